Background: an optimization exercise with open tools, aiming at small area. Do not read the settings as production practice.
Only simulation tests tie the RTL to the original design; equivalence was not proved.
Order is by start time. A run may have started before the one above it ended, and the first run may already hold edits.
Not every run is shown, and edits may drop behaviour that the tests do not exercise.

==> design.v <==
`timescale 1ns / 1ps
module PosedgeDetector(edgeout, clk, signal, rst);
	input clk;
	input signal;
	input rst;
	output edgeout;
	wire signal;
	wire edgeout;
	reg signal_d;
	always @ (posedge clk) begin
		if (rst)
			signal_d <= 1'b0;
		else
			signal_d <= signal;
	end
	assign edgeout = signal & (~signal_d);
endmodule
`timescale 1ns / 1ps
module ShiftReg(Qout, clk, en, rst);
	input clk;
	input en;
	input rst;
	output [3:0] Qout;
	reg [3:0] Q;
	always @ (posedge clk) begin
		if (rst) begin
			Q <= 4'b0001;
		end else if (en) begin
			Q[3]<=Q[0];
			Q[2]<=Q[3];
			Q[1]<=Q[2];
			Q[0]<=Q[1];
		end
	end
	assign Qout = Q;
endmodule
`timescale 1ns / 1ps
module GameClockDivider(clock_out, tick, clock_in, hz, rst);
	 input [10:0] hz;
    input clock_in;
    input rst;
    output clock_out;
    output tick;
	 reg c_out;
	 reg [28:0] count;
	 wire wrap = (count >= 100000 / hz);
	 always @ (posedge clock_in) begin
		if (rst) begin
			c_out <= 1'b0;
			count <= 29'b0;
		end else begin
			count <= count + 1'b1;
			if (wrap) begin
				c_out <= c_out + 1'b1;
				count <= 29'b0;
			end
		end
	end
	assign clock_out = c_out;
	assign tick = wrap & ~c_out;
endmodule
`timescale 1ns / 1ps
module Clock220(clock_out, tick, clock_in, rst);
    input clock_in;
    input rst;
    output clock_out;
    output tick;
	 reg c_out;
	 reg [25:0] count;
	 wire wrap = (count >= 227);  
	 always @ (posedge clock_in) begin
		if (rst) begin
			c_out <= 1'b0;
			count <= 26'b0;
		end else begin
			count <= count + 1'b1;
			if (wrap) begin
				c_out <= c_out + 1'b1;
				count <= 26'b0;
			end
		end
	end
	assign clock_out = c_out;
	assign tick = wrap & ~c_out;
endmodule
`timescale 1ns / 1ps
module Debouncer250ms(debounced, signal, clk, rst);
	input signal;
	input clk;
	input rst;
	output debounced;
	reg [25:0] delay;
	reg [1:0] state;
	reg debounced;
	always @ (posedge clk) begin
		if (rst) begin
			delay <= 26'b0;
			state <= 2'b00;
			debounced <= 1'b0;
		end else begin
		case (state)
			2'b00: begin
				if (signal) begin
					state <= 2'b01;
				end
				debounced <= 0;
				delay <= 26'b0;
			end
			2'b01: begin
				debounced <= 1;
				state <= 2'b10;
			end
			2'b10: begin
				if (delay >= 25000) begin
					state <= 2'b00;
				end
				else begin
					delay <= delay + 1;
				end
			end
		endcase
		end
	end
endmodule
`timescale 1ns / 1ps
module Debouncer500ms(debounced, signal, clk, rst);
	input signal;
	input clk;
	input rst;
	output debounced;
	reg [25:0] delay;
	reg [1:0] state;
	reg debounced;
	always @ (posedge clk) begin
		if (rst) begin
			delay <= 26'b0;
			state <= 2'b00;
			debounced <= 1'b0;
		end else begin
		case (state)
			2'b00: begin
				if (signal) begin
					state <= 2'b01;
				end
				debounced <= 0;
				delay <= 26'b0;
			end
			2'b01: begin
				debounced <= 1;
				state <= 2'b10;
			end
			2'b10: begin
				debounced <= 0;
				if (delay >= 50000) begin
					state <= 2'b00;
				end
				else begin
					delay <= delay + 1;
				end
			end
		endcase
		end
	end
endmodule
`timescale 1ns / 1ps
module ButtonDebouncer(debounced, signal, clk, rst);
    input signal;
    input clk;
    input rst;
    output debounced;
	reg [25:0] delay;
	reg [1:0] state;
	reg debounced;
	always @ (posedge clk) begin
		if (rst) begin
			delay <= 26'b0;
			state <= 2'b00;
			debounced <= 1'b0;
		end else begin
		case (state)
			2'b00: begin
				if (signal) begin
					state <= 2'b01;
				end
				debounced <= 0;
				delay <= 26'b0;
			end
			2'b01: begin
				debounced <= 1;
				state <= 2'b10;
			end
			2'b10: begin
				debounced <= 0;
				if (delay >= 454) begin
					state <= 2'b00;
				end else begin
					delay <= delay + 1;
				end
			end
		endcase
		end
	end
endmodule
`timescale 1ns / 1ps
module Clock_Counter(count_o, clk, rst);
	input clk;
	input rst;
	output reg count_o;
	reg [13:0] count;
	always @ (posedge clk) begin
		if (rst) begin
			count <= 14'b0;
			count_o <= 1'b0;
		end else begin
			count <= count + 1'b1;
			if (count <= 8192)
				count_o <= 1'b0;
			else
				count_o <= 1'b1;
		end
	end
endmodule
`timescale 1ns / 1ps
module LED_Driver(LED, AN, num_0, num_1, count);
	input count;
	input [3:0] num_0, num_1;
	output reg [6:0] LED;
	output reg [3:0] AN;
	reg [3:0] led_num;
	always @ * begin
		case (count)
			1'b0: begin
				led_num <= num_0;
				AN = 4'b0111;
			end
			1'b1: begin
				led_num <= num_1;
				AN = 4'b1110;
			end
		endcase
	end
	always @ * begin
		case (led_num)
			4'b0000: LED = 7'b0000001;
			4'b0001: LED = 7'b1001111;
			4'b0010: LED = 7'b0010010;
			4'b0011: LED = 7'b0000110;
			4'b0100: LED = 7'b1001100;
			4'b0101: LED = 7'b0100100;
			4'b0110: LED = 7'b0100000;
			4'b0111: LED = 7'b0001111;		
			4'b1000: LED = 7'b0000000;
			4'b1001: LED = 7'b0000100;
			default LED = 7'b0000001;
		endcase
	end
endmodule
`timescale 1ns / 1ps
module ButtonCounter(countout, btn_0, btn_1, reset, clk, num_0, num_1, paddlewidth);
	input btn_0, btn_1, reset, clk;
	input [3:0] num_0, num_1;
	output [8:0] countout;	
	reg [8:0] count;
	wire btn_0_edge, btn_1_edge;
	input [5:0] paddlewidth;
	wire reset_debounced;
	PosedgeDetector p1(btn_0_edge, clk, btn_0, reset);
	PosedgeDetector p2(btn_1_edge, clk, btn_1, reset);
	Debouncer250ms d1(reset_debounced, reset, clk, reset);
	always @ (posedge clk) begin
		if (reset || reset_debounced || num_0 > 8 || num_1 > 8) begin
			count <= 9'b011011100;
		end else if (btn_0_edge && count >= 10 && count <= 470 - paddlewidth) begin
			count <= count + 9'b111111111;
		end else if (btn_1_edge && count <= 470 - paddlewidth && count >= 10) begin
			count <= count + 9'b000000001;
		end else if (count < 10) begin
			count <= 10;
		end else if (count > 470 - paddlewidth) begin
			count <= 470 - paddlewidth;
		end else begin
			count <= count;
		end
	end
	assign countout = count;
endmodule
`timescale 1ns / 1ps
module Collision(coll_L, coll_R, coll_T, coll_B, reset, score, 
						x, y, paddle_0, paddle_1, clk, en, rst, paddlewidth);
	input [9:0] x;
	input [8:0] y;
	input [8:0] paddle_0, paddle_1;
	input clk;
	input en;
	input rst;
	input [5:0] paddlewidth;
	output reg coll_L, coll_R, coll_T, coll_B, reset;
	output reg [1:0] score;
	always @ (posedge clk) begin
		if (rst) begin
			coll_L <= 0;
			coll_R <= 0;
			coll_T <= 0;
			coll_B <= 0;
			reset <= 0;
			score <= 0;
		end
		else if (en) begin
		if (y >= 10 && y <= (480 - 8 - 10) && x >= 40 && x <= (600 - 8)) begin    
			coll_L <= 0;
			coll_R <= 0;
			coll_T <= 0;
			coll_B <= 0;
			reset <= 0;
			score <= 0;
		end
		else begin		 
			if (y <= 10) begin		 
				coll_L <= 0;
				coll_R <= 0;
				coll_T <= 1;
				coll_B <= 0;
				reset <= 0;
				score <= 0;
			end
			else if ( y >= (480 - 8 - 10)) begin	 
				coll_L <= 0;
				coll_R <= 0;
				coll_T <= 0;
				coll_B <= 1;
				reset <= 0;
				score <= 0;
			end
			else if (x <= 40) begin	
				if ((y + 8) >= paddle_0 && (y) <= paddle_0 + paddlewidth) begin	 
					coll_L <= 1;
					coll_R <= 0;
					coll_T <= 0;
					coll_B <= 0;
					reset <= 0;
					score <= 0;
				end
				else begin
					coll_L <= 0;
					coll_R <= 0;
					coll_T <= 0;
					coll_B <= 0;
					reset <= 1;
					score <= 2;		 
				end
			end
			else if (x >= (600 - 8)) begin
				if ((y + 8) >= paddle_1 && (y) <= paddle_1 + paddlewidth) begin
					coll_L <= 0;
					coll_R <= 1;
					coll_T <= 0;
					coll_B <= 0;
					reset <= 0;
					score <= 0;	
				end
				else begin
					coll_L <= 0;
					coll_R <= 0;
					coll_T <= 0;
					coll_B <= 0;
					reset <= 1;
					score <= 1;		 
				end
			end
		end
		end
	end
endmodule
`timescale 1ns / 1ps
module AI(comppos, ball_x, ball_y, clk, rst, paddlewidth, gamestate, enabled, outofbounds);
	input [9:0] ball_x;
	input [8:0] ball_y;
	input clk;
	input rst;
	input [5:0] paddlewidth;
	input [3:0] gamestate;
	input enabled;
	input outofbounds;
	output [8:0] comppos;
	wire gs1_edge;
	wire gs2_edge;
	wire oob_edge;
	wire clock220;
	wire tick220;
	reg [8:0] aipos;
	reg hitreg;
	reg [1:0] noise;
	reg [6:0] count;
	PosedgeDetector p1(gs1_edge, clk, gamestate[0], rst);
	PosedgeDetector p2(gs2_edge, clk, gamestate[3], rst);
	PosedgeDetector p3(oob_edge, clk, outofbounds, rst);
	always @ (posedge clk) begin
		if (rst) begin
			hitreg <= 1'b0;
			noise <= 2'b0;
		end
		else if (gs1_edge || gs2_edge || oob_edge) begin
			if (count >= 100 && ~oob_edge) begin
				hitreg <= 0;  
			end
			else begin
				hitreg <= 1;  
			end
			if (count[0]) begin
				noise <= 0;  
			end
			else begin
				noise <= 1;  
			end
		end
	end
	Clock220 c220(clock220, tick220, clk, rst);
	always @ (posedge clk) begin
		if (rst) begin
			count <= 7'b0;
			aipos <= 9'b011011100;
		end
		else if (tick220) begin
		count <= count + 1;
		if (ball_x < 320 && (gamestate == 1 || gamestate == 8) && enabled && hitreg) begin 
			if (ball_y - paddlewidth/4 * noise  + 6 > aipos && aipos - (paddlewidth/2) <= 470 - paddlewidth) begin
				aipos <= aipos + 1;
			end
			else if (ball_y + paddlewidth/4 * noise - 6 < aipos && aipos - (paddlewidth/2) > 10) begin
				aipos <= aipos - 1;
			end
		end
		else if (ball_x < 320 && (gamestate == 1 || gamestate == 8) && enabled && ~hitreg) begin
			if ((paddlewidth/2 + 10 > ball_y) || (ball_y - paddlewidth/2 - 10 > aipos && aipos - (paddlewidth/2) <= 470 - paddlewidth)) begin
				aipos <= aipos + 1;
			end
			else if (ball_y + paddlewidth/2 + 10 < aipos && aipos - (paddlewidth/2) > 10) begin
				aipos <= aipos - 1;
			end		
		end
		else begin
			if (240 > aipos && aipos - (paddlewidth/2) <= 470 - paddlewidth) begin
				aipos <= aipos + 1;
			end
			else if (240 < aipos && aipos - (paddlewidth/2) > 10) begin
				aipos <= aipos - 1;
			end		
		end
		end
	end
	assign comppos = aipos - (paddlewidth / 2);
endmodule
`timescale 1ns / 1ps
module GameFSM(ballX, ballY, score1, score2, ballclockout, balltickout, winner, paddlewidth, gamestate, 
						clk, button0, button1, button2, button3, outofbounds, whoscored,
							coll_L, coll_T, coll_R, coll_B, reset, varyballspeed);
	input clk;
	input button0;
	input button1;
	input button2;
	input button3;
	input outofbounds;
	input [1:0] whoscored;
	input coll_L;
	input coll_T;
	input coll_R;
	input coll_B;
	input reset;
	input varyballspeed;
	output [9:0] ballX;
	output [8:0] ballY;
	output [3:0] score1;
	output [3:0] score2;
	output ballclockout;
	output balltickout;
	output [1:0] winner;
	output [5:0] paddlewidth;
	output [3:0] gamestate;
	reg [3:0] score1reg;
	reg [3:0] score2reg;
	reg [3:0] state;
	wire ballclock;
	wire balltick;
	reg startgamereg;
	reg [9:0] ballXreg;
	reg [8:0] ballYreg;
	reg stopgame;	
	reg [10:0] hz;
	reg gameover;
	wire startgame;
	wire outofbounds_debounced;
	wire [3:0] Qout;
	reg [1:0] winnereg;
	reg [5:0] paddlewidthreg;
	reg [10:0] hzreg;
	GameClockDivider CD(ballclock, balltick, clk, hzreg, reset);
	Debouncer250ms D(startgame, startgamereg, clk, reset);
	Debouncer500ms OOB(outofbounds_debounced, outofbounds, clk, reset);
	ShiftReg r1 (Qout, clk, balltick, reset);
	always @ * begin
		if (state == 0 && (button0 || button1 || button2 || button3) && gameover == 1'b0) begin  
			startgamereg = 1'b1;
		end 
		else begin
			startgamereg = 1'b0;
		end
	end
	always @ * begin
		if (varyballspeed && hz <= 250) begin
			hzreg = hz;
		end
		else if (varyballspeed) begin
			hzreg = 250;
		end
		else begin
			hzreg =  150;
		end
	end
	always @ (posedge clk) begin
		if (reset) begin
			ballXreg <= 0;
			ballYreg <= 0;
			score1reg <= 0;
			score2reg <= 0;
			gameover <= 1'b0;
			stopgame <= 1'b0;
			hz <=  150;
			state <= 0;
			winnereg <= 2'b00;
			paddlewidthreg <= 40;
		end
		else if (balltick || outofbounds_debounced) begin
		if (gameover == 1'b1) begin
			stopgame <= 1'b1;
			hz <= 150;
			state <= 0;
			ballXreg <= 316;  
			ballYreg <= 236;  
			if (score1reg > 8) begin
				winnereg <= 2'b01;
			end
			else if (score2reg > 8) begin
				winnereg <= 2'b10;
			end
		end
		else if (outofbounds_debounced) begin  
			stopgame <= 1'b1;
			if (score1reg > 8) begin
				winnereg <= 2'b01;
			end
			else if (score2reg > 8) begin
				winnereg <= 2'b10;
			end
		end 
		else begin
			if (score1reg > 8) begin
				winnereg <= 2'b01;
			end
			else if (score2reg > 8) begin
				winnereg <= 2'b10;
			end
			if (stopgame == 1'b1) begin  
				stopgame <= 1'b0;
				if (whoscored[0] == 1'b1 && score1reg < 9 && gameover == 1'b0) begin
					score1reg <= score1reg + 1;
					if (paddlewidthreg >= 18) begin
						paddlewidthreg <= paddlewidthreg - 2;
					end
				end 
				else if (whoscored[1] == 1'b1 && score1reg < 9 && gameover == 1'b0) begin
					score2reg <= score2reg + 1;
					if (paddlewidthreg >= 18) begin
						paddlewidthreg <= paddlewidthreg - 2;
					end
				end
				if (score1reg > 8 || score2reg > 8) begin
					gameover <= 1'b1;
				end
				ballXreg <= 316;  
				ballYreg <= 236;  
				state <= 0;
			end 
			else begin
				case (state)
						0: begin  
							ballXreg <= 316;  
							ballYreg <= 236;  
							if (startgame == 1'b1 && gameover == 1'b0 && score1reg < 9 && score2reg < 9) begin  
								state <= Qout;  
							end 
							else begin
								state <= 0;
							end
						end
						1: begin
							ballXreg <= ballXreg - 2;
							ballYreg <= ballYreg - 1;
							if (coll_T) begin
								state <= 8;
							end 
							else if (coll_L) begin
								state <= 2;
								hz <= hz + 10;
							end 
							else begin
								state <= 1;
							end							
						end
						2: begin
							ballXreg <= ballXreg + 2;
							ballYreg <= ballYreg - 1;
							state <= 2;
							if (coll_T) begin
								state <= 4;
							end 
							else if (coll_R) begin
								state <= 1;
								hz <= hz + 10;
							end 
							else begin
								state <= 2;
							end							
						end
						4: begin
							ballXreg <= ballXreg + 2;
							ballYreg <= ballYreg + 1;
							state <= 4;
							if (coll_B) begin
								state <= 2;
							end 
							else if (coll_R) begin
								state <= 8;
								hz <= hz + 10;
							end 
							else begin
								state <= 4;
							end							
						end				
						8: begin
							ballXreg <= ballXreg - 2;
							ballYreg <= ballYreg + 1;
							state <= 8;
							if (coll_B) begin
								state <= 1;
							end 
							else if (coll_L) begin
								state <= 4;
								hz <= hz + 10;
							end 
							else begin
								state <= 8;
							end							
						end			
				endcase
			end
		end
		end
	end
	assign ballX = ballXreg;
	assign ballY = ballYreg;
	assign score1 = score1reg;
	assign score2 = score2reg;
	assign ballclockout = ballclock;
	assign balltickout = balltick;
	assign winner = winnereg;
	assign paddlewidth = paddlewidthreg;
	assign gamestate = state;
endmodule
`timescale 1ns / 1ps
module vga_controller_640_60 (rst,clk,pixel_en,HS,VS,hcounter,vcounter,blank);
	input rst, clk;	 
	input pixel_en;	 
	output reg HS, VS, blank;	 
	output reg [10:0] hcounter, vcounter;	 
	parameter HMAX = 800; 	 
	parameter VMAX = 525; 	 
	parameter HLINES = 640;	 
	parameter HFP = 648; 	 
	parameter HSP = 744; 	 
	parameter VLINES = 480;	 
	parameter VFP = 482; 	 
	parameter VSP = 484; 	 
	parameter SPP = 0;		 
	wire video_enable;	 
	always@(posedge clk)begin
		if(rst == 1) blank <= 1'b1;
		else if (pixel_en) blank <= ~video_enable; 
	end
	always@(posedge clk)begin
		if(rst == 1) hcounter <= 0;
		else if (!pixel_en) hcounter <= hcounter;
		else if (hcounter == HMAX) hcounter <= 0;
		else hcounter <= hcounter + 1'b1;
	end
	always@(posedge clk)begin
		if(rst == 1) vcounter <=0;
		else if(pixel_en && hcounter == HMAX) begin
			if(vcounter == VMAX) vcounter <= 0;
			else vcounter <= vcounter + 1'b1; 
		end
	end
	always@(posedge clk)begin
		if(rst == 1) HS <= ~SPP;
		else if (!pixel_en) HS <= HS;
		else if(hcounter >= HFP && hcounter < HSP) HS <= SPP;
		else HS <= ~SPP; 
	end
	always@(posedge clk)begin
		if(rst == 1) VS <= ~SPP;
		else if (!pixel_en) VS <= VS;
		else if(vcounter >= VFP && vcounter < VSP) VS <= SPP;
		else VS <= ~SPP; 
	end
	assign video_enable = (hcounter < HLINES && vcounter < VLINES) ? 1'b1 : 1'b0;
endmodule
`timescale 1ns / 1ps
module vga_display(R, G, B, HS, VS, 
							rst, clk, invis_switch, count_0, count_1, 
								ball_x, ball_y, score0, score1, winner, paddlewidth);
	input rst;	 
	input clk;	 
	input [3:0] score0;
	input [3:0] score1;
	input [1:0] winner;
	input [5:0] paddlewidth;
	input invis_switch; 
	input [8:0] count_0, count_1;
	output reg [2:0] R, G;
	output reg [1:0] B;
	output HS;
	output VS;
	input [9:0] ball_x;
	input [8:0] ball_y;
	wire [10:0] hcount, vcount;	 
	wire blank;	 
	wire paddle_0;	 
	wire paddle_1;
	wire ball;
	wire frame_t, frame_b;
	parameter N = 2;	 
	reg clk_25Mhz;
	reg [N-1:0] count;
	always @ (posedge clk) begin
		if (rst) begin
			count <= 0;
			clk_25Mhz <= 1'b0;
		end else begin
			count <= count + 1'b1;
			clk_25Mhz <= count[N-1];
		end
	end
	wire pixel_en = count[N-1] & ~clk_25Mhz;
	vga_controller_640_60 vc(
		.rst(rst), 
		.clk(clk), 
		.pixel_en(pixel_en), 
		.HS(HS), 
		.VS(VS), 
		.hcounter(hcount), 
		.vcounter(vcount), 
		.blank(blank));
	wire [9:0] ssd_0_offset_x = 10;
	wire [9:0] ssd_0_offset_y = 20;
	reg num_0_A;
	reg num_0_B;
	reg num_0_C;
	reg num_0_D;
	reg num_0_E;
	reg num_0_F;
	reg num_0_G;
	reg [6:0] num_0_all;
	reg [9:0] ssd_w_offset_x;
	reg [9:0] ssd_w_offset_y;
	reg [9:0] ssd_i_offset_x;
	reg [9:0] ssd_i_offset_y;
	reg [9:0] ssd_n_offset_x;
	reg [9:0] ssd_n_offset_y;
	wire [9:0] ssd_1_offset_x = 620;
	wire [9:0] ssd_1_offset_y = 20;
	reg num_1_A;
	reg num_1_B;
	reg num_1_C;
	reg num_1_D;
	reg num_1_E;
	reg num_1_F;
	reg num_1_G;
	reg [6:0] num_1_all;
	wire ssd_0_A, ssd_0_B, ssd_0_C, ssd_0_D, ssd_0_E, ssd_0_F, ssd_0_G;
	wire ssd_w_1;
	wire ssd_w_2;
	wire ssd_w_3;
	wire ssd_w_4;
	wire ssd_i_1;
	wire ssd_n_1;
	wire ssd_n_2;
	wire ssd_n_3;	
	wire ssd_1_A, ssd_1_B, ssd_1_C, ssd_1_D, ssd_1_E, ssd_1_F, ssd_1_G;
	assign paddle_0 = ~blank & (hcount >= 30 & hcount <= 40 & vcount >= count_0 & vcount <= count_0 + paddlewidth);
	assign paddle_1 = ~blank & (hcount >= 600 & hcount <= 610 & vcount >= count_1 & vcount <= count_1 + paddlewidth);
	assign ball = ~blank & (hcount >= ball_x & hcount <= ball_x + 8 & vcount >= ball_y & vcount <= ball_y + 8);
	assign frame_t = ~blank & (hcount >= 0 & hcount <= 640 & vcount >= 0 & vcount <= 10);
	assign frame_b = ~blank & (hcount >= 0 & hcount <= 640 & vcount >= 470 & vcount <= 480);
	assign ssd_0_A = ~blank & (hcount >= ssd_0_offset_x & hcount <= ssd_0_offset_x + 12 & vcount >= ssd_0_offset_y & vcount <= ssd_0_offset_y + 3) & ~num_0_A;
	assign ssd_0_B = ~blank & (hcount >= ssd_0_offset_x + 9 & hcount <= ssd_0_offset_x + 12 & vcount >= ssd_0_offset_y & vcount <= ssd_0_offset_y + 10) & ~num_0_B;
	assign ssd_0_C = ~blank & (hcount >= ssd_0_offset_x + 9 & hcount <= ssd_0_offset_x + 12 & vcount >= ssd_0_offset_y + 10 & vcount <= ssd_0_offset_y + 20) & ~num_0_C;
	assign ssd_0_D = ~blank & (hcount >= ssd_0_offset_x & hcount <= ssd_0_offset_x + 12 & vcount >= ssd_0_offset_y + 17 & vcount <= ssd_0_offset_y + 20) & ~num_0_D;
	assign ssd_0_E = ~blank & (hcount >= ssd_0_offset_x & hcount <= ssd_0_offset_x + 3 & vcount >= ssd_0_offset_y + 10 & vcount <= ssd_0_offset_y + 20) & ~num_0_E;
	assign ssd_0_F = ~blank & (hcount >= ssd_0_offset_x & hcount <= ssd_0_offset_x + 3 & vcount >= ssd_0_offset_y & vcount <= ssd_0_offset_y + 10) & ~num_0_F;
	assign ssd_0_G = ~blank & (hcount >= ssd_0_offset_x & hcount <= ssd_0_offset_x + 12 & vcount >= ssd_0_offset_y + 9 & vcount <= ssd_0_offset_y + 12) & ~num_0_G;
	assign ssd_1_A = ~blank & (hcount >= ssd_1_offset_x & hcount <= ssd_1_offset_x + 12 & vcount >= ssd_1_offset_y & vcount <= ssd_1_offset_y + 3) & ~num_1_A;
	assign ssd_1_B = ~blank & (hcount >= ssd_1_offset_x + 9 & hcount <= ssd_1_offset_x + 12 & vcount >= ssd_1_offset_y & vcount <= ssd_1_offset_y + 10) & ~num_1_B;
	assign ssd_1_C = ~blank & (hcount >= ssd_1_offset_x + 9 & hcount <= ssd_1_offset_x + 12 & vcount >= ssd_1_offset_y + 10 & vcount <= ssd_1_offset_y + 20) & ~num_1_C;
	assign ssd_1_D = ~blank & (hcount >= ssd_1_offset_x & hcount <= ssd_1_offset_x + 12 & vcount >= ssd_1_offset_y + 17 & vcount <= ssd_1_offset_y + 20) & ~num_1_D;
	assign ssd_1_E = ~blank & (hcount >= ssd_1_offset_x & hcount <= ssd_1_offset_x + 3 & vcount >= ssd_1_offset_y + 10 & vcount <= ssd_1_offset_y + 20) & ~num_1_E;
	assign ssd_1_F = ~blank & (hcount >= ssd_1_offset_x & hcount <= ssd_1_offset_x + 3 & vcount >= ssd_1_offset_y & vcount <= ssd_1_offset_y + 10) & ~num_1_F;
	assign ssd_1_G = ~blank & (hcount >= ssd_1_offset_x & hcount <= ssd_1_offset_x + 12 & vcount >= ssd_1_offset_y + 9 & vcount <= ssd_1_offset_y + 12) & ~num_1_G;
	assign ssd_w_1 = (winner != 2'b0) & ~blank & (hcount >= ssd_w_offset_x & hcount <= ssd_w_offset_x + 5 & vcount >= ssd_w_offset_y & vcount <= ssd_w_offset_y + 26);
	assign ssd_w_2 = (winner != 2'b0) & ~blank & (hcount >= ssd_w_offset_x + 5 & hcount <= ssd_w_offset_x + 13 & vcount >= (-1 * hcount + ssd_w_offset_y + ssd_w_offset_x + 26) & vcount <= (-1 * hcount + ssd_w_offset_y + ssd_w_offset_x + 26 + 5));
	assign ssd_w_3 = (winner != 2'b0) & ~blank & (hcount >= ssd_w_offset_x + 13 & hcount <= ssd_w_offset_x + 21 & vcount >= (1 * hcount + ssd_w_offset_y - ssd_w_offset_x) & vcount <= (1 * hcount + ssd_w_offset_y - ssd_w_offset_x + 5));
	assign ssd_w_4 = (winner != 2'b0) & ~blank & (hcount >= ssd_w_offset_x + 21 & hcount <= ssd_w_offset_x + 26 & vcount >= ssd_w_offset_y & vcount <= ssd_w_offset_y + 26);
	assign ssd_i_1 = (winner != 2'b0) & ~blank & (hcount >= ssd_i_offset_x & hcount <= ssd_i_offset_x + 5 & vcount >= ssd_i_offset_y & vcount <= ssd_i_offset_y + 26);
	assign ssd_n_1 = (winner != 2'b0) & ~blank & (hcount >= ssd_n_offset_x & hcount <= ssd_n_offset_x + 5 & vcount >= ssd_n_offset_y & vcount <= ssd_n_offset_y + 26);
	assign ssd_n_2 = (winner != 2'b0) & ~blank & (hcount >= ssd_n_offset_x + 5 & hcount <= ssd_n_offset_x + 21 & vcount >= (1 * hcount + ssd_n_offset_y - ssd_n_offset_x - 5) & vcount <= (1 * hcount + ssd_n_offset_y - ssd_n_offset_x + 5));
	assign ssd_n_3 = (winner != 2'b0) & ~blank & (hcount >= ssd_n_offset_x + 21 & hcount <= ssd_n_offset_x + 26 & vcount >= ssd_n_offset_y & vcount <= ssd_n_offset_y + 26);
	always @ (posedge clk) begin
		case (score0)
			4'b0000: num_0_all = 7'b0000001;
			4'b0001: num_0_all = 7'b1001111;
			4'b0010: num_0_all = 7'b0010010;
			4'b0011: num_0_all = 7'b0000110;
			4'b0100: num_0_all = 7'b1001100;
			4'b0101: num_0_all = 7'b0100100;
			4'b0110: num_0_all = 7'b0100000;
			4'b0111: num_0_all = 7'b0001111;		
			4'b1000: num_0_all = 7'b0000000;
			4'b1001: num_0_all = 7'b0000100;
			default num_0_all = 7'b0000001;
		endcase
		case (score1)
			4'b0000: num_1_all = 7'b0000001;
			4'b0001: num_1_all = 7'b1001111;
			4'b0010: num_1_all = 7'b0010010;
			4'b0011: num_1_all = 7'b0000110;
			4'b0100: num_1_all = 7'b1001100;
			4'b0101: num_1_all = 7'b0100100;
			4'b0110: num_1_all = 7'b0100000;
			4'b0111: num_1_all = 7'b0001111;		
			4'b1000: num_1_all = 7'b0000000;
			4'b1001: num_1_all = 7'b0000100;
			default num_1_all = 7'b0000001;
		endcase
		num_0_A <= num_0_all[6];
		num_0_B <= num_0_all[5];
		num_0_C <= num_0_all[4];
		num_0_D <= num_0_all[3];
		num_0_E <= num_0_all[2];
		num_0_F <= num_0_all[1];
		num_0_G <= num_0_all[0];
		num_1_A <= num_1_all[6];
		num_1_B <= num_1_all[5];
		num_1_C <= num_1_all[4];
		num_1_D <= num_1_all[3];
		num_1_E <= num_1_all[2];
		num_1_F <= num_1_all[1];
		num_1_G <= num_1_all[0];
	end
	always @ * begin
		case (winner)
			2'b01: begin
				ssd_w_offset_x = 150;
				ssd_w_offset_y = 230;
				ssd_i_offset_x = 180;
				ssd_i_offset_y = 230;
				ssd_n_offset_x = 190;
				ssd_n_offset_y = 230;			
			end
			2'b10: begin
				ssd_w_offset_x = 424;
				ssd_w_offset_y = 230;
				ssd_i_offset_x = 454;
				ssd_i_offset_y = 230;
				ssd_n_offset_x = 464;
				ssd_n_offset_y = 230;				
			end
			default: begin
				ssd_w_offset_x = 150;
				ssd_w_offset_y = 230;
				ssd_i_offset_x = 180;
				ssd_i_offset_y = 230;
				ssd_n_offset_x = 190;
				ssd_n_offset_y = 230;					
			end
		endcase
	end
	always @ (posedge clk) begin
		if (paddle_0 || paddle_1) begin	 
			R <= {invis_switch, invis_switch, invis_switch};
			G <= {invis_switch, invis_switch, invis_switch};
			B <= {invis_switch, invis_switch};
		end
		else if (ssd_n_1 || ssd_n_2 || ssd_n_3 || ssd_w_1 || ssd_w_2 || ssd_w_3 || ssd_w_4 || ssd_i_1 || ball || frame_t || frame_b || ssd_0_A || ssd_0_B || ssd_0_C || ssd_0_D || ssd_0_E || ssd_0_F || ssd_0_G|| ssd_1_A || ssd_1_B || ssd_1_C || ssd_1_D || ssd_1_E || ssd_1_F || ssd_1_G) begin
			R <= 3'b111;
			G <= 3'b111;
			B <= 2'b11;
		end
		else begin	 
			R <= 0;
			G <= 0;
			B <= 0;
		end
	end
endmodule
`timescale 1ns / 1ps
module Main(LED, AN, R, G, B, HS, VS, 
					reset, clk, i_0, i_1, i_2, i_3, AI_switch, invis_switch, paddlesize_switch, ballspeed_switch);
	input i_0, i_1, i_2, i_3, clk, reset;
	input AI_switch;
	input paddlesize_switch;
	input ballspeed_switch;
	input invis_switch;
	output [2:0] R, G;
	output [1:0] B;
	output HS;
	output VS;
	output [6:0] LED;
	output [3:0] AN;
	wire btn_0, btn_1, btn_2, btn_3;
	wire [8:0] count_1, count_0_player;
	wire [3:0] num_0, num_1;
	wire clk_new;
	wire count_clk;
	wire ball_tick;
	wire [9:0] ball_x;
	wire [8:0] ball_y;
	wire ball_clk;
	wire [1:0] who_scored;
	wire coll_L, coll_R, coll_T, coll_B;
	wire outofbounds;
	wire [8:0] comppos;
	wire [1:0] winner;
	wire [5:0] variablepaddlewidth;
	wire [3:0] gamestate;
	reg [8:0] count_0;
	reg [5:0] paddlewidth;
	vga_display v0 (R, G, B, HS, VS, 
							reset, clk, invis_switch, count_0, count_1, 
								ball_x, ball_y, num_0, num_1, winner, paddlewidth);
	AI complayer(comppos, ball_x, ball_y, clk, reset, paddlewidth, gamestate, AI_switch, outofbounds);
	always @ * begin
		if (AI_switch) begin
			count_0 = comppos;
		end else begin
			count_0 = count_0_player;
		end
		if (paddlesize_switch) begin
			if (variablepaddlewidth >= 16) begin
				paddlewidth = variablepaddlewidth;
			end else begin
				paddlewidth = 16;
			end
		end else begin
			paddlewidth = 40;
		end
	end
	ButtonDebouncer d0 (btn_0, i_0, clk, reset);
	ButtonDebouncer d1 (btn_1, i_1, clk, reset);
	ButtonDebouncer d2 (btn_2, i_2, clk, reset);
	ButtonDebouncer d3 (btn_3, i_3, clk, reset);
	ButtonCounter b0 (count_0_player, btn_0, btn_1, reset, clk, num_0, num_1, paddlewidth);
	ButtonCounter b1 (count_1, btn_2, btn_3, reset, clk, num_0, num_1, paddlewidth);
	Clock_Counter c0 (count_clk, clk, reset);
	LED_Driver l0 (LED, AN, num_0, num_1, count_clk);
	GameFSM g0 (ball_x, ball_y, num_0, num_1, ball_clk, ball_tick, winner, variablepaddlewidth, gamestate, 
					clk, btn_0, btn_1, btn_2, btn_3, outofbounds, who_scored,
						coll_L, coll_T, coll_R, coll_B, reset, ballspeed_switch);
	Collision c1(coll_L, coll_R, coll_T, coll_B, outofbounds, who_scored, 
						ball_x, ball_y, count_0, count_1, clk, ball_tick, reset, paddlewidth);
endmodule
==> run.sh <==
#!/bin/bash
# synth_recipe.tcl (not shown) runs the flow's synth.tcl, then flattens the netlist and writes it again
# the make line also repeats each setting of config.mk as NAME=value (left out here)
make -C /OpenROAD-flow-scripts/flow DESIGN_CONFIG=/design/flow/config.mk WORK_HOME=/design/flow/orfs CLKGATE_MAP_FILE= SYNTH_SCRIPT=/design/flow/synth_recipe.tcl finish
==> config.mk <==
export PLATFORM = sky130hd
export DESIGN_NAME = Main
export DESIGN_NICKNAME = Main
export VERILOG_FILES = /design/flow/design.v
export SDC_FILE = /design/flow/constraint.sdc
export NUM_CORES = 4
export LEC_CHECK = 0
export CAP_MARGIN = 20
export CORE_MARGIN = 2
export CORE_UTILIZATION = 40
export SLEW_MARGIN = 20
==> constraint.sdc <==
create_clock -name core_clock -period 100.0 [get_ports {clk}]
set_input_delay 20.0000 -clock core_clock [delete_from_list [all_inputs] [get_ports {clk}]]
set_output_delay 20.0000 -clock core_clock [all_outputs]
set_load 0.01 [all_outputs]
==> results of run 1 <==
flip-flops by register name (all words and copies together), names as in the netlist, 5 cells and up:
| signal | flops |
|---|---|
| g0.D.delay | 26 |
| g0.ballXreg | 9 |
| complayer.count | 7 |
| complayer.c220.count | 26 |
| d0.delay | 26 |
| d1.delay | 26 |
| b1.count | 9 |
| g0.ballYreg | 9 |
| g0.CD.count | 29 |
| d3.delay | 26 |
| c0.count | 14 |
| g0.paddlewidthreg | 5 |
| b0.count | 9 |
| d2.delay | 26 |
| v0.vc.vcounter | 11 |
| complayer.aipos | 9 |
| v0.vc.hcounter | 11 |
| g0.OOB.delay | 26 |
| g0.hz | 10 |
kinds of logic after synthesis:
group,after synthesis
flops,392
compound gates,2040
simple gates,2798
mux,119
other cells,2
xor+xnor,514
buf+inv,609
fa+ha+maj,828
repair_timing:
action	in CTS	in global routing
setup buffers	1	79
gates resized for setup	11	140
setup endpoints to repair	89	90
hold endpoints to repair	0	0
cloned	2	5
pin swaps	3	66
how the worst max path moves through the flow:
stage	from	slack (ps)	to	cells after the start
global route	ballspeed_switch	-620	g0.hz[10]$_SDFFE_PP0P_	452
global placement	ballspeed_switch	170	g0.state[3]$_SDFFE_PP0P_	437
CTS	ballspeed_switch	60	g0.hz[10]$_SDFFE_PP0P_	445
floorplan	ballspeed_switch	7	g0.hz[10]$_SDFFE_PP0P_	478
detailed placement	ballspeed_switch	-1520	g0.state[3]$_SDFFE_PP0P_	443
finish	ballspeed_switch	5510	g0.hz[10]$_SDFFE_PP0P_	445
final cells by class:
type	count	area, um2
fill	13800	74000
multi-input combinational	6424	45300
sequential	392	7850
timing repair buffer	331	2560
tap	1781	2230
inverter	408	1570
clock buffer	60	1270
clock inverter	21	343
timing repair inverter	1	5.00
antenna	2	5.00
through the flow:
| stage | setup slack, ps | hold WS [ps] | cell area (um2) | std cells |
|---|---|---|---|---|
| final | 5510 | 431 | 61100 | 9420 |
| after global routing | -621 | 448 | 61100 | 9418 |
| after CTS | 64.0 | 444 | 60000 | 9334 |
| after detailed placement | -1520 | 431 | 58300 | 9250 |
| after global placement | 175 | 422 | 58300 | 9250 |
| after floorplan | 6.84 | 387 | 55000 | 7419 |
placed cells by master, fill, tap and decap left out, types with 210 or more instances in the layout:
cell type,count
a21oi_1,540
buf_4,302
dfxtp_1,392
ha_1,767
inv_1,381
nand2_1,487
nand2b_1,210
nand3_1,233
nor2_1,780
o21ai_0,403
xnor2_1,326
metal layers:
layer / share of wire / wire length, um
met5: 0 / 0
met4: 0.024 / 3780
met3: 0.044 / 7040
met2: 0.46 / 72700
met1: 0.47 / 74900
==> flow_metrics.py, run 1 <==
metrics = {
    "clocking": {
        "cts-root-buf": "clkbuf_16",
        "cts.sinks": 392,
        "clkTransAtPathRegs_ps": 70,
        "htreeDepth": 2,
        "tritoncts": "yes",
        "clkLatencyLatePin_ps": 610,
        "hold_buffers": 0,
        "numCtsBuffers": 44,
        "cts_max_path_buffers": 3,
    },
    "die": {
        "coreArea_um2": 135000,
        "dieArea_um2": 139000,
        "start_util": 0.402,
        "die_w_um": 373,
        "ios": 31,
        "die_y_um": 373,
        "rows": 135,
    },
    "synth": {
        "synth_cells": 7302,
        "synth_fa_ha_area_frac": 0.199,
        "muxShareOfSynthArea": 0.0240,
        "syn_area_um2": 54400,
        "ys_seq_area_frac": 0.144,
        "yosysTopAreaCell": "ha_1",
        "synth-seq-cells": 392,
        "synth_xor_area_frac": 0.0828,
        "yosys.area.top_type_share": 0.177,
        "ys_warn_count": 16,
        "synth_simple_gate_area_share": 0.262,
        "async_flop_share": 0,
        "synth_compound_area_frac": 0.244,
        "synth.distinct_cells": 134,
        "synth_most_common_cell": "nor2_1",
        "synth_area_leaders": "ha_1 18%, dfxtp_1 14%, nor2_1 5.4%",
        "synth_edf_count": 0,
        "yosys-top-cells-count": "787 x nor2_1, 769 x ha_1, 581 x a21oi_1, 493 x nand2_1, 430 x o21ai_0",
        "synth_top_family_by_area": "simple AND/OR/NAND/NOR gates",
        "synth_top_flop_cell": "dfxtp_1",
        "syn_avg_cell_area_um2": 7.45,
    },
    "critical_path": {
        "crit_type": "input pin to register",
        "worst_setup_path_start_kind": "input pin",
        "worst-path-max-fanout": 12,
        "reg2reg_setup_slack_ps": 24120,
        "r2r_cells": 443,
        "arrival_ps": 94950,
        "cp_num_buf_inv": 31,
        "crit_required_ps": 100460,
        "cpLargestDelayFamily": "compound AO/OA/AOI/OAI gates",
        "critical_path.most_common_cell": "a21o_1",
        "end_kind": "register",
        "cpMaxStageDelayCell": "or4b_4",
        "reg2reg_from": "g0.hz[1]$_SDFFE_PP1P_",
        "cpPeakStageDelay_ps": 630,
        "timing.rr.end": "g0.hz[10]$_SDFFE_PP0P_",
    },
    "worst_hold_path": {
        "hold_path.class": "register to register",
        "hold_end": "v0.R[1]$_DFF_P_",
        "hold_depth": 1,
        "hold_start": "v0.vc.blank$_SDFFE_PP1P_",
    },
    "sta": {
        "final-setup-viol-count": 0,
        "slew_viol_final": 0,
        "fmax_ghz": 0.0106,
        "min_period_ps": 94490,
        "relSlewSlack": 0.199,
        "finalClockSkew_ps": 40.3,
        "finalSetupTns_ps": 0,
        "worst_pin_slew_ps": 1170,
        "finalHoldViolCount": 0,
        "min_period_over_period": 0.945,
    },
    "routing": {
        "routed_wl_mm": 158,
        "vias_per_cell": 5.71,
        "drtIter0Drc": 3987,
        "firstDrtPassIters": 7,
        "wl_per_cell_um": 16.8,
        "vias": 53800,
        "postRouteAntennaNets": 0,
        "drc": 0,
    },
    "grt": {
        "antenna_found_initial": 1,
        "gr-total-overflow": 0,
        "busiest_layer": "met2",
        "met3_usage": 0.0186,
        "use_met1": 0.294,
        "grt_pass1_wl_mm": 258,
        "grt_pass1_vias": 50600,
        "grt_max_degree": 74,
        "met2_usage": 0.366,
        "grt_util_all_layers": 0.216,
    },
    "cells_and_area": {
        "final_util": 0.452,
        "nets": 8440,
        "areaGrowthSynthToFinish_pct": 12.4,
        "drive_above_1_share": 0.0952,
    },
    "outcome": {
        "status": "no timing/DRC/antenna violations",
    },
    "placed_design": {
        "dp_hpwl_mm": 123,
        "place.gp.congestion": 0.929,
        "io_buffers": 28,
    },
    "flow_run": {
        "maxCapViolCount": 0,
    },
}
Power of run 1 is not shown: the default activity estimate is doubtful for this run.
==> run 2, diff against run 1 <==
==> design.v (replaced) <==
module Deb454(deb, sig, clk, rst);
  input sig, clk, rst;
  output deb;
  reg [8:0] c;
  always @(posedge clk) begin
    if (rst) c <= 9'd0;
    else if (c == 9'd0) c <= {8'd0, sig};
    else if (c == 9'd456) c <= 9'd0;
    else c <= c + 9'd1;
  end
  assign deb = (c == 9'd2);
endmodule
module Main(LED, AN, R, G, B, HS, VS,
            reset, clk, i_0, i_1, i_2, i_3, AI_switch, invis_switch, paddlesize_switch, ballspeed_switch);
  input i_0, i_1, i_2, i_3, clk, reset;
  input AI_switch;
  input paddlesize_switch;
  input ballspeed_switch;
  input invis_switch;
  output [2:0] R, G;
  output [1:0] B;
  output HS;
  output VS;
  output [6:0] LED;
  output [3:0] AN;
  function [6:0] seg;
    input [3:0] n;
    case (n)
      4'd0: seg = 7'b0000001;
      4'd1: seg = 7'b1001111;
      4'd2: seg = 7'b0010010;
      4'd3: seg = 7'b0000110;
      4'd4: seg = 7'b1001100;
      4'd5: seg = 7'b0100100;
      4'd6: seg = 7'b0100000;
      4'd7: seg = 7'b0001111;
      4'd8: seg = 7'b0000000;
      4'd9: seg = 7'b0000100;
      default: seg = 7'b0000001;
    endcase
  endfunction
  reg [13:0] cc;
  reg cc_o;
  always @(posedge clk) begin
    if (reset) begin
      cc <= 14'd0;
      cc_o <= 1'b0;
    end else begin
      cc <= cc + 14'd1;
      cc_o <= (cc > 14'd8192);
    end
  end
  wire pixel_en = (cc[1:0] == 2'd2);
  reg [9:0] hc, vc;
  always @(posedge clk) begin
    if (reset) begin
      hc <= 10'd0;
      vc <= 10'd0;
    end else if (pixel_en) begin
      if (hc == 10'd800) begin
        hc <= 10'd0;
        vc <= (vc == 10'd525) ? 10'd0 : vc + 10'd1;
      end else
        hc <= hc + 10'd1;
    end
  end
  wire vis = (hc != 10'd0) && (hc <= 10'd640) && (vc < 10'd480);
  assign HS = ~((hc >= 10'd649) && (hc <= 10'd744));
  assign VS = ~((hc != 10'd0) ? (vc == 10'd482 || vc == 10'd483) : (vc == 10'd483 || vc == 10'd484));
  wire btn_0, btn_1, btn_2, btn_3;
  Deb454 d0(btn_0, i_0, clk, reset);
  Deb454 d1(btn_1, i_1, clk, reset);
  Deb454 d2(btn_2, i_2, clk, reset);
  Deb454 d3(btn_3, i_3, clk, reset);
  reg [3:0] s1, s2;
  reg gameover, stopgame;
  reg [9:0] hh;            
  reg mv, left, up;        
  reg ql, qu;              
  reg [1:0] winner;
  reg [3:0] pk;            
  reg [8:0] bx;            
  reg [8:0] by;
  reg cL, cR, cT, cB;
  reg [1:0] sc;
  wire outofbounds = sc[0] | sc[1];
  wire [5:0] pwreg = 6'd16 + {1'b0, pk, 1'b0};
  wire [5:0] paddlewidth = paddlesize_switch ? pwreg : 6'd40;
  wire [9:0] ball_x = {bx, 1'b0};
  wire [8:0] ball_y = by;
  wire [9:0] hsel = ballspeed_switch ? ((hh <= 10'd125) ? hh : 10'd125) : 10'd75;
  reg [15:0] tdiv;
  always @* begin
    case (hsel[6:0])
      7'd0: tdiv = 16'd0;
      7'd1: tdiv = 16'd50000;
      7'd2: tdiv = 16'd25000;
      7'd3: tdiv = 16'd16666;
      7'd4: tdiv = 16'd12500;
      7'd5: tdiv = 16'd10000;
      7'd6: tdiv = 16'd8333;
      7'd7: tdiv = 16'd7142;
      7'd8: tdiv = 16'd6250;
      7'd9: tdiv = 16'd5555;
      7'd10: tdiv = 16'd5000;
      7'd11: tdiv = 16'd4545;
      7'd12: tdiv = 16'd4166;
      7'd13: tdiv = 16'd3846;
      7'd14: tdiv = 16'd3571;
      7'd15: tdiv = 16'd3333;
      7'd16: tdiv = 16'd3125;
      7'd17: tdiv = 16'd2941;
      7'd18: tdiv = 16'd2777;
      7'd19: tdiv = 16'd2631;
      7'd20: tdiv = 16'd2500;
      7'd21: tdiv = 16'd2380;
      7'd22: tdiv = 16'd2272;
      7'd23: tdiv = 16'd2173;
      7'd24: tdiv = 16'd2083;
      7'd25: tdiv = 16'd2000;
      7'd26: tdiv = 16'd1923;
      7'd27: tdiv = 16'd1851;
      7'd28: tdiv = 16'd1785;
      7'd29: tdiv = 16'd1724;
      7'd30: tdiv = 16'd1666;
      7'd31: tdiv = 16'd1612;
      7'd32: tdiv = 16'd1562;
      7'd33: tdiv = 16'd1515;
      7'd34: tdiv = 16'd1470;
      7'd35: tdiv = 16'd1428;
      7'd36: tdiv = 16'd1388;
      7'd37: tdiv = 16'd1351;
      7'd38: tdiv = 16'd1315;
      7'd39: tdiv = 16'd1282;
      7'd40: tdiv = 16'd1250;
      7'd41: tdiv = 16'd1219;
      7'd42: tdiv = 16'd1190;
      7'd43: tdiv = 16'd1162;
      7'd44: tdiv = 16'd1136;
      7'd45: tdiv = 16'd1111;
      7'd46: tdiv = 16'd1086;
      7'd47: tdiv = 16'd1063;
      7'd48: tdiv = 16'd1041;
      7'd49: tdiv = 16'd1020;
      7'd50: tdiv = 16'd1000;
      7'd51: tdiv = 16'd980;
      7'd52: tdiv = 16'd961;
      7'd53: tdiv = 16'd943;
      7'd54: tdiv = 16'd925;
      7'd55: tdiv = 16'd909;
      7'd56: tdiv = 16'd892;
      7'd57: tdiv = 16'd877;
      7'd58: tdiv = 16'd862;
      7'd59: tdiv = 16'd847;
      7'd60: tdiv = 16'd833;
      7'd61: tdiv = 16'd819;
      7'd62: tdiv = 16'd806;
      7'd63: tdiv = 16'd793;
      7'd64: tdiv = 16'd781;
      7'd65: tdiv = 16'd769;
      7'd66: tdiv = 16'd757;
      7'd67: tdiv = 16'd746;
      7'd68: tdiv = 16'd735;
      7'd69: tdiv = 16'd724;
      7'd70: tdiv = 16'd714;
      7'd71: tdiv = 16'd704;
      7'd72: tdiv = 16'd694;
      7'd73: tdiv = 16'd684;
      7'd74: tdiv = 16'd675;
      7'd75: tdiv = 16'd666;
      7'd76: tdiv = 16'd657;
      7'd77: tdiv = 16'd649;
      7'd78: tdiv = 16'd641;
      7'd79: tdiv = 16'd632;
      7'd80: tdiv = 16'd625;
      7'd81: tdiv = 16'd617;
      7'd82: tdiv = 16'd609;
      7'd83: tdiv = 16'd602;
      7'd84: tdiv = 16'd595;
      7'd85: tdiv = 16'd588;
      7'd86: tdiv = 16'd581;
      7'd87: tdiv = 16'd574;
      7'd88: tdiv = 16'd568;
      7'd89: tdiv = 16'd561;
      7'd90: tdiv = 16'd555;
      7'd91: tdiv = 16'd549;
      7'd92: tdiv = 16'd543;
      7'd93: tdiv = 16'd537;
      7'd94: tdiv = 16'd531;
      7'd95: tdiv = 16'd526;
      7'd96: tdiv = 16'd520;
      7'd97: tdiv = 16'd515;
      7'd98: tdiv = 16'd510;
      7'd99: tdiv = 16'd505;
      7'd100: tdiv = 16'd500;
      7'd101: tdiv = 16'd495;
      7'd102: tdiv = 16'd490;
      7'd103: tdiv = 16'd485;
      7'd104: tdiv = 16'd480;
      7'd105: tdiv = 16'd476;
      7'd106: tdiv = 16'd471;
      7'd107: tdiv = 16'd467;
      7'd108: tdiv = 16'd462;
      7'd109: tdiv = 16'd458;
      7'd110: tdiv = 16'd454;
      7'd111: tdiv = 16'd450;
      7'd112: tdiv = 16'd446;
      7'd113: tdiv = 16'd442;
      7'd114: tdiv = 16'd438;
      7'd115: tdiv = 16'd434;
      7'd116: tdiv = 16'd431;
      7'd117: tdiv = 16'd427;
      7'd118: tdiv = 16'd423;
      7'd119: tdiv = 16'd420;
      7'd120: tdiv = 16'd416;
      7'd121: tdiv = 16'd413;
      7'd122: tdiv = 16'd409;
      7'd123: tdiv = 16'd406;
      7'd124: tdiv = 16'd403;
      7'd125: tdiv = 16'd400;
      default: tdiv = 16'd0;
    endcase
  end
  reg [15:0] gcnt;
  reg gc_o;
  wire gwrap = (gcnt >= tdiv);
  always @(posedge clk) begin
    if (reset) begin
      gcnt <= 16'd0;
      gc_o <= 1'b0;
    end else if (gwrap) begin
      gcnt <= 16'd0;
      gc_o <= ~gc_o;
    end else
      gcnt <= gcnt + 16'd1;
  end
  wire balltick = gwrap & ~gc_o;
  wire startgamereg = ~mv & (btn_0 | btn_1 | btn_2 | btn_3) & ~gameover;
  reg [14:0] sd;
  always @(posedge clk) begin
    if (reset) sd <= 15'd0;
    else if (sd == 15'd0 || sd == 15'd25003) sd <= {14'd0, startgamereg};
    else if (sd == 15'd25002) sd <= 15'd25003;
    else sd <= sd + 15'd1;
  end
  wire startgame = (sd >= 15'd2);
  reg [15:0] od;
  always @(posedge clk) begin
    if (reset) od <= 16'd0;
    else if (od == 16'd0) od <= {15'd0, outofbounds};
    else if (od == 16'd50002) od <= 16'd0;
    else od <= od + 16'd1;
  end
  wire oobd = (od == 16'd2);
  reg [8:0] aipos;
  wire [8:0] comppos = aipos - (paddlewidth / 2);
  reg [8:0] p0, p1;
  wire [8:0] count_0 = AI_switch ? comppos : p0;
  wire [8:0] count_1 = p1;
  wire prst = reset | (s1 > 4'd8) | (s2 > 4'd8);
  always @(posedge clk) begin
    if (prst) p0 <= 9'd220;
    else if (btn_0 && p0 >= 10 && p0 <= 470 - paddlewidth) p0 <= p0 - 9'd1;
    else if (btn_1 && p0 <= 470 - paddlewidth && p0 >= 10) p0 <= p0 + 9'd1;
    else if (p0 < 10) p0 <= 9'd10;
    else if (p0 > 470 - paddlewidth) p0 <= 470 - paddlewidth;
  end
  always @(posedge clk) begin
    if (prst) p1 <= 9'd220;
    else if (btn_2 && p1 >= 10 && p1 <= 470 - paddlewidth) p1 <= p1 - 9'd1;
    else if (btn_3 && p1 <= 470 - paddlewidth && p1 >= 10) p1 <= p1 + 9'd1;
    else if (p1 < 10) p1 <= 9'd10;
    else if (p1 > 470 - paddlewidth) p1 <= 470 - paddlewidth;
  end
  always @(posedge clk) begin
    if (reset) begin
      cL <= 0; cR <= 0; cT <= 0; cB <= 0; sc <= 2'd0;
    end else if (balltick) begin
      cL <= 0; cR <= 0; cT <= 0; cB <= 0; sc <= 2'd0;
      if (ball_y >= 10 && ball_y <= 462 && ball_x >= 40 && ball_x <= 592) begin
      end else if (ball_y <= 10) cT <= 1;
      else if (ball_y >= 462) cB <= 1;
      else if (ball_x <= 40) begin
        if ((ball_y + 8) >= count_0 && (ball_y) <= count_0 + paddlewidth) cL <= 1;
        else sc <= 2'd2;
      end else if (ball_x >= 592) begin
        if ((ball_y + 8) >= count_1 && (ball_y) <= count_1 + paddlewidth) cR <= 1;
        else sc <= 2'd1;
      end
    end
  end
  wire gev = balltick | oobd;
  wire scoring = gev & ~gameover & ~oobd & stopgame;
  wire inc1 = scoring & sc[0] & (s1 < 4'd9);
  wire inc2 = scoring & ~(sc[0] & (s1 < 4'd9)) & sc[1] & (s1 < 4'd9);
  always @(posedge clk) begin
    if (reset) begin
      bx <= 9'd0; by <= 9'd0; s1 <= 4'd0; s2 <= 4'd0;
      gameover <= 1'b0; stopgame <= 1'b0; hh <= 10'd75;
      mv <= 1'b0; left <= 1'b0; up <= 1'b0; winner <= 2'b00; pk <= 4'd12;
    end else if (gev) begin
      if (s1 > 4'd8) winner <= 2'b01;
      else if (s2 > 4'd8) winner <= 2'b10;
      if (gameover) begin
        stopgame <= 1'b1; hh <= 10'd75; mv <= 1'b0; bx <= 9'd158; by <= 9'd236;
      end else if (oobd) begin
        stopgame <= 1'b1;
      end else if (stopgame) begin
        stopgame <= 1'b0;
        if (inc1) s1 <= s1 + 4'd1;
        if (inc2) s2 <= s2 + 4'd1;
        if ((inc1 | inc2) && pk != 4'd0) pk <= pk - 4'd1;
        if (s1 > 4'd8 || s2 > 4'd8) gameover <= 1'b1;
        bx <= 9'd158; by <= 9'd236; mv <= 1'b0;
      end else if (!mv) begin
        bx <= 9'd158; by <= 9'd236;
        if (startgame && s1 < 4'd9 && s2 < 4'd9) begin
          mv <= 1'b1; left <= ql; up <= qu;
        end
      end else begin
        bx <= left ? bx - 9'd1 : bx + 9'd1;
        by <= up ? by - 9'd1 : by + 9'd1;
        if (up ? cT : cB) up <= ~up;
        else if (left ? cL : cR) begin
          left <= ~left;
          hh <= hh + 10'd5;
        end
      end
    end
  end
  always @(posedge clk) begin
    if (reset) begin
      ql <= 1'b1; qu <= 1'b1;
    end else if (balltick) begin
      ql <= qu; qu <= ~ql;
    end
  end
  wire gs1 = mv & left & up;
  wire gs2 = mv & left & ~up;
  reg gs1_d, gs2_d, oob_d;
  always @(posedge clk) begin
    if (reset) begin
      gs1_d <= 1'b0; gs2_d <= 1'b0; oob_d <= 1'b0;
    end else begin
      gs1_d <= gs1; gs2_d <= gs2; oob_d <= outofbounds;
    end
  end
  wire gs1_edge = gs1 & ~gs1_d;
  wire gs2_edge = gs2 & ~gs2_d;
  wire oob_edge = outofbounds & ~oob_d;
  reg hitreg;
  reg noise;
  reg [6:0] aicnt;
  always @(posedge clk) begin
    if (reset) begin
      hitreg <= 1'b0; noise <= 1'b0;
    end else if (gs1_edge || gs2_edge || oob_edge) begin
      hitreg <= ~(aicnt >= 7'd100 && ~oob_edge);
      noise <= ~aicnt[0];
    end
  end
  reg [8:0] c220;
  always @(posedge clk) begin
    if (reset) c220 <= 9'd0;
    else if (c220 == 9'd455) c220 <= 9'd0;
    else c220 <= c220 + 9'd1;
  end
  wire tick220 = (c220 == 9'd227);
  wire [1:0] noise2 = {1'b0, noise};
  wire aiplay = (ball_x < 320) && mv && left && AI_switch;
  always @(posedge clk) begin
    if (reset) begin
      aicnt <= 7'd0;
      aipos <= 9'd220;
    end else if (tick220) begin
      aicnt <= aicnt + 7'd1;
      if (aiplay && hitreg) begin
        if (ball_y - paddlewidth/4 * noise2 + 6 > aipos && aipos - (paddlewidth/2) <= 470 - paddlewidth)
          aipos <= aipos + 9'd1;
        else if (ball_y + paddlewidth/4 * noise2 - 6 < aipos && aipos - (paddlewidth/2) > 10)
          aipos <= aipos - 9'd1;
      end else if (aiplay && ~hitreg) begin
        if ((paddlewidth/2 + 10 > ball_y) || (ball_y - paddlewidth/2 - 10 > aipos && aipos - (paddlewidth/2) <= 470 - paddlewidth))
          aipos <= aipos + 9'd1;
        else if (ball_y + paddlewidth/2 + 10 < aipos && aipos - (paddlewidth/2) > 10)
          aipos <= aipos - 9'd1;
      end else begin
        if (240 > aipos && aipos - (paddlewidth/2) <= 470 - paddlewidth)
          aipos <= aipos + 9'd1;
        else if (240 < aipos && aipos - (paddlewidth/2) > 10)
          aipos <= aipos - 9'd1;
      end
    end
  end
  wire [3:0] led_num = cc_o ? s2 : s1;
  assign AN = cc_o ? 4'b1110 : 4'b0111;
  assign LED = seg(led_num);
  reg inc1_d, inc2_d;
  always @(posedge clk) begin
    if (reset) begin
      inc1_d <= 1'b0; inc2_d <= 1'b0;
    end else begin
      inc1_d <= inc1; inc2_d <= inc2;
    end
  end
  wire [6:0] n0 = seg(s1 - {3'd0, inc1_d});
  wire [6:0] n1 = seg(s2 - {3'd0, inc2_d});
  wire [10:0] h = {1'b0, hc};
  wire [10:0] v = {1'b0, vc};
  wire pad0 = (h >= 30 && h <= 40 && v >= count_0 && v <= count_0 + paddlewidth);
  wire pad1 = (h >= 600 && h <= 610 && v >= count_1 && v <= count_1 + paddlewidth);
  wire ball = (h >= ball_x && h <= ball_x + 8 && v >= ball_y && v <= ball_y + 8);
  wire frame = (v <= 10) || (v >= 470);
  wire d0A = (h >= 10 && h <= 22 && v >= 20 && v <= 23) & ~n0[6];
  wire d0B = (h >= 19 && h <= 22 && v >= 20 && v <= 30) & ~n0[5];
  wire d0C = (h >= 19 && h <= 22 && v >= 30 && v <= 40) & ~n0[4];
  wire d0D = (h >= 10 && h <= 22 && v >= 37 && v <= 40) & ~n0[3];
  wire d0E = (h >= 10 && h <= 13 && v >= 30 && v <= 40) & ~n0[2];
  wire d0F = (h >= 10 && h <= 13 && v >= 20 && v <= 30) & ~n0[1];
  wire d0G = (h >= 10 && h <= 22 && v >= 29 && v <= 32) & ~n0[0];
  wire d1A = (h >= 620 && h <= 632 && v >= 20 && v <= 23) & ~n1[6];
  wire d1B = (h >= 629 && h <= 632 && v >= 20 && v <= 30) & ~n1[5];
  wire d1C = (h >= 629 && h <= 632 && v >= 30 && v <= 40) & ~n1[4];
  wire d1D = (h >= 620 && h <= 632 && v >= 37 && v <= 40) & ~n1[3];
  wire d1E = (h >= 620 && h <= 623 && v >= 30 && v <= 40) & ~n1[2];
  wire d1F = (h >= 620 && h <= 623 && v >= 20 && v <= 30) & ~n1[1];
  wire d1G = (h >= 620 && h <= 632 && v >= 29 && v <= 32) & ~n1[0];
  wire digits = d0A | d0B | d0C | d0D | d0E | d0F | d0G | d1A | d1B | d1C | d1D | d1E | d1F | d1G;
  wire signed [11:0] dh = {1'b0, h} - ((winner == 2'b10) ? 12'sd424 : 12'sd150);
  wire signed [11:0] dv = {1'b0, v} - 12'sd230;
  wire signed [11:0] sp = dv + dh;
  wire signed [11:0] sm = dv - dh;
  wire bar = (dv >= 0) && (dv <= 26);
  wire w1 = (dh >= 0) && (dh <= 5) && bar;
  wire w2 = (dh >= 5) && (dh <= 13) && (sp >= 26) && (sp <= 31);
  wire w3 = (dh >= 13) && (dh <= 21) && (sm >= 0) && (sm <= 5);
  wire w4 = (dh >= 21) && (dh <= 26) && bar;
  wire i1 = (dh >= 30) && (dh <= 35) && bar;
  wire m1 = (dh >= 40) && (dh <= 45) && bar;
  wire m2 = (dh >= 45) && (dh <= 61) && (sm >= -45) && (sm <= -35);
  wire m3 = (dh >= 61) && (dh <= 66) && bar;
  wire win = (winner != 2'b00) && (w1 | w2 | w3 | w4 | i1 | m1 | m2 | m3);
  wire pad = vis & (pad0 | pad1);
  wire white = vis & (ball | frame | digits | win);
  reg col;
  always @(posedge clk) col <= pad ? invis_switch : white;
  assign R = {3{col}};
  assign G = {3{col}};
  assign B = {2{col}};
endmodule
--- a/config.mk
+++ b/config.mk
@@ -5,7 +5,8 @@
 export SDC_FILE = /design/flow/constraint.sdc
 export NUM_CORES = 4
 export LEC_CHECK = 0
+export ABC_AREA = 1
 export CAP_MARGIN = 20
 export CORE_MARGIN = 2
-export CORE_UTILIZATION = 40
+export CORE_UTILIZATION = 70
 export SLEW_MARGIN = 20
==> run 2 against run 1 <==
Sequential cell count shrank 167. Critical path depth decreased by 415. Synthesized cell count down 50%. Non-clock buffer count decreased by 295. Synthesized area down 55%. Worst setup slack better by 69000 ps. Cell area shrank 58%. Clock skew decreased by 20 ps. Sequential share of layout area grew 4.6 points. Critical endpoint is now col$_DFF_P_. Largest cell class unchanged.
==> flow_metrics.py, run 2 <==
metrics = {
    "routing": {
        "vias": 25800,
        "wl_per_cell_um": 17.4,
        "vias_per_cell": 6.22,
        "routed_wl_mm": 72.2,
        "drtIter0Drc": 2759,
        "postRouteAntennaNets": 0,
        "drc": 0,
        "firstDrtPassIters": 6,
    },
    "critical_path": {
        "crit_type": "input pin to register",
        "worst_setup_path_start_kind": "input pin",
        "cpPeakStageDelay_ps": 520,
        "cpLargestDelayFamily": "compound AO/OA/AOI/OAI gates",
        "cp_num_buf_inv": 8,
        "arrival_ps": 25870,
        "cpMaxStageDelayCell": "clkdlybuf4s50_1",
        "end_kind": "register",
        "worst-path-max-fanout": 10,
        "critical_path.most_common_cell": "inv_1",
        "crit_required_ps": 100450,
        "reg2reg_from": "hh[1]$_SDFFE_PP1P_",
        "reg2reg_setup_slack_ps": 93770,
        "startpoint": "paddlesize_switch",
    },
    "synth": {
        "synth-seq-cells": 225,
        "ys_seq_area_frac": 0.185,
        "yosys-top-cells-count": "679 x nand2_1, 505 x inv_1, 406 x nor2_1, 377 x ha_1, 273 x a21oi_1",
        "synth.distinct_cells": 80,
        "syn_avg_cell_area_um2": 6.65,
        "synth_cells": 3672,
        "async_flop_share": 0,
        "synth_most_common_cell": "nand2_1",
        "yosysTopAreaCell": "ha_1",
        "synth_edf_count": 0,
        "synth_top_flop_cell": "dfxtp_1",
        "ys_warn_count": 2,
        "yosys.area.top_type_share": 0.193,
        "syn_area_um2": 24400,
        "synth_area_leaders": "ha_1 19%, dfxtp_1 18%, nand2_1 10%",
    },
    "grt": {
        "grt_max_degree": 49,
        "gr-total-overflow": 0,
        "antenna_found_initial": 0,
        "grt_pass1_vias": 24500,
        "grt_util_all_layers": 0.389,
        "grt_pass1_wl_mm": 118,
    },
    "sta": {
        "relSlewSlack": 0.363,
        "worst_pin_slew_ps": 955,
        "min_period_over_period": 0.254,
        "final-setup-viol-count": 0,
        "finalHoldViolCount": 0,
        "finalClockSkew_ps": 20.1,
        "whs_ps": 448,
        "min_period_ps": 25430,
        "finalSetupTns_ps": 0,
        "slew_viol_final": 0,
        "fmax_ghz": 0.0393,
        "rsz0062_at_grt": "false",
    },
    "clocking": {
        "cts-root-buf": "clkbuf_16",
        "cts_setup_buffers": 0,
        "hold_buffers": 0,
        "cts_resized": 0,
        "numCtsBuffers": 27,
        "htreeDepth": 1,
        "cts.sinks": 225,
        "clkTransAtPathRegs_ps": 60,
        "tritoncts": "yes",
        "cts_max_path_buffers": 3,
        "clkLatencyLatePin_ps": 590,
    },
    "cells_and_area": {
        "final_util": 0.750,
        "final_common_cell": "nand2_1",
        "nets": 4069,
        "areaGrowthSynthToFinish_pct": 5.88,
        "seq_area_um2": 4500,
        "top_regs": "gcnt x16, od x16, sd x15",
        "multi_input_area_um2": 17500,
        "drive_above_1_share": 0.0396,
        "mostFrequentLayoutCells": "679 x nand2_1, 504 x inv_1, 405 x nor2_1",
        "fillers": 2702,
        "fin_area_um2": 25800,
    },
    "die": {
        "die_w_um": 191,
        "rows": 68,
        "die_y_um": 191,
        "start_util": 0.708,
        "ios": 31,
        "dieArea_um2": 36400,
        "coreArea_um2": 34500,
    },
    "outcome": {
        "status": "no timing/DRC/antenna violations",
    },
    "placed_design": {
        "io_buffers": 28,
        "placed_area_um2": 25000,
        "place.gp.congestion": 1.04,
        "dp_hpwl_mm": 54.4,
    },
    "worst_hold_path": {
        "hold_path.class": "register to register",
        "hold_start": "cc[0]$_SDFF_PP0_",
    },
    "flow_run": {
        "maxCapViolCount": 0,
    },
}
-- run 2: cell types whose count changed after synthesis, moves of 104 or more --
cell	delta
ha_1	-392
nor2b_1	-146
nor2_1	-381
nor3_1	-108
o21a_1	-104
nand2_1	+186
a21oi_1	-308
dfxtp_1	-167
nand2b_1	-210
xnor2_1	-297
inv_1	+119
clkbuf_1	-115
o21ai_0	-228
a21o_1	-165
-- run 2: routing by layer --
metal	GRT usage	wire length (um)
met1	0.499	30000
met2	0.647	32200
met3	0.0615	7030
met4	0.167	3020
met5	0	0
-- run 2: kinds of logic after synthesis --
family                     after synthesis  share of synthesized area
and+or+nand+nor                       1617                      0.294
xor gates and xnor gates               148                     0.0539
buffers and inverters                  603                     0.0972
other                                    1                   0.000154
AOI/OAI and AO/OA                      688                      0.166
muxes                                    1                   0.000410
DFF                                    225                      0.185
adders and majority gates              389                      0.203
-- run 2: final timing paths --
check	endpoint	cells after the start
hold / removal	cc[0]$_SDFF_PP0_	1
setup / recovery	col$_DFF_P_	30
hold reg to reg	cc[0]$_SDFF_PP0_	1
setup reg to reg	bx[6]$_SDFFE_PP0P_	28
-- run 2: final cells by class --
type / count / area share
tap: 455 / 0.0220
clock inverter: 10 / 0.00499
antenna: 2 / 0.000194
timing repair buffer: 36 / 0.0130
multi-input combinational: 2845 / 0.679
clock buffer: 36 / 0.0290
sequential: 225 / 0.174
inverter: 535 / 0.0777
-- run 2: per-stage QoR --
| step | setup slack (ps) | std cells |
|---|---|---|
| 4_1_cts | 74610 | 4142 |
| 3_3_place_gp | 74340 | 4096 |
| 6_report | 74570 | 4144 |
| 2_1_floorplan | 76120 | 3673 |
| 5_1_grt | 74030 | 4142 |
| 3_5_place_dp | 74060 | 4096 |
-- run 2: worst register-to-register path: cells and delay by family, from the launching register on --
kind | cells | cell delay (ps)
flops | 1 | 360
compound gates | 6 | 880
fa+ha+maj | 2 | 470
simple gates | 17 | 3520
buf+inv | 3 | 920
Power of run 2 is not shown: the default activity estimate is doubtful for this run.
==> run 3, diff against run 2 <==
--- a/design.v
+++ b/design.v
@@ -272,21 +272,24 @@
     else if (p1 < 10) p1 <= 9'd10;
     else if (p1 > 470 - paddlewidth) p1 <= 470 - paddlewidth;
   end
+  wire yT = (by <= 10);
+  wire yB = (by >= 462);
+  wire xL = (bx <= 20);
+  wire mid = (by >= 10) && (by <= 462) && (bx >= 20) && (bx <= 296);
+  wire [8:0] cpad = xL ? count_0 : count_1;
+  wire [9:0] fy = {1'b0, by} - {1'b0, cpad};
+  wire [9:0] cw = {1'b0, cpad} + {4'b0, paddlewidth};
+  wire hit = !cw[9] && (fy[9] ? (fy[8:3] == 6'h3f) : (fy[8:0] <= {3'b0, paddlewidth}));
+  wire side = !yT && !yB && !mid;
   always @(posedge clk) begin
     if (reset) begin
       cL <= 0; cR <= 0; cT <= 0; cB <= 0; sc <= 2'd0;
     end else if (balltick) begin
-      cL <= 0; cR <= 0; cT <= 0; cB <= 0; sc <= 2'd0;
-      if (ball_y >= 10 && ball_y <= 462 && ball_x >= 40 && ball_x <= 592) begin
-      end else if (ball_y <= 10) cT <= 1;
-      else if (ball_y >= 462) cB <= 1;
-      else if (ball_x <= 40) begin
-        if ((ball_y + 8) >= count_0 && (ball_y) <= count_0 + paddlewidth) cL <= 1;
-        else sc <= 2'd2;
-      end else if (ball_x >= 592) begin
-        if ((ball_y + 8) >= count_1 && (ball_y) <= count_1 + paddlewidth) cR <= 1;
-        else sc <= 2'd1;
-      end
+      cT <= yT && !mid;
+      cB <= !yT && yB && !mid;
+      cL <= side && xL && hit;
+      cR <= side && !xL && hit;
+      sc <= {side && xL && !hit, side && !xL && !hit};
     end
   end
   wire gev = balltick | oobd;
@@ -366,30 +369,32 @@
     else c220 <= c220 + 9'd1;
   end
   wire tick220 = (c220 == 9'd227);
-  wire [1:0] noise2 = {1'b0, noise};
-  wire aiplay = (ball_x < 320) && mv && left && AI_switch;
+  wire aiplay = (bx < 9'd160) && mv && left && AI_switch;
+  wire [4:0] hp = paddlewidth[5:1];             
+  wire [3:0] qn = noise ? paddlewidth[5:2] : 4'd0;   
+  wire signed [11:0] sby = {3'b0, by};
+  wire signed [11:0] sap = {3'b0, aipos};
+  wire signed [11:0] shp = {7'b0, hp};
+  wire signed [11:0] sqn = {8'b0, qn};
+  wire signed [11:0] dya = sby - sap;
+  wire Bc = (sap >= shp) && (sap + shp <= 12'sd470);
+  wire Dc = (sap < shp) || (sap > shp + 12'sd10);
+  wire cA = (sby + 12'sd6 < sqn) || (dya + 12'sd6 - sqn > 12'sd0);
+  wire cC = (sby + sqn >= 12'sd6) && (dya + sqn - 12'sd6 < 12'sd0);
+  wire cE = (sby < shp + 12'sd10) || ((dya > shp + 12'sd10) && Bc);
+  wire cF = (dya + shp + 12'sd10 < 12'sd0) && Dc;
+  wire cG = (sap < 12'sd240) && Bc;
+  wire cH = (sap > 12'sd240) && Dc;
+  wire ai_inc = aiplay ? (hitreg ? (cA && Bc) : cE) : cG;
+  wire ai_dec = aiplay ? (hitreg ? (cC && Dc) : cF) : cH;
   always @(posedge clk) begin
     if (reset) begin
       aicnt <= 7'd0;
       aipos <= 9'd220;
     end else if (tick220) begin
       aicnt <= aicnt + 7'd1;
-      if (aiplay && hitreg) begin
-        if (ball_y - paddlewidth/4 * noise2 + 6 > aipos && aipos - (paddlewidth/2) <= 470 - paddlewidth)
-          aipos <= aipos + 9'd1;
-        else if (ball_y + paddlewidth/4 * noise2 - 6 < aipos && aipos - (paddlewidth/2) > 10)
-          aipos <= aipos - 9'd1;
-      end else if (aiplay && ~hitreg) begin
-        if ((paddlewidth/2 + 10 > ball_y) || (ball_y - paddlewidth/2 - 10 > aipos && aipos - (paddlewidth/2) <= 470 - paddlewidth))
-          aipos <= aipos + 9'd1;
-        else if (ball_y + paddlewidth/2 + 10 < aipos && aipos - (paddlewidth/2) > 10)
-          aipos <= aipos - 9'd1;
-      end else begin
-        if (240 > aipos && aipos - (paddlewidth/2) <= 470 - paddlewidth)
-          aipos <= aipos + 9'd1;
-        else if (240 < aipos && aipos - (paddlewidth/2) > 10)
-          aipos <= aipos - 9'd1;
-      end
+      if (ai_inc) aipos <= aipos + 9'd1;
+      else if (ai_dec) aipos <= aipos - 9'd1;
     end
   end
   wire [3:0] led_num = cc_o ? s2 : s1;
@@ -405,42 +410,45 @@
   end
   wire [6:0] n0 = seg(s1 - {3'd0, inc1_d});
   wire [6:0] n1 = seg(s2 - {3'd0, inc2_d});
-  wire [10:0] h = {1'b0, hc};
-  wire [10:0] v = {1'b0, vc};
-  wire pad0 = (h >= 30 && h <= 40 && v >= count_0 && v <= count_0 + paddlewidth);
-  wire pad1 = (h >= 600 && h <= 610 && v >= count_1 && v <= count_1 + paddlewidth);
-  wire ball = (h >= ball_x && h <= ball_x + 8 && v >= ball_y && v <= ball_y + 8);
-  wire frame = (v <= 10) || (v >= 470);
-  wire d0A = (h >= 10 && h <= 22 && v >= 20 && v <= 23) & ~n0[6];
-  wire d0B = (h >= 19 && h <= 22 && v >= 20 && v <= 30) & ~n0[5];
-  wire d0C = (h >= 19 && h <= 22 && v >= 30 && v <= 40) & ~n0[4];
-  wire d0D = (h >= 10 && h <= 22 && v >= 37 && v <= 40) & ~n0[3];
-  wire d0E = (h >= 10 && h <= 13 && v >= 30 && v <= 40) & ~n0[2];
-  wire d0F = (h >= 10 && h <= 13 && v >= 20 && v <= 30) & ~n0[1];
-  wire d0G = (h >= 10 && h <= 22 && v >= 29 && v <= 32) & ~n0[0];
-  wire d1A = (h >= 620 && h <= 632 && v >= 20 && v <= 23) & ~n1[6];
-  wire d1B = (h >= 629 && h <= 632 && v >= 20 && v <= 30) & ~n1[5];
-  wire d1C = (h >= 629 && h <= 632 && v >= 30 && v <= 40) & ~n1[4];
-  wire d1D = (h >= 620 && h <= 632 && v >= 37 && v <= 40) & ~n1[3];
-  wire d1E = (h >= 620 && h <= 623 && v >= 30 && v <= 40) & ~n1[2];
-  wire d1F = (h >= 620 && h <= 623 && v >= 20 && v <= 30) & ~n1[1];
-  wire d1G = (h >= 620 && h <= 632 && v >= 29 && v <= 32) & ~n1[0];
-  wire digits = d0A | d0B | d0C | d0D | d0E | d0F | d0G | d1A | d1B | d1C | d1D | d1E | d1F | d1G;
-  wire signed [11:0] dh = {1'b0, h} - ((winner == 2'b10) ? 12'sd424 : 12'sd150);
-  wire signed [11:0] dv = {1'b0, v} - 12'sd230;
-  wire signed [11:0] sp = dv + dh;
-  wire signed [11:0] sm = dv - dh;
-  wire bar = (dv >= 0) && (dv <= 26);
-  wire w1 = (dh >= 0) && (dh <= 5) && bar;
-  wire w2 = (dh >= 5) && (dh <= 13) && (sp >= 26) && (sp <= 31);
-  wire w3 = (dh >= 13) && (dh <= 21) && (sm >= 0) && (sm <= 5);
-  wire w4 = (dh >= 21) && (dh <= 26) && bar;
-  wire i1 = (dh >= 30) && (dh <= 35) && bar;
-  wire m1 = (dh >= 40) && (dh <= 45) && bar;
-  wire m2 = (dh >= 45) && (dh <= 61) && (sm >= -45) && (sm <= -35);
-  wire m3 = (dh >= 61) && (dh <= 66) && bar;
-  wire win = (winner != 2'b00) && (w1 | w2 | w3 | w4 | i1 | m1 | m2 | m3);
-  wire pad = vis & (pad0 | pad1);
+  wire hl = (hc >= 30 && hc <= 40);
+  wire hr = (hc >= 600 && hc <= 610);
+  wire [8:0] cp = hc[9] ? count_1 : count_0;
+  wire [10:0] e0 = {1'b0, vc} - {2'b0, cp};
+  wire padx = (hl | hr) && !e0[10] && e0[9:6] == 4'd0 && e0[5:0] <= paddlewidth;
+  wire [9:0] eh = {1'b0, hc[9:1]} - {1'b0, bx};
+  wire [10:0] ev = {1'b0, vc} - {2'b0, by};
+  wire ball = (eh[9:2] == 8'd0 || eh == 10'd4 && !hc[0]) && !ev[10] && (ev[9:3] == 8'd0 || ev[9:0] == 10'd8);
+  wire frame = (vc <= 10) || (vc >= 470);
+  wire h0 = (hc >= 10 && hc <= 22);
+  wire h0l = (hc >= 10 && hc <= 13);
+  wire h0r = (hc >= 19 && hc <= 22);
+  wire h1 = (hc >= 620 && hc <= 632);
+  wire h1l = (hc >= 620 && hc <= 623);
+  wire h1r = (hc >= 629 && hc <= 632);
+  wire vA = (vc >= 20 && vc <= 23);
+  wire vBF = (vc >= 20 && vc <= 30);
+  wire vCE = (vc >= 30 && vc <= 40);
+  wire vD = (vc >= 37 && vc <= 40);
+  wire vG = (vc >= 29 && vc <= 32);
+  wire digits = (h0 & (vA & ~n0[6] | vD & ~n0[3] | vG & ~n0[0])) | (h0r & (vBF & ~n0[5] | vCE & ~n0[4])) | (h0l & (vCE & ~n0[2] | vBF & ~n0[1]))
+              | (h1 & (vA & ~n1[6] | vD & ~n1[3] | vG & ~n1[0])) | (h1r & (vBF & ~n1[5] | vCE & ~n1[4])) | (h1l & (vCE & ~n1[2] | vBF & ~n1[1]));
+  wire wr = (winner == 2'b10);
+  wire [9:0] dh10 = hc - (wr ? 10'd424 : 10'd150);
+  wire [6:0] dh = dh10[6:0];
+  wire bar = (vc >= 230) && (vc <= 256);
+  wire [4:0] dv = vc[4:0] + 5'd26;
+  wire [5:0] s6 = {2'b0, dh[3:0]} + {1'b0, dv};
+  wire [5:0] d6 = {1'b0, dv} - {1'b0, dh[4:0]};
+  wire w1 = (dh <= 5);
+  wire w2 = (dh >= 5) && (dh <= 13) && (s6 >= 26) && (s6 <= 31);
+  wire w3 = (dh >= 13) && (dh <= 21) && (d6 <= 5);
+  wire w4 = (dh >= 21) && (dh <= 26);
+  wire i1 = (dh >= 30) && (dh <= 35);
+  wire m1 = (dh >= 40) && (dh <= 45);
+  wire m2 = (dh >= 45) && (dh <= 61) && (d6 >= 64-13) && (d6 <= 64-3);
+  wire m3 = (dh >= 61) && (dh <= 66);
+  wire win = (winner != 2'b00) && bar && (dh10[9:7] == 3'd0) && (w1 | w2 | w3 | w4 | i1 | m1 | m2 | m3);
+  wire pad = vis & padx;
   wire white = vis & (ball | frame | digits | win);
   reg col;
   always @(posedge clk) col <= pad ? invis_switch : white;
==> run 3 against run 2 <==
Still clean. Critical path depth is 9 higher. Final cell count is 9.5% lower. Via count is 12% lower. Maximum frequency is 0.28% lower. Non-clock buffer count is 1 lower. Largest cell class unchanged. Highest routed layer unchanged.
==> flow_metrics.py, run 3 <==
metrics = {
    "grt": {
        "grt_util_all_layers": 0.363,
        "gr-total-overflow": 0,
        "grt_max_degree": 60,
        "antenna_found_initial": 0,
        "grt_pass1_vias": 21900,
        "grt_pass1_wl_mm": 101,
    },
    "synth": {
        "yosys.area.top_type_share": 0.207,
        "synth.distinct_cells": 66,
        "ys_warn_count": 2,
        "muxShareOfSynthArea": 0,
        "synth_most_common_cell": "nand2_1",
        "async_flop_share": 0,
        "synth_compound_area_frac": 0.173,
        "synth_simple_gate_area_share": 0.293,
        "syn_area_um2": 21800,
        "yosysTopAreaCell": "dfxtp_1",
        "synth_edf_count": 0,
        "synth-seq-cells": 225,
        "yosys-top-cells-count": "651 x nand2_1, 512 x inv_1, 344 x nor2_1, 279 x ha_1, 252 x a21oi_1",
        "synth_xor_area_frac": 0.0446,
        "synth_fa_ha_area_frac": 0.175,
        "synth_area_leaders": "dfxtp_1 21%, ha_1 16%, nand2_1 11%",
        "synth_cells": 3344,
        "ys_seq_area_frac": 0.207,
        "synth_top_flop_cell": "dfxtp_1",
        "synth_top_family_by_area": "simple AND/OR/NAND/NOR gates",
        "syn_avg_cell_area_um2": 6.51,
    },
    "clocking": {
        "cts_resized": 0,
        "clkLatencyLatePin_ps": 590,
        "numCtsBuffers": 26,
        "cts_max_path_buffers": 3,
        "tritoncts": "yes",
        "cts-root-buf": "clkbuf_16",
        "clkTransAtPathRegs_ps": 60,
        "hold_buffers": 0,
        "htreeDepth": 1,
        "cts.sinks": 225,
        "cts_setup_buffers": 0,
    },
    "die": {
        "die_w_um": 180,
        "rows": 64,
        "die_y_um": 180,
        "coreArea_um2": 30600,
        "ios": 31,
        "dieArea_um2": 32500,
        "start_util": 0.712,
    },
    "routing": {
        "drtIter0Drc": 2617,
        "postRouteAntennaNets": 0,
        "routed_wl_mm": 60.6,
        "wl_per_cell_um": 16.1,
        "firstDrtPassIters": 7,
        "vias": 22700,
        "drc": 0,
        "vias_per_cell": 6.05,
    },
    "sta": {
        "min_period_over_period": 0.255,
        "rsz0062_at_grt": "false",
        "finalSetupTns_ps": 0,
        "worst_slack_ps": 74500,
        "relSlewSlack": 0.245,
        "finalHoldViolCount": 0,
        "final-setup-viol-count": 0,
        "min_period_ps": 25500,
        "finalClockSkew_ps": 48.2,
        "fmax_ghz": 0.0392,
        "slew_viol_final": 0,
        "worst_pin_slew_ps": 1130,
    },
    "cells_and_area": {
        "final_common_cell": "nand2_1",
        "nets": 3641,
        "drive_above_1_share": 0.0361,
        "mostFrequentLayoutCells": "651 x nand2_1, 511 x inv_1, 344 x nor2_1",
        "top_regs": "gcnt x16, od x16, sd x15",
        "fin_cells": 3750,
        "areaGrowthSynthToFinish_pct": 6.42,
        "antenna_cells": 0,
    },
    "outcome": {
        "status": "no timing/DRC/antenna violations",
    },
    "placed_design": {
        "place.gp.congestion": 0.970,
        "dp.cells": 3704,
        "dpl_worst_slack_ps": 74090,
        "dp_hpwl_mm": 45.0,
        "io_buffers": 28,
    },
    "critical_path": {
        "crit_type": "input pin to register",
        "cpPeakStageDelay_ps": 640,
        "worst-path-max-fanout": 11,
        "cpMaxStageDelayCell": "nor2_1",
        "critical_path.most_common_cell": "nand2_1",
        "arrival_ps": 25950,
        "end_kind": "register",
        "worst_setup_path_start_kind": "input pin",
        "crit_required_ps": 100450,
    },
    "flow_run": {
        "maxCapViolCount": 0,
    },
    "worst_hold_path": {
        "hold_path.class": "register to register",
    },
}
[run 3: cell count changes after synthesis, moves of 12 or more]
cell	before	now
ha_1	377	279
a21oi_1	273	252
nand4_1	77	47
a211oi_1	25	13
xor2_1	118	79
a31oi_1	19	32
nor2_1	406	344
nand2_1	679	651
[run 3: final cells by class]
type	instances	area, um2
clock buffer	33	697
timing repair buffer	35	328
clock inverter	13	250
inverter	526	1970
tap	396	495
fill	2359	7410
multi-input combinational	2522	14900
sequential	225	4500
[run 3: kinds of logic (layout without fill, tap and decap cells)]
logic type / Yosys count / after routing
AOI/OAI and AO/OA: 651 / 651
xor gates and xnor gates: 111 / 111
adders and majority gates: 295 / 295
buffers and inverters: 598 / 607
DFF: 225 / 225
other: 1 / 2
and+or+nand+nor: 1463 / 1463
[run 3: critical path: cells and delay by family]
kind | cells | cell delay, ps
simple gates | 24 | 2660
buf+inv | 7 | 1480
fa+ha+maj | 3 | 1030
compound gates | 5 | 770
[run 3: path summary, 6_finish.rpt]
path                               from                    end  slack [ps]  cells after the start
setup reg to reg     by[0]$_SDFFE_PP0P_  aipos[8]$_SDFFE_PP0P_       93950                     40
hold / removal    aicnt[6]$_SDFFE_PP0P_  aicnt[6]$_SDFFE_PP0P_         450                      2
setup / recovery      paddlesize_switch  aipos[8]$_SDFFE_PP0P_       74500                     39
hold reg to reg   aicnt[6]$_SDFFE_PP0P_  aicnt[6]$_SDFFE_PP0P_         450                      2
[run 3: metrics by stage]
step | hold WS (ps) | util | instance area (um2)
after floorplan | 418 | - | 21800
after global placement | 430 | 0.727 | 22200
after detailed placement | 439 | 0.727 | 22200
after CTS | 455 | 0.758 | 23200
after global routing | 486 | 0.758 | 23200
final | 449 | 0.758 | 23200
[run 3: routing by layer]
metal / GRT usage / vias up / routed length [um]
met4: 0.148 / 0 / 2410
met2: 0.619 / 1073 / 27900
li1: - / 11100 / -
met5: 0 / - / 0
met1: 0.457 / 10300 / 25000
met3: 0.0576 / 212 / 5210
Power of run 3 is not shown: the default activity estimate is doubtful for this run.
==> run 4, diff against run 3 <==
--- a/design.v
+++ b/design.v
@@ -4,9 +4,8 @@
   reg [8:0] c;
   always @(posedge clk) begin
     if (rst) c <= 9'd0;
-    else if (c == 9'd0) c <= {8'd0, sig};
-    else if (c == 9'd456) c <= 9'd0;
-    else c <= c + 9'd1;
+    else if (c == 9'd108) c <= 9'd0;
+    else c <= {c[7:0], c[8] ^ c[4]} | {8'd0, (c == 9'd0) & sig};
   end
   assign deb = (c == 9'd2);
 endmodule
@@ -39,18 +38,22 @@
       default: seg = 7'b0000001;
     endcase
   endfunction
-  reg [13:0] cc;
+  reg [1:0] cl;
+  reg [11:0] cu;
   reg cc_o;
   always @(posedge clk) begin
     if (reset) begin
-      cc <= 14'd0;
+      cl <= 2'd0;
+      cu <= 12'd0;
       cc_o <= 1'b0;
     end else begin
-      cc <= cc + 14'd1;
-      cc_o <= (cc > 14'd8192);
+      cl <= cl + 2'd1;
+      if (cl == 2'd3) cu <= {cu[10:0], cu[11] ^ cu[5] ^ cu[3] ^ cu[0] ^ (cu[10:0] == 11'd0)};
+      if (cu == 12'd1601 && cl == 2'd1) cc_o <= 1'b1;        
+      else if (cu == 12'd0 && cl == 2'd0) cc_o <= 1'b0;      
     end
   end
-  wire pixel_en = (cc[1:0] == 2'd2);
+  wire pixel_en = (cl == 2'd2);
   reg [9:0] hc, vc;
   always @(posedge clk) begin
     if (reset) begin
@@ -239,17 +242,15 @@
   reg [14:0] sd;
   always @(posedge clk) begin
     if (reset) sd <= 15'd0;
-    else if (sd == 15'd0 || sd == 15'd25003) sd <= {14'd0, startgamereg};
-    else if (sd == 15'd25002) sd <= 15'd25003;
-    else sd <= sd + 15'd1;
+    else if (sd == 15'd0 || sd == 15'd18002) sd <= {14'd0, startgamereg};
+    else sd <= {sd[13:0], sd[14] ^ sd[13]};
   end
-  wire startgame = (sd >= 15'd2);
+  wire startgame = (sd != 15'd0) && (sd != 15'd1);
   reg [15:0] od;
   always @(posedge clk) begin
     if (reset) od <= 16'd0;
-    else if (od == 16'd0) od <= {15'd0, outofbounds};
-    else if (od == 16'd50002) od <= 16'd0;
-    else od <= od + 16'd1;
+    else if (od == 16'd63010) od <= 16'd0;
+    else od <= {od[14:0], od[15] ^ od[14] ^ od[12] ^ od[3]} | {15'd0, (od == 16'd0) & outofbounds};
   end
   wire oobd = (od == 16'd2);
   reg [8:0] aipos;
@@ -258,19 +259,22 @@
   wire [8:0] count_0 = AI_switch ? comppos : p0;
   wire [8:0] count_1 = p1;
   wire prst = reset | (s1 > 4'd8) | (s2 > 4'd8);
+  wire [8:0] plim = 9'd470 - {3'd0, paddlewidth};
+  wire p0le = p0 <= plim;
+  wire p0ge = p0 >= 9'd10;
+  wire p1le = p1 <= plim;
+  wire p1ge = p1 >= 9'd10;
   always @(posedge clk) begin
     if (prst) p0 <= 9'd220;
-    else if (btn_0 && p0 >= 10 && p0 <= 470 - paddlewidth) p0 <= p0 - 9'd1;
-    else if (btn_1 && p0 <= 470 - paddlewidth && p0 >= 10) p0 <= p0 + 9'd1;
-    else if (p0 < 10) p0 <= 9'd10;
-    else if (p0 > 470 - paddlewidth) p0 <= 470 - paddlewidth;
+    else if (p0ge && p0le && (btn_0 || btn_1)) p0 <= p0 + {{8{btn_0}}, 1'b1};
+    else if (!p0ge) p0 <= 9'd10;
+    else if (!p0le) p0 <= plim;
   end
   always @(posedge clk) begin
     if (prst) p1 <= 9'd220;
-    else if (btn_2 && p1 >= 10 && p1 <= 470 - paddlewidth) p1 <= p1 - 9'd1;
-    else if (btn_3 && p1 <= 470 - paddlewidth && p1 >= 10) p1 <= p1 + 9'd1;
-    else if (p1 < 10) p1 <= 9'd10;
-    else if (p1 > 470 - paddlewidth) p1 <= 470 - paddlewidth;
+    else if (p1ge && p1le && (btn_2 || btn_3)) p1 <= p1 + {{8{btn_2}}, 1'b1};
+    else if (!p1ge) p1 <= 9'd10;
+    else if (!p1le) p1 <= plim;
   end
   wire yT = (by <= 10);
   wire yB = (by >= 462);
@@ -364,11 +368,11 @@
   end
   reg [8:0] c220;
   always @(posedge clk) begin
-    if (reset) c220 <= 9'd0;
-    else if (c220 == 9'd455) c220 <= 9'd0;
-    else c220 <= c220 + 9'd1;
+    if (reset) c220 <= 9'd1;
+    else if (c220 == 9'd108) c220 <= 9'd1;
+    else c220 <= {c220[7:0], c220[8] ^ c220[4]};
   end
-  wire tick220 = (c220 == 9'd227);
+  wire tick220 = (c220 == 9'd374);
   wire aiplay = (bx < 9'd160) && mv && left && AI_switch;
   wire [4:0] hp = paddlewidth[5:1];             
   wire [3:0] qn = noise ? paddlewidth[5:2] : 4'd0;   
==> flow/run.sh (new file) <==
#!/bin/bash
# Own layout flow: the standard synthesis, then the combinational logic between the
# registers is re-mapped for area with ABC (registers untouched), then the standard
# layout from floorplan to finish.
set -euo pipefail
WORK=$(pwd)
R=$WORK/orfs/results/${FLOW_PLATFORM}/Main/base
YOSYS=${FLOW_HOME}/../tools/install/yosys/bin/yosys
LIB=${FLOW_HOME}/platforms/${FLOW_PLATFORM}/lib/sky130_fd_sc_hd__tt_025C_1v80.lib

bash standard.sh synth > $WORK/flow_synth.log 2>&1

cp $R/1_2_yosys.v $WORK/std_synth.v
ABC_SCRIPT=$(cat $WORK/flow/abc.script | tr -d '\n')
$YOSYS -p "
read_liberty -ignore_miss_func $LIB
read_verilog $WORK/std_synth.v
hierarchy -top ${FLOW_TOP}
setattr -mod -set keep_hierarchy 1 sky130_fd_sc_hd__df*
flatten
opt_clean -purge
abc -liberty $LIB -script +$ABC_SCRIPT -dont_use *probe* -dont_use *lpflow*
opt_clean -purge
hilomap -singleton -hicell sky130_fd_sc_hd__conb_1 HI -locell sky130_fd_sc_hd__conb_1 LO
insbuf -buf sky130_fd_sc_hd__buf_4 A X
splitnets
opt_clean -purge
select ${FLOW_TOP}
tee -o $WORK/reopt_stat.txt stat -liberty $LIB
write_verilog -noattr -nohex -nodec -selected $WORK/reopt.v
" > $WORK/flow_reopt.log 2>&1

cp $WORK/reopt.v $R/1_2_yosys.v
rm -f $R/1_synth.odb
bash standard.sh finish > $WORK/flow_layout.log 2>&1
==> flow/abc.script (new file) <==
strash;&get,-n;&deepsyn,-T,60;&put;&get,-n;&nf;&put
==> standard.sh (new file) <==
#!/bin/bash
# synth_recipe.tcl (not shown) runs the flow's synth.tcl, then flattens the netlist and writes it again
# the make line also repeats each setting of config.mk as NAME=value (left out here)
make -C /OpenROAD-flow-scripts/flow DESIGN_CONFIG=/design/flow/config.mk WORK_HOME=/design/flow/orfs CLKGATE_MAP_FILE= SYNTH_SCRIPT=/design/flow/synth_recipe.tcl "${@:-finish}"
--- a/config.mk
+++ b/config.mk
@@ -8,5 +8,5 @@
 export ABC_AREA = 1
 export CAP_MARGIN = 20
 export CORE_MARGIN = 2
-export CORE_UTILIZATION = 70
+export CORE_UTILIZATION = 55
 export SLEW_MARGIN = 20
removed: run.sh
==> run 4 against run 3 <==
Hold slack lost 13 ps. Synthesized cell count shrank 43%. Wire length shrank 27%. Register-to-register slack gained 90 ps. Global-route usage shrank 4.8 points. Non-clock buffer count grew 17. Final cell count shrank 38%.
==> flow_metrics.py, run 4 <==
metrics = {
    "sta": {
        "rsz0062_at_grt": "false",
        "relSlewSlack": 0.218,
        "worst_pin_slew_ps": 1160,
        "finalClockSkew_ps": 22.6,
        "finalSetupTns_ps": 0,
        "finalHoldViolCount": 0,
        "slew_viol_final": 0,
        "min_period_ps": 25620,
        "final-setup-viol-count": 0,
        "fmax_ghz": 0.0390,
        "min_period_over_period": 0.256,
        "worst_slack_ps": 74380,
    },
    "grt": {
        "grt_pass1_vias": 14300,
        "antenna_found_initial": 0,
        "grt_pass1_wl_mm": 73.7,
        "gr-total-overflow": 0,
        "grt_max_degree": 46,
        "grt_util_all_layers": 0.315,
    },
    "critical_path": {
        "crit_required_ps": 100460,
        "crit_type": "input pin to register",
        "cpPeakStageDelay_ps": 800,
        "end_kind": "register",
        "worst_setup_path_start_kind": "input pin",
        "timing.rr.end": "hh[9]$_SDFFE_PP0P_",
        "worst-path-max-fanout": 17,
        "arrival_ps": 26080,
        "cpMaxStageDelayCell": "a2111oi_0",
        "reg2reg_from": "hh[9]$_SDFFE_PP0P_",
        "r2r_cells": 17,
        "path_cells": "clkdlybuf4s50_1, or4b_1, nor3_1, nor2_1, a221o_1, a221oi_1, o21ai_0, a311oi_1, o22ai_1, a21oi_1, o221ai_1, a21oi_1, o21ai_0, a2111oi_0, nand4_1, nor4_1, o21ai_0, a21oi_1",
        "reg2reg_setup_slack_ps": 94040,
    },
    "die": {
        "die_y_um": 166,
        "dieArea_um2": 27500,
        "coreArea_um2": 25900,
        "rows": 59,
        "ios": 31,
        "start_util": 0.556,
        "die_w_um": 166,
    },
    "flow_run": {
        "maxCapViolCount": 0,
    },
    "outcome": {
        "status": "no timing/DRC/antenna violations",
    },
    "routing": {
        "firstDrtPassIters": 6,
        "drtIter0Drc": 1735,
        "wl_per_cell_um": 19.0,
        "vias": 15300,
        "routed_wl_mm": 44.3,
        "drc": 0,
        "postRouteAntennaNets": 0,
        "vias_per_cell": 6.55,
    },
    "placed_design": {
        "dpl_worst_slack_ps": 74100,
        "dp.cells": 2290,
        "dp_hpwl_mm": 31.1,
        "io_buffers": 28,
        "place.gp.congestion": 1.03,
    },
    "cells_and_area": {
        "fillers": 2408,
        "final_common_cell": "dfxtp_1",
        "fin_cells": 2336,
        "top_regs": "gcnt x16, od x16, sd x15",
        "mostFrequentLayoutCells": "225 x dfxtp_1, 209 x nor2_1, 190 x nand2_1",
        "areaGrowthSynthToFinish_pct": 12.0,
        "antenna_cells": 0,
        "drive_above_1_share": 0.0365,
        "nets": 1992,
    },
    "synth": {
        "synth_cells": 1913,
        "syn_avg_cell_area_um2": 7.53,
        "ys_warn_count": 2,
        "syn_area_um2": 14400,
    },
    "clocking": {
        "cts-root-buf": "clkbuf_16",
        "tritoncts": "yes",
        "cts_max_path_buffers": 3,
        "cts.sinks": 225,
        "numCtsBuffers": 25,
        "htreeDepth": 1,
        "cts_setup_buffers": 0,
        "clkTransAtPathRegs_ps": 60,
        "cts_resized": 0,
        "clkLatencyLatePin_ps": 550,
        "hold_buffers": 0,
    },
    "worst_hold_path": {
        "hold_depth": 2,
        "hold_path.class": "register to register",
        "hold_start": "c220[1]$_SDFF_PP0_",
        "hold_end": "c220[2]$_SDFF_PP0_",
    },
}
==> run 4: metrics by stage <==
step	hold WS, ps	cell area, um2	util
2_1_floorplan	407	14400	-
3_5_place_dp	425	15200	0.588
5_1_grt	461	16100	0.623
3_3_place_gp	431	15200	0.588
6_report	436	16100	0.623
4_1_cts	438	16100	0.623
==> run 4: worst max-delay path by stage <==
stage / cells after the start / to / start / slack [ps]
floorplan: 15 / sc[0]$_SDFFE_PP0P_ / paddlesize_switch / 75430
global placement: 18 / hh[9]$_SDFFE_PP0P_ / ballspeed_switch / 74070
detailed placement: 18 / hh[9]$_SDFFE_PP0P_ / ballspeed_switch / 74100
CTS: 18 / hh[9]$_SDFFE_PP0P_ / ballspeed_switch / 74600
global route: 18 / hh[9]$_SDFFE_PP0P_ / ballspeed_switch / 73790
finish: 18 / hh[9]$_SDFFE_PP0P_ / ballspeed_switch / 74380
==> run 4: final cells by class <==
| cell class | count | area (um2) | area share |
|---|---|---|---|
| multi-input cells | 1623 | 9640 | 0.598 |
| flip-flops and latches | 225 | 4500 | 0.279 |
| clock buffers | 31 | 698 | 0.0433 |
| repair buffers | 52 | 458 | 0.0284 |
| well taps | 335 | 419 | 0.0260 |
| clock inverters | 15 | 206 | 0.0128 |
| inverters | 55 | 206 | 0.0128 |
==> run 4: worst max-delay path, delay by kind of cell <==
| family | cells | cell delay (ps) |
|---|---|---|
| AOI/OAI and AO/OA | 12 | 3130 |
| and+or+nand+nor | 5 | 2260 |
| buffers and inverters | 1 | 680 |
==> run 4: metal layers <==
| metal | vias to the layer above | GRT usage | part of all wire |
|---|---|---|---|
| met5 | - | 0 | 0 |
| met4 | 0 | 0.113 | 0.038 |
| met3 | 144 | 0.0620 | 0.090 |
| met2 | 739 | 0.499 | 0.44 |
| met1 | 7088 | 0.429 | 0.43 |
| li1 | 7329 | - | - |
Power of run 4 is not shown: the default activity estimate is doubtful for this run.
==> run 5, diff against run 4 <==
--- a/design.v
+++ b/design.v
@@ -286,14 +286,15 @@
   wire hit = !cw[9] && (fy[9] ? (fy[8:3] == 6'h3f) : (fy[8:0] <= {3'b0, paddlewidth}));
   wire side = !yT && !yB && !mid;
   always @(posedge clk) begin
-    if (reset) begin
-      cL <= 0; cR <= 0; cT <= 0; cB <= 0; sc <= 2'd0;
-    end else if (balltick) begin
+    if (reset) sc <= 2'd0;
+    else if (balltick) sc <= {side && xL && !hit, side && !xL && !hit};
+  end
+  always @(posedge clk) begin
+    if (balltick) begin
       cT <= yT && !mid;
       cB <= !yT && yB && !mid;
       cL <= side && xL && hit;
       cR <= side && !xL && hit;
-      sc <= {side && xL && !hit, side && !xL && !hit};
     end
   end
   wire gev = balltick | oobd;
@@ -346,11 +347,7 @@
   wire gs2 = mv & left & ~up;
   reg gs1_d, gs2_d, oob_d;
   always @(posedge clk) begin
-    if (reset) begin
-      gs1_d <= 1'b0; gs2_d <= 1'b0; oob_d <= 1'b0;
-    end else begin
-      gs1_d <= gs1; gs2_d <= gs2; oob_d <= outofbounds;
-    end
+    gs1_d <= gs1; gs2_d <= gs2; oob_d <= outofbounds;
   end
   wire gs1_edge = gs1 & ~gs1_d;
   wire gs2_edge = gs2 & ~gs2_d;
@@ -374,23 +371,25 @@
   end
   wire tick220 = (c220 == 9'd374);
   wire aiplay = (bx < 9'd160) && mv && left && AI_switch;
-  wire [4:0] hp = paddlewidth[5:1];             
-  wire [3:0] qn = noise ? paddlewidth[5:2] : 4'd0;   
+  wire [4:0] hp = paddlewidth[5:1];                   
+  wire [3:0] qn = noise ? paddlewidth[5:2] : 4'd0;    
   wire signed [11:0] sby = {3'b0, by};
   wire signed [11:0] sap = {3'b0, aipos};
   wire signed [11:0] shp = {7'b0, hp};
   wire signed [11:0] sqn = {8'b0, qn};
   wire signed [11:0] dya = sby - sap;
-  wire Bc = (sap >= shp) && (sap + shp <= 12'sd470);
-  wire Dc = (sap < shp) || (sap > shp + 12'sd10);
-  wire cA = (sby + 12'sd6 < sqn) || (dya + 12'sd6 - sqn > 12'sd0);
-  wire cC = (sby + sqn >= 12'sd6) && (dya + sqn - 12'sd6 < 12'sd0);
-  wire cE = (sby < shp + 12'sd10) || ((dya > shp + 12'sd10) && Bc);
-  wire cF = (dya + shp + 12'sd10 < 12'sd0) && Dc;
-  wire cG = (sap < 12'sd240) && Bc;
-  wire cH = (sap > 12'sd240) && Dc;
-  wire ai_inc = aiplay ? (hitreg ? (cA && Bc) : cE) : cG;
-  wire ai_dec = aiplay ? (hitreg ? (cC && Dc) : cF) : cH;
+  wire signed [11:0] aoff = hitreg ? (sqn - 12'sd6) : (shp + 12'sd10);
+  wire aup = (dya - aoff) > 12'sd0;
+  wire adn = (dya + aoff) < 12'sd0;
+  wire Bc = (sap >= shp) && (sap + shp <= 12'sd470);            
+  wire Dc = (sap < shp) || (sap > shp + 12'sd10);               
+  wire lowA = (sby + 12'sd6 < sqn);
+  wire lowC = (sby + sqn < 12'sd6);
+  wire lowE = (sby < shp + 12'sd10);
+  wire pinc = hitreg ? ((lowA || aup) && Bc) : (lowE || (aup && Bc));
+  wire pdec = hitreg ? (!lowC && adn && Dc) : (adn && Dc);
+  wire ai_inc = aiplay ? pinc : ((sap < 12'sd240) && Bc);
+  wire ai_dec = aiplay ? pdec : ((sap > 12'sd240) && Dc);
   always @(posedge clk) begin
     if (reset) begin
       aicnt <= 7'd0;
@@ -406,14 +405,10 @@
   assign LED = seg(led_num);
   reg inc1_d, inc2_d;
   always @(posedge clk) begin
-    if (reset) begin
-      inc1_d <= 1'b0; inc2_d <= 1'b0;
-    end else begin
-      inc1_d <= inc1; inc2_d <= inc2;
-    end
+    inc1_d <= inc1 & ~reset; inc2_d <= inc2 & ~reset;
   end
-  wire [6:0] n0 = seg(s1 - {3'd0, inc1_d});
-  wire [6:0] n1 = seg(s2 - {3'd0, inc2_d});
+  wire [3:0] sd_sel = hc[9] ? (s2 - {3'd0, inc2_d}) : (s1 - {3'd0, inc1_d});
+  wire [6:0] nd = seg(sd_sel);
   wire hl = (hc >= 30 && hc <= 40);
   wire hr = (hc >= 600 && hc <= 610);
   wire [8:0] cp = hc[9] ? count_1 : count_0;
@@ -423,19 +418,15 @@
   wire [10:0] ev = {1'b0, vc} - {2'b0, by};
   wire ball = (eh[9:2] == 8'd0 || eh == 10'd4 && !hc[0]) && !ev[10] && (ev[9:3] == 8'd0 || ev[9:0] == 10'd8);
   wire frame = (vc <= 10) || (vc >= 470);
-  wire h0 = (hc >= 10 && hc <= 22);
-  wire h0l = (hc >= 10 && hc <= 13);
-  wire h0r = (hc >= 19 && hc <= 22);
-  wire h1 = (hc >= 620 && hc <= 632);
-  wire h1l = (hc >= 620 && hc <= 623);
-  wire h1r = (hc >= 629 && hc <= 632);
+  wire hA = (hc >= 10 && hc <= 22) || (hc >= 620 && hc <= 632);
+  wire hL = (hc >= 10 && hc <= 13) || (hc >= 620 && hc <= 623);
+  wire hR = (hc >= 19 && hc <= 22) || (hc >= 629 && hc <= 632);
   wire vA = (vc >= 20 && vc <= 23);
   wire vBF = (vc >= 20 && vc <= 30);
   wire vCE = (vc >= 30 && vc <= 40);
   wire vD = (vc >= 37 && vc <= 40);
   wire vG = (vc >= 29 && vc <= 32);
-  wire digits = (h0 & (vA & ~n0[6] | vD & ~n0[3] | vG & ~n0[0])) | (h0r & (vBF & ~n0[5] | vCE & ~n0[4])) | (h0l & (vCE & ~n0[2] | vBF & ~n0[1]))
-              | (h1 & (vA & ~n1[6] | vD & ~n1[3] | vG & ~n1[0])) | (h1r & (vBF & ~n1[5] | vCE & ~n1[4])) | (h1l & (vCE & ~n1[2] | vBF & ~n1[1]));
+  wire digits = (hA & (vA & ~nd[6] | vD & ~nd[3] | vG & ~nd[0])) | (hR & (vBF & ~nd[5] | vCE & ~nd[4])) | (hL & (vCE & ~nd[2] | vBF & ~nd[1]));
   wire wr = (winner == 2'b10);
   wire [9:0] dh10 = hc - (wr ? 10'd424 : 10'd150);
   wire [6:0] dh = dh10[6:0];
==> flow/run.sh (replaced) <==
#!/bin/bash
# Own layout flow: the standard synthesis, then the combinational logic between the
# registers is re-mapped for area with ABC (registers untouched; a few ABC seeds are
# tried in parallel and the smallest netlist kept), then the standard layout from
# floorplan to finish with the knobs in flow/knobs.sh.
set -euo pipefail
WORK=$(pwd)
R=$WORK/orfs/results/${FLOW_PLATFORM}/Main/base
YOSYS=${FLOW_HOME}/../tools/install/yosys/bin/yosys
LIB=${FLOW_HOME}/platforms/${FLOW_PLATFORM}/lib/sky130_fd_sc_hd__tt_025C_1v80.lib

# layout knobs read by the ORFS scripts
source $WORK/flow/knobs.sh

bash standard.sh synth > $WORK/flow_synth.log 2>&1
cp $R/1_2_yosys.v $WORK/std_synth.v

reopt() {
  local S=$1
  local SCRIPT
  SCRIPT=$(sed "s/@SEED@/$S/" $WORK/flow/abc.script | tr -d '\n')
  $YOSYS -p "
read_liberty -ignore_miss_func $LIB
read_verilog $WORK/std_synth.v
hierarchy -top ${FLOW_TOP}
setattr -mod -set keep_hierarchy 1 sky130_fd_sc_hd__*df* sky130_fd_sc_hd__*dl*
flatten
opt_clean -purge
abc -liberty $LIB -script +$SCRIPT -dont_use *probe* -dont_use *lpflow*
opt_clean -purge
hilomap -singleton -hicell sky130_fd_sc_hd__conb_1 HI -locell sky130_fd_sc_hd__conb_1 LO
insbuf -buf sky130_fd_sc_hd__buf_4 A X
splitnets
opt_clean -purge
select ${FLOW_TOP}
tee -o $WORK/reopt_stat_$S.txt stat -liberty $LIB
write_verilog -noattr -nohex -nodec -selected $WORK/reopt_$S.v
" > $WORK/flow_reopt_$S.log 2>&1 || true
}

SEEDS="1 2 3"
for S in $SEEDS; do reopt $S & done
wait

# keep the smallest re-mapped netlist that has exactly the standard synthesis's registers
seqcells() { grep -oE '^ *sky130_fd_sc_hd__[a-z0-9_]*(df|dl)[a-z0-9_]* +[^ ]+' "$1" | sed 's/^ *//' | sort; }
seqcells $WORK/std_synth.v > $WORK/std_regs.txt
best=""; best_area=""
for S in $SEEDS; do
  f=$WORK/reopt_$S.v
  [[ -s $f ]] || continue
  grep -qE '^ *reg ' $f && continue
  seqcells $f | cmp -s - $WORK/std_regs.txt || continue
  a=$(grep -oE "Chip area for module .*: [0-9.]+" $WORK/reopt_stat_$S.txt | awk '{print $NF}' || true)
  [[ -n "$a" ]] || continue
  echo "seed $S area $a" >> $WORK/reopt_choice.txt
  if [[ -z "$best" ]] || awk -v a="$a" -v b="$best_area" 'BEGIN{exit !(a<b)}'; then best=$S; best_area=$a; fi
done
if [[ -n "$best" ]]; then
  echo "chosen seed $best" >> $WORK/reopt_choice.txt
  cp $WORK/reopt_$best.v $R/1_2_yosys.v
else
  echo "no re-mapped netlist kept, using the standard one" >> $WORK/reopt_choice.txt
fi
rm -f $R/1_synth.odb
bash standard.sh finish > $WORK/flow_layout.log 2>&1
==> flow/abc.script (replaced) <==
strash;&get,-n;&deepsyn,-T,300,-S,@SEED@;&put;dch;amap;topo
==> flow/knobs.sh (new file) <==
# Port buffers: the smallest buffer. Clock tree: no dummy loads, clkbuf_8 leaves of at most 15 sinks.
export BUFFER_PORTS_ARGS="-buffer_cell sky130_fd_sc_hd__buf_1"
export CTS_ARGS="-sink_clustering_enable -repair_clock_nets -dont_use_dummy_load -buf_list sky130_fd_sc_hd__clkbuf_8 -sink_clustering_size 15 -sink_clustering_max_diameter 60"
==> run 5 against run 4 <==
Non-clock buffer count down 10. Clock skew grew 51 ps. Largest cell class unchanged. Hold slack worse by 14 ps. Sequential cell count unchanged. Still clean. Register-to-register slack worse by 2100 ps. Synthesized cell count up 4.1%.
==> flow_metrics.py, run 5 <==
metrics = {
    "outcome": {
        "status": "no timing/DRC/antenna violations",
    },
    "critical_path": {
        "timing.rr.end": "by[8]$_SDFFE_PP0P_",
        "critical_path.most_common_cell": "nor2_1",
        "cpPeakStageDelay_ps": 540,
        "cp_num_buf_inv": 4,
        "cpMaxStageDelayCell": "nor2_1",
        "reg2reg_from": "hh[0]$_SDFFE_PP1P_",
        "worst_setup_path_start_kind": "input pin",
        "crit_type": "input pin to register",
        "end_kind": "register",
        "r2r_cells": 38,
        "cpLargestDelayFamily": "simple AND/OR/NAND/NOR gates",
        "reg2reg_setup_slack_ps": 91970,
        "worst-path-max-fanout": 10,
        "arrival_ps": 25980,
        "crit_required_ps": 100440,
    },
    "routing": {
        "firstDrtPassIters": 6,
        "wl_per_cell_um": 17.8,
        "vias": 14900,
        "postRouteAntennaNets": 0,
        "routed_wl_mm": 42.2,
        "drc": 0,
        "vias_per_cell": 6.30,
        "drtIter0Drc": 1469,
    },
    "die": {
        "die_w_um": 160,
        "rows": 57,
        "coreArea_um2": 24100,
        "dieArea_um2": 25700,
        "die_y_um": 160,
        "start_util": 0.557,
        "ios": 31,
    },
    "cells_and_area": {
        "areaGrowthSynthToFinish_pct": 6.16,
        "drive_above_1_share": 0.0176,
        "nets": 2056,
        "antenna_cells": 0,
        "final_common_cell": "nor2_1",
        "top_regs": "gcnt x16, od x16, sd x15",
        "mostFrequentLayoutCells": "448 x nor2_1, 274 x clkinv_1, 221 x dfxtp_1",
    },
    "placed_design": {
        "io_buffers": 28,
        "dpl_worst_slack_ps": 73980,
        "place.gp.congestion": 1.03,
        "dp_hpwl_mm": 32.3,
    },
    "clocking": {
        "hold_buffers": 0,
        "clkLatencyLatePin_ps": 550,
        "cts.sinks": 225,
        "numCtsBuffers": 21,
        "tritoncts": "yes",
        "cts_setup_buffers": 0,
        "cts_max_path_buffers": 3,
        "cts_resized": 0,
        "htreeDepth": 1,
        "clkTransAtPathRegs_ps": 90,
        "cts-root-buf": "clkbuf_8",
    },
    "sta": {
        "finalSetupTns_ps": 0,
        "min_period_ps": 25540,
        "finalClockSkew_ps": 73.3,
        "fmax_ghz": 0.0392,
        "worst_slack_ps": 74460,
        "final-setup-viol-count": 0,
        "min_period_over_period": 0.255,
        "finalHoldViolCount": 0,
        "whs_ps": 422,
        "slew_viol_final": 0,
        "relSlewSlack": 0.307,
        "worst_pin_slew_ps": 1030,
        "rsz0062_at_grt": "false",
    },
    "synth": {
        "synth_cells": 1991,
        "syn_avg_cell_area_um2": 6.74,
        "ys_warn_count": 2,
        "syn_area_um2": 13400,
    },
    "worst_hold_path": {
        "hold_depth": 2,
        "hold_path.class": "register to register",
        "hold_start": "d3.c[7]$_SDFF_PP0_",
        "hold_end": "d3.c[8]$_SDFF_PP0_",
    },
    "grt": {
        "grt_pass1_vias": 13500,
        "grt_util_all_layers": 0.320,
        "antenna_found_initial": 0,
        "grt_pass1_wl_mm": 67.9,
        "grt_max_degree": 49,
        "gr-total-overflow": 0,
    },
    "flow_run": {
        "maxCapViolCount": 0,
    },
}
==> run 5: cell count changes in the layout (fill, tap and decap cells not counted), sizes merged, moves of 23 or more <==
cell           previous run  this run
nor2b                    55        30
nand3                    52        28
nand2                   190       167
clkdlybuf4s50            27         0
xor2                     31         0
a211oi                   29        53
and2                     83         6
nor2                    209       448
clkinv                   60       274
xnor2                    63         0
a21oi                   158       100
o22ai                    19        73
nand2b                   42         2
==> run 5: worst register-to-register path: cells and delay by family, from the launching register on <==
kind	cells	cell delay [ps]
compound gates	17	2890
flops	1	700
simple gates	16	3020
buf+inv	5	1360
==> run 5: final cells by class <==
cell class,count,area (um2)
Clock buffer,21,289
Timing Repair Buffer,42,211
Sequential cell,225,4540
Fill cell,2330,9860
Tap cell,324,405
Inverter,274,1030
Multi-Input combinational cell,1482,7760
==> run 5: how the worst max path moves through the flow <==
stage	start	endpoint	cells past startpoint
2_1_floorplan	ballspeed_switch	by[8]$_SDFFE_PP0P_	37
3_3_place_gp	ballspeed_switch	by[8]$_SDFFE_PP0P_	39
3_5_place_dp	ballspeed_switch	by[8]$_SDFFE_PP0P_	39
4_1_cts	ballspeed_switch	by[8]$_SDFFE_PP0P_	39
5_1_grt	ballspeed_switch	by[8]$_SDFFE_PP0P_	39
6_report	ballspeed_switch	by[8]$_SDFFE_PP0P_	39
==> run 5: routing by layer <==
layer,routed length [um],vias to the layer above,global-route usage
met2,18500,730,0.513
met3,3540,147,0.0327
met4,2050,0,0.145
met5,0,-,0
li1,-,7289,-
met1,18200,6762,0.436
==> run 5: through the flow <==
stage / cells / cell area (um2) / utilization
final: 2368 / 14200 / 0.591
after global routing: 2368 / 14200 / 0.591
after CTS: 2368 / 14200 / 0.591
after detailed placement: 2347 / 14000 / 0.579
after global placement: 2347 / 14000 / 0.579
after floorplan: 1992 / 13400 / -
Power of run 5 is not shown: the default activity estimate is doubtful for this run.
==> run 6, diff against run 5 <==
--- a/design.v
+++ b/design.v
@@ -254,7 +254,8 @@
   end
   wire oobd = (od == 16'd2);
   reg [8:0] aipos;
-  wire [8:0] comppos = aipos - (paddlewidth / 2);
+  wire [9:0] cpx = {1'b0, aipos} - {5'b0, paddlewidth[5:1]};    
+  wire [8:0] comppos = cpx[8:0];
   reg [8:0] p0, p1;
   wire [8:0] count_0 = AI_switch ? comppos : p0;
   wire [8:0] count_1 = p1;
@@ -381,8 +382,8 @@
   wire signed [11:0] aoff = hitreg ? (sqn - 12'sd6) : (shp + 12'sd10);
   wire aup = (dya - aoff) > 12'sd0;
   wire adn = (dya + aoff) < 12'sd0;
-  wire Bc = (sap >= shp) && (sap + shp <= 12'sd470);            
-  wire Dc = (sap < shp) || (sap > shp + 12'sd10);               
+  wire Bc = !cpx[9] && (comppos <= plim);                       
+  wire Dc = cpx[9] || (comppos > 9'd10);                        
   wire lowA = (sby + 12'sd6 < sqn);
   wire lowC = (sby + sqn < 12'sd6);
   wire lowE = (sby < shp + 12'sd10);
==> run 6 against run 5 <==
Still clean. Cell area is 0.15% lower. Die area is essentially flat. Maximum frequency is 0.94% higher. Wire length rose by 1.1%. Clock-buffer cell count rose by 1. Synthesized area about the same. Hold slack got worse by 14 ps. Critical path depth down 6. Largest cell class unchanged.
==> flow_metrics.py, run 6 <==
metrics = {
    "clocking": {
        "cts_setup_buffers": 0,
        "numCtsBuffers": 22,
        "htreeDepth": 1,
        "tritoncts": "yes",
        "clkTransAtPathRegs_ps": 80,
        "cts-root-buf": "clkbuf_8",
        "hold_buffers": 0,
        "cts_resized": 0,
        "cts.sinks": 225,
        "cts_max_path_buffers": 3,
        "clkLatencyLatePin_ps": 550,
    },
    "cells_and_area": {
        "mostFrequentLayoutCells": "458 x nor2_1, 270 x clkinv_1, 221 x dfxtp_1",
        "areaGrowthSynthToFinish_pct": 6.11,
        "drive_above_1_share": 0.0167,
        "final_common_cell": "nor2_1",
        "fin_cells": 2357,
        "final_util": 0.590,
        "antenna_cells": 0,
        "top_regs": "gcnt x16, od x16, sd x15",
        "nets": 2045,
        "fin_area_um2": 14200,
    },
    "placed_design": {
        "dp.cells": 2335,
        "placed_area_um2": 13900,
        "io_buffers": 28,
        "place.gp.congestion": 0.987,
        "dp_hpwl_mm": 32.2,
    },
    "grt": {
        "grt_max_degree": 47,
        "gr-total-overflow": 0,
        "grt_pass1_vias": 13800,
        "grt_pass1_wl_mm": 69.2,
        "grt_util_all_layers": 0.326,
        "antenna_found_initial": 0,
    },
    "synth": {
        "ys_warn_count": 2,
        "syn_area_um2": 13400,
        "synth_cells": 1983,
        "syn_avg_cell_area_um2": 6.76,
    },
    "sta": {
        "finalHoldViolCount": 0,
        "min_period_over_period": 0.253,
        "relSlewSlack": 0.283,
        "slew_viol_final": 0,
        "worst_pin_slew_ps": 1060,
        "finalClockSkew_ps": 46.7,
        "final-setup-viol-count": 0,
        "finalSetupTns_ps": 0,
        "fmax_ghz": 0.0395,
        "min_period_ps": 25300,
        "rsz0062_at_grt": "false",
    },
    "routing": {
        "routed_wl_mm": 42.7,
        "vias": 15000,
        "drc": 0,
        "postRouteAntennaNets": 0,
        "drtIter0Drc": 1568,
        "wl_per_cell_um": 18.1,
        "vias_per_cell": 6.34,
        "firstDrtPassIters": 6,
    },
    "die": {
        "die_w_um": 160,
        "dieArea_um2": 25600,
        "start_util": 0.556,
        "ios": 31,
        "coreArea_um2": 24100,
        "rows": 57,
        "die_y_um": 160,
    },
    "critical_path": {
        "r2r_cells": 39,
        "cpPeakStageDelay_ps": 520,
        "worst-path-max-fanout": 11,
        "crit_type": "input pin to register",
        "cpMaxStageDelayCell": "a2111oi_0",
        "worst_setup_path_start_kind": "input pin",
        "critical_path.most_common_cell": "nor2_1",
        "startpoint": "ballspeed_switch",
        "end_kind": "register",
        "reg2reg_from": "hh[0]$_SDFFE_PP1P_",
        "arrival_ps": 25760,
        "crit_required_ps": 100450,
    },
    "outcome": {
        "status": "no timing/DRC/antenna violations",
    },
    "worst_hold_path": {
        "hold_start": "d1.c[0]$_SDFF_PP0_",
        "hold_path.class": "register to register",
        "hold_depth": 2,
    },
    "flow_run": {
        "maxCapViolCount": 0,
    },
}
==> run 6: area by class of cell <==
class / count / area, um2
repair buffers: 38 / 181
fillers: 2369 / 9880
flip-flops and latches: 225 / 4540
inverters: 270 / 1010
multi-input cells: 1478 / 7770
clock buffers: 22 / 303
well taps: 324 / 405
==> run 6: worst max-delay path: cells and delay by family <==
kind,cells,cell delay [ps]
compound gates,16,2610
simple gates,12,2380
buf+inv,5,750
==> run 6: worst paths after layout <==
kind                   endpoint  slack (ps)
max          bx[8]$_SDFFE_PP0P_       74700
min          d1.c[1]$_SDFF_PP0_         410
max reg2reg  bx[8]$_SDFFE_PP0P_       91130
min reg2reg  d1.c[1]$_SDFF_PP0_         410
==> run 6: per-stage QoR <==
stage,setup WS (ps),hold slack [ps]
floorplan,75130,398
global route,73720,424
detailed placement,74220,411
finish,74700,408
global placement,74370,408
CTS,74780,412
==> run 6: metal layers <==
metal	part of all wire	GRT usage	vias up	routed length [um]
met4	0.043	0.146	0	1850
met1	0.43	0.428	6805	18100
li1	-	-	7252	-
met2	0.44	0.530	741	19000
met3	0.087	0.0501	153	3730
met5	0	0	-	0
Power of run 6 is not shown: the default activity estimate is doubtful for this run.
==> run 7, diff against run 6 <==
--- a/design.v
+++ b/design.v
@@ -283,8 +283,7 @@
   wire mid = (by >= 10) && (by <= 462) && (bx >= 20) && (bx <= 296);
   wire [8:0] cpad = xL ? count_0 : count_1;
   wire [9:0] fy = {1'b0, by} - {1'b0, cpad};
-  wire [9:0] cw = {1'b0, cpad} + {4'b0, paddlewidth};
-  wire hit = !cw[9] && (fy[9] ? (fy[8:3] == 6'h3f) : (fy[8:0] <= {3'b0, paddlewidth}));
+  wire hit = fy[9] ? (fy[8:3] == 6'h3f) : (fy[8:0] <= {3'b0, paddlewidth});
   wire side = !yT && !yB && !mid;
   always @(posedge clk) begin
     if (reset) sc <= 2'd0;
--- a/flow/run.sh
+++ b/flow/run.sh
@@ -25,6 +25,7 @@
 hierarchy -top ${FLOW_TOP}
 setattr -mod -set keep_hierarchy 1 sky130_fd_sc_hd__*df* sky130_fd_sc_hd__*dl*
 flatten
+blackbox sky130_fd_sc_hd__*df* sky130_fd_sc_hd__*dl*
 opt_clean -purge
 abc -liberty $LIB -script +$SCRIPT -dont_use *probe* -dont_use *lpflow*
 opt_clean -purge
@@ -38,7 +39,7 @@
 " > $WORK/flow_reopt_$S.log 2>&1 || true
 }
 
-SEEDS="1 2 3"
+SEEDS="1 2 3 4"
 for S in $SEEDS; do reopt $S & done
 wait
 
==> flow/abc.script (replaced) <==
strash;&get,-n;&deepsyn,-T,420,-S,@SEED@;&put;dch;amap;topo
==> run 7 against run 6 <==
Wire length decreased by 2.2%. Synthesized cell count increased by 1.2%. Register-to-register slack gained 450 ps. First-iteration DRC count up 1.4%. Via count is essentially flat. Worst setup slack better by 310 ps.
==> flow_metrics.py, run 7 <==
metrics = {
    "sta": {
        "fmax_ghz": 0.0400,
        "min_period_ps": 24990,
        "final-setup-viol-count": 0,
        "min_period_over_period": 0.250,
        "finalClockSkew_ps": 94.8,
        "worst_slack_ps": 75010,
        "rsz0062_at_grt": "false",
        "worst_pin_slew_ps": 1030,
        "slew_viol_final": 0,
        "finalHoldViolCount": 0,
        "relSlewSlack": 0.315,
        "finalSetupTns_ps": 0,
        "whs_ps": 419,
    },
    "critical_path": {
        "cpLargestDelayFamily": "simple AND/OR/NAND/NOR gates",
        "reg2reg_from": "hh[3]$_SDFFE_PP1P_",
        "r2r_cells": 38,
        "end_kind": "register",
        "timing.rr.end": "by[1]$_SDFFE_PP0P_",
        "reg2reg_setup_slack_ps": 91580,
        "crit_required_ps": 100450,
        "path_depth": 30,
        "cpPeakStageDelay_ps": 570,
        "worst_setup_path_start_kind": "input pin",
        "cp_num_buf_inv": 6,
        "arrival_ps": 25440,
        "cpMaxStageDelayCell": "a21oi_1",
        "crit_type": "input pin to register",
        "worst-path-max-fanout": 10,
    },
    "die": {
        "die_y_um": 160,
        "dieArea_um2": 25700,
        "die_w_um": 160,
        "start_util": 0.555,
        "ios": 31,
        "rows": 57,
        "coreArea_um2": 24200,
    },
    "synth": {
        "syn_avg_cell_area_um2": 6.69,
        "ys_warn_count": 2,
        "synth_cells": 2007,
        "syn_area_um2": 13400,
    },
    "grt": {
        "gr-total-overflow": 0,
        "grt_util_all_layers": 0.319,
        "grt_max_degree": 43,
        "grt_pass1_wl_mm": 68.8,
        "grt_pass1_vias": 13900,
        "antenna_found_initial": 0,
    },
    "clocking": {
        "cts-root-buf": "clkbuf_8",
        "clkTransAtPathRegs_ps": 90,
        "tritoncts": "yes",
        "hold_buffers": 0,
        "cts.sinks": 225,
        "clkLatencyLatePin_ps": 580,
        "cts_resized": 0,
        "numCtsBuffers": 22,
        "cts_max_path_buffers": 3,
        "htreeDepth": 1,
        "cts_setup_buffers": 0,
    },
    "cells_and_area": {
        "areaGrowthSynthToFinish_pct": 5.98,
        "drive_above_1_share": 0.0156,
        "final_common_cell": "nor2_1",
        "seq_area_um2": 4540,
        "multi_input_area_um2": 7770,
        "top_regs": "gcnt x16, od x16, sd x15",
        "antenna_cells": 0,
        "mostFrequentLayoutCells": "456 x nor2_1, 277 x clkinv_1, 221 x dfxtp_1",
        "fillers": 2329,
        "nets": 2068,
    },
    "routing": {
        "vias": 14900,
        "drc": 0,
        "firstDrtPassIters": 9,
        "drtIter0Drc": 1590,
        "routed_wl_mm": 41.7,
        "vias_per_cell": 6.28,
        "wl_per_cell_um": 17.5,
        "postRouteAntennaNets": 0,
    },
    "flow_run": {
        "maxCapViolCount": 0,
    },
    "placed_design": {
        "place.gp.congestion": 1.00,
        "io_buffers": 28,
        "dp_hpwl_mm": 31.3,
        "dpl_worst_slack_ps": 74600,
    },
    "worst_hold_path": {
        "hold_start": "od[8]$_SDFF_PP0_",
        "hold_path.class": "register to register",
        "hold_depth": 2,
        "hold_end": "od[9]$_SDFF_PP0_",
    },
    "outcome": {
        "status": "no timing/DRC/antenna violations",
    },
}
==> run 7: changes by cell type in the layout (fill, tap and decap cells not counted), moves of 4 or more <==
cell | previous run | this run
a21oi_1 | 91 | 109
a22oi_1 | 21 | 28
a211oi_1 | 64 | 54
nor3_1 | 97 | 122
clkinv_1 | 270 | 277
nor2b_1 | 31 | 22
nor4_1 | 29 | 33
or2_0 | 11 | 7
or3_1 | 9 | 13
o21ai_0 | 155 | 140
nand2_1 | 151 | 157
o22a_1 | 4 | 11
==> run 7: area by class of cell <==
class | count | share of cell area
multi-input combinational | 1495 | 0.546
sequential | 225 | 0.319
inverter | 277 | 0.0731
tap | 324 | 0.0285
clock buffer | 22 | 0.0213
timing repair buffer | 37 | 0.0122
==> run 7: worst max-delay path by stage <==
stage	end	start
finish	by[1]$_SDFFE_PP0P_	ballspeed_switch
global route	by[1]$_SDFFE_PP0P_	ballspeed_switch
CTS	by[1]$_SDFFE_PP0P_	ballspeed_switch
detailed placement	by[4]$_SDFFE_PP0P_	ballspeed_switch
global placement	by[1]$_SDFFE_PP0P_	ballspeed_switch
floorplan	by[4]$_SDFFE_PP0P_	ballspeed_switch
==> run 7: per-layer routing <==
layer	wire [um]	track usage	vias to the layer above
met3	3820	0.0525	151
met4	1590	0.112	0
li1	-	-	7323
met2	18000	0.514	753
met5	0	0	-
met1	18300	0.434	6716
==> run 7: worst register-to-register path, delay by kind of cell (launching register included) <==
kind / cells / cell delay, ps
buffers and inverters: 7 / 2070
and+or+nand+nor: 16 / 2830
AOI/OAI and AO/OA: 15 / 2790
DFF: 1 / 670
==> run 7: stage by stage <==
step	std cells	utilization	cell area [um2]
3_3_place_gp	2358	0.576	13900
5_1_grt	2380	0.589	14200
4_1_cts	2380	0.589	14200
2_1_floorplan	2008	-	13400
3_5_place_dp	2358	0.576	13900
6_report	2380	0.589	14200
Power of run 7 is not shown: the default activity estimate is doubtful for this run.
==> run 8, diff against run 7 <==
--- a/design.v
+++ b/design.v
@@ -373,23 +373,24 @@
   wire aiplay = (bx < 9'd160) && mv && left && AI_switch;
   wire [4:0] hp = paddlewidth[5:1];                   
   wire [3:0] qn = noise ? paddlewidth[5:2] : 4'd0;    
-  wire signed [11:0] sby = {3'b0, by};
-  wire signed [11:0] sap = {3'b0, aipos};
-  wire signed [11:0] shp = {7'b0, hp};
-  wire signed [11:0] sqn = {8'b0, qn};
-  wire signed [11:0] dya = sby - sap;
-  wire signed [11:0] aoff = hitreg ? (sqn - 12'sd6) : (shp + 12'sd10);
-  wire aup = (dya - aoff) > 12'sd0;
-  wire adn = (dya + aoff) < 12'sd0;
+  wire [9:0] dya = {1'b0, by} - {1'b0, aipos};         
+  wire dbig = !dya[9] && (dya[8:5] != 4'd0);            
+  wire dneg = dya[9] && (dya[8:5] != 4'hf);             
+  wire signed [6:0] d7 = {dya[9], dya[5:0]};            
+  wire signed [6:0] qn7 = {3'b0, qn};
+  wire signed [6:0] hp7 = {2'b0, hp};
+  wire signed [6:0] aoff = hitreg ? (qn7 - 7'sd6) : (hp7 + 7'sd10);
+  wire aup = dbig || (!dneg && (d7 > aoff));              
+  wire adn = dneg || (!dbig && (d7 + aoff < 7'sd0));      
   wire Bc = !cpx[9] && (comppos <= plim);                       
   wire Dc = cpx[9] || (comppos > 9'd10);                        
-  wire lowA = (sby + 12'sd6 < sqn);
-  wire lowC = (sby + sqn < 12'sd6);
-  wire lowE = (sby < shp + 12'sd10);
+  wire lowA = ({1'b0, by} + 10'd6 < {6'b0, qn});         
+  wire lowC = ({1'b0, by} + {6'b0, qn} < 10'd6);         
+  wire lowE = ({1'b0, by} < {5'b0, hp} + 10'd10);        
   wire pinc = hitreg ? ((lowA || aup) && Bc) : (lowE || (aup && Bc));
   wire pdec = hitreg ? (!lowC && adn && Dc) : (adn && Dc);
-  wire ai_inc = aiplay ? pinc : ((sap < 12'sd240) && Bc);
-  wire ai_dec = aiplay ? pdec : ((sap > 12'sd240) && Dc);
+  wire ai_inc = aiplay ? pinc : ((aipos < 9'd240) && Bc);
+  wire ai_dec = aiplay ? pdec : ((aipos > 9'd240) && Dc);
   always @(posedge clk) begin
     if (reset) begin
       aicnt <= 7'd0;
@@ -407,7 +408,7 @@
   always @(posedge clk) begin
     inc1_d <= inc1 & ~reset; inc2_d <= inc2 & ~reset;
   end
-  wire [3:0] sd_sel = hc[9] ? (s2 - {3'd0, inc2_d}) : (s1 - {3'd0, inc1_d});
+  wire [3:0] sd_sel = (hc[9] ? s2 : s1) - {3'd0, hc[9] ? inc2_d : inc1_d};
   wire [6:0] nd = seg(sd_sel);
   wire hl = (hc >= 30 && hc <= 40);
   wire hr = (hc >= 600 && hc <= 610);
==> run 8 against run 7 <==
Still clean on timing, DRC and antenna. Global-route usage fell by 0.79 points. Hold slack got worse by 11 ps. Via count fell by 1.5%. Sequential cell count did not move. Critical path type unchanged.
==> flow_metrics.py, run 8 <==
metrics = {
    "routing": {
        "wl_met2_mm": 17.7,
        "vias_per_cell": 6.21,
        "firstDrtPassIters": 8,
        "wl_per_cell_um": 17.2,
        "drc": 0,
        "highest_layer": "met4",
        "postRouteAntennaNets": 0,
        "wl_met3_mm": 3.22,
        "drtIter0Drc": 1447,
        "vias": 14700,
        "drt-met1-wl_mm": 18.1,
        "routed_wl_mm": 40.6,
    },
    "critical_path": {
        "end_kind": "register",
        "crit_type": "input pin to register",
        "cpMaxStageDelayCell": "nor2_1",
        "critical_path.most_common_cell": "o21ai_0",
        "worst_setup_path_start_kind": "input pin",
        "cpLargestDelayFamily": "simple AND/OR/NAND/NOR gates",
        "cpPeakStageDelay_ps": 490,
        "worst-path-max-fanout": 8,
        "cp_num_buf_inv": 4,
        "crit_required_ps": 100430,
        "arrival_ps": 25580,
    },
    "sta": {
        "min_period_ps": 25150,
        "final-setup-viol-count": 0,
        "relSlewSlack": 0.333,
        "slew_viol_final": 0,
        "rsz0062_at_grt": "false",
        "worst_pin_slew_ps": 988,
        "finalHoldViolCount": 0,
        "finalSetupTns_ps": 0,
        "fmax_ghz": 0.0398,
        "finalClockSkew_ps": 89.4,
        "min_period_over_period": 0.252,
        "whs_ps": 408,
    },
    "synth": {
        "syn_avg_cell_area_um2": 6.72,
        "syn_area_um2": 13400,
        "synth_cells": 1991,
        "ys_warn_count": 2,
    },
    "grt": {
        "grt_pass1_vias": 13500,
        "antenna_found_initial": 0,
        "grt_util_all_layers": 0.311,
        "grt_pass1_wl_mm": 66.8,
        "gr-total-overflow": 0,
        "grt_max_degree": 60,
    },
    "placed_design": {
        "place.gp.congestion": 0.979,
        "dp_hpwl_mm": 30.2,
        "io_buffers": 28,
        "dp.cells": 2344,
        "placed_area_um2": 13900,
    },
    "cells_and_area": {
        "antenna_cells": 0,
        "mostFrequentLayoutCells": "472 x nor2_1, 286 x clkinv_1, 221 x dfxtp_1",
        "fillers": 2367,
        "top_regs": "gcnt x16, od x16, sd x15",
        "fin_cells": 2368,
        "nets": 2056,
        "final_common_cell": "nor2_1",
        "drive_above_1_share": 0.0181,
        "areaGrowthSynthToFinish_pct": 6.37,
        "fin_area_um2": 14200,
    },
    "outcome": {
        "status": "no timing/DRC/antenna violations",
    },
    "die": {
        "die_y_um": 160,
        "rows": 57,
        "coreArea_um2": 24100,
        "ios": 31,
        "die_w_um": 160,
        "dieArea_um2": 25600,
        "start_util": 0.555,
    },
    "clocking": {
        "cts_max_path_buffers": 3,
        "numCtsBuffers": 24,
        "cts.sinks": 225,
        "hold_buffers": 0,
        "cts_setup_buffers": 0,
        "tritoncts": "yes",
        "clkTransAtPathRegs_ps": 90,
        "cts-root-buf": "clkbuf_8",
        "cts_resized": 0,
        "htreeDepth": 1,
        "clkLatencyLatePin_ps": 580,
    },
    "flow_run": {
        "maxCapViolCount": 0,
    },
    "worst_hold_path": {
        "hold_path.class": "register to register",
    },
}
## run 8: worst min-delay path, stage by stage (launching register included)
cell      delay, ps
dfxtp_1         310
clkinv_1         50
nor2_1           40
## run 8: stage by stage
step | util | setup slack [ps]
after CTS | 0.590 | 74930
after detailed placement | 0.577 | 74430
after global routing | 0.591 | 74140
final | 0.591 | 74850
after floorplan | - | 75390
after global placement | 0.577 | 74580
## run 8: final timing paths
| check | start | end | slack (ps) | depth (start not counted) |
|---|---|---|---|---|
| max reg2reg | hh[5]$_SDFFE_PP0P_ | by[8]$_SDFFE_PP0P_ | 91650 | 38 |
| min reg2reg | d0.c[2]$_SDFF_PP0_ | d0.c[3]$_SDFF_PP0_ | 410 | 2 |
| max | ballspeed_switch | by[8]$_SDFFE_PP0P_ | 74850 | 30 |
| min | d0.c[2]$_SDFF_PP0_ | d0.c[3]$_SDFF_PP0_ | 410 | 2 |
## run 8: metal layers
layer,vias up,GRT usage
met3,120,0.0452
met4,0,0.127
met1,6691,0.421
li1,7245,-
met5,-,0
met2,659,0.501
## run 8: final cells by class
type                            instances  area (um2)  share of cell area
Multi-Input combinational cell       1470        7700               0.541
Sequential cell                       225        4540               0.319
Tap cell                              324         405              0.0285
Inverter                              286        1070              0.0754
Clock buffer                           24         330              0.0232
Timing Repair Buffer                   39         189              0.0133
Power of run 8 is not shown: the default activity estimate is doubtful for this run.
==> run 9, diff against run 8 <==
--- a/design.v
+++ b/design.v
@@ -267,14 +267,12 @@
   wire p1ge = p1 >= 9'd10;
   always @(posedge clk) begin
     if (prst) p0 <= 9'd220;
-    else if (p0ge && p0le && (btn_0 || btn_1)) p0 <= p0 + {{8{btn_0}}, 1'b1};
-    else if (!p0ge) p0 <= 9'd10;
+    else if (!p0ge || (p0le && (btn_0 || btn_1))) p0 <= p0 + {{8{btn_0 & p0ge}}, 1'b1};
     else if (!p0le) p0 <= plim;
   end
   always @(posedge clk) begin
     if (prst) p1 <= 9'd220;
-    else if (p1ge && p1le && (btn_2 || btn_3)) p1 <= p1 + {{8{btn_2}}, 1'b1};
-    else if (!p1ge) p1 <= 9'd10;
+    else if (!p1ge || (p1le && (btn_2 || btn_3))) p1 <= p1 + {{8{btn_2 & p1ge}}, 1'b1};
     else if (!p1le) p1 <= plim;
   end
   wire yT = (by <= 10);
==> run 9 against run 8 <==
Still clean on timing, DRC and antenna. Hold slack better by 8.6 ps. Cell area down 0.39%. Sequential share of layout area up 0.12 points. Clock skew up 36 ps. First-iteration DRC count down 3.2%. Utilization down 0.23 points. Final cell count down 0.17%. Die area down 0.24%. Maximum frequency down 2.5%. Clock-buffer cell count down 2. Highest routed layer unchanged.
==> flow_metrics.py, run 9 <==
metrics = {
    "outcome": {
        "status": "no timing/DRC/antenna violations",
    },
    "die": {
        "coreArea_um2": 24100,
        "die_y_um": 160,
        "rows": 57,
        "die_w_um": 160,
        "ios": 31,
        "start_util": 0.554,
        "dieArea_um2": 25500,
    },
    "critical_path": {
        "reg2reg_setup_slack_ps": 91500,
        "r2r_cells": 27,
        "arrival_ps": 26200,
        "end_kind": "register",
        "timing.rr.end": "bx[8]$_SDFFE_PP0P_",
        "worstSetupEndpoint": "bx[8]$_SDFFE_PP0P_",
        "cpPeakStageDelay_ps": 810,
        "crit_required_ps": 100420,
        "worst_setup_path_start_kind": "input pin",
        "cpLargestDelayFamily": "simple AND/OR/NAND/NOR gates",
        "crit_type": "input pin to register",
        "startpoint": "ballspeed_switch",
        "critical_path.most_common_cell": "nor2_1",
        "worst-path-max-fanout": 9,
        "cp_num_buf_inv": 6,
        "path_depth": 29,
        "cpMaxStageDelayCell": "nor3_1",
        "reg2reg_from": "hh[3]$_SDFFE_PP1P_",
    },
    "routing": {
        "vias": 14500,
        "drc": 0,
        "wl_per_cell_um": 17.1,
        "postRouteAntennaNets": 0,
        "drtIter0Drc": 1401,
        "firstDrtPassIters": 6,
        "routed_wl_mm": 40.4,
        "vias_per_cell": 6.15,
    },
    "sta": {
        "rsz0062_at_grt": "false",
        "worst_pin_slew_ps": 1140,
        "min_period_over_period": 0.258,
        "finalClockSkew_ps": 126,
        "min_period_ps": 25790,
        "worst_slack_ps": 74210,
        "final-setup-viol-count": 0,
        "slew_viol_final": 0,
        "finalHoldViolCount": 0,
        "relSlewSlack": 0.234,
        "fmax_ghz": 0.0388,
        "finalSetupTns_ps": 0,
    },
    "grt": {
        "grt_util_all_layers": 0.309,
        "gr-total-overflow": 0,
        "antenna_found_initial": 0,
        "grt_pass1_vias": 13200,
        "grt_max_degree": 75,
        "grt_pass1_wl_mm": 66.2,
    },
    "clocking": {
        "cts_max_path_buffers": 3,
        "clkTransAtPathRegs_ps": 90,
        "htreeDepth": 1,
        "cts_setup_buffers": 0,
        "clkLatencyLatePin_ps": 580,
        "cts-root-buf": "clkbuf_8",
        "numCtsBuffers": 22,
        "cts.sinks": 225,
        "tritoncts": "yes",
        "cts_resized": 0,
        "hold_buffers": 0,
    },
    "synth": {
        "ys_warn_count": 2,
        "synth_cells": 1991,
        "syn_avg_cell_area_um2": 6.71,
        "syn_area_um2": 13400,
    },
    "worst_hold_path": {
        "hold_path.class": "register to register",
    },
    "cells_and_area": {
        "final_util": 0.588,
        "fin_area_um2": 14200,
        "final_common_cell": "nor2_1",
        "antenna_cells": 0,
        "drive_above_1_share": 0.0176,
        "mostFrequentLayoutCells": "492 x nor2_1, 269 x clkinv_1, 221 x dfxtp_1",
        "fillers": 2382,
        "areaGrowthSynthToFinish_pct": 6.23,
        "top_regs": "gcnt x16, od x16, sd x15",
        "nets": 2052,
    },
    "placed_design": {
        "place.gp.congestion": 0.999,
        "placed_area_um2": 13900,
        "io_buffers": 28,
        "dp_hpwl_mm": 30.1,
        "dpl_worst_slack_ps": 73900,
    },
    "flow_run": {
        "maxCapViolCount": 0,
    },
}
[run 9: tightest hold or removal path: cells and delay by family, from the launching register on]
| family | cells | cell delay, ps |
|---|---|---|
| buffers and inverters | 1 | 50 |
| flip-flops | 1 | 300 |
| AND/OR/NAND/NOR | 1 | 40 |
[run 9: worst min path at each step]
stage                                  start                  to  depth (start not counted)
after floorplan             od[6]$_SDFF_PP0_    od[7]$_SDFF_PP0_                          2
after global placement    c220[6]$_SDFF_PP0_  c220[7]$_SDFF_PP0_                          2
after detailed placement    od[4]$_SDFF_PP0_    od[5]$_SDFF_PP0_                          2
after CTS                  sd[11]$_SDFF_PP0_   sd[12]$_SDFF_PP0_                          2
after global routing        od[6]$_SDFF_PP0_    od[7]$_SDFF_PP0_                          2
final                      sd[11]$_SDFF_PP0_   sd[12]$_SDFF_PP0_                          2
[run 9: per-stage QoR]
stage          instances  hold WS (ps)
6_report            2364           417
5_1_grt             2364           447
4_1_cts             2364           413
3_5_place_dp        2342           416
3_3_place_gp        2342           411
2_1_floorplan       1992           403
[run 9: per-layer routing]
layer	GRT usage	share of wire	up-vias
met3	0.0517	0.090	120
met2	0.482	0.43	632
met1	0.430	0.44	6560
met4	0.121	0.036	0
li1	-	-	7223
met5	0	0	-
[run 9: layout make-up]
cell class	instances	area (um2)	area share
Clock buffer	22	303	0.0213
Inverter	269	1010	0.0712
Multi-Input combinational cell	1487	7750	0.546
Sequential cell	225	4540	0.320
Tap cell	324	405	0.0286
Timing Repair Buffer	37	174	0.0123
Power of run 9 is not shown: the default activity estimate is doubtful for this run.
==> run 10, diff against run 9 <==
--- a/design.v
+++ b/design.v
@@ -91,151 +91,35 @@
   wire [5:0] paddlewidth = paddlesize_switch ? pwreg : 6'd40;
   wire [9:0] ball_x = {bx, 1'b0};
   wire [8:0] ball_y = by;
-  wire [9:0] hsel = ballspeed_switch ? ((hh <= 10'd125) ? hh : 10'd125) : 10'd75;
-  reg [15:0] tdiv;
-  always @* begin
-    case (hsel[6:0])
-      7'd0: tdiv = 16'd0;
-      7'd1: tdiv = 16'd50000;
-      7'd2: tdiv = 16'd25000;
-      7'd3: tdiv = 16'd16666;
-      7'd4: tdiv = 16'd12500;
-      7'd5: tdiv = 16'd10000;
-      7'd6: tdiv = 16'd8333;
-      7'd7: tdiv = 16'd7142;
-      7'd8: tdiv = 16'd6250;
-      7'd9: tdiv = 16'd5555;
-      7'd10: tdiv = 16'd5000;
-      7'd11: tdiv = 16'd4545;
-      7'd12: tdiv = 16'd4166;
-      7'd13: tdiv = 16'd3846;
-      7'd14: tdiv = 16'd3571;
-      7'd15: tdiv = 16'd3333;
-      7'd16: tdiv = 16'd3125;
-      7'd17: tdiv = 16'd2941;
-      7'd18: tdiv = 16'd2777;
-      7'd19: tdiv = 16'd2631;
-      7'd20: tdiv = 16'd2500;
-      7'd21: tdiv = 16'd2380;
-      7'd22: tdiv = 16'd2272;
-      7'd23: tdiv = 16'd2173;
-      7'd24: tdiv = 16'd2083;
-      7'd25: tdiv = 16'd2000;
-      7'd26: tdiv = 16'd1923;
-      7'd27: tdiv = 16'd1851;
-      7'd28: tdiv = 16'd1785;
-      7'd29: tdiv = 16'd1724;
-      7'd30: tdiv = 16'd1666;
-      7'd31: tdiv = 16'd1612;
-      7'd32: tdiv = 16'd1562;
-      7'd33: tdiv = 16'd1515;
-      7'd34: tdiv = 16'd1470;
-      7'd35: tdiv = 16'd1428;
-      7'd36: tdiv = 16'd1388;
-      7'd37: tdiv = 16'd1351;
-      7'd38: tdiv = 16'd1315;
-      7'd39: tdiv = 16'd1282;
-      7'd40: tdiv = 16'd1250;
-      7'd41: tdiv = 16'd1219;
-      7'd42: tdiv = 16'd1190;
-      7'd43: tdiv = 16'd1162;
-      7'd44: tdiv = 16'd1136;
-      7'd45: tdiv = 16'd1111;
-      7'd46: tdiv = 16'd1086;
-      7'd47: tdiv = 16'd1063;
-      7'd48: tdiv = 16'd1041;
-      7'd49: tdiv = 16'd1020;
-      7'd50: tdiv = 16'd1000;
-      7'd51: tdiv = 16'd980;
-      7'd52: tdiv = 16'd961;
-      7'd53: tdiv = 16'd943;
-      7'd54: tdiv = 16'd925;
-      7'd55: tdiv = 16'd909;
-      7'd56: tdiv = 16'd892;
-      7'd57: tdiv = 16'd877;
-      7'd58: tdiv = 16'd862;
-      7'd59: tdiv = 16'd847;
-      7'd60: tdiv = 16'd833;
-      7'd61: tdiv = 16'd819;
-      7'd62: tdiv = 16'd806;
-      7'd63: tdiv = 16'd793;
-      7'd64: tdiv = 16'd781;
-      7'd65: tdiv = 16'd769;
-      7'd66: tdiv = 16'd757;
-      7'd67: tdiv = 16'd746;
-      7'd68: tdiv = 16'd735;
-      7'd69: tdiv = 16'd724;
-      7'd70: tdiv = 16'd714;
-      7'd71: tdiv = 16'd704;
-      7'd72: tdiv = 16'd694;
-      7'd73: tdiv = 16'd684;
-      7'd74: tdiv = 16'd675;
-      7'd75: tdiv = 16'd666;
-      7'd76: tdiv = 16'd657;
-      7'd77: tdiv = 16'd649;
-      7'd78: tdiv = 16'd641;
-      7'd79: tdiv = 16'd632;
-      7'd80: tdiv = 16'd625;
-      7'd81: tdiv = 16'd617;
-      7'd82: tdiv = 16'd609;
-      7'd83: tdiv = 16'd602;
-      7'd84: tdiv = 16'd595;
-      7'd85: tdiv = 16'd588;
-      7'd86: tdiv = 16'd581;
-      7'd87: tdiv = 16'd574;
-      7'd88: tdiv = 16'd568;
-      7'd89: tdiv = 16'd561;
-      7'd90: tdiv = 16'd555;
-      7'd91: tdiv = 16'd549;
-      7'd92: tdiv = 16'd543;
-      7'd93: tdiv = 16'd537;
-      7'd94: tdiv = 16'd531;
-      7'd95: tdiv = 16'd526;
-      7'd96: tdiv = 16'd520;
-      7'd97: tdiv = 16'd515;
-      7'd98: tdiv = 16'd510;
-      7'd99: tdiv = 16'd505;
-      7'd100: tdiv = 16'd500;
-      7'd101: tdiv = 16'd495;
-      7'd102: tdiv = 16'd490;
-      7'd103: tdiv = 16'd485;
-      7'd104: tdiv = 16'd480;
-      7'd105: tdiv = 16'd476;
-      7'd106: tdiv = 16'd471;
-      7'd107: tdiv = 16'd467;
-      7'd108: tdiv = 16'd462;
-      7'd109: tdiv = 16'd458;
-      7'd110: tdiv = 16'd454;
-      7'd111: tdiv = 16'd450;
-      7'd112: tdiv = 16'd446;
-      7'd113: tdiv = 16'd442;
-      7'd114: tdiv = 16'd438;
-      7'd115: tdiv = 16'd434;
-      7'd116: tdiv = 16'd431;
-      7'd117: tdiv = 16'd427;
-      7'd118: tdiv = 16'd423;
-      7'd119: tdiv = 16'd420;
-      7'd120: tdiv = 16'd416;
-      7'd121: tdiv = 16'd413;
-      7'd122: tdiv = 16'd409;
-      7'd123: tdiv = 16'd406;
-      7'd124: tdiv = 16'd403;
-      7'd125: tdiv = 16'd400;
-      default: tdiv = 16'd0;
-    endcase
-  end
-  reg [15:0] gcnt;
+  wire [6:0] kh = (hh <= 10'd125) ? hh[6:0] : 7'd125;
+  wire hh_go75 = gev & gameover;
+  wire hh_inc = gev & ~gameover & ~oobd & ~stopgame & mv & ~(up ? cT : cB) & (left ? cL : cR);
+  wire [9:0] hh_n = (reset | hh_go75) ? 10'd75 : hh_inc ? hh + 10'd5 : hh;
+  wire [6:0] kh_n = (hh_n <= 10'd125) ? hh_n[6:0] : 7'd125;
+  reg [9:0] g10;
+  reg [15:0] akh;
+  reg k75;
   reg gc_o;
-  wire gwrap = (gcnt >= tdiv);
+  wire g10_over = (g10 >= 10'd666);
+  wire akh_over = (akh > 16'd50000);
+  wire gwrap = (ballspeed_switch & ~k75) ? ((kh == 7'd0) | akh_over) : g10_over;
   always @(posedge clk) begin
+    hh <= hh_n;
     if (reset) begin
-      gcnt <= 16'd0;
+      g10 <= 10'd0;
+      akh <= 16'd75;
+      k75 <= 1'b1;
       gc_o <= 1'b0;
     end else if (gwrap) begin
-      gcnt <= 16'd0;
+      g10 <= 10'd0;
+      akh <= {9'd0, kh_n};
+      k75 <= 1'b0;
       gc_o <= ~gc_o;
-    end else
-      gcnt <= gcnt + 16'd1;
+    end else begin
+      if (!g10_over) g10 <= g10 + 10'd1;
+      if (!akh_over) akh <= akh + {9'd0, kh};
+      if (hh_go75) k75 <= 1'b1;
+    end
   end
   wire balltick = gwrap & ~gc_o;
   wire startgamereg = ~mv & (btn_0 | btn_1 | btn_2 | btn_3) & ~gameover;
@@ -302,13 +186,13 @@
   always @(posedge clk) begin
     if (reset) begin
       bx <= 9'd0; by <= 9'd0; s1 <= 4'd0; s2 <= 4'd0;
-      gameover <= 1'b0; stopgame <= 1'b0; hh <= 10'd75;
+      gameover <= 1'b0; stopgame <= 1'b0;
       mv <= 1'b0; left <= 1'b0; up <= 1'b0; winner <= 2'b00; pk <= 4'd12;
     end else if (gev) begin
       if (s1 > 4'd8) winner <= 2'b01;
       else if (s2 > 4'd8) winner <= 2'b10;
       if (gameover) begin
-        stopgame <= 1'b1; hh <= 10'd75; mv <= 1'b0; bx <= 9'd158; by <= 9'd236;
+        stopgame <= 1'b1; mv <= 1'b0; bx <= 9'd158; by <= 9'd236;
       end else if (oobd) begin
         stopgame <= 1'b1;
       end else if (stopgame) begin
@@ -329,7 +213,6 @@
         if (up ? cT : cB) up <= ~up;
         else if (left ? cL : cR) begin
           left <= ~left;
-          hh <= hh + 10'd5;
         end
       end
     end
==> run 10 against run 9 <==
Clock skew shrank 38 ps. Worst setup slack gained 580 ps. Register-to-register slack gained 1500 ps. Clock-buffer cell count grew 2. Critical path type unchanged. Die area shrank 5.1%. Maximum frequency grew 2.3%. Hold slack gained 7.7 ps. Non-clock buffer count shrank 4. Final cell count shrank 9.4%. Highest routed layer unchanged. Wire length shrank 15%.
==> flow_metrics.py, run 10 <==
metrics = {
    "die": {
        "start_util": 0.559,
        "coreArea_um2": 22600,
        "ios": 31,
        "dieArea_um2": 24200,
        "rows": 55,
        "die_y_um": 156,
        "die_w_um": 156,
    },
    "cells_and_area": {
        "multi_input_area_um2": 6900,
        "final_common_cell": "nor2_1",
        "top_regs": "akh x16, od x16, sd x15",
        "antenna_cells": 0,
        "drive_above_1_share": 0.0167,
        "areaGrowthSynthToFinish_pct": 6.00,
        "nets": 1869,
        "fillers": 2200,
        "mostFrequentLayoutCells": "411 x nor2_1, 244 x clkinv_1, 232 x dfxtp_1",
        "seq_area_um2": 4760,
    },
    "worst_hold_path": {
        "hold_start": "d1.c[2]$_SDFF_PP0_",
        "hold_path.class": "register to register",
    },
    "critical_path": {
        "startpoint": "ballspeed_switch",
        "crit_required_ps": 100470,
        "worst-path-max-fanout": 13,
        "reg2reg_setup_slack_ps": 92970,
        "arrival_ps": 25670,
        "worst_setup_path_start_kind": "input pin",
        "critical_path.most_common_cell": "clkinv_1",
        "crit_type": "input pin to register",
        "cpPeakStageDelay_ps": 520,
        "reg2reg_from": "akh[3]$_SDFFE_PP1P_",
        "end_kind": "register",
        "cpMaxStageDelayCell": "a31oi_1",
    },
    "placed_design": {
        "dp_hpwl_mm": 26.0,
        "place.gp.congestion": 0.956,
        "io_buffers": 28,
    },
    "routing": {
        "vias_per_cell": 6.02,
        "wl_per_cell_um": 16.1,
        "drc": 0,
        "drtIter0Drc": 1071,
        "routed_wl_mm": 34.4,
        "firstDrtPassIters": 7,
        "postRouteAntennaNets": 0,
        "vias": 12900,
    },
    "clocking": {
        "htreeDepth": 1,
        "clkTransAtPathRegs_ps": 90,
        "cts_max_path_buffers": 3,
        "numCtsBuffers": 24,
        "cts_setup_buffers": 0,
        "hold_buffers": 0,
        "cts-root-buf": "clkbuf_8",
        "tritoncts": "yes",
        "cts.sinks": 236,
        "clkLatencyLatePin_ps": 590,
        "cts_resized": 0,
    },
    "sta": {
        "finalSetupTns_ps": 0,
        "final-setup-viol-count": 0,
        "min_period_ps": 25210,
        "worst_pin_slew_ps": 943,
        "min_period_over_period": 0.252,
        "finalClockSkew_ps": 87.6,
        "relSlewSlack": 0.364,
        "fmax_ghz": 0.0397,
        "rsz0062_at_grt": "false",
        "finalHoldViolCount": 0,
        "slew_viol_final": 0,
    },
    "flow_run": {
        "maxCapViolCount": 0,
    },
    "grt": {
        "grt_pass1_wl_mm": 56.0,
        "grt_util_all_layers": 0.279,
        "gr-total-overflow": 0,
        "grt_pass1_vias": 11300,
        "grt_max_degree": 50,
        "antenna_found_initial": 0,
    },
    "synth": {
        "syn_area_um2": 12700,
        "ys_warn_count": 2,
        "synth_cells": 1810,
        "syn_avg_cell_area_um2": 6.99,
    },
    "outcome": {
        "status": "no timing/DRC/antenna violations",
    },
}
[run 10: changes by cell type in the layout (fill, tap and decap cells not counted), moves of 8 or more]
cell and delta:
a221oi_1 -9, a31oi_1 -8, and3_1 +10, clkinv_1 -25, dfxtp_1 +11, nand2_1 -11, nand3_1 -11, nor2_1 -81
nor3_1 -19, nor4_1 -9, o21ai_0 -10, o22a_1 -9, o22ai_1 +14
[run 10: worst max-delay path, delay by kind of cell]
kind | cells | cell delay, ps
AOI/OAI and AO/OA | 8 | 1920
and+or+nand+nor | 10 | 2580
buffers and inverters | 8 | 1180
[run 10: layer usage]
layer  global-route usage  routed length [um]  vias to the layer above
li1                     -                   -                     6581
met2                0.431               14500                      442
met3               0.0417                2560                       71
met5                    0                   0                        -
met4               0.0917                1080                        0
met1                0.399               16300                     5803
[run 10: final timing paths]
path | cells past startpoint | endpoint
max | 26 | akh[0]$_SDFFE_PP1P_
min | 2 | d1.c[3]$_SDFF_PP0_
max reg2reg | 29 | akh[0]$_SDFFE_PP1P_
min reg2reg | 2 | d1.c[3]$_SDFF_PP0_
[run 10: area by class of cell]
class,count,share of cell area
inverters,244,0.0683
well taps,285,0.0266
multi-input cells,1320,0.515
flip-flops and latches,236,0.355
repair buffers,33,0.0107
clock buffers,24,0.0246
[run 10: through the flow]
step | utilization | setup slack [ps] | std cells | instance area [um2] | hold WS (ps)
floorplan | - | 75540 | 1811 | 12700 | 402
global placement | 0.578 | 74600 | 2118 | 13100 | 410
detailed placement | 0.578 | 74310 | 2118 | 13100 | 412
CTS | 0.592 | 74900 | 2142 | 13400 | 427
global route | 0.592 | 74000 | 2142 | 13400 | 438
finish | 0.592 | 74790 | 2142 | 13400 | 424
Power of run 10 is not shown: the default activity estimate is doubtful for this run.
==> run 11, diff against run 10 <==
--- a/flow/run.sh
+++ b/flow/run.sh
@@ -39,7 +39,7 @@
 " > $WORK/flow_reopt_$S.log 2>&1 || true
 }
 
-SEEDS="1 2 3 4"
+SEEDS="5 6 7 8"
 for S in $SEEDS; do reopt $S & done
 wait
 
==> flow/knobs.sh (replaced) <==
# Port buffers: the smallest buffer. Clock tree: no dummy loads, clkbuf_4 leaves of at most 10 sinks.
export BUFFER_PORTS_ARGS="-buffer_cell sky130_fd_sc_hd__buf_1"
export CTS_ARGS="-sink_clustering_enable -repair_clock_nets -dont_use_dummy_load -buf_list sky130_fd_sc_hd__clkbuf_4 -sink_clustering_size 10 -sink_clustering_max_diameter 50"
==> run 11 against run 10 <==
Register-to-register slack better by 490 ps. Critical path depth down 1. First-iteration DRC count down 1.8%. Synthesized cell count down 0.11%. Final cell count up 0.47%. Global-route usage up 0.69 points. Clock skew up 26 ps. Synthesized area up 0.13%. Sequential share of layout area up 0.12 points. Critical path type unchanged.
==> flow_metrics.py, run 11 <==
metrics = {
    "outcome": {
        "status": "no timing/DRC/antenna violations",
    },
    "placed_design": {
        "place.gp.congestion": 0.969,
        "dp_hpwl_mm": 25.9,
        "io_buffers": 28,
    },
    "die": {
        "coreArea_um2": 22600,
        "die_w_um": 156,
        "rows": 55,
        "dieArea_um2": 24300,
        "ios": 31,
        "start_util": 0.560,
        "die_y_um": 156,
    },
    "clocking": {
        "htreeDepth": 2,
        "clkTransAtPathRegs_ps": 100,
        "numCtsBuffers": 34,
        "clkLatencyLatePin_ps": 680,
        "cts-root-buf": "clkbuf_4",
        "tritoncts": "yes",
        "cts.sinks": 236,
        "hold_buffers": 0,
        "cts_resized": 0,
        "cts_max_path_buffers": 3,
        "cts_setup_buffers": 0,
    },
    "sta": {
        "slew_viol_final": 0,
        "finalSetupTns_ps": 0,
        "worst_pin_slew_ps": 984,
        "rsz0062_at_grt": "false",
        "final-setup-viol-count": 0,
        "min_period_ps": 24870,
        "relSlewSlack": 0.337,
        "finalClockSkew_ps": 114,
        "finalHoldViolCount": 0,
        "min_period_over_period": 0.249,
        "fmax_ghz": 0.0402,
    },
    "grt": {
        "gr-total-overflow": 0,
        "grt_util_all_layers": 0.285,
        "met3_usage": 0.0461,
        "use_met1": 0.395,
        "antenna_found_initial": 1,
        "busiest_layer": "met2",
        "grt_pass1_wl_mm": 57.2,
        "grt_max_degree": 44,
        "met2_usage": 0.457,
        "grt_pass1_vias": 11700,
    },
    "synth": {
        "syn_area_um2": 12700,
        "synth_cells": 1808,
        "syn_avg_cell_area_um2": 7.01,
        "ys_warn_count": 2,
    },
    "critical_path": {
        "arrival_ps": 25420,
        "end_kind": "register",
        "worst-path-max-fanout": 10,
        "crit_required_ps": 100560,
        "crit_type": "input pin to register",
        "worst_setup_path_start_kind": "input pin",
    },
    "cells_and_area": {
        "top_regs": "akh x16, od x16, sd x15",
        "mostFrequentLayoutCells": "407 x nor2_1, 241 x clkinv_1, 232 x dfxtp_1",
        "areaGrowthSynthToFinish_pct": 5.52,
        "drive_above_1_share": 0.0230,
        "final_common_cell": "nor2_1",
        "nets": 1878,
    },
    "flow_run": {
        "maxCapViolCount": 0,
    },
    "routing": {
        "routed_wl_mm": 34.8,
        "drc": 0,
        "vias_per_cell": 6.07,
        "drtIter0Drc": 1052,
        "wl_per_cell_um": 16.2,
        "vias": 13100,
        "firstDrtPassIters": 6,
        "postRouteAntennaNets": 0,
    },
    "worst_hold_path": {
        "hold_path.class": "register to register",
    },
}
==> run 11: per-layer routing <==
layer / share of wire / routed length (um)
met5: 0 / 0
met4: 0.030 / 1030
met3: 0.079 / 2770
met2: 0.43 / 14900
met1: 0.46 / 16100
==> run 11: metrics by stage <==
stage / cell area (um2) / utilization / setup WS, ps / hold WS (ps) / cells
4_1_cts: 13400 / 0.590 / 75290 / 430 / 2151
6_report: 13400 / 0.590 / 75130 / 423 / 2152
3_5_place_dp: 13100 / 0.579 / 74590 / 412 / 2117
2_1_floorplan: 12700 / - / 75700 / 402 / 1809
3_3_place_gp: 13100 / 0.579 / 74830 / 415 / 2117
5_1_grt: 13400 / 0.590 / 74550 / 447 / 2152
==> run 11: cell type report <==
type	instances	area, um2
multi-input cells	1321	6930
repair buffers	34	151
inverters	241	905
well taps	285	357
fillers	2170	9270
clock buffers	34	255
flip-flops and latches	236	4760
diodes	1	2.50
==> run 11: final timing paths <==
path	startpoint	to	slack (ps)	cells after the start
setup reg to reg	hh[8]$_DFF_P_	akh[3]$_SDFFE_PP1P_	93460	27
setup / recovery	ballspeed_switch	akh[3]$_SDFFE_PP1P_	75130	25
hold / removal	c220[6]$_SDFF_PP0_	c220[7]$_SDFF_PP0_	420	2
hold reg to reg	c220[6]$_SDFF_PP0_	c220[7]$_SDFF_PP0_	420	2
==> run 11: critical path: stages <==
cell and delay [ps]:
buf_1 60, nor2b_1 230, o21ai_0 260, nor2_1 530, clkinv_1 180, nor2_1 220
clkinv_1 110, nor2_1 210, nand2_1 100, nor2_1 210, clkinv_1 300, a221oi_1 470
nand2_1 140, o21ai_0 360, nand2_1 140, o21ai_0 260, clkinv_1 130, nand2_1 110
nor2_1 70, and2_0 190, o21ai_0 160, a21oi_1 70, nor4_1 460, nand2_1 220
o32a_1 210
Power of run 11 is not shown: the default activity estimate is doubtful for this run.
==> run 12, diff against run 11 <==
--- a/design.v
+++ b/design.v
@@ -100,23 +100,23 @@
   reg [15:0] akh;
   reg k75;
   reg gc_o;
-  wire g10_over = (g10 >= 10'd666);
+  wire g10_over = (g10 == 10'd594);
   wire akh_over = (akh > 16'd50000);
   wire gwrap = (ballspeed_switch & ~k75) ? ((kh == 7'd0) | akh_over) : g10_over;
   always @(posedge clk) begin
     hh <= hh_n;
     if (reset) begin
-      g10 <= 10'd0;
+      g10 <= 10'd1;
       akh <= 16'd75;
       k75 <= 1'b1;
       gc_o <= 1'b0;
     end else if (gwrap) begin
-      g10 <= 10'd0;
+      g10 <= 10'd1;
       akh <= {9'd0, kh_n};
       k75 <= 1'b0;
       gc_o <= ~gc_o;
     end else begin
-      if (!g10_over) g10 <= g10 + 10'd1;
+      if (!g10_over) g10 <= {g10[8:0], g10[9] ^ g10[6]};
       if (!akh_over) akh <= akh + {9'd0, kh};
       if (hh_go75) k75 <= 1'b1;
     end
--- a/flow/run.sh
+++ b/flow/run.sh
@@ -39,7 +39,7 @@
 " > $WORK/flow_reopt_$S.log 2>&1 || true
 }
 
-SEEDS="5 6 7 8"
+SEEDS="9 10 11 12"
 for S in $SEEDS; do reopt $S & done
 wait
 
==> flow/knobs.sh (replaced) <==
# Port buffers: the smallest buffer. Clock tree: no dummy loads, clkbuf_8 leaves of at most 15 sinks.
export BUFFER_PORTS_ARGS="-buffer_cell sky130_fd_sc_hd__buf_1"
export CTS_ARGS="-sink_clustering_enable -repair_clock_nets -dont_use_dummy_load -buf_list sky130_fd_sc_hd__clkbuf_8 -sink_clustering_size 15 -sink_clustering_max_diameter 60"
==> run 12 against run 11 <==
Synthesized cell count fell by 0.33%. Clock skew fell by 15 ps. Register-to-register slack improved by 40 ps. Cell area barely moved. Largest cell class unchanged.
==> flow_metrics.py, run 12 <==
metrics = {
    "placed_design": {
        "io_buffers": 28,
        "placed_area_um2": 13000,
        "dp_hpwl_mm": 26.3,
        "place.gp.congestion": 0.971,
    },
    "routing": {
        "wl_per_cell_um": 16.5,
        "vias_per_cell": 6.01,
        "routed_wl_mm": 35.1,
        "drtIter0Drc": 1187,
        "drc": 0,
        "firstDrtPassIters": 7,
        "vias": 12800,
        "postRouteAntennaNets": 0,
    },
    "die": {
        "ios": 31,
        "dieArea_um2": 24100,
        "rows": 55,
        "coreArea_um2": 22600,
        "die_y_um": 155,
        "start_util": 0.558,
        "die_w_um": 155,
    },
    "flow_run": {
        "maxCapViolCount": 0,
    },
    "sta": {
        "final-setup-viol-count": 0,
        "min_period_ps": 24730,
        "finalSetupTns_ps": 0,
        "worst_pin_slew_ps": 808,
        "finalHoldViolCount": 0,
        "finalClockSkew_ps": 98.1,
        "rsz0062_at_grt": "false",
        "relSlewSlack": 0.461,
        "min_period_over_period": 0.247,
        "fmax_ghz": 0.0404,
        "slew_viol_final": 0,
    },
    "grt": {
        "gr-total-overflow": 0,
        "grt_max_degree": 51,
        "grt_util_all_layers": 0.287,
        "antenna_found_initial": 0,
        "grt_pass1_wl_mm": 56.9,
        "grt_pass1_vias": 11300,
    },
    "cells_and_area": {
        "top_regs": "akh x16, od x16, sd x15",
        "mostFrequentLayoutCells": "406 x nor2_1, 245 x clkinv_1, 232 x dfxtp_1",
        "final_util": 0.592,
        "nets": 1861,
        "areaGrowthSynthToFinish_pct": 6.08,
        "final_common_cell": "nor2_1",
        "drive_above_1_share": 0.0178,
        "antenna_cells": 0,
        "fin_area_um2": 13400,
    },
    "clocking": {
        "clkLatencyLatePin_ps": 590,
        "htreeDepth": 1,
        "cts-root-buf": "clkbuf_8",
        "clkTransAtPathRegs_ps": 90,
        "cts.sinks": 236,
        "tritoncts": "yes",
        "cts_setup_buffers": 0,
        "cts_max_path_buffers": 3,
        "hold_buffers": 0,
        "numCtsBuffers": 24,
        "cts_resized": 0,
    },
    "critical_path": {
        "r2r_cells": 26,
        "worst_setup_path_start_kind": "input pin",
        "crit_type": "input pin to register",
        "crit_required_ps": 100430,
        "worst-path-max-fanout": 11,
        "arrival_ps": 25160,
        "end_kind": "register",
    },
    "synth": {
        "synth_cells": 1802,
        "syn_area_um2": 12600,
        "syn_avg_cell_area_um2": 7.00,
        "ys_warn_count": 2,
    },
    "worst_hold_path": {
        "hold_depth": 2,
        "hold_path.class": "register to register",
    },
    "outcome": {
        "status": "no timing/DRC/antenna violations",
    },
}
-- run 12: final cells by class --
class | count | area [um2]
Fill cell | 2178 | 9200
Multi-Input combinational cell | 1310 | 6850
Sequential cell | 236 | 4760
Inverter | 246 | 923
Tap cell | 285 | 357
Clock buffer | 24 | 330
Timing Repair Buffer | 33 | 144
-- run 12: worst paths after layout --
path	from	endpoint	slack, ps
max	paddlesize_switch	aipos[8]$_SDFFE_PP0P_	75270
max reg2reg	g10[2]$_SDFFE_PP0N_	akh[1]$_SDFFE_PP1P_	93500
min	d3.c[7]$_SDFF_PP0_	d3.c[8]$_SDFF_PP0_	400
min reg2reg	d3.c[7]$_SDFF_PP0_	d3.c[8]$_SDFF_PP0_	400
-- run 12: per-stage QoR --
| step | setup slack (ps) | hold slack (ps) | instances |
|---|---|---|---|
| after floorplan | 76020 | 398 | 1803 |
| after global placement | 75070 | 409 | 2110 |
| after detailed placement | 74900 | 416 | 2110 |
| after CTS | 75420 | 404 | 2134 |
| after global routing | 74600 | 426 | 2134 |
| final | 75270 | 402 | 2134 |
-- run 12: per-layer routing --
metal | routed length, um | share of wire | track usage
met1 | 16600 | 0.47 | 0.418
met3 | 2550 | 0.073 | 0.0432
met2 | 14900 | 0.42 | 0.440
met5 | 0 | 0 | 0
met4 | 1140 | 0.032 | 0.0874
-- run 12: worst max-delay path: stages --
cell	delay [ps]
buf_1	130
clkinv_1	130
nor2_1	630
clkinv_1	530
o22ai_1	320
nand2_1	100
o21a_1	150
nor3_1	230
a31oi_1	100
a21oi_1	200
nand2_1	130
nor2_1	200
clkinv_1	120
nor2_1	170
nor2_1	80
o21a_1	190
a31o_1	190
o21ai_0	120
nand3_1	170
nor2_1	150
nand2_1	100
nor2_1	140
o22ai_1	120
nor2_1	200
o221ai_1	180
nor2_1	170
nor2_1	50
a211oi_1	150
Power of run 12 is not shown: the default activity estimate is doubtful for this run.
==> run 13, diff against run 12 <==
--- a/flow/run.sh
+++ b/flow/run.sh
@@ -39,7 +39,7 @@
 " > $WORK/flow_reopt_$S.log 2>&1 || true
 }
 
-SEEDS="9 10 11 12"
+SEEDS="13 14 15 16"
 for S in $SEEDS; do reopt $S & done
 wait
 
==> flow/knobs.sh (replaced) <==
# Port buffers: the smallest buffer. Clock tree: no dummy loads, clkbuf_4 leaves of at most 10 sinks.
export BUFFER_PORTS_ARGS="-buffer_cell sky130_fd_sc_hd__buf_1"
export CTS_ARGS="-sink_clustering_enable -repair_clock_nets -dont_use_dummy_load -buf_list sky130_fd_sc_hd__clkbuf_4 -sink_clustering_size 10 -sink_clustering_max_diameter 50"
==> run 13 against run 12 <==
First-iteration DRC count increased by 1.9%. Non-clock buffer count up 5. Critical path depth unchanged. Hold slack better by 23 ps. Clock-buffer cell count increased by 7. Wire length increased by 2.7%. Global-route usage rose by 0.76 points. Critical path type unchanged.
==> flow_metrics.py, run 13 <==
metrics = {
    "placed_design": {
        "place.gp.congestion": 0.959,
        "io_buffers": 28,
        "dp_hpwl_mm": 26.5,
    },
    "die": {
        "coreArea_um2": 22500,
        "ios": 31,
        "die_y_um": 155,
        "dieArea_um2": 24000,
        "die_w_um": 155,
        "start_util": 0.558,
        "rows": 55,
    },
    "grt": {
        "grt_util_all_layers": 0.295,
        "grt_max_degree": 43,
        "antenna_found_initial": 1,
        "grt_pass1_vias": 11600,
        "grt_pass1_wl_mm": 58.4,
        "gr-total-overflow": 0,
    },
    "sta": {
        "final-setup-viol-count": 0,
        "finalSetupTns_ps": 0,
        "relSlewSlack": 0.294,
        "finalClockSkew_ps": 64.7,
        "min_period_over_period": 0.245,
        "finalHoldViolCount": 0,
        "min_period_ps": 24490,
        "worst_pin_slew_ps": 1030,
        "rsz0062_at_grt": "false",
        "fmax_ghz": 0.0408,
        "slew_viol_final": 0,
    },
    "critical_path": {
        "worst-path-max-fanout": 14,
        "worst_setup_path_start_kind": "input pin",
        "worstSetupEndpoint": "aipos[8]$_SDFFE_PP0P_",
        "arrival_ps": 25130,
        "reg2reg_from": "g10[0]$_SDFFE_PP1N_",
        "reg2reg_setup_slack_ps": 94050,
        "end_kind": "register",
        "crit_type": "input pin to register",
        "crit_required_ps": 100630,
        "startpoint": "paddlesize_switch",
        "r2r_cells": 20,
        "timing.rr.end": "akh[5]$_SDFFE_PP0P_",
    },
    "routing": {
        "drtIter0Drc": 1209,
        "firstDrtPassIters": 5,
        "routed_wl_mm": 36.1,
        "vias_per_cell": 6.07,
        "drc": 0,
        "wl_per_cell_um": 16.9,
        "vias": 12900,
        "postRouteAntennaNets": 0,
    },
    "synth": {
        "ys_warn_count": 2,
        "synth_cells": 1787,
        "syn_avg_cell_area_um2": 7.02,
        "syn_area_um2": 12500,
    },
    "clocking": {
        "clkLatencyLatePin_ps": 740,
        "clkTransAtPathRegs_ps": 100,
        "cts_resized": 0,
        "hold_buffers": 0,
        "numCtsBuffers": 31,
        "cts-root-buf": "clkbuf_4",
        "cts_max_path_buffers": 3,
        "cts_setup_buffers": 0,
        "htreeDepth": 1,
        "tritoncts": "yes",
        "cts.sinks": 236,
    },
    "cells_and_area": {
        "top_regs": "akh x16, od x16, sd x15",
        "final_common_cell": "nor2_1",
        "mostFrequentLayoutCells": "393 x nor2_1, 237 x clkinv_1, 232 x dfxtp_1",
        "areaGrowthSynthToFinish_pct": 5.70,
        "nets": 1858,
        "fillers": 2216,
        "drive_above_1_share": 0.0244,
    },
    "flow_run": {
        "maxCapViolCount": 0,
    },
    "worst_hold_path": {
        "hold_path.class": "register to register",
    },
    "outcome": {
        "status": "no timing/DRC/antenna violations",
    },
}
run 13: layout make-up:
type	instances	area [um2]	area share
sequential	236	4760	0.359
tap	285	357	0.0269
clock buffer	31	233	0.0175
inverter	237	890	0.0671
multi-input combinational	1304	6840	0.515
antenna	1	2.50	0.000189
timing repair buffer	38	181	0.0137
run 13: worst min-delay path by stage:
stage	endpoint	from	cells after the start	slack (ps)
finish	c220[7]$_SDFF_PP0_	c220[6]$_SDFF_PP0_	2	420
global route	c220[1]$_SDFF_PP0_	c220[0]$_SDFF_PP1_	2	430
CTS	c220[7]$_SDFF_PP0_	c220[6]$_SDFF_PP0_	2	420
detailed placement	sd[9]$_SDFF_PP0_	sd[8]$_SDFF_PP0_	2	410
global placement	sd[9]$_SDFF_PP0_	sd[8]$_SDFF_PP0_	2	410
floorplan	g10[2]$_SDFFE_PP0N_	g10[1]$_SDFFE_PP0N_	2	400
run 13: critical path: stages:
cell and delay [ps]:
buf_1 70, clkinv_1 120, nor2_1 110, buf_4 230
clkinv_1 370, nor2_1 570, a21oi_1 240, o32ai_1 400
clkinv_1 190, a222oi_1 270, nor2_1 70, o21ai_0 120
a41oi_1 190, o21a_1 240, a221oi_1 220, o32a_1 180
o32ai_1 140, clkinv_1 120, nor4_1 50, o21ai_0 250
clkinv_1 130, o221ai_1 120, clkinv_1 140, o221ai_1 110
clkinv_1 120, o21ai_0 120, nor2_1 70, a211oi_1 160
run 13: routing by layer:
| layer | GRT usage | wire length (um) | share of wire | vias up |
|---|---|---|---|---|
| met5 | 0 | 0 | 0 | - |
| met4 | 0.104 | 1260 | 0.035 | 0 |
| met3 | 0.0476 | 2880 | 0.080 | 96 |
| met2 | 0.455 | 15300 | 0.42 | 513 |
| met1 | 0.419 | 16600 | 0.46 | 5843 |
| li1 | - | - | - | 6493 |
run 13: metrics by stage:
step	std cells	hold WS (ps)	instance area, um2	util	worst slack [ps]
global route	2132	435	13300	0.589	74970
CTS	2131	424	13200	0.589	75770
finish	2132	425	13300	0.589	75510
floorplan	1788	398	12600	-	75930
global placement	2100	407	13000	0.578	75120
detailed placement	2100	410	13000	0.578	75020
Power of run 13 is not shown: the default activity estimate is doubtful for this run.

[static timing again, ports no longer ideal]
Ports are ideal in the flow. The routed layouts listed here were re-timed in OpenROAD. Step 1, drivers: a clkbuf_16 drives clk and a buf_2 each remaining input, both assumed. Step 2 times the ports against the registers' clock, not the clock port: input delays grow and output delays shrink by t, the midpoint of the rising clock arrivals with the driver on. Three values: ideal, step 1, step 2; two values: the first two.
run | shift t [ns] | setup slack, ns | worst slew at a driven data input, ns | pins driven straight from the clock port
run 1 | 0.637 | 5.506 / 5.416 / 4.779 | 0.13 | 1
run 2 | 0.633 | 74.574 / 74.594 / 73.961 | 0.05 | 1
run 3 | 0.625 | 74.502 / 74.495 / 73.870 | 0.06 | 1
run 4 | 0.590 | 74.385 / 74.414 / 73.824 | 0.04 | 1
run 5 | 0.555 | 74.460 / 74.481 / 73.926 | 0.06 | 1
run 6 | 0.576 | 74.697 / 74.725 / 74.149 | 0.04 | 1
run 7 | 0.574 | 75.011 / 75.031 / 74.457 | 0.05 | 1
run 8 | 0.581 | 74.849 / 74.869 / 74.288 | 0.04 | 1
run 9 | 0.566 | 74.213 / 74.237 / 73.671 | 0.05 | 1
run 10 | 0.597 | 74.792 / 74.811 / 74.214 | 0.03 | 1
run 11 | 0.667 | 75.132 / 75.152 / 74.485 | 0.03 | 1
run 12 | 0.585 | 75.268 / 75.287 / 74.702 | 0.04 | 1
run 13 | 0.748 | 75.507 / 75.529 / 74.780 | 0.04 | 1
After both steps every run listed still meets setup and hold.
